This design comes from an exercise in tuning for small area and a short achievable clock period on the open sky130 flow, not from production work. At most, simulation tests tie the RTL to the original design; equivalence was not proved. The runs stand in the order in which they began. Some may have run side by side, so a run need not build on the results above it, and the first need not be the original design. Some runs may be left out. An edit can pass the tests and still lose a function that they never use. For runs 5 to 7, 16 and 17, only the layout was checked, not whether the RTL still works.

<file path="flow/run.sh">
#!/bin/bash
# synth_recipe.tcl (not shown) runs the flow's synth.tcl, then flattens the netlist and writes it again
# the make line also repeats each setting of config.mk as NAME=value (left out here)
make -C /OpenROAD-flow-scripts/flow DESIGN_CONFIG=/design/flow/config.mk WORK_HOME=/design/flow/orfs CLKGATE_MAP_FILE= SYNTH_SCRIPT=/design/flow/synth_recipe.tcl finish
</file>
<file path="flow/config.mk">
export PLATFORM = sky130hd
export DESIGN_NAME = Xoroshiro128StarStar
export DESIGN_NICKNAME = Xoroshiro128StarStar
export VERILOG_FILES = /design/flow/design.v
export SDC_FILE = /design/flow/constraint.sdc
export NUM_CORES = 4
export LEC_CHECK = 0
export CAP_MARGIN = 20
export CORE_MARGIN = 2
export CORE_UTILIZATION = 40
export SLEW_MARGIN = 20
</file>
<file path="flow/constraint.sdc">
create_clock -name core_clock -period 5.0 [get_ports {clk}]
set_input_delay 1.0000 -clock core_clock [delete_from_list [all_inputs] [get_ports {clk}]]
set_output_delay 1.0000 -clock core_clock [all_outputs]
set_load 0.01 [all_outputs]
</file>
<file path="flow/design.v">
module Xoroshiro128StarStar (
      output [31:0] io_prngHigh,
      output [31:0] io_prngLow,
      input   io_next,
      input   clk,
      input   reset);
  wire [63:0] _zz_3;
  wire [63:0] _zz_4;
  wire [63:0] _zz_5;
  reg [63:0] s0;
  reg [63:0] s1;
  reg [63:0] p1;
  wire [63:0] s0_;
  wire [63:0] _zz_1;
  wire [63:0] s1_;
  wire [63:0] _zz_2;
  wire [63:0] prng;
  assign _zz_3 = ((s1 ^ s0) <<< 16);
  assign _zz_4 = (s0 <<< 2);
  assign _zz_5 = (p1 <<< 3);
  assign s0_ = (({s0[39 : 0],s0[63 : 40]} ^ (s1 ^ s0)) ^ _zz_3);
  assign _zz_1 = (s1 ^ s0);
  assign s1_ = {_zz_1[26 : 0],_zz_1[63 : 27]};
  assign _zz_2 = (_zz_4 + s0);
  assign prng = (_zz_5 + p1);
  assign io_prngHigh = prng[63 : 32];
  assign io_prngLow = prng[31 : 0];
  always @ (posedge clk or posedge reset) begin
    if (reset) begin
      s0 <= (64'b0000000000000000000000000000000000000000000000000000000000000001);
      s1 <= (64'b0000000000000000000000000000000000000000000000000000000000000000);
      p1 <= (64'b0000000000000000000000000000000000000000000000000000000000000000);
    end else begin
      if(io_next)begin
        s0 <= s0_;
        s1 <= s1_;
        p1 <= {_zz_2[56 : 0],_zz_2[63 : 57]};
      end
    end
  end
endmodule
</file>
==> results of run 1 <==
==> worst min-delay path by stage <==
stage          startpoint     end  slack (ns)
6_report            s0[0]   s0[0]        0.54
5_1_grt            p1[13]  p1[13]        0.56
4_1_cts            p1[13]  p1[13]        0.54
3_5_place_dp       p1[13]  p1[13]        0.53
3_3_place_gp       p1[63]  p1[63]        0.52
2_1_floorplan      p1[16]  p1[16]        0.48
==> sequential cells by signal (all words and copies together) (netlist names) <==
| signal | count |
|---|---|
| s1 | 64 |
| s0 | 64 |
| p1 | 64 |
==> metrics by stage <==
stage / setup slack (ns) / utilization [%]
6_report: 0.161 / 45.4
5_1_grt: 0.00425 / 45.4
3_5_place_dp: 0.0947 / 43.4
2_1_floorplan: 1.09 / -
3_3_place_gp: 0.108 / 43.4
4_1_cts: 0.00155 / 45.0
==> cell type report <==
cell class / instances / area, µm²
Clock inverter: 14 / 180
Tap cell: 525 / 657
Timing Repair Buffer: 85 / 875
Fill cell: 3901 / 21700
Inverter: 55 / 211
Sequential cell: 192 / 4810
Multi-Input combinational cell: 1579 / 10900
Clock buffer: 18 / 429
==> cells by family (layout without fill, tap and decap cells) <==
kind of cell             Yosys count  count (layout)  synth area share [%]
AO/OA/AOI/OAI                    515             515                  20.1
XOR/XNOR                         339             339                  18.5
adder cells (fa/ha/maj)          123             123                  9.66
buffers and inverters            135             172                  3.29
flip-flops                       192             192                  29.9
multiplexers                      43              43                  2.99
AND/OR/NAND/NOR                  559             559                  15.7
==> cells in the final DEF (no fill, tap or decap), types with 14 or more instances in the layout <==
cell type and n:
nand2_1 171, clkdlybuf4s50_1 56, a21oi_1 208, nor2_1 210, mux2_2 41, nand3_1 29, buf_4 15, xor2_1 96
o211ai_1 19, dfrtp_1 189, clkbuf_16 17, a211oi_1 14, a21o_1 52, nor3_1 30, xnor2_1 243, o21ai_0 71
o21bai_1 37, ha_1 118, nand4_1 39, inv_1 53
==> repair_timing <==
action | 4_1_cts | 5_1_grt
pin swaps | 2 | 3
hold buffers | 0 | 0
resized for setup | 15 | 31
setup endpoints to repair | 22 | 23
setup buffers | 1 | 2
==> routing by layer <==
| layer | global-route usage [%] | vias up |
|---|---|---|
| li1 | - | 6789 |
| met1 | 30.9 | 6735 |
| met2 | 38.2 | 231 |
| met3 | 2.26 | 50 |
| met4 | 6.44 | 0 |
| met5 | 0 | - |
==> impl_metrics.toml, run 1 <==
[run_status]
status = "timing/DRC/antenna clean"

[worst_setup_path]
end_kind = "output port"
critPathTopFamily = "compound AO/OA/AOI/OAI gates"
path_cells = "ha_1 -> fa_1 -> a21o_1 -> a311o_1 -> nand3_2 -> nand3_4 -> o21ai_4 -> buf_4 -> o31ai_1 -> a21oi_2 -> buf_4 -> xnor2_1 -> clkdlybuf4s50_1"
startpoint_type = "flip-flop"
rr_worst_depth = 13
crit_cells = 13
crit_path_max_incr_delay_ns = 0.55
startpoint = "p1[3]"
crit_type = "reg -> out"
required_ns = 4.00
worst_path_most_repeated_cell = "buf_4"
critPathCapture = "io_prngHigh[7]"
timing.rr.start = "s0[2]"
arrival_ns = 3.84
slowest_stage = "clkdlybuf4s50_1"
path_max_fanout = 4
timing.rr.end = "p1[3]"
regToRegSetupSlack_ns = 0.85
cp_num_buf_inv = 3

[synth]
syn_nets = 2032
synth_top_area_share_pct = 29.7
synth_seq_cells = 192
yosys_warnings = 1
synth_edf_count = 0
synthArstFlopShare_pct = 100
syn_avg_cell_area_um2 = 8.44
netlist_instances = 1906
synth_area_mm2 = 0.0161
synthTopCellsByCount = "243 x xnor2_1, 215 x a21oi_1, 210 x nor2_1"
yosysSeqAreaShare_pct = 29.9
synth_area_leaders = "dfrtp_1 30%, xnor2_1 13%, ha_1 9.4%, a21oi_1 6.7%, xor2_1 5.2%"
yosysTopAreaCell = "dfrtp_1"
synth.most_common_cell = "xnor2_1"
synthFlopType = "dfrtp_1"
yosys.cell_types.count = 78

[route]
ant_nets = 0
highest_layer = "met4"
drt_pre_antenna_iters = 5
viasPerCell = 5.59
wire_per_inst_um = 18.9
wl_met3_um = 1220
drt_iter0_markers = 783
via_count = 13800
drc = 0
wl_met1_um = 22200
dr_wl_met2_um = 22100
routed_wl_um = 46600

[clocking]
cts_max_path_buffers = 2
cts_sinks = 192
cts_tree = "yes"
cts_max_level = 4
worstSkewPairLatency_ns = 0.45
cts_root_buf = "clkbuf_16"
clk_pin_slew_ns = 0.08
cts_made_buffers = 17

[global_routing]
grt_start_max_net_pins = 98
grt_pass1_vias = 13400
grt_pass1_wl_um = 75000
grtUsageTotal_pct = 22.7
antenna_found_initial = 0
grt-ovfl-total = 0

[cells_and_area]
layout.cells.non_filler = 2468
nets = 2056
areaGrowthSynthToFinish_pct = 12.1
layout-drive-gt1-share_pct = 7.10
post-route-cell-area_mm2 = 0.0180
diodes = 0

[timing]
final-hold-violation-count = 0
hold_slack_ns = 0.541
maxSlewHeadroom_pct = 38.0
setup_viol = 0
finClkSkew_ns = 0.0115
fin_tns_setup_ns = 0
worst_pin_slew_ns = 0.930
post-route-min-period_ns = 4.84
period_share_pct = 96.8
rsz0062_at_grt = "no"
max_clock_freq_mhz = 207
slew_viol_final = 0

[worst_hold_path]
hold_path_depth = 1
hold_class = "reg -> reg"

[floorplan]
dieArea_mm2 = 0.0418
core_area_mm2 = 0.0397
row_count = 73
die_w_um = 205
die_h_um = 205
io-pin-count = 67
start_util_pct = 40.5

[place]
gp_congestion = 0.922
dpl.hpwl_um = 36900
place_area_mm2 = 0.0172
placed_cells = 2432
port_buffers = 66

[run]
drv_cap = 0
Power of run 1 is left out: the tool's default activity adds up to more than one toggle a clock period on the data nets, which glitch-free logic cannot reach.
==> run 2, diff against run 1 <==
==> flow/design.v (replaced) <==
module Xoroshiro128StarStar (
      output [31:0] io_prngHigh,
      output [31:0] io_prngLow,
      input   io_next,
      input   clk,
      input   reset);
  reg [63:0] a0;
  reg [63:0] a1;
  reg c5;
  reg [63:0] q;
  reg [31:0] rlo;
  reg c9;
  reg [34:0] qh;
  reg [63:0] out;
  wire [63:0] t = a0 ^ a1;
  wire [63:0] a0_ = {a0[39:0], a0[63:40]} ^ t ^ (t << 16);
  wire [63:0] a1_ = {t[26:0], t[63:27]};
  wire [32:0] c5s = {1'b0, a0_[31:0]} + {1'b0, a0_[29:0], 2'b00};
  wire c5_ = c5s[32];
  wire [31:0] m5lo = a0[31:0] + {a0[29:0], 2'b00};
  wire [32:0] m5hs = {a0[63:32], 1'b1} + {a0[61:30], c5};
  wire [31:0] m5hi = m5hs[32:1];
  wire [63:0] m5 = {m5hi, m5lo};
  wire [63:0] q_ = {m5[56:0], m5[63:57]};
  wire [32:0] r9 = {1'b0, q[31:0]} + {1'b0, q[28:0], 3'b000};
  wire [32:0] ohs = {qh[34:3], 1'b1} + {qh[31:0], c9};
  wire [31:0] ohi = ohs[32:1];
  assign io_prngHigh = out[63:32];
  assign io_prngLow = out[31:0];
  always @ (posedge clk or posedge reset) begin
    if (reset) begin
      a0 <= 64'h0021002100000001;
      a1 <= 64'h2020002000000400;
      c5 <= 1'b0;
      q <= 64'h0000000282800280;
      rlo <= 32'h1680;
      c9 <= 1'b0;
      qh <= 35'h0;
      out <= 64'h0000000000000000;
    end else if (io_next) begin
      a0 <= a0_;
      a1 <= a1_;
      c5 <= c5_;
      q <= q_;
      rlo <= r9[31:0];
      c9 <= r9[32];
      qh <= q[63:29];
      out <= {ohi, rlo};
    end
  end
endmodule
==> flow/flow/run.sh (new file) <==
#!/bin/bash
# Own layout flow: the standard synthesis, then the combinational logic between
# the registers is mapped again by ABC for delay (registers, their names and cells are
# kept as the standard synthesis made them), then the standard ORFS flow from floorplan.
# Each tool's full output goes to a log file in the work folder.
set -euo pipefail
WORK=$(pwd)
FLOWDIR=$WORK/flow
R=$WORK/orfs/results/$FLOW_PLATFORM/Xoroshiro128StarStar/base
PLAT=$FLOW_HOME/platforms/$FLOW_PLATFORM
LIB=$PLAT/lib/sky130_fd_sc_hd__tt_025C_1v80.lib
YOSYS=$(command -v yosys || echo "$FLOW_HOME/../tools/install/yosys/bin/yosys")
D=${ABC_DELAY_PS:-1000}

bash standard.sh synth > "$WORK/log_1_standard_synth.log" 2>&1
cp "$R/1_2_yosys.v" "$WORK/standard_synth.v"

DU=$(sed -n '/DONT_USE_CELLS +=/,/^#/p' "$PLAT/config.mk" | grep -o 'sky130_fd_sc_hd__[a-z0-9_]*' | sed 's/^/-dont_use /' | tr '\n' ' ')
printf 'set_driving_cell sky130_fd_sc_hd__buf_1\nset_load 5\n' > "$WORK/abc.constr"
sed "s/@D@/$D/g" "$FLOWDIR/abc_delay.script" > "$WORK/abc_delay.script"
cat > "$WORK/remap.ys" <<EOY
read_liberty -ignore_miss_func $LIB
delete sky130_fd_sc_hd__dfrtp_* sky130_fd_sc_hd__dfstp_* sky130_fd_sc_hd__conb_1
read_verilog $FLOWDIR/stubs.v
read_verilog $WORK/standard_synth.v
hierarchy -top $FLOW_TOP
flatten
delete t:\\\$scopeinfo
opt_clean
abc -script $WORK/abc_delay.script -liberty $LIB $DU -constr $WORK/abc.constr -D $D
read_liberty -lib -overwrite $LIB
opt_clean -purge
hilomap -singleton -hicell sky130_fd_sc_hd__conb_1 HI -locell sky130_fd_sc_hd__conb_1 LO
splitnets
opt_clean -purge
rename -hide w:*.*
check -assert -mapped
stat -liberty $LIB
write_verilog -noattr -noexpr -nohex -nodec $WORK/remapped.v
EOY
"$YOSYS" -l "$WORK/log_2_remap_yosys.log" "$WORK/remap.ys" > /dev/null
cp "$WORK/remapped.v" "$R/1_2_yosys.v"
rm -f "$R/1_synth.odb" "$R/1_synth.sdc"
bash standard.sh > "$WORK/log_3_standard_flow.log" 2>&1
==> flow/flow/abc_delay.script (new file) <==
strash
dch
map -D @D@
buffer
upsize -D @D@
dnsize -D @D@
==> flow/flow/stubs.v (new file) <==
(* blackbox *) module sky130_fd_sc_hd__dfrtp_1 (output Q, input CLK, input D, input RESET_B); endmodule
(* blackbox *) module sky130_fd_sc_hd__dfrtp_2 (output Q, input CLK, input D, input RESET_B); endmodule
(* blackbox *) module sky130_fd_sc_hd__dfrtp_4 (output Q, input CLK, input D, input RESET_B); endmodule
(* blackbox *) module sky130_fd_sc_hd__dfstp_1 (output Q, input CLK, input D, input SET_B); endmodule
(* blackbox *) module sky130_fd_sc_hd__dfstp_2 (output Q, input CLK, input D, input SET_B); endmodule
(* blackbox *) module sky130_fd_sc_hd__dfstp_4 (output Q, input CLK, input D, input SET_B); endmodule
(* blackbox *) module sky130_fd_sc_hd__conb_1 (output HI, output LO); endmodule
==> flow/standard.sh (new file) <==
#!/bin/bash
# synth_recipe.tcl (not shown) runs the flow's synth.tcl, then flattens the netlist and writes it again
# the make line also repeats each setting of config.mk as NAME=value (left out here)
make -C /OpenROAD-flow-scripts/flow DESIGN_CONFIG=/design/flow/config.mk WORK_HOME=/design/flow/orfs CLKGATE_MAP_FILE= SYNTH_SCRIPT=/design/flow/synth_recipe.tcl "${@:-finish}"
--- a/flow/config.mk
+++ b/flow/config.mk
@@ -10,2 +10,3 @@
 export CORE_UTILIZATION = 40
+export SETUP_SLACK_MARGIN = 2.6
 export SLEW_MARGIN = 20
removed: flow/run.sh
==> run 2 against run 1 <==
Compared with the run above: final cell count increased by 49%; sequential cell count increased by 133; clock skew increased by 0.0091 ns; hold slack worse by 0.081 ns; sequential share of layout area grew 5.9 points; critical path depth is 3 lower; non-clock buffer count rose by 94; clock-buffer cell count increased by 40; highest routed layer unchanged.
==> impl_metrics.toml, run 2 <==
[run_status]
status = "timing/DRC/antenna clean"

[synth]
syn_nets = 2856
syn_avg_cell_area_um2 = 7.31
netlist_instances = 2853
synth_area_mm2 = 0.0209
yosys_warnings = 1

[floorplan]
dieArea_mm2 = 0.0540
row_count = 83
core_area_mm2 = 0.0514
start_util_pct = 40.6
io-pin-count = 67
die_w_um = 232
die_h_um = 232

[timing]
setup_viol = 0
rsz0062_at_grt = "yes"
post-route-min-period_ns = 2.43
max_clock_freq_mhz = 411
maxSlewHeadroom_pct = 40.0
worst_pin_slew_ns = 0.900
period_share_pct = 48.6
slew_viol_final = 0
final-hold-violation-count = 0
hold_slack_ns = 0.461
finClkSkew_ns = 0.0206

[clocking]
clk_pin_slew_ns = 0.06
cts_made_buffers = 42
cts_max_level = 2
cts_sinks = 325
cts_root_buf = "clkbuf_16"
cts_tree = "yes"
worstSkewPairLatency_ns = 0.58
ctsHoldBuffers = 0
cts_max_path_buffers = 3

[route]
via_count = 19600
ant_nets = 0
viasPerCell = 5.33
drt_iter0_markers = 1552
drt_pre_antenna_iters = 5
wire_per_inst_um = 18.1
routed_wl_um = 66700
drc = 0

[worst_hold_path]
hold_class = "reg -> reg"

[cells_and_area]
final_common_cell = "nand2_1"
layout_common_cells = "719 x nand2_1, 302 x nor2_1, 248 x dfrtp_1, 231 x inv_1, 213 x o21ai_0"
nets = 2967
post-route-cell-area_mm2 = 0.0253
layout-drive-gt1-share_pct = 16.8
areaGrowthSynthToFinish_pct = 21.1
fillers = 5061

[place]
dpl.hpwl_um = 48900
port_buffers = 66
gp_congestion = 0.953
place_area_mm2 = 0.0221

[worst_setup_path]
timing.rr.end = "c5"
critPathTopFamily = "simple AND/OR/NAND/NOR gates"
path_cells = "xnor2_2 -> nand2_1 -> nand3b_1 -> nand2_1 -> nand3_1 -> nand4_1 -> nor3_4 -> nand4_1 -> o211a_1 -> a31oi_1"
critPathCapture = "c5"
crit_path_max_incr_delay_ns = 0.51
crit_cells = 10
startpoint = "a0[30]"
arrival_ns = 2.92
regToRegSetupSlack_ns = 2.57
timing.rr.start = "a0[30]"
path_max_fanout = 8
cp_num_buf_inv = 0
crit_type = "reg -> reg"
startpoint_type = "flip-flop"
rr_worst_depth = 10
end_kind = "flip-flop"
slowest_stage = "dfrtp_2"
required_ns = 5.49

[global_routing]
grt_start_max_net_pins = 164
antenna_found_initial = 0
grtUsageTotal_pct = 24.2
grt-ovfl-total = 0
grt_pass1_wl_um = 101000
grt_pass1_vias = 18000

[run]
drv_cap = 0
## run 2: layer usage
layer | track usage [%] | share of wire (%) | vias up
met4 | 9.19 | 3.3 | 0
li1 | - | - | 9635
met3 | 4.90 | 6.3 | 98
met2 | 36.2 | 45 | 521
met5 | 0 | 0 | -
met1 | 34.3 | 46 | 9338
## run 2: worst min-delay path by stage
stage	cells past startpoint	from	end	slack (ns)
after floorplan	2	q[36]	qh[7]	0.45
after global placement	2	out[13]	out[13]	0.45
after detailed placement	2	out[22]	out[22]	0.46
after CTS	2	out[22]	out[22]	0.47
after global routing	2	out[16]	out[16]	0.48
final	2	out[4]	out[4]	0.46
## run 2: layout make-up
class                      instances  area [µm²]  share of cell area (%)
timing repair buffer             179        1630                    6.43
antenna                            1        2.50                 0.00990
tap                              680         851                    3.37
multi-input combinational       2151       12100                    47.9
clock buffer                      58        1180                    4.68
inverter                         265        1050                    4.17
sequential                       325        8230                    32.6
clock inverter                    18         226                   0.896
## run 2: metrics by stage
step	utilization, %	setup WS [ns]	instances	TNS, ns
detailed placement	42.9	2.00	3501	0
global placement	42.9	1.95	3501	0
CTS	46.2	2.40	3601	0
finish	49.1	2.57	3677	0
global route	49.1	2.47	3676	0
floorplan	-	-0.321	2853	-98.29
## run 2: worst min-delay path: stages, from the launching register on
cell,delay [ns]
dfrtp_1,0.33
nand2_1,0.05
nand2_1,0.05
## run 2: what timing repair did
action	CTS	global route
pin swaps	3	60
buffers inserted	24	75
resized for setup	129	199
endpoints found under the setup margin	99	64
Power of run 2 is not shown: the default activity estimate is doubtful for this run.
==> run 3, diff against run 2 <==
--- a/flow/config.mk
+++ b/flow/config.mk
@@ -10,3 +10,3 @@
 export CORE_UTILIZATION = 40
-export SETUP_SLACK_MARGIN = 2.6
+export SETUP_SLACK_MARGIN = 2.9
 export SLEW_MARGIN = 20
==> run 3 against run 2 <==
Compared with the run above: synthesized area stayed put; hold slack gained 0.0058 ns; clock-buffer cell count down 5; die area is the same; clock skew shrank 0.0032 ns; design area rose by 7.8%; utilization up 3.9 points; synthesized cell count unchanged; critical path depth increased by 5; still clean on timing, DRC and antenna; sequential share of layout area shrank 2.3 points.
==> impl_metrics.toml, run 3 <==
[synth]
synth_area_mm2 = 0.0209
syn_nets = 2856
netlist_instances = 2853
syn_avg_cell_area_um2 = 7.31
yosys_warnings = 1

[floorplan]
io-pin-count = 67
die_h_um = 232
row_count = 83
die_w_um = 232
start_util_pct = 40.6
core_area_mm2 = 0.0514
dieArea_mm2 = 0.0540

[clocking]
cts_sinks = 325
cts_root_buf = "clkbuf_16"
worstSkewPairLatency_ns = 0.59
cts_max_path_buffers = 3
cts_tree = "yes"
cts_made_buffers = 42
ctsHoldBuffers = 0
cts_max_level = 2
clk_pin_slew_ns = 0.06

[route]
viasPerCell = 5.36
routed_wl_um = 72300
ant_nets = 0
via_count = 20400
drt_pre_antenna_iters = 8
drt_iter0_markers = 1421
wire_per_inst_um = 19.0
drc = 0

[timing]
post-route-min-period_ns = 2.32
setup_viol = 0
final-hold-violation-count = 0
maxSlewHeadroom_pct = 44.0
hold_slack_ns = 0.467
max_clock_freq_mhz = 431
finClkSkew_ns = 0.0174
worst_pin_slew_ns = 0.840
rsz0062_at_grt = "yes"
period_share_pct = 46.4
worst_slack_ns = 2.68
slew_viol_final = 0

[cells_and_area]
diodes = 0
nets = 3095
final_common_cell = "nand2_1"
fillers = 4910
layout_common_cells = "669 x nand2_1, 286 x nor2_1, 238 x dfrtp_1, 217 x inv_1, 206 x buf_4"
layout-drive-gt1-share_pct = 27.8
post-route-cell-area_mm2 = 0.0272
areaGrowthSynthToFinish_pct = 30.6

[run_status]
status = "timing/DRC/antenna clean"

[global_routing]
antenna_found_initial = 0
gr-max-usage-layer = "met2"
grt_pass1_wl_um = 109000
use_met1_pct = 36.1
grt_start_max_net_pins = 166
use_met3_pct = 6.30
grt_use_met2_pct = 40.1
grt_pass1_vias = 19000
grtUsageTotal_pct = 26.2
grt-ovfl-total = 0

[worst_setup_path]
cp_num_buf_inv = 1
arrival_ns = 2.76
crit_type = "reg -> reg"
path_cells = "clkinvlp_4 -> nand2_2 -> nand2_4 -> a21oi_2 -> a21oi_2 -> nor2_1 -> o21ai_2 -> nand2_2 -> nand3_4 -> nand3_4 -> nand3_4 -> nand2_4 -> nand2_2 -> nand3_1 -> o21ai_1"
startpoint_type = "flip-flop"
path_max_fanout = 4
critPathTopFamily = "simple AND/OR/NAND/NOR gates"
required_ns = 5.44
crit_path_max_incr_delay_ns = 0.62
slowest_stage = "dfstp_2"
end_kind = "flip-flop"

[place]
gp_congestion = 1.02
place_area_mm2 = 0.0220
dpl.hpwl_um = 50700
port_buffers = 66
dpl_worst_slack_ns = 2.19

[run]
drv_cap = 0

[worst_hold_path]
hold_class = "reg -> reg"
## run 3: cell type report
type | count | area [µm²] | share of cell area, %
multi-input combinational | 2151 | 13100 | 48.2
sequential | 325 | 8260 | 30.3
timing repair buffer | 307 | 2470 | 9.08
clock buffer | 53 | 1170 | 4.31
inverter | 265 | 1060 | 3.90
tap | 680 | 851 | 3.12
clock inverter | 25 | 308 | 1.13
## run 3: worst paths after layout
check                      slack, ns       to  depth (start not counted)    start
setup / recovery                2.68     q[4]                         15   a0[48]
hold / removal                  0.47  out[15]                          2  out[15]
setup reg to reg                2.68     q[4]                         15   a0[48]
hold reg to reg                 0.47  out[15]                          2  out[15]
max in group asynchronous       3.20   a0[21]                          3    reset
min in group asynchronous       0.94  out[48]                          3    reset
## run 3: through the flow
stage | cells | utilization (%) | setup TNS (ns)
2_1_floorplan | 2853 | - | -98.29
3_3_place_gp | 3499 | 42.9 | 0
3_5_place_dp | 3499 | 42.9 | 0
4_1_cts | 3724 | 50.1 | 0
5_1_grt | 3806 | 53.0 | 0
6_report | 3806 | 53.0 | 0
## run 3: per-layer routing
layer  up-vias  share of wire (%)
met3       129                6.7
met1      9810                 45
met5         -                  0
met2       585                 45
li1       9890                  -
met4         0                3.8
## run 3: what timing repair did
item                                    in CTS  in global routing
setup buffers                              147                 82
gates resized for setup                    609                213
endpoints found under the setup margin     157                166
pin swaps                                   97                110
## run 3: worst min-delay path, delay by kind of cell, from the launching register on
kind	cells	cell delay [ns]
DFF	1	0.34
and+or+nand+nor	2	0.09
Power of run 3 is not shown: the default activity estimate is doubtful for this run.
==> run 4, diff against run 3 <==
--- a/flow/config.mk
+++ b/flow/config.mk
@@ -10,2 +10,4 @@
 export CORE_UTILIZATION = 40
+export CTS_CLUSTER_DIAMETER = 100
+export CTS_CLUSTER_SIZE = 30
 export SETUP_SLACK_MARGIN = 2.9
==> run 4 against run 3 <==
Compared with the run above: critical path depth fell by 5; largest cell class unchanged; routed wire length rose by 0.93%; sequential share of layout area rose by 0.25 points; highest routed layer is now met5; final cell count rose by 0.11%; register-to-register slack got worse by 0.02 ns.
==> impl_metrics.toml, run 4 <==
[timing]
period_share_pct = 46.7
worst_pin_slew_ns = 0.837
slew_viol_final = 0
rsz0062_at_grt = "yes"
max_clock_freq_mhz = 428
hold_slack_ns = 0.479
final-hold-violation-count = 0
maxSlewHeadroom_pct = 44.2
post-route-min-period_ns = 2.34
finClkSkew_ns = 0.0315
fin_tns_setup_ns = 0
worst_slack_ns = 2.66
setup_viol = 0

[synth]
yosys_warnings = 1
syn_avg_cell_area_um2 = 7.31
netlist_instances = 2853
synth_area_mm2 = 0.0209
syn_nets = 2856

[clocking]
worstSkewPairLatency_ns = 0.59
clk_pin_slew_ns = 0.12
cts_max_level = 1
cts_max_path_buffers = 3
cts_tree = "yes"
cts_root_buf = "clkbuf_16"
ctsHoldBuffers = 0
cts_sinks = 325
cts_made_buffers = 19

[cells_and_area]
layout_common_cells = "665 x nand2_1, 278 x nor2_1, 240 x buf_4, 231 x dfrtp_1, 214 x inv_1"
layout-drive-gt1-share_pct = 28.7
diodes = 0
nets = 3120
final_common_cell = "nand2_1"
post-route-util_pct = 52.6
areaGrowthSynthToFinish_pct = 29.5
fillers = 4947

[global_routing]
grt_pass1_vias = 19000
antenna_found_initial = 1
grt_start_max_net_pins = 166
grtUsageTotal_pct = 26.2
grt-ovfl-total = 0
grt_pass1_wl_um = 110000

[floorplan]
die_w_um = 232
core_area_mm2 = 0.0514
dieArea_mm2 = 0.0540
start_util_pct = 40.6
die_h_um = 232
row_count = 83
io-pin-count = 67

[worst_setup_path]
timing.rr.end = "c5"
timing.rr.start = "a0[0]"
crit_path_max_incr_delay_ns = 0.53
worst_path_most_repeated_cell = "nand4_1"
slowest_stage = "dfstp_4"
rr_worst_depth = 10
crit_type = "reg -> reg"
arrival_ns = 2.83
path_cells = "buf_8 -> buf_4 -> clkinvlp_4 -> nand3_1 -> nand4_1 -> nand4_1 -> nor3_2 -> nand4_1 -> o211a_1 -> a31oi_1"
required_ns = 5.50
path_max_fanout = 4
regToRegSetupSlack_ns = 2.66
end_kind = "flip-flop"
startpoint_type = "flip-flop"

[route]
drc = 0
viasPerCell = 5.38
wire_per_inst_um = 19.2
drt_pre_antenna_iters = 5
drt_iter0_markers = 1544
via_count = 20500
routed_wl_um = 73000
ant_nets = 0

[worst_hold_path]
hold_path_depth = 2
hp-start = "out[31]"
worstHoldEndpoint = "out[31]"
hold_class = "reg -> reg"

[place]
gp_congestion = 1.02
dpl.hpwl_um = 50700
port_buffers = 66
dpl_worst_slack_ns = 2.19

[run]
drv_cap = 0

[run_status]
status = "timing/DRC/antenna clean"
run 4: layout make-up:
cell class	instances	area [µm²]	share of cell area, %
clock inverter	13	193	0.713
tap	680	851	3.15
inverter	265	1070	3.98
clock buffer	21	483	1.79
timing repair buffer	355	2930	10.9
multi-input combinational	2151	13200	49.0
sequential	325	8260	30.5
run 4: what timing repair did:
action,4_1_cts,5_1_grt
resized for setup,621,249
setup endpoints to repair,156,161
pin swaps,101,129
buffers inserted,186,91
gates cloned,0,0
run 4: through the flow:
step | cells | cell area [µm²]
6_report | 3810 | 27000
5_1_grt | 3810 | 27000
4_1_cts | 3719 | 25400
3_5_place_dp | 3499 | 22000
3_3_place_gp | 3499 | 22000
2_1_floorplan | 2853 | 20900
run 4: worst max-delay path, delay by kind of cell (launching register included):
kind / cells / cell delay (ns)
buffers and inverters: 3 / 0.45
DFF: 1 / 0.53
AOI/OAI and AO/OA: 2 / 0.35
and+or+nand+nor: 5 / 0.92
run 4: how the worst max path moves through the flow:
stage / start / endpoint / slack (ns) / cells after the start
finish: a0[0] / c5 / 2.66 / 10
global route: a0[10] / q[35] / 2.57 / 12
CTS: qh[6] / out[49] / 2.76 / 12
detailed placement: io_next / a0[38] / 2.19 / 6
global placement: io_next / a0[38] / 2.19 / 6
floorplan: reset / a0[10] / -0.32 / 1
run 4: routing by layer:
metal	track usage [%]	up-vias	share of wire, %
met3	3.84	109	5.9
met5	0	-	0.025
met1	37.4	9924	46
met4	8.75	2	3.2
li1	-	9910	-
met2	40.4	564	45
Power of run 4 is not shown: the default activity estimate is doubtful for this run.
==> run 5, diff against run 4 <==
--- a/flow/design.v
+++ b/flow/design.v
@@ -7,3 +7,3 @@
   reg [63:0] a0;
-  reg [63:0] a1;
+  reg [63:0] at;
   reg c5;
@@ -14,5 +14,4 @@
   reg [63:0] out;
-  wire [63:0] t = a0 ^ a1;
-  wire [63:0] a0_ = {a0[39:0], a0[63:40]} ^ t ^ (t << 16);
-  wire [63:0] a1_ = {t[26:0], t[63:27]};
+  wire [63:0] a0_ = {a0[39:0], a0[63:40]} ^ at ^ (at << 16);
+  wire [63:0] at_ = a0_ ^ {at[26:0], at[63:27]};
   wire [32:0] c5s = {1'b0, a0_[31:0]} + {1'b0, a0_[29:0], 2'b00};
@@ -32,3 +31,3 @@
       a0 <= 64'h0021002100000001;
-      a1 <= 64'h2020002000000400;
+      at <= 64'h2001000100000401;
       c5 <= 1'b0;
@@ -41,3 +40,3 @@
       a0 <= a0_;
-      a1 <= a1_;
+      at <= at_;
       c5 <= c5_;
--- a/flow/config.mk
+++ b/flow/config.mk
@@ -10,4 +10,2 @@
 export CORE_UTILIZATION = 40
-export CTS_CLUSTER_DIAMETER = 100
-export CTS_CLUSTER_SIZE = 30
 export SETUP_SLACK_MARGIN = 2.9
==> run 5 against run 4 <==
Compared with the run above: via count increased by 10%; critical endpoint is now q[52]; still clean on timing, DRC and antenna; utilization decreased by 2.8 points; sequential share of layout area decreased by 0.37 points; setup slack improved by 0.11 ns; highest routed layer is now met4; hold slack got worse by 0.017 ns; sequential cell count unchanged; routed wire length increased by 2.9%; clock-buffer cell count increased by 35; design area increased by 1.1%.
==> impl_metrics.toml, run 5 <==
[timing]
post-route-min-period_ns = 2.22
finClkSkew_ns = 0.0285
worst_pin_slew_ns = 0.759
final-hold-violation-count = 0
max_clock_freq_mhz = 450
worst_slack_ns = 2.78
setup_viol = 0
rsz0062_at_grt = "yes"
slew_viol_final = 0
maxSlewHeadroom_pct = 49.2
period_share_pct = 44.4
fin_tns_setup_ns = 0

[clocking]
cts_tree = "yes"
cts_sinks = 325
worstSkewPairLatency_ns = 0.59
cts_root_buf = "clkbuf_16"
clk_pin_slew_ns = 0.06
cts_max_path_buffers = 3
cts_max_level = 2
ctsHoldBuffers = 0
cts_made_buffers = 41

[place]
gp_congestion = 0.982
dpl_worst_slack_ns = 2.17
dpl.hpwl_um = 54500
place_area_mm2 = 0.0233
placed_cells = 3874
port_buffers = 66

[global_routing]
grt_pass1_vias = 21200
grtUsageTotal_pct = 25.7
grt_pass1_wl_um = 117000
antenna_found_initial = 0
grt-ovfl-total = 0
grt_start_max_net_pins = 139

[worst_hold_path]
hp-start = "at[52]"
hold_path_depth = 1
hold_class = "reg -> reg"

[cells_and_area]
post-route-cell-area_mm2 = 0.0273
layout_common_cells = "762 x nand2_1, 316 x inv_1, 309 x nor2_1, 236 x dfrtp_1, 216 x o21ai_0"
fillers = 5469
areaGrowthSynthToFinish_pct = 23.4
multi_input_area_mm2 = 0.0134
layout.cells.non_filler = 4138
diodes = 0
final_common_cell = "nand2_1"
seq_area_mm2 = 0.00824
nets = 3405
layout-drive-gt1-share_pct = 21.6

[route]
viasPerCell = 5.47
drc = 0
routed_wl_um = 75100
drt_iter0_markers = 1756
via_count = 22600
drt_pre_antenna_iters = 6
ant_nets = 0
wire_per_inst_um = 18.2

[synth]
syn_avg_cell_area_um2 = 6.90
netlist_instances = 3209
synth_area_mm2 = 0.0221
yosys_warnings = 1
syn_nets = 3212

[worst_setup_path]
timing.rr.start = "a0[37]"
path_max_fanout = 5
required_ns = 5.49
rr_worst_depth = 9
startpoint_type = "flip-flop"
crit_type = "reg -> reg"
end_kind = "flip-flop"
startpoint = "a0[37]"
arrival_ns = 2.71

[floorplan]
die_h_um = 239
dieArea_mm2 = 0.0572
row_count = 86
io-pin-count = 67
die_w_um = 239
start_util_pct = 40.3
core_area_mm2 = 0.0549

[run]
drv_cap = 0

[run_status]
status = "timing/DRC/antenna clean"
==> run 5: layout make-up <==
type / instances / share of cell area [%]
inverters: 342 / 4.79
repair buffers: 268 / 7.43
clock buffers: 56 / 4.22
flip-flops and latches: 325 / 30.2
multi-input cells: 2424 / 49.0
clock inverters: 19 / 1.15
well taps: 704 / 3.22
==> run 5: path summary, 6_finish.rpt <==
| kind | to | slack, ns |
|---|---|---|
| worst max register to register | q[52] | 2.78 |
| worst min register to register | at[25] | 0.46 |
| worst max-delay path | q[52] | 2.78 |
| max in group asynchronous | q[15] | 3.26 |
| min in group asynchronous | qh[23] | 0.76 |
| worst min-delay path | at[25] | 0.46 |
==> run 5: critical path, stage by stage, from the launching register on <==
cell	delay [ns]
dfstp_2	0.64
inv_2	0.05
a31o_1	0.21
a21oi_4	0.19
nand4_1	0.21
nand3_4	0.16
a31oi_4	0.12
o211ai_1	0.14
o211ai_1	0.20
a31oi_1	0.20
==> run 5: what timing repair did <==
action,in CTS,in global routing
resized for setup,461,233
endpoints found under the setup margin,161,172
pin swaps,59,95
buffers inserted,121,68
==> run 5: layer usage <==
| layer | vias up | part of all wire [%] | global-route usage [%] | wire (µm) |
|---|---|---|---|---|
| met1 | 10700 | 46 | 36.0 | 34700 |
| met3 | 146 | 5.1 | 3.20 | 3830 |
| li1 | 11100 | - | - | - |
| met5 | - | 0 | 0 | 0 |
| met2 | 659 | 45 | 40.7 | 33700 |
| met4 | 0 | 3.8 | 9.81 | 2890 |
==> run 5: through the flow <==
stage	utilization (%)	hold WS, ns
floorplan	-	0.435
global placement	42.5	0.446
detailed placement	42.5	0.455
CTS	47.5	0.459
global route	49.8	0.488
finish	49.8	0.462
Power of run 5 is not shown: the default activity estimate is doubtful for this run.
==> run 6, diff against run 5 <==
--- a/flow/design.v
+++ b/flow/design.v
@@ -6,10 +6,18 @@
       input   reset);
-  reg [63:0] a0;
-  reg [63:0] at;
-  reg c5;
-  reg [63:0] q;
-  reg [31:0] rlo;
-  reg c9;
-  reg [34:0] qh;
-  reg [63:0] out;
+  reg [63:0] a0_r;
+  wire [63:0] a0 = a0_r ^ 64'h21002100000001;
+  reg [63:0] at_r;
+  wire [63:0] at = at_r ^ 64'h2001000100000401;
+  reg c5_r;
+  wire c5 = c5_r ^ 1'h0;
+  reg [63:0] q_r;
+  wire [63:0] q = q_r ^ 64'h282800280;
+  reg [31:0] rlo_r;
+  wire [31:0] rlo = rlo_r ^ 32'h1680;
+  reg c9_r;
+  wire c9 = c9_r ^ 1'h0;
+  reg [34:0] qh_r;
+  wire [34:0] qh = qh_r ^ 35'h0;
+  reg [63:0] out_r;
+  wire [63:0] out = out_r ^ 64'h0;
   wire [63:0] a0_ = {a0[39:0], a0[63:40]} ^ at ^ (at << 16);
@@ -30,19 +38,19 @@
     if (reset) begin
-      a0 <= 64'h0021002100000001;
-      at <= 64'h2001000100000401;
-      c5 <= 1'b0;
-      q <= 64'h0000000282800280;
-      rlo <= 32'h1680;
-      c9 <= 1'b0;
-      qh <= 35'h0;
-      out <= 64'h0000000000000000;
+      a0_r <= 64'h0;
+      at_r <= 64'h0;
+      c5_r <= 1'h0;
+      q_r <= 64'h0;
+      rlo_r <= 32'h0;
+      c9_r <= 1'h0;
+      qh_r <= 35'h0;
+      out_r <= 64'h0;
     end else if (io_next) begin
-      a0 <= a0_;
-      at <= at_;
-      c5 <= c5_;
-      q <= q_;
-      rlo <= r9[31:0];
-      c9 <= r9[32];
-      qh <= q[63:29];
-      out <= {ohi, rlo};
+      a0_r <= a0_ ^ 64'h21002100000001;
+      at_r <= at_ ^ 64'h2001000100000401;
+      c5_r <= c5_ ^ 1'h0;
+      q_r <= q_ ^ 64'h282800280;
+      rlo_r <= r9[31:0] ^ 32'h1680;
+      c9_r <= r9[32] ^ 1'h0;
+      qh_r <= q[63:29] ^ 35'h0;
+      out_r <= {ohi, rlo} ^ 64'h0;
     end
==> run 6 against run 5 <==
Compared with the run above: setup slack got worse by 0.12 ns; non-clock buffer count increased by 102; sequential share of layout area decreased by 0.89 points; design area increased by 3.2%; synthesized cell count decreased by 8.6%; fmax decreased by 5.2%; final cell count decreased by 4.0%; first-iteration DRC count decreased by 2.3%; register-to-register slack got worse by 0.12 ns; die area decreased by 4.7%; routed wire length decreased by 1.1%; global-route usage increased by 0.61 points; largest cell class unchanged.
==> impl_metrics.toml, run 6 <==
[floorplan]
die_w_um = 234
row_count = 84
dieArea_mm2 = 0.0545
start_util_pct = 40.3
io-pin-count = 67
die_h_um = 234
core_area_mm2 = 0.0523

[cells_and_area]
post-route-util_pct = 53.9
nets = 3254
multi_input_area_mm2 = 0.0135
post-route-cell-area_mm2 = 0.0282
layout_common_cells = "573 x nand2_1, 311 x nor2_1, 269 x buf_4, 263 x inv_1, 228 x dfrtp_1"
fillers = 4926
final_common_cell = "nand2_1"
diodes = 0
areaGrowthSynthToFinish_pct = 33.8
layout-drive-gt1-share_pct = 30.4
layout.cells.non_filler = 3971
seq_area_mm2 = 0.00825

[clocking]
cts_max_path_buffers = 3
cts_tree = "yes"
cts_sinks = 325
cts_made_buffers = 40
clk_pin_slew_ns = 0.06
cts_root_buf = "clkbuf_16"
worstSkewPairLatency_ns = 0.57
cts_max_level = 2

[worst_setup_path]
startpoint_type = "flip-flop"
end_kind = "flip-flop"
timing.rr.end = "q_r[0]"
arrival_ns = 2.83
crit_type = "reg -> reg"
required_ns = 5.49
timing.rr.start = "a0_r[46]"
path_max_fanout = 5
rr_worst_depth = 10
regToRegSetupSlack_ns = 2.66

[timing]
setup_viol = 0
max_clock_freq_mhz = 427
final-hold-violation-count = 0
maxSlewHeadroom_pct = 57.7
slew_viol_final = 0
post-route-min-period_ns = 2.34
rsz0062_at_grt = "yes"
worst_pin_slew_ns = 0.634
finClkSkew_ns = 0.0168
hold_slack_ns = 0.447
period_share_pct = 46.9

[global_routing]
antenna_found_initial = 1
grt-ovfl-total = 0
grt_pass1_wl_um = 113000
grt_start_max_net_pins = 149
grt_pass1_vias = 20100
grtUsageTotal_pct = 26.4

[synth]
synth_area_mm2 = 0.0211
syn_nets = 2936
syn_avg_cell_area_um2 = 7.18
netlist_instances = 2933
yosys_warnings = 1

[route]
routed_wl_um = 74300
via_count = 21600
ant_nets = 0
wire_per_inst_um = 18.7
drt_iter0_markers = 1716
drc = 0
viasPerCell = 5.44
drt_pre_antenna_iters = 5

[place]
place_area_mm2 = 0.0223
dpl.hpwl_um = 50200
placed_cells = 3603
gp_congestion = 0.981
port_buffers = 66

[worst_hold_path]
hp-start = "rlo_r[7]"
hold_class = "reg -> reg"
hold_path_depth = 1
worstHoldEndpoint = "out_r[7]"

[run]
drv_cap = 0

[run_status]
status = "timing/DRC/antenna clean"
## run 6: timing repair
action,4_1_cts,5_1_grt
resized for setup,606,355
hold endpoints to repair,0,0
hold buffers,0,0
buffers inserted,155,137
pin swaps,88,147
gates cloned,1,0
setup endpoints to repair,194,154
## run 6: how the worst max path moves through the flow
stage                      to  slack, ns  depth (start not counted)      from
detailed placement   at_r[62]       2.12                          6   io_next
CTS                 rlo_r[30]       2.78                         11   q_r[11]
global route        rlo_r[29]       2.54                         14    q_r[7]
finish                 q_r[0]       2.66                         10  a0_r[46]
floorplan             a0_r[0]      -0.34                          1     reset
global placement     at_r[46]       2.14                          6   io_next
## run 6: through the flow
| stage | setup WS, ns | setup TNS [ns] |
|---|---|---|
| 4_1_cts | 2.78 | 0 |
| 5_1_grt | 2.54 | 0 |
| 6_report | 2.66 | 0 |
| 3_3_place_gp | 2.14 | 0 |
| 2_1_floorplan | -0.337 | -109.44 |
| 3_5_place_dp | 2.12 | 0 |
## run 6: layout make-up
type	instances	area share, %
multi-input combinational	2184	47.8
sequential	325	29.3
timing repair buffer	370	10.4
inverter	330	4.59
clock buffer	58	4.22
tap	688	3.05
clock inverter	16	0.604
## run 6: worst max-delay path, cell delays in order, from the launching register on
cell and delay [ns]:
dfrtp_2 0.53, nor2_4 0.08, buf_6 0.13, nor2_4 0.16
nand4_4 0.18, o211ai_2 0.21, nand3_2 0.15, a41oi_4 0.29
nand4_1 0.19, a31o_1 0.22, a31oi_1 0.12
## run 6: metal layers
metal  part of all wire [%]  vias to the layer above  global-route usage [%]
li1                       -                    10300                       -
met1                     45                    10400                    37.2
met2                     45                      682                    41.5
met3                    6.0                      151                    3.23
met4                    3.6                        0                    9.36
met5                      0                        -                       0
Power of run 6 is not shown: the default activity estimate is doubtful for this run.
==> run 7, diff against run 6 <==
--- a/flow/config.mk
+++ b/flow/config.mk
@@ -10,2 +10,3 @@
 export CORE_UTILIZATION = 40
+export CTS_BUF_LIST = sky130_fd_sc_hd__clkbuf_4 sky130_fd_sc_hd__clkbuf_8
 export SETUP_SLACK_MARGIN = 2.9
==> run 7 against run 6 <==
Compared with the run above: still clean; critical path depth up 2; setup slack got worse by 0.042 ns; via count grew 1.1%; clock-buffer cell count grew 31; non-clock buffer count grew 7; first-iteration DRC count increased by 14%; global-route usage down 0.14 points; critical endpoint is now out_r[55].
==> impl_metrics.toml, run 7 <==
[synth]
synth_area_mm2 = 0.0211
syn_avg_cell_area_um2 = 7.18
netlist_instances = 2933
syn_nets = 2936
yosys_warnings = 1

[global_routing]
grt-ovfl-total = 0
antenna_found_initial = 2
grtUsageTotal_pct = 26.2
grt_start_max_net_pins = 226
grt_pass1_wl_um = 112000
grt_pass1_vias = 20300

[route]
drt_pre_antenna_iters = 8
wire_per_inst_um = 18.8
via_count = 21800
ant_nets = 0
viasPerCell = 5.44
routed_wl_um = 75300
drt_iter0_markers = 1958
drc = 0

[timing]
worst_slack_ns = 2.61
finClkSkew_ns = 0.0374
maxSlewHeadroom_pct = 34.9
worst_pin_slew_ns = 0.977
max_clock_freq_mhz = 419
post-route-min-period_ns = 2.39
final-hold-violation-count = 0
period_share_pct = 47.7
hold_slack_ns = 0.455
setup_viol = 0
slew_viol_final = 0
fin_tns_setup_ns = 0
rsz0062_at_grt = "yes"

[worst_setup_path]
cp_num_buf_inv = 2
path_cells = "buf_6 -> nor2_4 -> nor2_2 -> nand3_2 -> o211ai_1 -> nand4_1 -> buf_4 -> a21oi_4 -> nand2_2 -> nand4_1 -> nand4_1 -> nand2_1"
slowest_stage = "dfrtp_1"
arrival_ns = 3.00
required_ns = 5.61
startpoint_type = "flip-flop"
end_kind = "flip-flop"
crit_path_max_incr_delay_ns = 0.41
crit_type = "reg -> reg"
path_max_fanout = 5
worst_path_most_repeated_cell = "nand4_1"
critPathTopFamily = "simple AND/OR/NAND/NOR gates"

[floorplan]
die_h_um = 234
row_count = 84
core_area_mm2 = 0.0523
io-pin-count = 67
start_util_pct = 40.3
dieArea_mm2 = 0.0545
die_w_um = 234

[worst_hold_path]
hold_class = "reg -> reg"

[run_status]
status = "timing/DRC/antenna clean"

[place]
gp_congestion = 0.981
dpl.hpwl_um = 50200
port_buffers = 66
dpl_worst_slack_ns = 2.12

[run]
drv_cap = 0

[clocking]
cts_max_path_buffers = 3
cts_tree = "yes"
worstSkewPairLatency_ns = 0.68
cts_root_buf = "clkbuf_8"
cts_made_buffers = 59
cts_sinks = 325
clk_pin_slew_ns = 0.06
cts_max_level = 2
ctsHoldBuffers = 0

[cells_and_area]
nets = 3281
layout-drive-gt1-share_pct = 31.1
multi_input_area_mm2 = 0.0134
areaGrowthSynthToFinish_pct = 33.3
final_common_cell = "nand2_1"
layout_common_cells = "582 x nand2_1, 312 x nor2_1, 276 x buf_4, 272 x inv_1, 231 x dfrtp_1"
seq_area_mm2 = 0.00825
fillers = 4928
==> run 7: cell types whose count changed in the layout (fill, tap and decap cells not counted), sizes merged <==
cell	before	now
clkbuf	58	89
clkinv	8	15
bufbuf	1	0
buf	368	376
diode	0	1
clkinvlp	5	2
inv	330	328
==> run 7: per-layer routing <==
layer	GRT usage (%)	part of all wire [%]	vias up
met5	0	0.019	-
met4	9.63	4.1	2
met3	4.08	6.5	169
met2	41.3	45	770
met1	36.3	44	10400
li1	-	-	10400
==> run 7: timing repair <==
action / 4_1_cts / 5_1_grt
pin swaps: 83 / 144
cloned: 0 / 1
setup buffers: 174 / 127
endpoints found under the setup margin: 154 / 161
resized for setup: 619 / 314
==> run 7: stage by stage <==
| step | utilization, % | cell area, µm² | instances |
|---|---|---|---|
| 2_1_floorplan | - | 21100 | 2933 |
| 3_3_place_gp | 42.6 | 22300 | 3603 |
| 3_5_place_dp | 42.6 | 22300 | 3603 |
| 4_1_cts | 49.5 | 25900 | 3883 |
| 5_1_grt | 53.7 | 28100 | 4011 |
| 6_report | 53.7 | 28100 | 4012 |
==> run 7: worst paths after layout <==
path	start	endpoint	slack (ns)	depth (start not counted)
worst max register to register	qh_r[8]	out_r[55]	2.61	12
worst min-delay path	rlo_r[7]	out_r[7]	0.46	1
worst min register to register	rlo_r[7]	out_r[7]	0.46	1
max in group asynchronous	reset	a0_r[19]	3.07	3
worst max-delay path	qh_r[8]	out_r[55]	2.61	12
min in group asynchronous	reset	out_r[55]	0.88	2
==> run 7: layout make-up <==
| type | instances | share of cell area (%) |
|---|---|---|
| sequential | 325 | 29.4 |
| multi-input combinational | 2184 | 47.6 |
| clock buffer | 89 | 4.09 |
| clock inverter | 17 | 0.610 |
| inverter | 330 | 4.63 |
| tap | 688 | 3.06 |
| timing repair inverter | 1 | 0.0401 |
| antenna | 1 | 0.00891 |
| timing repair buffer | 377 | 10.6 |
Power of run 7 is not shown: the default activity estimate is doubtful for this run.
==> run 8, diff against run 7 <==
--- a/flow/design.v
+++ b/flow/design.v
@@ -10,4 +10,12 @@
   wire [63:0] at = at_r ^ 64'h2001000100000401;
-  reg c5_r;
-  wire c5 = c5_r ^ 1'h0;
+  reg c16_r;
+  wire c16 = c16_r ^ 1'h0;
+  reg g1_r;
+  wire g1 = g1_r ^ 1'h0;
+  reg p1_r;
+  wire p1 = p1_r ^ 1'h0;
+  reg g2_r;
+  wire g2 = g2_r ^ 1'h0;
+  reg p2_r;
+  wire p2 = p2_r ^ 1'h0;
   reg [63:0] q_r;
@@ -18,2 +26,6 @@
   wire c9 = c9_r ^ 1'h0;
+  reg h2_r;
+  wire h2 = h2_r ^ 1'h0;
+  reg k2_r;
+  wire k2 = k2_r ^ 1'h0;
   reg [34:0] qh_r;
@@ -24,12 +36,31 @@
   wire [63:0] at_ = a0_ ^ {at[26:0], at[63:27]};
-  wire [32:0] c5s = {1'b0, a0_[31:0]} + {1'b0, a0_[29:0], 2'b00};
-  wire c5_ = c5s[32];
-  wire [31:0] m5lo = a0[31:0] + {a0[29:0], 2'b00};
-  wire [32:0] m5hs = {a0[63:32], 1'b1} + {a0[61:30], c5};
-  wire [31:0] m5hi = m5hs[32:1];
-  wire [63:0] m5 = {m5hi, m5lo};
+  wire [63:0] a4_ = a0_ << 2;
+  wire [16:0] s0x = {1'b0, a0_[15:0]} + {1'b0, a4_[15:0]};
+  wire [16:0] s1x = {1'b0, a0_[31:16]} + {1'b0, a4_[31:16]};
+  wire [16:0] s2x = {1'b0, a0_[47:32]} + {1'b0, a4_[47:32]};
+  wire n_c16 = s0x[16];
+  wire n_g1 = s1x[16];
+  wire n_p1 = &(a0_[31:16] ^ a4_[31:16]);
+  wire n_g2 = s2x[16];
+  wire n_p2 = &(a0_[47:32] ^ a4_[47:32]);
+  wire [63:0] a4 = a0 << 2;
+  wire c32 = g1 | (p1 & c16);
+  wire c48 = g2 | (p2 & g1) | (p2 & p1 & c16);
+  wire [15:0] m0 = a0[15:0] + a4[15:0];
+  wire [16:0] m1 = {a0[31:16], 1'b1} + {a4[31:16], c16};
+  wire [16:0] m2 = {a0[47:32], 1'b1} + {a4[47:32], c32};
+  wire [16:0] m3 = {a0[63:48], 1'b1} + {a4[63:48], c48};
+  wire [63:0] m5 = {m3[16:1], m2[16:1], m1[16:1], m0};
   wire [63:0] q_ = {m5[56:0], m5[63:57]};
-  wire [32:0] r9 = {1'b0, q[31:0]} + {1'b0, q[28:0], 3'b000};
-  wire [32:0] ohs = {qh[34:3], 1'b1} + {qh[31:0], c9};
-  wire [31:0] ohi = ohs[32:1];
+  wire [63:0] q8 = q << 3;
+  wire [32:0] r9 = {1'b0, q[31:0]} + {1'b0, q8[31:0]};
+  wire [16:0] r2 = {1'b0, q[47:32]} + {1'b0, q8[47:32]};
+  wire n_h2 = r2[16];
+  wire n_k2 = &(q[47:32] ^ q8[47:32]);
+  wire [34:0] qh8 = qh << 3;
+  wire c948 = h2 | (k2 & c9);
+  wire [16:0] o2s = {qh[18:3], 1'b1} + {qh8[18:3], c9};
+  wire [16:0] o3s = {qh[34:19], 1'b1} + {qh8[34:19], c948};
+  wire [15:0] o2 = o2s[16:1];
+  wire [15:0] o3 = o3s[16:1];
   assign io_prngHigh = out[63:32];
@@ -40,3 +71,7 @@
       at_r <= 64'h0;
-      c5_r <= 1'h0;
+      c16_r <= 1'h0;
+      g1_r <= 1'h0;
+      p1_r <= 1'h0;
+      g2_r <= 1'h0;
+      p2_r <= 1'h0;
       q_r <= 64'h0;
@@ -44,2 +79,4 @@
       c9_r <= 1'h0;
+      h2_r <= 1'h0;
+      k2_r <= 1'h0;
       qh_r <= 35'h0;
@@ -49,3 +86,7 @@
       at_r <= at_ ^ 64'h2001000100000401;
-      c5_r <= c5_ ^ 1'h0;
+      c16_r <= n_c16 ^ 1'h0;
+      g1_r <= n_g1 ^ 1'h0;
+      p1_r <= n_p1 ^ 1'h0;
+      g2_r <= n_g2 ^ 1'h0;
+      p2_r <= n_p2 ^ 1'h0;
       q_r <= q_ ^ 64'h282800280;
@@ -53,4 +94,6 @@
       c9_r <= r9[32] ^ 1'h0;
+      h2_r <= n_h2 ^ 1'h0;
+      k2_r <= n_k2 ^ 1'h0;
       qh_r <= q[63:29] ^ 35'h0;
-      out_r <= {ohi, rlo} ^ 64'h0;
+      out_r <= {o3, o2, rlo} ^ 64'h0;
     end
--- a/flow/config.mk
+++ b/flow/config.mk
@@ -10,3 +10,2 @@
 export CORE_UTILIZATION = 40
-export CTS_BUF_LIST = sky130_fd_sc_hd__clkbuf_4 sky130_fd_sc_hd__clkbuf_8
 export SETUP_SLACK_MARGIN = 2.9
==> run 8 against run 7 <==
Compared with the run above: design area down 10%; non-clock buffer count shrank 182; utilization shrank 4.7 points; critical path depth is 11 lower.
==> impl_metrics.toml, run 8 <==
[run_status]
status = "timing/DRC/antenna clean"

[floorplan]
row_count = 83
io-pin-count = 67
die_h_um = 233
core_area_mm2 = 0.0515
die_w_um = 233
dieArea_mm2 = 0.0542
start_util_pct = 40.7

[route]
drt_iter0_markers = 1739
routed_wl_um = 73700
drc = 0
viasPerCell = 5.42
ant_nets = 0
wire_per_inst_um = 19.3
drt_pre_antenna_iters = 6
via_count = 20700

[place]
dpl.hpwl_um = 52400
gp_congestion = 0.961
port_buffers = 66
place_area_mm2 = 0.0222
placed_cells = 3618

[clocking]
cts_tree = "yes"
clk_pin_slew_ns = 0.05
cts_sinks = 331
cts_max_level = 2
cts_made_buffers = 41
worstSkewPairLatency_ns = 0.58
ctsHoldBuffers = 0
cts_root_buf = "clkbuf_16"
cts_max_path_buffers = 3

[timing]
rsz0062_at_grt = "yes"
max_clock_freq_mhz = 466
hold_slack_ns = 0.447
period_share_pct = 42.9
setup_viol = 0
post-route-min-period_ns = 2.14
worst_pin_slew_ns = 0.668
finClkSkew_ns = 0.0183
maxSlewHeadroom_pct = 55.2
slew_viol_final = 0
final-hold-violation-count = 0

[cells_and_area]
layout_common_cells = "740 x nand2_1, 321 x nor2_1, 284 x inv_1, 250 x dfrtp_1, 242 x o21ai_0"
areaGrowthSynthToFinish_pct = 20.6
layout.cells.non_filler = 3811
diodes = 0
post-route-cell-area_mm2 = 0.0252
final_common_cell = "nand2_1"
nets = 3104
post-route-util_pct = 49.0
layout-drive-gt1-share_pct = 18.3
fillers = 5228

[worst_setup_path]
critPathCapture = "io_prngHigh[6]"
startpoint = "out_r[38]"
crit_type = "reg -> out"
cp_num_buf_inv = 1
required_ns = 4.00
crit_path_max_incr_delay_ns = 0.43
timing.rr.start = "a0_r[21]"
end_kind = "output port"
critPathTopFamily = "flip-flops"
arrival_ns = 1.14
crit_cells = 1
slowest_stage = "dfrtp_1"
path_cells = "buf_6"
path_max_fanout = 2
timing.rr.end = "q_r[36]"
regToRegSetupSlack_ns = 2.93
startpoint_type = "flip-flop"
rr_worst_depth = 10

[synth]
syn_nets = 2955
syn_avg_cell_area_um2 = 7.09
yosys_warnings = 1
synth_area_mm2 = 0.0209
netlist_instances = 2952

[worst_hold_path]
hold_class = "reg -> reg"

[global_routing]
antenna_found_initial = 0
grt_start_max_net_pins = 113
grtUsageTotal_pct = 26.5
grt-ovfl-total = 0
grt_pass1_wl_um = 111000
grt_pass1_vias = 19100

[run]
drv_cap = 0
## run 8: cell count changes in the layout (fill, tap and decap cells not counted), sizes merged, moves of 13 or more
cell and delta:
nor2 -50, buf -186, nand2 +123, xor2 -39, o22ai +13, clkbuf -27
## run 8: cell type report
class | count | area (µm²) | share of cell area [%]
clock buffers | 59 | 1180 | 4.69
clock inverters | 14 | 136 | 0.540
inverters | 318 | 1240 | 4.90
multi-input cells | 2212 | 11900 | 47.1
flip-flops and latches | 331 | 8380 | 33.2
well taps | 680 | 851 | 3.37
repair buffers | 195 | 1540 | 6.09
repair inverters | 2 | 13.8 | 0.0545
## run 8: layer usage
layer | global-route usage, % | up-vias | wire length [µm]
li1 | - | 10100 | -
met1 | 37.4 | 9814 | 33300
met2 | 41.9 | 649 | 32700
met3 | 3.42 | 151 | 4850
met4 | 9.12 | 0 | 2850
met5 | 0 | - | 0
## run 8: repair_timing
item                                    CTS  global route
endpoints found under the setup margin  318           216
gates resized for setup                 354           225
cloned                                    2             3
pin swaps                                 9            55
setup buffers                            41            74
## run 8: through the flow
| stage | setup TNS (ns) | setup WS (ns) |
|---|---|---|
| after global routing | 0 | 2.82 |
| after global placement | 0 | 1.91 |
| after CTS | 0 | 2.74 |
| after detailed placement | 0 | 1.94 |
| after floorplan | -139.24 | -0.421 |
| final | 0 | 2.86 |
## run 8: worst min-delay path by stage
stage | startpoint | to | slack (ns) | depth (start not counted)
global placement | rlo_r[7] | out_r[7] | 0.44 | 1
detailed placement | rlo_r[12] | out_r[12] | 0.44 | 1
CTS | rlo_r[12] | out_r[12] | 0.45 | 1
global route | rlo_r[9] | out_r[9] | 0.48 | 1
floorplan | rlo_r[9] | out_r[9] | 0.42 | 1
finish | rlo_r[12] | out_r[12] | 0.45 | 1
Power of run 8 is not shown: the default activity estimate is doubtful for this run.
==> run 9, diff against run 8 <==
--- a/flow/config.mk
+++ b/flow/config.mk
@@ -10,3 +10,3 @@
 export CORE_UTILIZATION = 40
-export SETUP_SLACK_MARGIN = 2.9
+export SETUP_SLACK_MARGIN = 3.05
 export SLEW_MARGIN = 20
==> run 9 against run 8 <==
Compared with the run above: still clean on timing, DRC and antenna; via count increased by 4.1%; sequential cell count is the same; design area rose by 7.9%; routed wire length increased by 1.2%; synthesized area did not move; fmax decreased by 0.48%; clock skew about the same; final cell count up 3.1%; synthesized cell count is the same; critical endpoint is now io_prngHigh[27].
==> impl_metrics.toml, run 9 <==
[worst_setup_path]
cp_num_buf_inv = 1
crit_path_max_incr_delay_ns = 0.42
path_cells = "buf_2"
startpoint_type = "flip-flop"
crit_type = "reg -> out"
arrival_ns = 1.15
end_kind = "output port"
required_ns = 4.00
path_max_fanout = 2
critPathTopFamily = "flip-flops"
slowest_stage = "dfrtp_1"

[route]
via_count = 21500
ant_nets = 0
wire_per_inst_um = 19.0
drt_iter0_markers = 1785
drt_pre_antenna_iters = 6
drc = 0
viasPerCell = 5.47
routed_wl_um = 74600

[place]
place_area_mm2 = 0.0222
dpl.hpwl_um = 52000
port_buffers = 66
gp_congestion = 1.02

[cells_and_area]
areaGrowthSynthToFinish_pct = 30.0
multi_input_area_mm2 = 0.0128
nets = 3223
layout-drive-gt1-share_pct = 27.2
post-route-cell-area_mm2 = 0.0272
layout_common_cells = "678 x nand2_1, 293 x nor2_1, 256 x inv_1, 236 x dfrtp_1, 227 x o21ai_0"
fillers = 4960
seq_area_mm2 = 0.00840
final_common_cell = "nand2_1"

[global_routing]
grt_start_max_net_pins = 115
grt_pass1_vias = 19600
grt-ovfl-total = 0
grtUsageTotal_pct = 26.4
grt_pass1_wl_um = 112000
antenna_found_initial = 0

[timing]
hold_slack_ns = 0.446
rsz0062_at_grt = "yes"
slew_viol_final = 0
period_share_pct = 43.1
worst_pin_slew_ns = 0.791
max_clock_freq_mhz = 464
final-hold-violation-count = 0
maxSlewHeadroom_pct = 47.0
post-route-min-period_ns = 2.15
setup_viol = 0
finClkSkew_ns = 0.0183

[clocking]
cts_tree = "yes"
cts_made_buffers = 40
ctsHoldBuffers = 0
cts_max_level = 2
cts_sinks = 331
clk_pin_slew_ns = 0.06
cts_root_buf = "clkbuf_16"
worstSkewPairLatency_ns = 0.57
cts_max_path_buffers = 3

[synth]
yosys_warnings = 1
netlist_instances = 2952
synth_area_mm2 = 0.0209
syn_avg_cell_area_um2 = 7.09
syn_nets = 2955

[worst_hold_path]
hold_class = "reg -> reg"

[floorplan]
dieArea_mm2 = 0.0542
start_util_pct = 40.7
io-pin-count = 67
core_area_mm2 = 0.0515
die_w_um = 233
die_h_um = 233
row_count = 83

[run_status]
status = "timing/DRC/antenna clean"

[run]
drv_cap = 0
## run 9: cell count changes in the layout (fill, tap and decap cells not counted), moves of 13 or more
cell,previous run,this run
nand3_1,110,95
inv_2,24,49
nor2_4,10,26
nand2_2,38,75
nand2_1,740,678
nor2_1,321,293
inv_1,284,256
dfrtp_2,81,95
nand2_4,8,33
dfrtp_1,250,236
o21ai_0,242,227
buf_6,12,25
buf_4,117,215
## run 9: stage by stage
step	utilization, %	setup TNS, ns	worst slack [ns]	instances
2_1_floorplan	-	-139.24	-0.421	2952
3_3_place_gp	43.2	0	1.74	3620
3_5_place_dp	43.2	0	1.83	3620
4_1_cts	47.8	0	2.84	3776
5_1_grt	52.9	0	2.79	3930
6_report	52.9	0	2.85	3931
## run 9: routing by layer
layer | GRT usage, % | wire [µm] | part of all wire [%] | up-vias
li1 | - | - | - | 10300
met1 | 36.9 | 33400 | 45 | 10400
met2 | 41.5 | 34100 | 46 | 654
met3 | 3.81 | 4320 | 5.8 | 141
met4 | 9.49 | 2730 | 3.7 | 0
met5 | 0 | 0 | 0 | -
## run 9: path summary, 6_finish.rpt
path                       startpoint         endpoint  slack [ns]  cells past startpoint
min                          rlo_r[9]         out_r[9]        0.45                      1
max                         out_r[59]  io_prngHigh[27]        2.85                      1
max in group asynchronous       reset         a0_r[12]        3.27                      3
min in group asynchronous       reset        out_r[62]        0.94                      2
min reg2reg                  rlo_r[9]         out_r[9]        0.45                      1
max reg2reg                     c16_r          q_r[54]        2.91                     12
## run 9: final cells by class
cell class                      count  share of cell area [%]
Antenna cell                        1                 0.00919
Clock buffer                       62                    4.61
Tap cell                          680                    3.13
Sequential cell                   331                    30.9
Timing Repair Buffer              315                    9.20
Multi-Input combinational cell   2212                    47.1
Clock inverter                     10                   0.501
Inverter                          318                    4.57
Timing Repair inverter              2                  0.0506
## run 9: what timing repair did
| item | in CTS | in global routing |
|---|---|---|
| setup endpoints to repair | 342 | 178 |
| pin swaps | 43 | 128 |
| setup buffers | 81 | 153 |
| resized for setup | 466 | 402 |
| cloned | 3 | 1 |
Power of run 9 is not shown: the default activity estimate is doubtful for this run.
==> run 10, diff against run 9 <==
--- a/flow/config.mk
+++ b/flow/config.mk
@@ -10,3 +10,5 @@
 export CORE_UTILIZATION = 40
-export SETUP_SLACK_MARGIN = 3.05
+export CTS_CLUSTER_DIAMETER = 80
+export CTS_CLUSTER_SIZE = 24
+export SETUP_SLACK_MARGIN = 2.95
 export SLEW_MARGIN = 20
==> run 10 against run 9 <==
Compared with the run above: still clean on timing, DRC and antenna; first-iteration DRC count decreased by 9.4%; synthesized area unchanged; fmax about the same; synthesized cell count unchanged; critical path depth unchanged; final cell count decreased by 2.1%; routed wire length decreased by 0.15%; global-route usage decreased by 0.16 points; sequential share of layout area increased by 1.4 points; non-clock buffer count decreased by 59; via count decreased by 2.1%; clock-buffer cell count decreased by 31; critical endpoint is now io_prngHigh[8].
==> impl_metrics.toml, run 10 <==
[run_status]
status = "timing/DRC/antenna clean"

[run]
drv_cap = 0

[floorplan]
row_count = 83
io-pin-count = 67
core_area_mm2 = 0.0515
dieArea_mm2 = 0.0542
start_util_pct = 40.7
die_w_um = 233
die_h_um = 233

[timing]
post-route-min-period_ns = 2.15
worst_pin_slew_ns = 0.653
hold_slack_ns = 0.452
setup_viol = 0
period_share_pct = 43.1
maxSlewHeadroom_pct = 56.3
rsz0062_at_grt = "yes"
final-hold-violation-count = 0
slew_viol_final = 0
finClkSkew_ns = 0.0188
max_clock_freq_mhz = 464

[cells_and_area]
post-route-util_pct = 50.4
areaGrowthSynthToFinish_pct = 24.1
layout-drive-gt1-share_pct = 22.8
fillers = 5178
final_common_cell = "nand2_1"
nets = 3151
post-route-cell-area_mm2 = 0.0260
layout_common_cells = "705 x nand2_1, 304 x nor2_1, 266 x inv_1, 244 x dfrtp_1, 240 x o21ai_0"
diodes = 0
multi_input_area_mm2 = 0.0124
seq_area_mm2 = 0.00839

[worst_setup_path]
cp_num_buf_inv = 1
arrival_ns = 1.15
startpoint_type = "flip-flop"
path_max_fanout = 2
critPathTopFamily = "flip-flops"
crit_path_max_incr_delay_ns = 0.41
crit_type = "reg -> out"
end_kind = "output port"
required_ns = 4.00
slowest_stage = "dfrtp_1"
path_cells = "buf_2"

[global_routing]
grt-ovfl-total = 0
grtUsageTotal_pct = 26.3
grt_use_met2_pct = 42.7
use_met1_pct = 37.1
grt_start_max_net_pins = 177
gr-max-usage-layer = "met2"
antenna_found_initial = 0
use_met3_pct = 2.68
grt_pass1_vias = 19200
grt_pass1_wl_um = 111000

[synth]
syn_nets = 2955
yosys_warnings = 1
syn_avg_cell_area_um2 = 7.09
synth_area_mm2 = 0.0209
netlist_instances = 2952

[clocking]
cts_sinks = 331
cts_max_path_buffers = 3
worstSkewPairLatency_ns = 0.60
cts_tree = "yes"
ctsHoldBuffers = 0
cts_made_buffers = 28
cts_max_level = 1
clk_pin_slew_ns = 0.08
cts_root_buf = "clkbuf_16"

[route]
wire_per_inst_um = 19.3
viasPerCell = 5.47
ant_nets = 0
drt_pre_antenna_iters = 5
drc = 0
routed_wl_um = 74500
drt_iter0_markers = 1618
via_count = 21100

[place]
place_area_mm2 = 0.0222
dpl.hpwl_um = 53100
gp_congestion = 0.946
port_buffers = 66

[worst_hold_path]
hold_class = "reg -> reg"
-- run 10: final cells by class --
cell class,count,share of cell area (%)
Clock buffer,31,2.86
Multi-Input combinational cell,2212,47.7
Clock inverter,21,1.08
Timing Repair Buffer,256,7.88
Tap cell,680,3.27
Timing Repair inverter,1,0.0433
Inverter,318,4.88
Sequential cell,331,32.3
-- run 10: path summary, 6_finish.rpt --
path                            from              to  slack [ns]  depth (start not counted)
setup / recovery           out_r[40]  io_prngHigh[8]        2.85                          1
hold / removal             rlo_r[12]       out_r[12]        0.45                          1
setup reg to reg             q_r[13]       rlo_r[30]        2.96                         10
hold reg to reg            rlo_r[12]       out_r[12]        0.45                          1
max in group asynchronous      reset         q_r[16]        3.14                          3
min in group asynchronous      reset        qh_r[18]        0.85                          2
-- run 10: per-stage QoR --
stage                     cells  TNS (ns)  worst slack [ns]
after CTS                  3713         0              2.79
after global placement     3616         0              1.86
after detailed placement   3616         0              1.88
after floorplan            2952   -139.24            -0.421
after global routing       3850         0              2.80
final                      3850         0              2.85
-- run 10: per-layer routing --
metal | up-vias | part of all wire, %
met3 | 121 | 5.3
met5 | - | 0
met2 | 623 | 46
met1 | 10100 | 45
li1 | 10200 | -
met4 | 0 | 3.4
-- run 10: repair_timing --
action | in CTS | in global routing
gates resized for setup | 399 | 326
cloned | 1 | 4
setup buffers | 44 | 133
pin swaps | 16 | 84
setup endpoints to repair | 262 | 137
Power of run 10 is not shown: the default activity estimate is doubtful for this run.
==> run 11, diff against run 10 <==
--- a/flow/config.mk
+++ b/flow/config.mk
@@ -10,5 +10,6 @@
 export CORE_UTILIZATION = 40
-export CTS_CLUSTER_DIAMETER = 80
-export CTS_CLUSTER_SIZE = 24
-export SETUP_SLACK_MARGIN = 2.95
+export CTS_CLUSTER_DIAMETER = 60
+export CTS_CLUSTER_SIZE = 20
+export PLACE_DENSITY = 0.75
+export SETUP_SLACK_MARGIN = 2.9
 export SLEW_MARGIN = 20
==> run 11 against run 10 <==
Compared with the run above: die area unchanged; synthesized area unchanged; synthesized cell count stayed put; sequential cell count unchanged; final cell count decreased by 2.3%; register-to-register slack worse by 0.08 ns; hold slack better by 0.0026 ns; first-iteration DRC count increased by 26%.
==> impl_metrics.toml, run 11 <==
[run_status]
status = "timing/DRC/antenna clean"

[worst_setup_path]
crit_path_max_incr_delay_ns = 0.40
critPathTopFamily = "flip-flops"
path_max_fanout = 2
end_kind = "output port"
crit_type = "reg -> out"
startpoint_type = "flip-flop"
cp_num_buf_inv = 1
arrival_ns = 1.13
required_ns = 4.00
timing.rr.start = "at_r[46]"
slowest_stage = "dfrtp_1"
path_cells = "buf_2"
startpoint = "out_r[31]"

[route]
routed_wl_um = 66100
drt_pre_antenna_iters = 9
drc = 0
drt_iter0_markers = 2042
ant_nets = 0
via_count = 20500
viasPerCell = 5.45
wire_per_inst_um = 17.6

[floorplan]
row_count = 83
die_h_um = 233
core_area_mm2 = 0.0515
io-pin-count = 67
dieArea_mm2 = 0.0542
start_util_pct = 40.7
die_w_um = 233

[global_routing]
grt_pass1_vias = 18500
antenna_found_initial = 2
grt-ovfl-total = 0
grt_start_max_net_pins = 175
grtUsageTotal_pct = 22.9
grt_pass1_wl_um = 99200

[place]
port_buffers = 66
gp_congestion = 1.02
dpl.hpwl_um = 47000
dpl_worst_slack_ns = 2.09

[clocking]
ctsHoldBuffers = 0
cts_tree = "yes"
cts_root_buf = "clkbuf_16"
cts_made_buffers = 28
worstSkewPairLatency_ns = 0.59
cts_max_level = 1
cts_max_path_buffers = 3
cts_sinks = 331
clk_pin_slew_ns = 0.08

[timing]
worst_pin_slew_ns = 0.773
period_share_pct = 42.7
rsz0062_at_grt = "yes"
setup_viol = 0
post-route-min-period_ns = 2.13
finClkSkew_ns = 0.0142
worst_slack_ns = 2.87
slew_viol_final = 0
max_clock_freq_mhz = 469
maxSlewHeadroom_pct = 48.3
final-hold-violation-count = 0

[worst_hold_path]
hold_class = "reg -> reg"
hp-start = "rlo_r[9]"

[synth]
yosys_warnings = 1
syn_avg_cell_area_um2 = 7.09
synth_area_mm2 = 0.0209
netlist_instances = 2952
syn_nets = 2955

[cells_and_area]
diodes = 0
layout_common_cells = "746 x nand2_1, 327 x nor2_1, 289 x inv_1, 272 x dfrtp_1, 246 x o21ai_0"
final_common_cell = "nand2_1"
areaGrowthSynthToFinish_pct = 16.7
layout-drive-gt1-share_pct = 15.4
nets = 3063

[run]
drv_cap = 0
==> run 11: area by class of cell <==
cell class,instances,area (µm²)
fill,5072,27100
multi-input combinational,2212,11700
sequential,331,8360
timing repair buffer,168,1320
inverter,318,1230
tap,680,851
clock buffer,30,728
clock inverter,22,259
timing repair inverter,1,11.3
==> run 11: stage by stage <==
step           area, µm²  hold WS [ns]  TNS (ns)  cells  util, %
2_1_floorplan      21000         0.422   -139.24   2952        -
3_3_place_gp       22200         0.431         0   3617     43.2
4_1_cts            23300         0.452         0   3695     45.2
5_1_grt            24400         0.475         0   3762     47.5
3_5_place_dp       22200         0.437         0   3617     43.2
6_report           24400         0.454         0   3762     47.5
==> run 11: timing repair <==
action,in CTS,in global routing
endpoints found under the setup margin,124,267
pin swaps,4,36
resized for setup,309,191
cloned,0,4
buffers inserted,26,63
==> run 11: routing by layer <==
| layer | vias to the layer above | share of wire [%] | GRT usage, % |
|---|---|---|---|
| met2 | 756 | 46 | 36.7 |
| met1 | 9626 | 43 | 31.3 |
| met4 | 2 | 4.4 | 8.96 |
| met3 | 151 | 7.4 | 2.98 |
| li1 | 9972 | - | - |
| met5 | - | 0.060 | 0 |
==> run 11: path summary, 6_finish.rpt <==
check | to | slack [ns] | depth (start not counted)
min reg2reg | out_r[9] | 0.45 | 1
max | io_prngLow[31] | 2.87 | 1
max in group asynchronous | qh_r[34] | 3.17 | 3
max reg2reg | g2_r | 2.88 | 8
min in group asynchronous | qh_r[17] | 0.91 | 2
min | out_r[9] | 0.45 | 1
Power of run 11 is not shown: the default activity estimate is doubtful for this run.
==> run 12, diff against run 11 <==
--- a/flow/config.mk
+++ b/flow/config.mk
@@ -9,3 +9,3 @@
 export CORE_MARGIN = 2
-export CORE_UTILIZATION = 40
+export CORE_UTILIZATION = 50
 export CTS_CLUSTER_DIAMETER = 60
==> run 12 against run 11 <==
Compared with the run above: still clean; via count up 1.5%; design area grew 1.7%; critical path depth unchanged; synthesized area stayed put; hold slack got worse by 0.012 ns.
==> impl_metrics.toml, run 12 <==
[worst_setup_path]
timing.rr.end = "g2_r"
startpoint_type = "flip-flop"
critPathTopFamily = "flip-flops"
slowest_stage = "dfrtp_1"
regToRegSetupSlack_ns = 2.88
crit_type = "reg -> out"
required_ns = 4.00
cp_num_buf_inv = 1
path_max_fanout = 2
end_kind = "output port"
path_cells = "buf_2"
rr_worst_depth = 11
timing.rr.start = "at_r[43]"
crit_path_max_incr_delay_ns = 0.41
arrival_ns = 1.17

[route]
drt_iter0_markers = 2349
routed_wl_um = 68900
ant_nets = 0
viasPerCell = 5.71
wire_per_inst_um = 18.9
drc = 0
drt_pre_antenna_iters = 6
via_count = 20800

[clocking]
cts_max_level = 1
cts_tree = "yes"
cts_max_path_buffers = 3
cts_root_buf = "clkbuf_16"
worstSkewPairLatency_ns = 0.61
ctsHoldBuffers = 0
cts_made_buffers = 31
cts_sinks = 331
clk_pin_slew_ns = 0.07

[timing]
final-hold-violation-count = 0
worst_slack_ns = 2.83
maxSlewHeadroom_pct = 53.7
worst_pin_slew_ns = 0.690
post-route-min-period_ns = 2.17
max_clock_freq_mhz = 461
slew_viol_final = 0
rsz0062_at_grt = "yes"
period_share_pct = 43.4
finClkSkew_ns = 0.0384
setup_viol = 0

[worst_hold_path]
hold_path_depth = 1
hold_class = "reg -> reg"
hp-start = "rlo_r[9]"
worstHoldEndpoint = "out_r[9]"

[cells_and_area]
areaGrowthSynthToFinish_pct = 18.7
post-route-util_pct = 60.5
final_common_cell = "nand2_1"
layout.cells.non_filler = 3645
post-route-cell-area_mm2 = 0.0249
fillers = 3750
nets = 3092
diodes = 0
layout_common_cells = "735 x nand2_1, 315 x nor2_1, 277 x inv_1, 252 x dfrtp_1, 241 x o21ai_0"
layout-drive-gt1-share_pct = 18.9

[global_routing]
grt-ovfl-total = 0
antenna_found_initial = 0
grt_pass1_vias = 18800
grtUsageTotal_pct = 30.5
grt_pass1_wl_um = 105000
grt_start_max_net_pins = 140

[place]
placed_cells = 3469
gp_congestion = 0.987
dpl.hpwl_um = 50200
port_buffers = 66
place_area_mm2 = 0.0221
dpl_worst_slack_ns = 2.00

[floorplan]
die_h_um = 209
io-pin-count = 67
core_area_mm2 = 0.0411
row_count = 74
die_w_um = 209
dieArea_mm2 = 0.0435
start_util_pct = 50.9

[synth]
netlist_instances = 2952
synth_area_mm2 = 0.0209
syn_avg_cell_area_um2 = 7.09
yosys_warnings = 1
syn_nets = 2955

[run]
drv_cap = 0

[run_status]
status = "timing/DRC/antenna clean"
[run 12: changes by cell type in the layout (fill, tap and decap cells not counted), sizes merged]
cell / delta
clkinvlp: +3
clkinv: -2
inv: -1
clkbuf: +3
buf: +28
[run 12: worst max-delay path by stage]
| stage | from | to | slack (ns) | depth (start not counted) |
|---|---|---|---|---|
| global route | out_r[32] | io_prngHigh[0] | 2.80 | 1 |
| finish | out_r[40] | io_prngHigh[8] | 2.83 | 1 |
| CTS | out_r[40] | io_prngHigh[8] | 2.80 | 1 |
| floorplan | reset | a0_r[0] | -0.42 | 1 |
| detailed placement | io_next | at_r[1] | 2.00 | 6 |
| global placement | io_next | a0_r[63] | 2.01 | 6 |
[run 12: routing by layer]
metal | track usage [%] | up-vias | routed length (µm)
met3 | 2.69 | 122 | 4340
met5 | 0 | - | 0
met4 | 10.6 | 0 | 2750
met1 | 44.3 | 9938 | 30800
li1 | - | 10000 | -
met2 | 47.8 | 722 | 31000
[run 12: stage by stage]
step | hold WS, ns | TNS (ns)
final | 0.442 | 0
after global routing | 0.452 | 0
after CTS | 0.441 | 0
after detailed placement | 0.429 | 0
after global placement | 0.436 | 0
after floorplan | 0.422 | -139.24
[run 12: area by class of cell]
| cell class | instances | area [µm²] | area share (%) |
|---|---|---|---|
| clock buffers | 35 | 811 | 3.26 |
| repair buffers | 194 | 1480 | 5.96 |
| repair inverters | 1 | 5.00 | 0.0201 |
| flip-flops and latches | 331 | 8380 | 33.7 |
| well taps | 532 | 666 | 2.68 |
| clock inverters | 22 | 246 | 0.992 |
| multi-input cells | 2212 | 12000 | 48.4 |
| inverters | 318 | 1230 | 4.96 |
[run 12: timing repair]
action / CTS / global route
endpoints found under the setup margin: 187 / 153
pin swaps: 7 / 60
resized for setup: 335 / 265
cloned: 0 / 2
buffers inserted: 32 / 85
Power of run 12 is not shown: the default activity estimate is doubtful for this run.
==> run 13, diff against run 12 <==
--- a/flow/config.mk
+++ b/flow/config.mk
@@ -9,7 +9,7 @@
 export CORE_MARGIN = 2
-export CORE_UTILIZATION = 50
+export CORE_UTILIZATION = 40
 export CTS_CLUSTER_DIAMETER = 60
 export CTS_CLUSTER_SIZE = 20
-export PLACE_DENSITY = 0.75
-export SETUP_SLACK_MARGIN = 2.9
+export PLACE_DENSITY = 0.8
+export SETUP_SLACK_MARGIN = 2.8
 export SLEW_MARGIN = 20
==> run 13 against run 12 <==
Compared with the run above: still clean on timing, DRC and antenna; hold slack better by 0.0087 ns; design area is 4.6% lower; via count is 1.4% lower; non-clock buffer count is 68 lower.
==> impl_metrics.toml, run 13 <==
[worst_hold_path]
hold_class = "reg -> reg"

[route]
routed_wl_um = 63600
wire_per_inst_um = 17.1
ant_nets = 0
drt_pre_antenna_iters = 6
drt_iter0_markers = 2084
via_count = 20500
viasPerCell = 5.51
drc = 0

[timing]
maxSlewHeadroom_pct = 58.9
max_clock_freq_mhz = 462
rsz0062_at_grt = "yes"
post-route-min-period_ns = 2.17
final-hold-violation-count = 0
fin_tns_setup_ns = 0
finClkSkew_ns = 0.0250
period_share_pct = 43.3
setup_viol = 0
slew_viol_final = 0
worst_pin_slew_ns = 0.614

[clocking]
cts_max_level = 1
ctsHoldBuffers = 0
clk_pin_slew_ns = 0.08
cts_tree = "yes"
cts_sinks = 331
cts_max_path_buffers = 3
worstSkewPairLatency_ns = 0.60
cts_root_buf = "clkbuf_16"
cts_made_buffers = 29

[floorplan]
row_count = 83
die_h_um = 233
core_area_mm2 = 0.0515
io-pin-count = 67
die_w_um = 233
dieArea_mm2 = 0.0542
start_util_pct = 40.7

[cells_and_area]
post-route-util_pct = 46.0
areaGrowthSynthToFinish_pct = 13.2
diodes = 0
layout.cells.non_filler = 3722
layout-drive-gt1-share_pct = 11.9
nets = 3022
final_common_cell = "nand2_1"
layout_common_cells = "765 x nand2_1, 336 x nor2_1, 299 x inv_1, 289 x dfrtp_1, 248 x o21ai_0"

[place]
gp_congestion = 1.04
port_buffers = 66
dpl.hpwl_um = 46700
placed_cells = 3619

[worst_setup_path]
path_max_fanout = 6
startpoint_type = "flip-flop"
crit_type = "reg -> reg"
arrival_ns = 2.65
end_kind = "flip-flop"
required_ns = 5.49

[synth]
netlist_instances = 2952
synth_area_mm2 = 0.0209
syn_nets = 2955
syn_avg_cell_area_um2 = 7.09
yosys_warnings = 1

[global_routing]
grt-ovfl-total = 0
grt_pass1_vias = 18900
grt_pass1_wl_um = 100000
grt_start_max_net_pins = 114
antenna_found_initial = 0
grtUsageTotal_pct = 23.1

[run]
drv_cap = 0

[run_status]
status = "timing/DRC/antenna clean"
## run 13: metrics by stage
step | setup WS [ns] | area (µm²) | hold WS (ns)
after CTS | 2.77 | 23200 | 0.452
after global routing | 2.73 | 23700 | 0.466
after global placement | 1.85 | 22200 | 0.434
after floorplan | -0.421 | 21000 | 0.422
final | 2.83 | 23700 | 0.451
after detailed placement | 1.83 | 22200 | 0.438
## run 13: path summary, 6_finish.rpt
| check | slack, ns | end | cells after the start | startpoint |
|---|---|---|---|---|
| hold / removal | 0.45 | out_r[7] | 1 | rlo_r[7] |
| min in group asynchronous | 0.75 | out_r[48] | 2 | reset |
| max in group asynchronous | 3.31 | a0_r[14] | 3 | reset |
| setup / recovery | 2.83 | p2_r | 7 | at_r[41] |
| setup reg to reg | 2.83 | p2_r | 7 | at_r[41] |
| hold reg to reg | 0.45 | out_r[7] | 1 | rlo_r[7] |
## run 13: layer usage
layer | vias to the layer above | global-route usage (%) | wire, µm
met5 | - | 0 | 0
met3 | 188 | 3.30 | 4850
met4 | 0 | 10.8 | 3360
met1 | 9612 | 31.3 | 27300
met2 | 813 | 36.3 | 28100
li1 | 9899 | - | -
## run 13: cell type report
| type | count | area, µm² |
|---|---|---|
| Tap cell | 680 | 851 |
| Multi-Input combinational cell | 2212 | 11500 |
| Timing Repair inverter | 1 | 8.76 |
| Fill cell | 5074 | 27800 |
| Clock buffer | 33 | 741 |
| Clock inverter | 21 | 225 |
| Sequential cell | 331 | 8340 |
| Inverter | 318 | 1220 |
| Timing Repair Buffer | 126 | 861 |
## run 13: critical path, stage by stage, from the launching register on
cell and delay (ns):
dfrtp_2 0.51, xor2_1 0.18, nand2_1 0.20, nand2_1 0.24, a22oi_2 0.23, o221a_2 0.19, nand4_1 0.19, o32ai_1 0.31
## run 13: repair_timing
action	4_1_cts	5_1_grt
cloned	1	0
setup endpoints to repair	145	52
setup buffers	28	20
pin swaps	0	12
gates resized for setup	283	122
Power of run 13 is not shown: the default activity estimate is doubtful for this run.
==> run 14, diff against run 13 <==
--- a/flow/flow/run.sh
+++ b/flow/flow/run.sh
@@ -12,3 +12,3 @@
 YOSYS=$(command -v yosys || echo "$FLOW_HOME/../tools/install/yosys/bin/yosys")
-D=${ABC_DELAY_PS:-1000}
+D=$(cat "$FLOWDIR/abc_delay_ps" 2>/dev/null || echo 1000)
 
==> flow/flow/abc_delay_ps (new file) <==
1250
--- a/flow/config.mk
+++ b/flow/config.mk
@@ -12,4 +12,3 @@
 export CTS_CLUSTER_SIZE = 20
-export PLACE_DENSITY = 0.8
-export SETUP_SLACK_MARGIN = 2.8
+export SETUP_SLACK_MARGIN = 2.9
 export SLEW_MARGIN = 20
==> run 14 against run 13 <==
Compared with the run above: still clean on timing, DRC and antenna; clock skew decreased by 0.0026 ns; via count decreased by 2.6%; critical path type unchanged; critical endpoint is now q_r[47]; sequential share of layout area decreased by 2.6 points; global-route usage increased by 1.2 points; first-iteration DRC count decreased by 30%; sequential cell count unchanged; synthesized cell count decreased by 3.4%; die area decreased by 0.71%; routed wire length increased by 4.9%; clock-buffer cell count increased by 5; final cell count increased by 0.70%; synthesized area decreased by 0.72%.
==> impl_metrics.toml, run 14 <==
[run_status]
status = "timing/DRC/antenna clean"

[clocking]
cts_root_buf = "clkbuf_16"
cts_max_path_buffers = 3
cts_sinks = 331
cts_max_level = 2
clk_pin_slew_ns = 0.08
worstSkewPairLatency_ns = 0.58
cts_tree = "yes"
cts_made_buffers = 37

[worst_setup_path]
startpoint_type = "flip-flop"
crit_type = "reg -> reg"
critPathCapture = "q_r[47]"
rr_worst_depth = 12
arrival_ns = 2.60
regToRegSetupSlack_ns = 2.87
timing.rr.start = "c16_r"
required_ns = 5.46
timing.rr.end = "q_r[47]"
end_kind = "flip-flop"
startpoint = "c16_r"
path_max_fanout = 4

[route]
drt_iter0_markers = 1455
wire_per_inst_um = 17.8
via_count = 20000
viasPerCell = 5.33
ant_nets = 0
drc = 0
drt_pre_antenna_iters = 5
routed_wl_um = 66700

[floorplan]
core_area_mm2 = 0.0513
die_w_um = 232
dieArea_mm2 = 0.0538
io-pin-count = 67
die_h_um = 232
row_count = 83
start_util_pct = 40.5

[timing]
finClkSkew_ns = 0.0224
final-hold-violation-count = 0
setup_viol = 0
max_clock_freq_mhz = 469
period_share_pct = 42.7
maxSlewHeadroom_pct = 53.0
rsz0062_at_grt = "yes"
worst_pin_slew_ns = 0.706
slew_viol_final = 0
post-route-min-period_ns = 2.13

[place]
port_buffers = 66
gp_congestion = 0.952
placed_cells = 3528
dpl.hpwl_um = 48600

[cells_and_area]
layout.cells.non_filler = 3748
areaGrowthSynthToFinish_pct = 23.7
seq_area_mm2 = 0.00836
layout_common_cells = "611 x nand2_1, 350 x nor2_1, 282 x inv_1, 268 x dfrtp_1, 238 x o21ai_0"
final_common_cell = "nand2_1"
nets = 3043
multi_input_area_mm2 = 0.0121
fillers = 5040
diodes = 0
layout-drive-gt1-share_pct = 21.9

[global_routing]
grt_start_max_net_pins = 116
grtUsageTotal_pct = 24.2
grt_pass1_vias = 18800
antenna_found_initial = 0
grt_pass1_wl_um = 103000
grt-ovfl-total = 0

[synth]
netlist_instances = 2852
syn_nets = 2855
synth_area_mm2 = 0.0208
yosys_warnings = 1
syn_avg_cell_area_um2 = 7.29

[worst_hold_path]
hold_class = "reg -> reg"

[run]
drv_cap = 0
-- run 14: repair_timing --
action                                  4_1_cts  5_1_grt
cloned                                        0        1
gates resized for setup                     385      231
endpoints found under the setup margin      203      153
hold buffers                                  0        0
buffers inserted                             50      102
pin swaps                                    18       73
-- run 14: layout make-up --
class | instances | area share, %
Sequential cell | 331 | 32.5
Clock buffer | 38 | 3.65
Tap cell | 680 | 3.31
Inverter | 324 | 4.85
Multi-Input combinational cell | 2112 | 47.2
Clock inverter | 29 | 1.43
Timing Repair Buffer | 234 | 7.06
-- run 14: per-stage QoR --
| stage | utilization (%) | setup WS [ns] | hold slack, ns | setup TNS (ns) | cell area (µm²) |
|---|---|---|---|---|---|
| after detailed placement | 43.2 | 2.01 | 0.445 | 0 | 22100 |
| after global placement | 43.2 | 2.05 | 0.431 | 0 | 22100 |
| after floorplan | - | -0.421 | 0.422 | -139.24 | 20800 |
| final | 50.1 | 2.87 | 0.445 | 0 | 25700 |
| after CTS | 46.8 | 2.84 | 0.439 | 0 | 24000 |
| after global routing | 50.1 | 2.73 | 0.460 | 0 | 25700 |
-- run 14: layer usage --
metal	wire length, µm	vias up	global-route usage, %
li1	-	9742	-
met1	31400	9559	35.0
met2	29400	557	37.0
met3	3500	111	2.76
met4	2400	0	9.58
met5	0	-	0
-- run 14: worst max-delay path, stage by stage (launching register included) --
cell and delay (ns):
dfrtp_2 0.44, a21oi_4 0.18, buf_12 0.15, o21ai_2 0.06, nand4_1 0.13, nand2_2 0.12
a31oi_4 0.22, nand4_1 0.12, o21ai_1 0.11, or2_1 0.14, o211ai_1 0.12, a21oi_2 0.17
a21oi_1 0.05
-- run 14: how the worst min path moves through the flow --
stage | slack [ns] | endpoint | start | cells after the start
after floorplan | 0.42 | out_r[9] | rlo_r[9] | 1
after global placement | 0.43 | out_r[9] | rlo_r[9] | 1
after detailed placement | 0.44 | out_r[9] | rlo_r[9] | 1
after CTS | 0.44 | out_r[9] | rlo_r[9] | 1
after global routing | 0.46 | out_r[9] | rlo_r[9] | 1
final | 0.45 | out_r[9] | rlo_r[9] | 1
Power of run 14 is not shown: the default activity estimate is doubtful for this run.
==> run 15, diff against run 14 <==
--- a/flow/flow/run.sh
+++ b/flow/flow/run.sh
@@ -12,3 +12,3 @@
 YOSYS=$(command -v yosys || echo "$FLOW_HOME/../tools/install/yosys/bin/yosys")
-D=$(cat "$FLOWDIR/abc_delay_ps" 2>/dev/null || echo 1000)
+D=${ABC_DELAY_PS:-1000}
 
removed: flow/flow/abc_delay_ps
==> run 15 against run 14 <==
Compared with the run above: sequential cell count did not move; clock skew shrank 0.0011 ns; synthesized area up 0.73%; sequential share of layout area up 0.43 points; critical path depth shrank 11; critical path type is now reg -> out; largest cell class unchanged; via count increased by 3.8%; final cell count increased by 1.7%.
==> impl_metrics.toml, run 15 <==
[run_status]
status = "timing/DRC/antenna clean"

[worst_setup_path]
path_cells = "buf_6"
timing.rr.start = "at_r[17]"
critPathTopFamily = "flip-flops"
end_kind = "output port"
path_max_fanout = 2
crit_path_max_incr_delay_ns = 0.44
slowest_stage = "dfrtp_1"
crit_type = "reg -> out"
cp_num_buf_inv = 1
startpoint = "out_r[38]"
required_ns = 4.00
startpoint_type = "flip-flop"
arrival_ns = 1.15

[place]
dpl_worst_slack_ns = 1.94
gp_congestion = 0.961
placed_cells = 3618
dpl.hpwl_um = 52400
port_buffers = 66

[cells_and_area]
final_common_cell = "nand2_1"
layout-drive-gt1-share_pct = 19.2
layout_common_cells = "729 x nand2_1, 316 x nor2_1, 279 x inv_1, 256 x dfrtp_1, 244 x o21ai_0"
multi_input_area_mm2 = 0.0120
nets = 3107
layout.cells.non_filler = 3812
seq_area_mm2 = 0.00838
areaGrowthSynthToFinish_pct = 21.4
fillers = 5204
post-route-util_pct = 49.4
diodes = 0

[synth]
netlist_instances = 2952
syn_nets = 2955
syn_avg_cell_area_um2 = 7.09
synth_area_mm2 = 0.0209
yosys_warnings = 1

[timing]
final-hold-violation-count = 0
max_clock_freq_mhz = 465
rsz0062_at_grt = "yes"
setup_viol = 0
finClkSkew_ns = 0.0213
worst_pin_slew_ns = 0.677
post-route-min-period_ns = 2.15
slew_viol_final = 0
maxSlewHeadroom_pct = 54.9
worst_slack_ns = 2.85
fin_tns_setup_ns = 0
period_share_pct = 43.0

[route]
routed_wl_um = 73800
wire_per_inst_um = 19.4
drt_iter0_markers = 1844
viasPerCell = 5.44
drc = 0
drt_pre_antenna_iters = 6
ant_nets = 0
via_count = 20700

[global_routing]
grt_start_max_net_pins = 113
antenna_found_initial = 0
grtUsageTotal_pct = 26.5
grt_pass1_vias = 19000
grt-ovfl-total = 0
grt_pass1_wl_um = 111000

[worst_hold_path]
hold_class = "reg -> reg"
hp-start = "rlo_r[12]"

[floorplan]
die_w_um = 233
core_area_mm2 = 0.0515
io-pin-count = 67
start_util_pct = 40.7
die_h_um = 233
row_count = 83
dieArea_mm2 = 0.0542

[clocking]
cts_made_buffers = 38
cts_max_level = 2
cts_sinks = 331
clk_pin_slew_ns = 0.07
cts_max_path_buffers = 3
worstSkewPairLatency_ns = 0.58
cts_tree = "yes"
cts_root_buf = "clkbuf_16"

[run]
drv_cap = 0
[run 15: repair_timing]
item / CTS / global route
endpoints found under the setup margin: 291 / 248
hold buffers: 0 / 0
setup buffers: 42 / 79
cloned: 2 / 3
gates resized for setup: 356 / 244
pin swaps: 9 / 59
[run 15: per-layer routing]
layer  global-route usage (%)  wire [µm]  share of wire, %  vias up
li1                         -          -                 -    10100
met1                     37.7      34200                46     9929
met2                     41.7      32800                44      611
met3                     3.24       4100               5.5      125
met4                     8.98       2700               3.7        0
met5                        0          0                 0        -
[run 15: path summary, 6_finish.rpt]
kind | end | slack, ns | cells after the start
worst max-delay path | io_prngHigh[6] | 2.85 | 1
worst min-delay path | out_r[12] | 0.44 | 1
worst max register to register | p2_r | 2.95 | 10
worst min register to register | out_r[12] | 0.44 | 1
max in group asynchronous | a0_r[59] | 3.09 | 3
min in group asynchronous | qh_r[13] | 0.95 | 2
[run 15: area by class of cell]
| type | count | area share [%] |
|---|---|---|
| well taps | 680 | 3.35 |
| repair inverters | 2 | 0.0541 |
| flip-flops and latches | 331 | 32.9 |
| inverters | 318 | 4.84 |
| clock inverters | 24 | 1.24 |
| multi-input cells | 2212 | 47.2 |
| clock buffers | 44 | 4.20 |
| repair buffers | 201 | 6.19 |
[run 15: per-stage QoR]
| stage | cell area [µm²] | hold slack, ns |
|---|---|---|
| after global routing | 25400 | 0.450 |
| after CTS | 24000 | 0.437 |
| after global placement | 22200 | 0.436 |
| final | 25400 | 0.440 |
| after floorplan | 21000 | 0.422 |
| after detailed placement | 22200 | 0.437 |
Power of run 15 is not shown: the default activity estimate is doubtful for this run.
==> run 16, diff against run 15 <==
--- a/flow/design.v
+++ b/flow/design.v
@@ -26,8 +26,4 @@
   wire c9 = c9_r ^ 1'h0;
-  reg h2_r;
-  wire h2 = h2_r ^ 1'h0;
-  reg k2_r;
-  wire k2 = k2_r ^ 1'h0;
-  reg [34:0] qh_r;
-  wire [34:0] qh = qh_r ^ 35'h0;
+  reg [31:0] hi0_r;
+  wire [31:0] hi0 = hi0_r ^ 32'h0;
   reg [63:0] out_r;
@@ -56,11 +52,4 @@
   wire [32:0] r9 = {1'b0, q[31:0]} + {1'b0, q8[31:0]};
-  wire [16:0] r2 = {1'b0, q[47:32]} + {1'b0, q8[47:32]};
-  wire n_h2 = r2[16];
-  wire n_k2 = &(q[47:32] ^ q8[47:32]);
-  wire [34:0] qh8 = qh << 3;
-  wire c948 = h2 | (k2 & c9);
-  wire [16:0] o2s = {qh[18:3], 1'b1} + {qh8[18:3], c9};
-  wire [16:0] o3s = {qh[34:19], 1'b1} + {qh8[34:19], c948};
-  wire [15:0] o2 = o2s[16:1];
-  wire [15:0] o3 = o3s[16:1];
+  wire [31:0] s9 = q[63:32] + q8[63:32];
+  wire [31:0] ohi = hi0 + {31'b0, c9};
   assign io_prngHigh = out[63:32];
@@ -79,5 +68,3 @@
       c9_r <= 1'h0;
-      h2_r <= 1'h0;
-      k2_r <= 1'h0;
-      qh_r <= 35'h0;
+      hi0_r <= 32'h0;
       out_r <= 64'h0;
@@ -94,6 +81,4 @@
       c9_r <= r9[32] ^ 1'h0;
-      h2_r <= n_h2 ^ 1'h0;
-      k2_r <= n_k2 ^ 1'h0;
-      qh_r <= q[63:29] ^ 35'h0;
-      out_r <= {o3, o2, rlo} ^ 64'h0;
+      hi0_r <= s9[31:0] ^ 32'h0;
+      out_r <= {ohi, rlo} ^ 64'h0;
     end
==> run 16 against run 15 <==
Compared with the run above: utilization increased by 1.7 points; register-to-register slack lost 0.17 ns; final cell count up 3.7%; highest routed layer unchanged; design area is 5.9% higher; hold slack better by 0.0051 ns; via count rose by 3.3%; non-clock buffer count increased by 86; still clean on timing, DRC and antenna; critical path depth increased by 9; setup slack lost 0.065 ns; clock skew grew 0.0074 ns; die area grew 2.3%.
==> impl_metrics.toml, run 16 <==
[run_status]
status = "timing/DRC/antenna clean"

[synth]
syn_nets = 3003
yosys_warnings = 1
synth_area_mm2 = 0.0214
netlist_instances = 3000
syn_avg_cell_area_um2 = 7.14

[worst_setup_path]
end_kind = "flip-flop"
path_max_fanout = 6
crit_type = "reg -> reg"
regToRegSetupSlack_ns = 2.78
startpoint_type = "flip-flop"
rr_worst_depth = 10
required_ns = 5.43
timing.rr.start = "q_r[35]"
arrival_ns = 2.64
timing.rr.end = "hi0_r[28]"

[timing]
setup_viol = 0
fin_tns_setup_ns = 0
max_clock_freq_mhz = 451
slew_viol_final = 0
finClkSkew_ns = 0.0287
period_share_pct = 44.4
worst_pin_slew_ns = 0.810
post-route-min-period_ns = 2.22
maxSlewHeadroom_pct = 46.0
rsz0062_at_grt = "yes"
final-hold-violation-count = 0

[clocking]
clk_pin_slew_ns = 0.07
cts_made_buffers = 37
ctsHoldBuffers = 0
worstSkewPairLatency_ns = 0.58
cts_max_level = 2
cts_tree = "yes"
cts_max_path_buffers = 3
cts_root_buf = "clkbuf_16"
cts_sinks = 326

[cells_and_area]
final_common_cell = "nand2_1"
diodes = 0
areaGrowthSynthToFinish_pct = 25.7
layout_common_cells = "628 x nand2_1, 334 x nor2_1, 295 x inv_1, 241 x dfrtp_1, 199 x o21ai_0"
layout.cells.non_filler = 3953
layout-drive-gt1-share_pct = 24.6
post-route-util_pct = 51.1
post-route-cell-area_mm2 = 0.0269
nets = 3239

[global_routing]
grt-ovfl-total = 0
grt_start_max_net_pins = 163
antenna_found_initial = 0
grt_pass1_vias = 19700
grtUsageTotal_pct = 25.5
grt_pass1_wl_um = 113000

[worst_hold_path]
worstHoldEndpoint = "out_r[10]"
hold_path_depth = 1
hp-start = "rlo_r[10]"
hold_class = "reg -> reg"

[floorplan]
row_count = 84
core_area_mm2 = 0.0528
die_h_um = 235
dieArea_mm2 = 0.0554
start_util_pct = 40.6
die_w_um = 235
io-pin-count = 67

[place]
placed_cells = 3676
dpl.hpwl_um = 53000
gp_congestion = 0.948
port_buffers = 66
place_area_mm2 = 0.0228

[route]
via_count = 21400
ant_nets = 0
viasPerCell = 5.42
drc = 0
drt_iter0_markers = 1715
drt_pre_antenna_iters = 6
routed_wl_um = 73300
wire_per_inst_um = 18.5

[run]
drv_cap = 0
run 16: layout make-up:
type	instances	area, µm²
clock buffers	43	1000
clock inverters	25	295
multi-input cells	2240	12900
flip-flops and latches	326	8260
well taps	688	861
fillers	5122	25800
repair buffers	287	2270
inverters	344	1330
run 16: through the flow:
stage	worst slack (ns)	hold WS, ns
finish	2.78	0.446
global route	2.69	0.473
global placement	1.90	0.430
detailed placement	1.89	0.442
CTS	2.84	0.452
floorplan	-0.351	0.418
run 16: worst max path at each step:
stage / start / end / slack [ns] / cells after the start
after CTS: out_r[6] / io_prngLow[6] / 2.84 / 1
final: q_r[35] / hi0_r[28] / 2.78 / 10
after floorplan: reset / a0_r[0] / -0.35 / 1
after global placement: io_next / hi0_r[31] / 1.90 / 6
after detailed placement: io_next / at_r[11] / 1.89 / 6
after global routing: q_r[35] / hi0_r[27] / 2.69 / 10
run 16: worst max-delay path, cell delays in order (launching register included):
cell	delay, ns
dfrtp_2	0.46
nor2_1	0.24
nor2_2	0.10
nand4_2	0.14
nand3_2	0.11
nand3_4	0.12
nand2_4	0.07
o211ai_4	0.28
nand4_4	0.21
a21oi_4	0.22
o211ai_1	0.10
run 16: per-layer routing:
metal  vias up  part of all wire, %  GRT usage (%)
li1      10400                    -              -
met2       597                   45           40.2
met3       109                  5.8           3.79
met4         0                  2.8           6.35
met1     10300                   46           36.7
met5         -                    0              0
run 16: what timing repair did:
action | CTS | global route
buffers inserted | 74 | 134
pin swaps | 23 | 84
gates resized for setup | 404 | 313
endpoints found under the setup margin | 271 | 159
cloned | 1 | 0
Power of run 16 is not shown: the default activity estimate is doubtful for this run.
==> run 17, diff against run 16 <==
--- a/flow/design.v
+++ b/flow/design.v
@@ -7,5 +7,5 @@
   reg [63:0] a0_r;
-  wire [63:0] a0 = a0_r ^ 64'h21002100000001;
+  wire [63:0] a0 = a0_r ^ 64'h1010001;
   reg [63:0] at_r;
-  wire [63:0] at = at_r ^ 64'h2001000100000401;
+  wire [63:0] at = at_r ^ 64'h2001010001;
   reg c16_r;
@@ -21,9 +21,3 @@
   reg [63:0] q_r;
-  wire [63:0] q = q_r ^ 64'h282800280;
-  reg [31:0] rlo_r;
-  wire [31:0] rlo = rlo_r ^ 32'h1680;
-  reg c9_r;
-  wire c9 = c9_r ^ 1'h0;
-  reg [31:0] hi0_r;
-  wire [31:0] hi0 = hi0_r ^ 32'h0;
+  wire [63:0] q = q_r ^ 64'h280;
   reg [63:0] out_r;
@@ -50,6 +44,3 @@
   wire [63:0] q_ = {m5[56:0], m5[63:57]};
-  wire [63:0] q8 = q << 3;
-  wire [32:0] r9 = {1'b0, q[31:0]} + {1'b0, q8[31:0]};
-  wire [31:0] s9 = q[63:32] + q8[63:32];
-  wire [31:0] ohi = hi0 + {31'b0, c9};
+  wire [63:0] o9 = q + (q << 3);
   assign io_prngHigh = out[63:32];
@@ -66,9 +57,6 @@
       q_r <= 64'h0;
-      rlo_r <= 32'h0;
-      c9_r <= 1'h0;
-      hi0_r <= 32'h0;
       out_r <= 64'h0;
     end else if (io_next) begin
-      a0_r <= a0_ ^ 64'h21002100000001;
-      at_r <= at_ ^ 64'h2001000100000401;
+      a0_r <= a0_ ^ 64'h1010001;
+      at_r <= at_ ^ 64'h2001010001;
       c16_r <= n_c16 ^ 1'h0;
@@ -78,7 +66,4 @@
       p2_r <= n_p2 ^ 1'h0;
-      q_r <= q_ ^ 64'h282800280;
-      rlo_r <= r9[31:0] ^ 32'h1680;
-      c9_r <= r9[32] ^ 1'h0;
-      hi0_r <= s9[31:0] ^ 32'h0;
-      out_r <= {ohi, rlo} ^ 64'h0;
+      q_r <= q_ ^ 64'h280;
+      out_r <= o9 ^ 64'h0;
     end
==> run 17 against run 16 <==
Compared with the run above: clock-buffer cell count down 6; die area down 13%; critical path depth up 2; setup slack worse by 0.45 ns; non-clock buffer count up 44; register-to-register slack worse by 0.45 ns; design area down 7.0%; routed wire length down 3.0%; sequential cell count down 65; critical path type unchanged; critical endpoint is now out_r[61]; largest cell class unchanged; highest routed layer unchanged.
==> impl_metrics.toml, run 17 <==
[worst_setup_path]
required_ns = 5.45
regToRegSetupSlack_ns = 2.34
arrival_ns = 3.11
startpoint_type = "flip-flop"
path_max_fanout = 6
end_kind = "flip-flop"
crit_type = "reg -> reg"
crit_path_max_incr_delay_ns = 0.45
slowest_stage = "dfrtp_2"
path_cells = "a22oi_2 -> o211ai_1 -> a41oi_4 -> a21oi_4 -> nand4_1 -> nand3_2 -> nand4_1 -> a21oi_2 -> o21ai_4 -> nand3_2 -> o2111ai_2 -> nand3_1"

[cells_and_area]
layout_common_cells = "488 x nand2_1, 353 x nor2_1, 297 x inv_1, 208 x buf_4, 184 x o21ai_0"
layout-drive-gt1-share_pct = 29.2
diodes = 0
areaGrowthSynthToFinish_pct = 34.8
nets = 2997
fillers = 4268
final_common_cell = "nand2_1"
post-route-util_pct = 55.0

[clocking]
cts_root_buf = "clkbuf_16"
cts_sinks = 261
cts_max_path_buffers = 3
worstSkewPairLatency_ns = 0.57
clk_pin_slew_ns = 0.07
cts_tree = "yes"
cts_made_buffers = 35
cts_max_level = 2

[place]
dpl.hpwl_um = 49600
port_buffers = 66
gp_congestion = 0.977

[worst_hold_path]
hold_class = "reg -> reg"

[floorplan]
io-pin-count = 67
dieArea_mm2 = 0.0482
die_w_um = 220
start_util_pct = 40.8
row_count = 78
core_area_mm2 = 0.0456
die_h_um = 220

[timing]
post-route-min-period_ns = 2.66
fin_tns_setup_ns = 0
maxSlewHeadroom_pct = 54.9
setup_viol = 0
finClkSkew_ns = 0.0226
slew_viol_final = 0
worst_pin_slew_ns = 0.674
max_clock_freq_mhz = 375
hold_slack_ns = 0.460
period_share_pct = 53.3
final-hold-violation-count = 0
rsz0062_at_grt = "yes"

[global_routing]
grt_pass1_wl_um = 106000
grt-ovfl-total = 0
grt_pass1_vias = 18700
grtUsageTotal_pct = 28.4
antenna_found_initial = 0
grt_start_max_net_pins = 196

[route]
wire_per_inst_um = 19.7
drt_iter0_markers = 1901
viasPerCell = 5.53
drt_pre_antenna_iters = 7
drc = 0
ant_nets = 0
routed_wl_um = 71100
via_count = 20000

[synth]
synth_area_mm2 = 0.0186
syn_nets = 2694
syn_avg_cell_area_um2 = 6.91
netlist_instances = 2691
yosys_warnings = 1

[run]
drv_cap = 0

[run_status]
status = "timing/DRC/antenna clean"
-- run 17: cell types whose count changed in the layout (fill, tap and decap cells not counted), sizes merged, moves of 17 or more --
| cell | before | now |
|---|---|---|
| buf | 285 | 329 |
| dfrtp | 326 | 261 |
| nand2 | 699 | 576 |
| nand3 | 159 | 126 |
| nand4 | 60 | 43 |
| nor3 | 44 | 27 |
-- run 17: final timing paths --
| kind | end | startpoint | depth (start not counted) |
|---|---|---|---|
| max in group asynchronous | out_r[43] | reset | 3 |
| worst max register to register | out_r[61] | q_r[15] | 12 |
| worst min register to register | at_r[30] | at_r[57] | 1 |
| min in group asynchronous | a0_r[61] | reset | 2 |
| worst max-delay path | out_r[61] | q_r[15] | 12 |
| worst min-delay path | at_r[30] | at_r[57] | 1 |
-- run 17: final cells by class --
type	count	area [µm²]	area share, %
multi-input combinational	2029	12400	49.7
timing repair buffer	331	2750	11.0
clock buffer	37	915	3.65
tap	600	751	3.00
sequential	261	6630	26.5
clock inverter	24	254	1.01
inverter	336	1300	5.20
-- run 17: stage by stage --
step	cell area [µm²]	std cells	worst slack (ns)
after floorplan	18600	2691	0.558
after global placement	19900	3300	1.83
after detailed placement	19900	3300	1.77
after CTS	22900	3506	2.35
after global routing	25100	3618	2.22
final	25100	3618	2.34
-- run 17: worst max-delay path, delay by kind of cell, from the launching register on --
| family | cells | cell delay (ns) |
|---|---|---|
| AOI/OAI and AO/OA | 7 | 1.32 |
| DFF | 1 | 0.45 |
| and+or+nand+nor | 5 | 0.78 |
-- run 17: metal layers --
layer  track usage [%]  part of all wire, %
met1              40.2                   45
met2              43.7                   45
met3              4.84                  7.0
met4              9.91                  3.4
met5                 0                    0
-- run 17: timing repair --
item                                    CTS  global route
setup buffers                           145           111
cloned                                    0             1
pin swaps                                72           128
hold buffers                              0             0
resized for setup                       560           333
endpoints found under the setup margin  227           288
endpoints found under the hold margin     0             0
Power of run 17 is not shown: default switching activity piles up to over one toggle a cycle in this logic, so the estimate is an artifact.
==> run 18, diff against run 17 <==
--- a/flow/design.v
+++ b/flow/design.v
@@ -7,5 +7,5 @@
   reg [63:0] a0_r;
-  wire [63:0] a0 = a0_r ^ 64'h1010001;
+  wire [63:0] a0 = a0_r ^ 64'h21002100000001;
   reg [63:0] at_r;
-  wire [63:0] at = at_r ^ 64'h2001010001;
+  wire [63:0] at = at_r ^ 64'h2001000100000401;
   reg c16_r;
@@ -21,3 +21,13 @@
   reg [63:0] q_r;
-  wire [63:0] q = q_r ^ 64'h280;
+  wire [63:0] q = q_r ^ 64'h282800280;
+  reg [31:0] rlo_r;
+  wire [31:0] rlo = rlo_r ^ 32'h1680;
+  reg c9_r;
+  wire c9 = c9_r ^ 1'h0;
+  reg h2_r;
+  wire h2 = h2_r ^ 1'h0;
+  reg k2_r;
+  wire k2 = k2_r ^ 1'h0;
+  reg [34:0] qh_r;
+  wire [34:0] qh = qh_r ^ 35'h0;
   reg [63:0] out_r;
@@ -44,3 +54,13 @@
   wire [63:0] q_ = {m5[56:0], m5[63:57]};
-  wire [63:0] o9 = q + (q << 3);
+  wire [63:0] q8 = q << 3;
+  wire [32:0] r9 = {1'b0, q[31:0]} + {1'b0, q8[31:0]};
+  wire [16:0] r2 = {1'b0, q[47:32]} + {1'b0, q8[47:32]};
+  wire n_h2 = r2[16];
+  wire n_k2 = &(q[47:32] ^ q8[47:32]);
+  wire [34:0] qh8 = qh << 3;
+  wire c948 = h2 | (k2 & c9);
+  wire [16:0] o2s = {qh[18:3], 1'b1} + {qh8[18:3], c9};
+  wire [16:0] o3s = {qh[34:19], 1'b1} + {qh8[34:19], c948};
+  wire [15:0] o2 = o2s[16:1];
+  wire [15:0] o3 = o3s[16:1];
   assign io_prngHigh = out[63:32];
@@ -57,6 +77,11 @@
       q_r <= 64'h0;
+      rlo_r <= 32'h0;
+      c9_r <= 1'h0;
+      h2_r <= 1'h0;
+      k2_r <= 1'h0;
+      qh_r <= 35'h0;
       out_r <= 64'h0;
     end else if (io_next) begin
-      a0_r <= a0_ ^ 64'h1010001;
-      at_r <= at_ ^ 64'h2001010001;
+      a0_r <= a0_ ^ 64'h21002100000001;
+      at_r <= at_ ^ 64'h2001000100000401;
       c16_r <= n_c16 ^ 1'h0;
@@ -66,4 +91,9 @@
       p2_r <= n_p2 ^ 1'h0;
-      q_r <= q_ ^ 64'h280;
-      out_r <= o9 ^ 64'h0;
+      q_r <= q_ ^ 64'h282800280;
+      rlo_r <= r9[31:0] ^ 32'h1680;
+      c9_r <= r9[32] ^ 1'h0;
+      h2_r <= n_h2 ^ 1'h0;
+      k2_r <= n_k2 ^ 1'h0;
+      qh_r <= q[63:29] ^ 35'h0;
+      out_r <= {o3, o2, rlo} ^ 64'h0;
     end
--- a/flow/config.mk
+++ b/flow/config.mk
@@ -12,3 +12,4 @@
 export CTS_CLUSTER_SIZE = 20
-export SETUP_SLACK_MARGIN = 2.9
+export PLACE_DENSITY = 0.75
+export SETUP_SLACK_MARGIN = 3.0
 export SLEW_MARGIN = 20
==> run 18 against run 17 <==
Compared with the run above: setup slack improved by 0.51 ns; clock skew rose by 0.011 ns; fmax grew 24%; synthesized area is 13% higher; via count is 8.4% higher; non-clock buffer count decreased by 26; hold slack is essentially flat; utilization shrank 3.3 points; clock-buffer cell count shrank 7; critical path depth fell by 11; final cell count is 7.8% higher; critical endpoint is now io_prngHigh[24]; highest routed layer unchanged.
==> impl_metrics.toml, run 18 <==
[floorplan]
row_count = 83
die_h_um = 233
start_util_pct = 40.7
die_w_um = 233
io-pin-count = 67
core_area_mm2 = 0.0515
dieArea_mm2 = 0.0542

[clocking]
cts_max_path_buffers = 3
cts_max_level = 1
cts_tree = "yes"
clk_pin_slew_ns = 0.08
cts_root_buf = "clkbuf_16"
worstSkewPairLatency_ns = 0.61
cts_sinks = 331
cts_made_buffers = 28

[cells_and_area]
layout_common_cells = "680 x nand2_1, 299 x nor2_1, 253 x inv_1, 234 x o21ai_0, 234 x dfrtp_1"
areaGrowthSynthToFinish_pct = 27.0
nets = 3201
final_common_cell = "nand2_1"
layout-drive-gt1-share_pct = 26.1
diodes = 0
post-route-util_pct = 51.6

[global_routing]
grtUsageTotal_pct = 23.4
antenna_found_initial = 0
grt_pass1_vias = 19100
grt-ovfl-total = 0
grt_start_max_net_pins = 140
grt_pass1_wl_um = 102000

[place]
dpl_worst_slack_ns = 1.97
gp_congestion = 0.991
dpl.hpwl_um = 46400
port_buffers = 66

[timing]
worst_pin_slew_ns = 0.846
finClkSkew_ns = 0.0333
maxSlewHeadroom_pct = 43.3
post-route-min-period_ns = 2.15
worst_slack_ns = 2.85
final-hold-violation-count = 0
slew_viol_final = 0
setup_viol = 0
max_clock_freq_mhz = 464
rsz0062_at_grt = "yes"
period_share_pct = 43.1

[worst_setup_path]
timing.rr.start = "p1_r"
crit_type = "reg -> out"
regToRegSetupSlack_ns = 2.95
crit_path_max_incr_delay_ns = 0.40
slowest_stage = "dfrtp_1"
arrival_ns = 1.15
path_cells = "buf_2"
rr_worst_depth = 10
startpoint_type = "flip-flop"
timing.rr.end = "q_r[0]"
critPathTopFamily = "flip-flops"
required_ns = 4.00
path_max_fanout = 2
cp_num_buf_inv = 1
end_kind = "output port"

[route]
viasPerCell = 5.56
ant_nets = 0
via_count = 21700
drt_iter0_markers = 2006
drt_pre_antenna_iters = 6
drc = 0
routed_wl_um = 68900
wire_per_inst_um = 17.7

[synth]
yosys_warnings = 1
synth_area_mm2 = 0.0209
netlist_instances = 2952
syn_nets = 2955
syn_avg_cell_area_um2 = 7.09

[worst_hold_path]
hold_path_depth = 1
hold_class = "reg -> reg"
hp-start = "rlo_r[7]"
worstHoldEndpoint = "out_r[7]"

[run_status]
status = "timing/DRC/antenna clean"

[run]
drv_cap = 0
-- run 18: how the worst max path moves through the flow --
stage | endpoint | from | depth (start not counted)
finish | io_prngHigh[24] | out_r[56] | 1
global route | rlo_r[25] | q_r[16] | 11
CTS | io_prngHigh[9] | out_r[41] | 1
detailed placement | rlo_r[22] | io_next | 8
global placement | rlo_r[22] | io_next | 8
floorplan | a0_r[0] | reset | 1
-- run 18: timing repair --
| action | CTS | global route |
|---|---|---|
| pin swaps | 28 | 120 |
| resized for setup | 425 | 393 |
| hold buffers | 0 | 0 |
| buffers inserted | 73 | 151 |
| endpoints found under the setup margin | 184 | 307 |
| gates cloned | 2 | 3 |
-- run 18: final cells by class --
cell class              count  area, µm²
fillers                  4713      24900
multi-input cells        2212      12700
flip-flops and latches    331       8400
repair buffers            305       2410
inverters                 318       1250
well taps                 680        851
clock buffers              30        728
clock inverters            22        279
repair inverters            2       13.8
-- run 18: per-layer routing --
layer / share of wire, % / wire [µm] / track usage (%)
met5: 0 / 0 / 0
met4: 4.9 / 3390 / 9.77
met3: 8.3 / 5720 / 3.77
met2: 46 / 31400 / 37.5
met1: 41 / 28300 / 31.3
-- run 18: through the flow --
| stage | instance area (µm²) | hold slack, ns | instances | TNS [ns] |
|---|---|---|---|---|
| final | 26600 | 0.460 | 3900 | 0 |
| after global routing | 26600 | 0.489 | 3900 | 0 |
| after CTS | 24100 | 0.458 | 3746 | 0 |
| after global placement | 22300 | 0.430 | 3619 | 0 |
| after floorplan | 21000 | 0.422 | 2952 | -139.24 |
| after detailed placement | 22300 | 0.444 | 3619 | 0 |
Power of run 18 is not shown: the default activity estimate is doubtful for this run.
==> run 19, diff against run 18 <==
--- a/flow/config.mk
+++ b/flow/config.mk
@@ -9,7 +9,7 @@
 export CORE_MARGIN = 2
-export CORE_UTILIZATION = 40
+export CORE_UTILIZATION = 45
 export CTS_CLUSTER_DIAMETER = 60
 export CTS_CLUSTER_SIZE = 20
-export PLACE_DENSITY = 0.75
-export SETUP_SLACK_MARGIN = 3.0
+export PLACE_DENSITY = 0.7
+export SETUP_SLACK_MARGIN = 2.9
 export SLEW_MARGIN = 20
==> run 19 against run 18 <==
Compared with the run above: sequential cell count stayed put; clock-buffer cell count is 7 higher; routed wire length is 6.0% higher; critical path type is now reg -> reg; register-to-register slack got worse by 0.06 ns; final cell count fell by 4.1%; global-route usage increased by 5.3 points; setup slack better by 0.039 ns; first-iteration DRC count rose by 7.5%; non-clock buffer count shrank 93; via count fell by 2.3%; sequential share of layout area is 1.6 points higher; utilization rose by 2.9 points.
==> impl_metrics.toml, run 19 <==
[run_status]
status = "timing/DRC/antenna clean"

[worst_hold_path]
hold_path_depth = 1
hold_class = "reg -> reg"

[cells_and_area]
post-route-cell-area_mm2 = 0.0253
nets = 3113
final_common_cell = "nand2_1"
layout_common_cells = "727 x nand2_1, 306 x nor2_1, 276 x inv_1, 252 x dfrtp_1, 241 x o21ai_0"
diodes = 0
areaGrowthSynthToFinish_pct = 20.6
layout-drive-gt1-share_pct = 20.0

[timing]
finClkSkew_ns = 0.0395
period_share_pct = 42.3
max_clock_freq_mhz = 473
maxSlewHeadroom_pct = 45.5
post-route-min-period_ns = 2.11
rsz0062_at_grt = "yes"
slew_viol_final = 0
worst_pin_slew_ns = 0.815
final-hold-violation-count = 0
setup_viol = 0

[synth]
yosys_warnings = 1
syn_avg_cell_area_um2 = 7.09
netlist_instances = 2952
syn_nets = 2955
synth_area_mm2 = 0.0209

[clocking]
ctsHoldBuffers = 0
cts_tree = "yes"
worstSkewPairLatency_ns = 0.58
cts_sinks = 331
cts_max_level = 2
cts_made_buffers = 34
cts_root_buf = "clkbuf_16"
clk_pin_slew_ns = 0.08
cts_max_path_buffers = 3

[floorplan]
row_count = 79
die_w_um = 220
start_util_pct = 45.3
die_h_um = 220
dieArea_mm2 = 0.0483
core_area_mm2 = 0.0463
io-pin-count = 67

[global_routing]
antenna_found_initial = 0
use_met1_pct = 39.7
grt_use_met2_pct = 45.4
grt_pass1_vias = 19000
grt_pass1_wl_um = 107000
grt-ovfl-total = 0
gr-max-usage-layer = "met2"
use_met3_pct = 3.38
grt_start_max_net_pins = 198
grtUsageTotal_pct = 28.7

[worst_setup_path]
path_max_fanout = 5
end_kind = "flip-flop"
arrival_ns = 2.59
rr_worst_depth = 8
crit_type = "reg -> reg"
startpoint_type = "flip-flop"
required_ns = 5.48

[route]
drt_iter0_markers = 2157
drt_pre_antenna_iters = 6
wire_per_inst_um = 19.5
drc = 0
viasPerCell = 5.66
ant_nets = 0
routed_wl_um = 73000
via_count = 21200

[run]
drv_cap = 0

[place]
gp_congestion = 0.971
dpl.hpwl_um = 52100
place_area_mm2 = 0.0222
port_buffers = 66
-- run 19: routing by layer --
metal	up-vias	wire (µm)
met5	-	0
met4	0	3150
met3	168	4990
met2	845	33200
met1	10100	31700
li1	10100	-
-- run 19: worst max-delay path, cell delays in order (launching register included) --
cell,delay (ns)
dfrtp_1,0.51
xnor2_1,0.31
xor2_1,0.46
nand2_1,0.15
nand2_1,0.10
a21oi_1,0.05
o21bai_1,0.16
nand4_1,0.11
a31oi_1,0.18
-- run 19: what timing repair did --
item | CTS | global route
pin swaps | 6 | 67
resized for setup | 342 | 290
cloned | 0 | 4
buffers inserted | 31 | 99
setup endpoints to repair | 192 | 161
-- run 19: final timing paths --
path | from | endpoint | slack, ns
min reg2reg | rlo_r[7] | out_r[7] | 0.45
max reg2reg | at_r[20] | g1_r | 2.89
max | at_r[20] | g1_r | 2.89
min in group asynchronous | reset | out_r[57] | 0.94
min | rlo_r[7] | out_r[7] | 0.45
max in group asynchronous | reset | at_r[29] | 3.05
-- run 19: stage by stage --
step                instances  setup WS [ns]  utilization (%)  TNS, ns  hold slack, ns
floorplan                2952         -0.421                -  -139.24           0.422
global placement         3547           2.10             47.9        0           0.430
detailed placement       3547           2.03             47.9        0           0.438
CTS                      3639           2.82             50.7        0           0.453
global route             3742           2.80             54.6        0           0.482
finish                   3742           2.89             54.6        0           0.453
-- run 19: area by class of cell --
type	count	area, µm²
Sequential cell	331	8380
Multi-Input combinational cell	2212	12100
Timing Repair Buffer	212	1700
Clock inverter	24	213
Inverter	318	1250
Timing Repair inverter	1	11.3
Tap cell	607	759
Fill cell	4380	21000
Clock buffer	37	883
Power of run 19 is not shown: the default activity estimate is doubtful for this run.
==> run 20, diff against run 19 <==
==> flow/flow/abc_delay.script (replaced) <==
strash
dch
map -D @D@
strash
dch
map -D @D@
buffer
upsize -D @D@
dnsize -D @D@
--- a/flow/config.mk
+++ b/flow/config.mk
@@ -9,6 +9,5 @@
 export CORE_MARGIN = 2
-export CORE_UTILIZATION = 45
+export CORE_UTILIZATION = 40
 export CTS_CLUSTER_DIAMETER = 60
 export CTS_CLUSTER_SIZE = 20
-export PLACE_DENSITY = 0.7
 export SETUP_SLACK_MARGIN = 2.9
==> run 20 against run 19 <==
Compared with the run above: first-iteration DRC count down 29%; clock skew decreased by 0.013 ns; register-to-register slack lost 0.02 ns; routed wire length shrank 5.9%; die area rose by 10%; critical path type is now reg -> out.
==> impl_metrics.toml, run 20 <==
[worst_setup_path]
rr_worst_depth = 5
timing.rr.end = "p2_r"
startpoint = "out_r[20]"
crit_path_max_incr_delay_ns = 0.40
cp_num_buf_inv = 1
crit_type = "reg -> out"
slowest_stage = "dfrtp_1"
regToRegSetupSlack_ns = 2.87
timing.rr.start = "at_r[19]"
required_ns = 4.00
end_kind = "output port"
critPathTopFamily = "flip-flops"
path_max_fanout = 2
arrival_ns = 1.13
path_cells = "buf_2"
startpoint_type = "flip-flop"

[place]
dpl_worst_slack_ns = 2.18
place_area_mm2 = 0.0219
gp_congestion = 0.968
dpl.hpwl_um = 50200
port_buffers = 66
placed_cells = 3548

[global_routing]
antenna_found_initial = 0
grt-ovfl-total = 0
grtUsageTotal_pct = 25.4
grt_pass1_wl_um = 106000
grt_pass1_vias = 18400
grt_start_max_net_pins = 157

[timing]
period_share_pct = 42.7
post-route-min-period_ns = 2.13
maxSlewHeadroom_pct = 48.2
setup_viol = 0
finClkSkew_ns = 0.0268
final-hold-violation-count = 0
max_clock_freq_mhz = 468
slew_viol_final = 0
rsz0062_at_grt = "yes"
worst_slack_ns = 2.87
worst_pin_slew_ns = 0.776

[route]
ant_nets = 0
wire_per_inst_um = 18.4
routed_wl_um = 68700
drt_iter0_markers = 1526
drc = 0
viasPerCell = 5.37
via_count = 20000
drt_pre_antenna_iters = 7

[clocking]
cts_made_buffers = 39
cts_sinks = 331
ctsHoldBuffers = 0
cts_max_path_buffers = 3
worstSkewPairLatency_ns = 0.58
cts_max_level = 2
cts_tree = "yes"
clk_pin_slew_ns = 0.08
cts_root_buf = "clkbuf_16"

[worst_hold_path]
worstHoldEndpoint = "out_r[9]"
hp-start = "rlo_r[9]"
hold_class = "reg -> reg"
hold_path_depth = 1

[cells_and_area]
fillers = 5168
final_common_cell = "nand2_1"
areaGrowthSynthToFinish_pct = 20.5
layout-drive-gt1-share_pct = 17.9
multi_input_area_mm2 = 0.0115
layout.cells.non_filler = 3726
seq_area_mm2 = 0.00836
diodes = 0
post-route-cell-area_mm2 = 0.0248
layout_common_cells = "675 x nand2_1, 312 x nor2_1, 296 x inv_1, 270 x dfrtp_1, 250 x o21ai_0"
nets = 3022

[floorplan]
io-pin-count = 67
die_w_um = 231
die_h_um = 231
row_count = 83
core_area_mm2 = 0.0511
start_util_pct = 40.2
dieArea_mm2 = 0.0532

[synth]
syn_avg_cell_area_um2 = 7.16
netlist_instances = 2869
synth_area_mm2 = 0.0205
syn_nets = 2872
yosys_warnings = 1

[run]
drv_cap = 0

[run_status]
status = "timing/DRC/antenna clean"
run 20: worst max path at each step:
stage | to | depth (start not counted)
after detailed placement | k2_r | 7
after global placement | k2_r | 7
after CTS | g2_r | 10
after global routing | rlo_r[30] | 9
after floorplan | a0_r[0] | 1
final | io_prngLow[20] | 1
run 20: layout make-up:
| cell class | instances | share of cell area (%) |
|---|---|---|
| timing repair buffer | 187 | 5.90 |
| sequential | 331 | 33.8 |
| tap | 680 | 3.44 |
| inverter | 328 | 5.10 |
| clock buffer | 44 | 4.14 |
| clock inverter | 24 | 1.23 |
| multi-input combinational | 2132 | 46.4 |
run 20: worst register-to-register path, cell delays in order, from the launching register on:
cell	delay (ns)
dfrtp_1	0.49
xnor2_2	0.32
xor2_2	0.47
xor2_1	0.25
o2111ai_1	0.17
o41ai_2	0.33
run 20: what timing repair did:
item	4_1_cts	5_1_grt
setup buffers	46	64
endpoints found under the setup margin	147	144
gates resized for setup	345	207
pin swaps	12	50
run 20: per-layer routing:
metal / track usage [%] / wire (µm)
met3: 2.61 / 3690
met1: 37.0 / 32200
met2: 39.0 / 30400
met4: 8.95 / 2380
met5: 0 / 0
run 20: per-stage QoR:
stage	hold slack, ns	setup TNS (ns)	utilization (%)
after floorplan	0.422	-139.24	-
after global placement	0.435	0	42.9
after detailed placement	0.441	0	42.9
after CTS	0.454	0	46.1
after global routing	0.469	0	48.5
final	0.449	0	48.5
Power of run 20 is not shown: the default activity estimate is doubtful for this run.
==> run 21, diff against run 20 <==
==> flow/flow/abc_delay.script (replaced) <==
strash
dch
map -D @D@
strash
dch
map -D @D@
strash
dch
map -D @D@
buffer
upsize -D @D@
dnsize -D @D@
==> run 21 against run 20 <==
Compared with the run above: critical path depth unchanged; global-route usage fell by 0.71 points; non-clock buffer count is 2 lower; synthesized cell count hardly changed; final cell count fell by 0.43%; utilization grew 0.38 points; sequential cell count is the same; clock-buffer cell count unchanged; clock skew down 0.0062 ns.
==> impl_metrics.toml, run 21 <==
[worst_setup_path]
slowest_stage = "dfrtp_1"
startpoint_type = "flip-flop"
required_ns = 4.00
critPathTopFamily = "flip-flops"
timing.rr.end = "rlo_r[10]"
regToRegSetupSlack_ns = 2.93
crit_path_max_incr_delay_ns = 0.43
path_max_fanout = 2
rr_worst_depth = 8
timing.rr.start = "q_r[4]"
crit_type = "reg -> out"
arrival_ns = 1.14
cp_num_buf_inv = 1
path_cells = "buf_2"
end_kind = "output port"

[timing]
period_share_pct = 42.9
fin_tns_setup_ns = 0
max_clock_freq_mhz = 466
rsz0062_at_grt = "yes"
slew_viol_final = 0
finClkSkew_ns = 0.0206
maxSlewHeadroom_pct = 47.4
setup_viol = 0
final-hold-violation-count = 0
worst_pin_slew_ns = 0.789
post-route-min-period_ns = 2.14

[cells_and_area]
fillers = 4968
layout_common_cells = "648 x nand2_1, 335 x nor2_1, 309 x inv_1, 265 x dfrtp_1, 249 x o21ai_0"
layout-drive-gt1-share_pct = 17.6
post-route-util_pct = 48.8
multi_input_area_mm2 = 0.0114
final_common_cell = "nand2_1"
nets = 3014
areaGrowthSynthToFinish_pct = 20.0
seq_area_mm2 = 0.00837
layout.cells.non_filler = 3710

[worst_hold_path]
worstHoldEndpoint = "out_r[9]"
hold_class = "reg -> reg"
hp-start = "rlo_r[9]"
hold_path_depth = 1

[global_routing]
grt_pass1_wl_um = 103000
grt-ovfl-total = 0
grt_start_max_net_pins = 192
grt_pass1_vias = 18400
antenna_found_initial = 0
grtUsageTotal_pct = 24.7

[synth]
yosys_warnings = 1
netlist_instances = 2867
syn_nets = 2870
syn_avg_cell_area_um2 = 7.15
synth_area_mm2 = 0.0205

[run]
drv_cap = 0

[route]
ant_nets = 0
routed_wl_um = 67900
viasPerCell = 5.38
drc = 0
drt_iter0_markers = 1825
wire_per_inst_um = 18.3
via_count = 20000
drt_pre_antenna_iters = 6

[clocking]
cts_max_path_buffers = 3
cts_max_level = 2
clk_pin_slew_ns = 0.07
worstSkewPairLatency_ns = 0.56
cts_tree = "yes"
cts_root_buf = "clkbuf_16"
cts_made_buffers = 36
cts_sinks = 331

[floorplan]
die_w_um = 230
row_count = 82
start_util_pct = 40.7
dieArea_mm2 = 0.0531
io-pin-count = 67
die_h_um = 230
core_area_mm2 = 0.0504

[place]
placed_cells = 3534
gp_congestion = 0.962
dpl.hpwl_um = 49100
port_buffers = 66

[run_status]
status = "timing/DRC/antenna clean"
==> run 21: cell types whose count changed in the layout (fill, tap and decap cells not counted), moves of 7 or more <==
cell,change
nor3_1,-7
nor2_1,+23
nand2_1,-27
nand3_1,-10
xnor2_1,-7
nand2_2,+8
inv_1,+13
buf_12,-8
o21ai_2,-7
nand3_2,-10
==> run 21: what timing repair did <==
item,in CTS,in global routing
pin swaps,3,43
setup endpoints to repair,151,181
resized for setup,306,259
endpoints found under the hold margin,0,0
cloned,0,3
buffers inserted,29,79
hold buffers,0,0
==> run 21: per-layer routing <==
metal / GRT usage (%) / vias up / wire [µm]
met5: 0 / - / 0
met4: 8.47 / 0 / 2060
met3: 5.08 / 96 / 3930
met2: 37.1 / 538 / 29800
met1: 35.2 / 9542 / 32100
li1: - / 9775 / -
==> run 21: layout make-up <==
cell class / instances / share of cell area (%)
tap: 672 / 3.42
clock buffer: 44 / 4.03
inverter: 345 / 5.39
clock inverter: 20 / 0.941
timing repair buffer: 185 / 5.93
sequential: 331 / 34.0
multi-input combinational: 2112 / 46.3
antenna: 1 / 0.0102
==> run 21: worst max path at each step <==
stage | startpoint | endpoint | slack, ns | depth (start not counted)
detailed placement | io_next | p2_r | 2.04 | 4
global route | out_r[25] | io_prngLow[25] | 2.80 | 1
floorplan | reset | a0_r[0] | -0.42 | 1
finish | out_r[25] | io_prngLow[25] | 2.86 | 1
CTS | out_r[25] | io_prngLow[25] | 2.82 | 1
global placement | io_next | p2_r | 2.08 | 4
==> run 21: metrics by stage <==
step	worst slack [ns]	cell area [µm²]	hold slack (ns)
CTS	2.82	23100	0.448
global route	2.80	24600	0.475
floorplan	-0.421	20500	0.422
global placement	2.08	21800	0.432
detailed placement	2.04	21800	0.434
finish	2.86	24600	0.446
Power of run 21 is not shown: the default activity estimate is doubtful for this run.
==> run 22, diff against run 21 <==
--- a/flow/config.mk
+++ b/flow/config.mk
@@ -12,2 +12,3 @@
 export CTS_CLUSTER_SIZE = 20
+export PLACE_DENSITY = 0.7
 export SETUP_SLACK_MARGIN = 2.9
==> run 22 against run 21 <==
Compared with the run above: fmax up 2.2%; synthesized cell count unchanged; hold slack about the same; synthesized area unchanged; design area down 3.1%; sequential cell count unchanged; first-iteration DRC count up 11%; via count down 2.8%; die area unchanged; utilization down 1.5 points.
==> impl_metrics.toml, run 22 <==
[run_status]
status = "timing/DRC/antenna clean"

[floorplan]
start_util_pct = 40.7
die_w_um = 230
row_count = 82
dieArea_mm2 = 0.0531
io-pin-count = 67
core_area_mm2 = 0.0504
die_h_um = 230

[clocking]
cts_made_buffers = 34
cts_sinks = 331
cts_max_level = 2
cts_max_path_buffers = 3
ctsHoldBuffers = 0
cts_tree = "yes"
worstSkewPairLatency_ns = 0.57
clk_pin_slew_ns = 0.07
cts_root_buf = "clkbuf_16"

[worst_setup_path]
arrival_ns = 1.10
path_cells = "buf_2"
startpoint_type = "flip-flop"
required_ns = 4.00
slowest_stage = "dfrtp_1"
cp_num_buf_inv = 1
critPathTopFamily = "flip-flops"
crit_type = "reg -> out"
end_kind = "output port"
crit_cells = 1
crit_path_max_incr_delay_ns = 0.40
path_max_fanout = 2
rr_worst_depth = 9

[route]
wire_per_inst_um = 16.4
viasPerCell = 5.29
drt_pre_antenna_iters = 6
drc = 0
routed_wl_um = 60300
via_count = 19400
drt_iter0_markers = 2031
ant_nets = 0

[global_routing]
grt_start_max_net_pins = 216
grt_pass1_wl_um = 94000
grtUsageTotal_pct = 22.1
grt_pass1_vias = 17300
antenna_found_initial = 0
grt-ovfl-total = 0

[synth]
syn_avg_cell_area_um2 = 7.15
synth_area_mm2 = 0.0205
netlist_instances = 2867
yosys_warnings = 1
syn_nets = 2870

[cells_and_area]
areaGrowthSynthToFinish_pct = 16.3
layout-drive-gt1-share_pct = 14.0
fillers = 4979
layout_common_cells = "666 x nand2_1, 344 x nor2_1, 320 x inv_1, 284 x dfrtp_1, 256 x o21ai_0"
final_common_cell = "nand2_1"
nets = 2971

[timing]
rsz0062_at_grt = "yes"
post-route-min-period_ns = 2.10
maxSlewHeadroom_pct = 36.3
worst_pin_slew_ns = 0.955
fin_tns_setup_ns = 0
period_share_pct = 42.0
setup_viol = 0
finClkSkew_ns = 0.0302
final-hold-violation-count = 0
slew_viol_final = 0
max_clock_freq_mhz = 477

[worst_hold_path]
hold_class = "reg -> reg"
hold_path_depth = 1

[place]
gp_congestion = 0.987
port_buffers = 66
dpl.hpwl_um = 43000

[run]
drv_cap = 0
-- run 22: layout make-up --
type | instances | area [µm²] | share of cell area (%)
multi-input cells | 2112 | 11100 | 46.5
flip-flops and latches | 331 | 8340 | 35.0
inverters | 345 | 1320 | 5.54
repair buffers | 143 | 1060 | 4.43
clock buffers | 44 | 970 | 4.07
well taps | 672 | 841 | 3.53
clock inverters | 17 | 223 | 0.934
repair inverters | 1 | 8.76 | 0.0367
diodes | 1 | 2.50 | 0.0105
-- run 22: through the flow --
step / hold slack [ns] / area [µm²] / setup slack [ns] / utilization [%] / instances
after floorplan: 0.422 / 20500 / -0.421 / - / 2867
after global placement: 0.432 / 21800 / 2.05 / 43.2 / 3534
after detailed placement: 0.434 / 21800 / 2.02 / 43.2 / 3534
after CTS: 0.445 / 22900 / 2.86 / 45.4 / 3612
after global routing: 0.473 / 23800 / 2.76 / 47.3 / 3665
final: 0.446 / 23800 / 2.90 / 47.3 / 3666
-- run 22: final timing paths --
kind / from / to / slack (ns)
max reg2reg: a0_r[55] / q_r[3] / 2.94
min reg2reg: rlo_r[12] / out_r[12] / 0.45
min in group asynchronous: reset / out_r[60] / 0.71
min: rlo_r[12] / out_r[12] / 0.45
max: out_r[63] / io_prngHigh[31] / 2.90
max in group asynchronous: reset / q_r[14] / 3.09
-- run 22: repair_timing --
item	in CTS	in global routing
endpoints found under the setup margin	155	126
pin swaps	2	34
gates resized for setup	286	175
buffers inserted	16	52
gates cloned	1	1
-- run 22: metal layers --
metal	routed length [µm]	up-vias	global-route usage (%)
li1	-	9691	-
met1	27900	9021	31.7
met3	3920	96	3.88
met2	26700	582	33.4
met4	1810	0	7.82
met5	0	-	0
Power of run 22 is not shown: the default activity estimate is doubtful for this run.
==> run 23, diff against run 22 <==
--- a/flow/config.mk
+++ b/flow/config.mk
@@ -12,3 +12,3 @@
 export CTS_CLUSTER_SIZE = 20
-export PLACE_DENSITY = 0.7
+export PLACE_DENSITY = 0.8
 export SETUP_SLACK_MARGIN = 2.9
==> run 23 against run 22 <==
Compared with the run above: fmax is 3.1% lower; utilization is 0.41 points higher; clock skew is 0.0071 ns higher; die area stayed put; via count is 3.8% higher; global-route usage is 0.18 points lower; synthesized cell count stayed put; first-iteration DRC count is 2.8% lower; clock-buffer cell count is 13 lower; critical path type unchanged; largest cell class unchanged; highest routed layer unchanged.
==> impl_metrics.toml, run 23 <==
[run_status]
status = "timing/DRC/antenna clean"

[route]
drc = 0
via_count = 20100
wire_per_inst_um = 16.7
drt_pre_antenna_iters = 6
viasPerCell = 5.47
drt_iter0_markers = 1975
ant_nets = 0
routed_wl_um = 61600

[global_routing]
grt_start_max_net_pins = 204
antenna_found_initial = 0
grtUsageTotal_pct = 21.9
grt_pass1_wl_um = 95100
grt-ovfl-total = 0
grt_pass1_vias = 18100

[clocking]
ctsHoldBuffers = 0
worstSkewPairLatency_ns = 0.61
cts_sinks = 331
cts_tree = "yes"
cts_max_level = 1
cts_root_buf = "clkbuf_16"
cts_made_buffers = 29
clk_pin_slew_ns = 0.08
cts_max_path_buffers = 3

[worst_setup_path]
arrival_ns = 1.17
end_kind = "output port"
crit_path_max_incr_delay_ns = 0.41
cp_num_buf_inv = 1
path_cells = "buf_2"
crit_type = "reg -> out"
slowest_stage = "dfrtp_1"
startpoint_type = "flip-flop"
critPathTopFamily = "flip-flops"
path_max_fanout = 2
required_ns = 4.00
regToRegSetupSlack_ns = 2.94

[cells_and_area]
nets = 2987
seq_area_mm2 = 0.00836
multi_input_area_mm2 = 0.0112
layout-drive-gt1-share_pct = 16.0
layout_common_cells = "656 x nand2_1, 344 x nor2_1, 311 x inv_1, 271 x dfrtp_1, 249 x o21ai_0"
diodes = 0
final_common_cell = "nand2_1"
areaGrowthSynthToFinish_pct = 17.3
post-route-cell-area_mm2 = 0.0240
layout.cells.non_filler = 3678
fillers = 4813

[floorplan]
die_h_um = 230
die_w_um = 230
dieArea_mm2 = 0.0531
core_area_mm2 = 0.0504
row_count = 82
io-pin-count = 67
start_util_pct = 40.7

[place]
port_buffers = 66
gp_congestion = 0.975
placed_cells = 3534
place_area_mm2 = 0.0218
dpl.hpwl_um = 43700

[synth]
syn_avg_cell_area_um2 = 7.15
yosys_warnings = 1
netlist_instances = 2867
synth_area_mm2 = 0.0205
syn_nets = 2870

[timing]
setup_viol = 0
max_clock_freq_mhz = 462
slew_viol_final = 0
post-route-min-period_ns = 2.17
maxSlewHeadroom_pct = 43.9
rsz0062_at_grt = "yes"
worst_pin_slew_ns = 0.841
period_share_pct = 43.3
finClkSkew_ns = 0.0372
final-hold-violation-count = 0

[worst_hold_path]
hold_class = "reg -> reg"

[run]
drv_cap = 0
## run 23: area by class of cell
| class | instances | share of cell area, % |
|---|---|---|
| multi-input cells | 2112 | 46.6 |
| flip-flops and latches | 331 | 34.8 |
| inverters | 345 | 5.54 |
| repair buffers | 164 | 5.11 |
| well taps | 672 | 3.50 |
| clock buffers | 31 | 3.13 |
| clock inverters | 22 | 1.36 |
| repair inverters | 1 | 0.0468 |
## run 23: repair_timing
item,CTS,global route
cloned,0,2
resized for setup,296,219
buffers inserted,30,59
setup endpoints to repair,114,153
pin swaps,1,41
## run 23: metal layers
metal	vias to the layer above	wire length (µm)	global-route usage [%]
met4	0	2210	7.18
met5	-	0	0
li1	9727	-	-
met3	134	4620	2.78
met2	745	28400	35.8
met1	9527	26400	30.1
## run 23: path summary, 6_finish.rpt
| check | startpoint | to | depth (start not counted) |
|---|---|---|---|
| worst min-delay path | rlo_r[9] | out_r[9] | 1 |
| worst min register to register | rlo_r[9] | out_r[9] | 1 |
| worst max register to register | a0_r[4] | q_r[22] | 9 |
| worst max-delay path | out_r[43] | io_prngHigh[11] | 1 |
| max in group asynchronous | reset | a0_r[10] | 3 |
| min in group asynchronous | reset | out_r[59] | 3 |
## run 23: per-stage QoR
step	TNS [ns]	utilization, %	hold WS (ns)	setup WS [ns]
5_1_grt	0	47.7	0.480	2.80
2_1_floorplan	-139.24	-	0.422	-0.421
3_3_place_gp	0	43.3	0.433	2.02
4_1_cts	0	45.5	0.456	2.78
6_report	0	47.7	0.452	2.83
3_5_place_dp	0	43.3	0.450	2.01
Power of run 23 is not shown: the default activity estimate is doubtful for this run.
==> run 24, diff against run 23 <==
--- a/flow/config.mk
+++ b/flow/config.mk
@@ -12,4 +12,4 @@
 export CTS_CLUSTER_SIZE = 20
-export PLACE_DENSITY = 0.8
-export SETUP_SLACK_MARGIN = 2.9
+export PLACE_DENSITY = 0.7
+export SETUP_SLACK_MARGIN = 2.95
 export SLEW_MARGIN = 20
==> run 24 against run 23 <==
Compared with the run above: non-clock buffer count increased by 42; die area unchanged; design area is 3.3% higher; sequential share of layout area shrank 1.0 points; routed wire length up 3.2%; setup slack improved by 0.012 ns; clock skew increased by 0.0012 ns; critical path depth stayed put.
==> impl_metrics.toml, run 24 <==
[synth]
synth_area_mm2 = 0.0205
netlist_instances = 2867
yosys_warnings = 1
syn_avg_cell_area_um2 = 7.15
syn_nets = 2870

[worst_hold_path]
hold_class = "reg -> reg"

[run_status]
status = "timing/DRC/antenna clean"

[worst_setup_path]
crit_path_max_incr_delay_ns = 0.39
crit_type = "reg -> out"
path_max_fanout = 2
startpoint_type = "flip-flop"
required_ns = 4.00
critPathTopFamily = "flip-flops"
path_cells = "buf_2"
cp_num_buf_inv = 1
end_kind = "output port"
arrival_ns = 1.15
slowest_stage = "dfrtp_1"

[global_routing]
grt_pass1_vias = 18400
grtUsageTotal_pct = 23.1
grt_pass1_wl_um = 99000
grt_start_max_net_pins = 121
antenna_found_initial = 0
grt-ovfl-total = 0

[timing]
period_share_pct = 43.1
maxSlewHeadroom_pct = 53.7
worst_pin_slew_ns = 0.694
post-route-min-period_ns = 2.15
final-hold-violation-count = 0
slew_viol_final = 0
finClkSkew_ns = 0.0384
max_clock_freq_mhz = 464
rsz0062_at_grt = "yes"
setup_viol = 0

[floorplan]
start_util_pct = 40.7
io-pin-count = 67
row_count = 82
core_area_mm2 = 0.0504
dieArea_mm2 = 0.0531
die_w_um = 230
die_h_um = 230

[route]
ant_nets = 0
drc = 0
viasPerCell = 5.38
wire_per_inst_um = 17.1
drt_pre_antenna_iters = 6
drt_iter0_markers = 1867
via_count = 20100
routed_wl_um = 63600

[cells_and_area]
areaGrowthSynthToFinish_pct = 21.2
layout_common_cells = "635 x nand2_1, 330 x nor2_1, 298 x inv_1, 255 x dfrtp_1, 247 x o21ai_0"
layout-drive-gt1-share_pct = 20.2
nets = 3031
fillers = 4897
final_common_cell = "nand2_1"
diodes = 0
layout.cells.non_filler = 3725

[place]
gp_congestion = 0.950
port_buffers = 66
placed_cells = 3536
dpl.hpwl_um = 43800

[clocking]
cts_made_buffers = 31
clk_pin_slew_ns = 0.08
cts_max_path_buffers = 3
cts_root_buf = "clkbuf_16"
cts_sinks = 331
cts_tree = "yes"
worstSkewPairLatency_ns = 0.62
cts_max_level = 1

[run]
drv_cap = 0
==> run 24: per-layer routing <==
metal | wire, µm | GRT usage, %
met1 | 28400 | 32.5
met2 | 28600 | 35.8
met3 | 4350 | 3.67
met4 | 2240 | 8.61
met5 | 0 | 0
==> run 24: layout make-up <==
cell class	count	area, µm²	share of cell area [%]
multi-input cells	2112	11600	46.7
flip-flops and latches	331	8380	33.7
repair buffers	206	1620	6.50
inverters	345	1330	5.33
well taps	672	841	3.38
clock buffers	35	821	3.30
clock inverters	23	255	1.03
repair inverters	1	8.76	0.0353
==> run 24: through the flow <==
step / util, % / setup TNS (ns) / worst slack, ns / instance area, µm² / hold WS [ns]
2_1_floorplan: - / -139.24 / -0.421 / 20500 / 0.422
3_3_place_gp: 43.3 / 0 / 1.85 / 21800 / 0.437
3_5_place_dp: 43.3 / 0 / 1.84 / 21800 / 0.442
4_1_cts: 45.9 / 0 / 2.83 / 23100 / 0.455
5_1_grt: 49.3 / 0 / 2.79 / 24800 / 0.478
6_report: 49.3 / 0 / 2.85 / 24800 / 0.448
==> run 24: what timing repair did <==
action	in CTS	in global routing
gates resized for setup	318	320
hold buffers	0	0
gates cloned	3	0
buffers inserted	35	93
endpoints found under the setup margin	309	139
pin swaps	7	75
==> run 24: final timing paths <==
kind	startpoint	endpoint	slack, ns	cells past startpoint
setup / recovery	out_r[57]	io_prngHigh[25]	2.85	1
hold / removal	at_r[63]	a0_r[63]	0.45	1
setup reg to reg	a0_r[55]	q_r[6]	2.93	11
hold reg to reg	at_r[63]	a0_r[63]	0.45	1
max in group asynchronous	reset	out_r[18]	3.27	3
min in group asynchronous	reset	qh_r[21]	0.77	2
Power of run 24 is not shown: the default activity estimate is doubtful for this run.
==> run 25, diff against run 24 <==
--- a/flow/config.mk
+++ b/flow/config.mk
@@ -12,4 +12,4 @@
 export CTS_CLUSTER_SIZE = 20
-export PLACE_DENSITY = 0.7
-export SETUP_SLACK_MARGIN = 2.95
+export PLACE_DENSITY = 0.65
+export SETUP_SLACK_MARGIN = 2.9
 export SLEW_MARGIN = 20
==> run 25 against run 24 <==
Compared with the run above: sequential cell count did not move; sequential share of layout area fell by 0.055 points; synthesized area did not move; final cell count rose by 0.13%; clock skew fell by 0.019 ns; critical endpoint is now io_prngLow[25]; largest cell class unchanged.
==> impl_metrics.toml, run 25 <==
[timing]
period_share_pct = 43.4
setup_viol = 0
maxSlewHeadroom_pct = 50.9
post-route-min-period_ns = 2.17
max_clock_freq_mhz = 461
worst_slack_ns = 2.83
final-hold-violation-count = 0
worst_pin_slew_ns = 0.737
slew_viol_final = 0
finClkSkew_ns = 0.0199
rsz0062_at_grt = "yes"

[clocking]
clk_pin_slew_ns = 0.07
cts_max_level = 2
cts_root_buf = "clkbuf_16"
cts_made_buffers = 37
cts_sinks = 331
worstSkewPairLatency_ns = 0.59
cts_tree = "yes"
ctsHoldBuffers = 0
cts_max_path_buffers = 3

[worst_setup_path]
end_kind = "output port"
startpoint_type = "flip-flop"
regToRegSetupSlack_ns = 2.88
timing.rr.start = "q_r[3]"
rr_worst_depth = 11
path_cells = "buf_6"
slowest_stage = "dfrtp_2"
crit_type = "reg -> out"
path_max_fanout = 2
timing.rr.end = "rlo_r[27]"
cp_num_buf_inv = 1
critPathTopFamily = "flip-flops"
crit_path_max_incr_delay_ns = 0.45
crit_cells = 1
required_ns = 4.00
arrival_ns = 1.17

[floorplan]
dieArea_mm2 = 0.0531
start_util_pct = 40.7
die_h_um = 230
die_w_um = 230
io-pin-count = 67
row_count = 82
core_area_mm2 = 0.0504

[global_routing]
grt_start_max_net_pins = 188
antenna_found_initial = 0
grtUsageTotal_pct = 25.2
grt-ovfl-total = 0
grt_pass1_vias = 18400
grt_pass1_wl_um = 105000

[synth]
netlist_instances = 2867
yosys_warnings = 1
synth_area_mm2 = 0.0205
syn_avg_cell_area_um2 = 7.15
syn_nets = 2870

[route]
drc = 0
drt_iter0_markers = 1540
viasPerCell = 5.42
drt_pre_antenna_iters = 6
via_count = 20200
routed_wl_um = 69600
ant_nets = 0
wire_per_inst_um = 18.7

[place]
dpl.hpwl_um = 50200
dpl_worst_slack_ns = 1.99
gp_congestion = 0.955
port_buffers = 66
place_area_mm2 = 0.0218

[cells_and_area]
post-route-cell-area_mm2 = 0.0249
fillers = 4941
diodes = 0
layout-drive-gt1-share_pct = 19.2
final_common_cell = "nand2_1"
nets = 3032
areaGrowthSynthToFinish_pct = 21.3
layout_common_cells = "642 x nand2_1, 332 x nor2_1, 305 x inv_1, 263 x dfrtp_1, 245 x o21ai_0"

[worst_hold_path]
hold_path_depth = 1
hold_class = "reg -> reg"
worstHoldEndpoint = "out_r[9]"
hp-start = "rlo_r[9]"

[run_status]
status = "timing/DRC/antenna clean"

[run]
drv_cap = 0
-- run 25: routing by layer --
layer / share of wire (%) / vias to the layer above / global-route usage (%) / wire (µm)
met2: 46 / 571 / 39.9 / 31900
li1: - / 9845 / - / -
met3: 6.4 / 97 / 4.43 / 4440
met5: 0 / - / 0 / 0
met1: 46 / 9706 / 35.8 / 31700
met4: 2.2 / 0 / 6.37 / 1560
-- run 25: how the worst max path moves through the flow --
stage	start	end	slack, ns
after global routing	q_r[4]	rlo_r[24]	2.75
final	out_r[25]	io_prngLow[25]	2.83
after detailed placement	io_next	rlo_r[22]	1.99
after floorplan	reset	a0_r[0]	-0.42
after CTS	out_r[25]	io_prngLow[25]	2.80
after global placement	io_next	rlo_r[22]	2.03
-- run 25: timing repair --
item,4_1_cts,5_1_grt
cloned,0,2
resized for setup,320,281
pin swaps,1,71
endpoints found under the setup margin,197,166
buffers inserted,30,93
-- run 25: area by class of cell --
| type | instances | area (µm²) | area share (%) |
|---|---|---|---|
| repair buffers | 201 | 1540 | 6.20 |
| clock inverters | 24 | 248 | 0.997 |
| flip-flops and latches | 331 | 8370 | 33.7 |
| repair inverters | 1 | 11.3 | 0.0453 |
| well taps | 672 | 841 | 3.38 |
| multi-input cells | 2112 | 11500 | 46.3 |
| inverters | 345 | 1330 | 5.37 |
| clock buffers | 44 | 1010 | 4.07 |
-- run 25: per-stage QoR --
stage | TNS (ns) | utilization (%) | instances | hold slack, ns
after floorplan | -139.24 | - | 2867 | 0.422
after global placement | 0 | 43.4 | 3537 | 0.431
after detailed placement | 0 | 43.4 | 3537 | 0.432
after CTS | 0 | 46.1 | 3635 | 0.441
after global routing | 0 | 49.3 | 3730 | 0.468
final | 0 | 49.3 | 3730 | 0.438
Power of run 25 is not shown: the default activity estimate is doubtful for this run.

re-timing with driven ports:
How much do the figures lean on ideal ports? The routed layouts below were timed once more, with nothing changed but the port constraints. Step 1 (the two cells are an assumption about what drives the block):
set clk [get_ports {clk}]
set_driving_cell -lib_cell sky130_fd_sc_hd__clkbuf_16 $clk
set_driving_cell -lib_cell sky130_fd_sc_hd__buf_2 [delete_from_list [all_inputs] $clk]
Step 2 also shifts input and output timing later by t, the mid clock arrival at the registers, as if the neighbouring blocks saw the same clock. Three values: ideal, step 1, step 2; two values: the first two.
run | shift t [ns] | slack for setup (ns) | worst hold slack (ns)
run 1 | 0.496 | 0.161 / 0.110 / 0.606 | 0.541 / 0.541 / 0.541
run 2 | 0.623 | 2.569 / 2.569 / 2.137 | 0.461 / 0.461 / 0.461
run 3 | 0.637 | 2.682 / 2.682 / 2.331 | 0.467 / 0.467 / 0.467
run 4 | 0.631 | 2.664 / 2.664 / 2.376 | 0.479 / 0.479 / 0.479
run 5 | 0.629 | 2.778 / 2.778 / 2.336 | 0.462 / 0.462 / 0.462
run 6 | 0.621 | 2.655 / 2.655 / 2.342 | 0.447 / 0.447 / 0.447
run 7 | 0.717 | 2.613 / 2.613 / 2.323 | 0.455 / 0.455 / 0.455
run 8 | 0.627 | 2.855 / 2.799 / 2.340 | 0.447 / 0.447 / 0.447
run 9 | 0.619 | 2.845 / 2.790 / 2.424 | 0.446 / 0.446 / 0.446
run 10 | 0.655 | 2.846 / 2.780 / 2.195 | 0.452 / 0.452 / 0.452
run 11 | 0.635 | 2.866 / 2.812 / 2.353 | 0.454 / 0.454 / 0.454
run 12 | 0.649 | 2.832 / 2.776 / 2.273 | 0.442 / 0.442 / 0.442
run 13 | 0.647 | 2.834 / 2.790 / 2.264 | 0.451 / 0.451 / 0.451
run 14 | 0.627 | 2.867 / 2.829 / 2.382 | 0.445 / 0.445 / 0.445
run 15 | 0.626 | 2.848 / 2.788 / 2.354 | 0.440 / 0.440 / 0.440
run 16 | 0.627 | 2.782 / 2.782 / 2.176 | 0.446 / 0.446 / 0.446
run 17 | 0.617 | 2.337 / 2.337 / 2.337 | 0.460 / 0.460 / 0.460
run 18 | 0.655 | 2.846 / 2.785 / 2.334 | 0.460 / 0.460 / 0.460
run 19 | 0.618 | 2.886 / 2.828 / 2.210 | 0.453 / 0.453 / 0.453
run 20 | 0.625 | 2.865 / 2.809 / 2.349 | 0.449 / 0.449 / 0.449
run 21 | 0.611 | 2.856 / 2.795 / 2.302 | 0.446 / 0.446 / 0.446
run 22 | 0.607 | 2.901 / 2.845 / 2.398 | 0.446 / 0.446 / 0.446
run 23 | 0.643 | 2.835 / 2.780 / 2.400 | 0.452 / 0.452 / 0.452
run 24 | 0.657 | 2.847 / 2.789 / 2.331 | 0.448 / 0.448 / 0.448
run 25 | 0.633 | 2.829 / 2.771 / 2.288 | 0.438 / 0.438 / 0.438
After both steps setup and hold are still met in every run listed. The setup slack of run 19, which loses most, moves by -0.058 ns with the drivers and by -0.676 ns with both steps.
